Background: an optimization exercise with open tools, aiming at small area. Do not read the settings as production practice. At most, simulation tests tie the RTL to the original design; equivalence was not proved. The runs stand in the order in which they began. Some may have run side by side, so a run need not build on the results above it, and the first need not be the original design. Some runs may be left out. An edit can pass the tests and still lose a function that they never use. For run 4, only the layout was checked, not whether the RTL still works. No activity file was given, so power comes from the tool's default toggle rates.

File: design.v
`timescale 1ns / 1ps
module DSP_DATA_SWITCH
#(parameter DATA_WIDTH_IN_BYTES = 4)
(
input   wire ACLK,
input   wire ARESETn,
input   wire   [7:0]                    s_axis_tdata_sel,
input   wire                            s_axis_tvalid_sel,
output  wire                            s_axis_tready_sel,
input  wire [8*DATA_WIDTH_IN_BYTES-1:0] s_axis_tdata_0,
input  wire                             s_axis_tvalid_0,
input  wire                             s_axis_tlast_0,
output wire                             s_axis_tready_0,
input  wire [8*DATA_WIDTH_IN_BYTES-1:0] s_axis_tdata_1,
input  wire                             s_axis_tlast_1,
input  wire                             s_axis_tvalid_1,
output wire                             s_axis_tready_1,
input  wire [8*DATA_WIDTH_IN_BYTES-1:0] s_axis_tdata_2,
input  wire                             s_axis_tvalid_2,
input  wire                             s_axis_tlast_2,
output wire                             s_axis_tready_2 ,
output wire [8*DATA_WIDTH_IN_BYTES-1:0] m_axis_tdata ,
output wire                             m_axis_tvalid,
output wire                             m_axis_tlast,
input  wire                             m_axis_tready,
output reg RDY
    );
reg [7:0] select;
reg [7:0] select_reg;
reg       state_sel,  next_state_sel;
reg [1:0] state_f,  next_state_f;
reg  allow_state_selection;
localparam [1:0] ST_W = 3'd0, 
ST_S0_go = 3'd1, ST_S1_go = 3'd2, ST_S2_go = 3'd3; 
reg                              m_axis_tvalid_int;
reg                              m_axis_tready_0_int;
reg                              m_axis_tready_1_int;
reg                              m_axis_tready_2_int;
reg  [8*DATA_WIDTH_IN_BYTES-1:0] m_axis_tdata_int; 
reg                              m_axis_tlast_int;
reg                              s_axis_tvalid_sel_int;
reg                              s_axis_tready_sel_int;
reg                              m_axis_tready_reg;
reg                              s_axis_tvalid_0_reg;
reg                              s_axis_tvalid_1_reg;
reg                              s_axis_tvalid_2_reg;
reg [8*DATA_WIDTH_IN_BYTES-1:0]  m_axis_tdata_reg; 
reg                              m_axis_tlast_reg;
reg [8*DATA_WIDTH_IN_BYTES-1:0]  temp_m_axis_tdata_reg ; 
reg                              temp_m_axis_tlast_reg ; 
assign  m_axis_tvalid   = m_axis_tvalid_int;
assign  s_axis_tready_0 = m_axis_tready_0_int;
assign  s_axis_tready_1 = m_axis_tready_1_int;
assign  s_axis_tready_2 = m_axis_tready_2_int;
assign  m_axis_tdata    = m_axis_tdata_reg;
assign  m_axis_tlast    = m_axis_tlast_reg;
assign  s_axis_tready_sel = s_axis_tready_sel_int;
always @(posedge ACLK) begin
    if (!ARESETn)
        RDY        <= 1;
    else begin  
        if (select > 8'd2) RDY <= 0;
        else               RDY <= 1;
    end
end
always @* begin
    case (state_sel)
        1'd0: begin
            if (!s_axis_tvalid_sel_int) begin   
                next_state_sel        = 1'd0;
            end else  begin 
                 next_state_sel = 1'd1;
                if (select > 8'd2 )
                next_state_sel = 1'd0;
            end    
        end
        1'd1:begin
            if (!m_axis_tlast_int) begin   
                if (select > 8'd2 )
                    next_state_sel = 1'd0; 
                else next_state_sel = 1'd1; 
            end else  begin 
                next_state_sel = 1'd0;
            end    
        end  
        default: begin
            if (!s_axis_tvalid_sel_int) begin   
                next_state_sel        = 1'd0;
            end else  begin 
            next_state_sel = 1'd1;
            end    
        end
    endcase 
end
always @( posedge ACLK ) begin
    if (!ARESETn) begin
        state_sel             <= 1'd0;
        s_axis_tvalid_sel_int <= 0;
        s_axis_tready_sel_int <= 0;
        allow_state_selection <= 1'b0; 
        select_reg            <= 0;
        select                <= 0;
    end else begin
    state_sel             <= next_state_sel;
    s_axis_tvalid_sel_int <= s_axis_tvalid_sel;
    case (state_sel) 
     1'd0: begin
        s_axis_tready_sel_int <= 1'b1;
        if (select > 8'd2) 
              select <= s_axis_tdata_sel ; 
        else  select <= select ; 
        allow_state_selection <= 1'b0;
     end
     1'd1:begin
        s_axis_tready_sel_int <= 1'b0;
        select_reg            <= s_axis_tdata_sel;
        allow_state_selection <= 1'b1;
        if (s_axis_tlast_0 || s_axis_tlast_1 || s_axis_tlast_2 ) begin
            select <= select_reg;
        end
     end
     default: begin
        s_axis_tready_sel_int <= 1'b1;
        select                <= select ;
        allow_state_selection <= 1'b0;
     end
    endcase
    end 
end 
always @* begin
    case (state_f)
        ST_W: begin
           if (m_axis_tready  && allow_state_selection) begin 
                    case (select)
                    8'd0: begin 
                        if ( s_axis_tvalid_0)   
                             next_state_f = ST_S0_go;
                        else next_state_f = ST_W;
                    end
                    8'd1: begin   
                        if (s_axis_tvalid_1_reg)   
                             next_state_f = ST_S1_go;
                        else next_state_f = ST_W;
                    end
                    8'd2: begin   
                        if (s_axis_tvalid_2_reg)   
                             next_state_f = ST_S2_go;
                        else next_state_f = ST_W;
                    end
                    default:begin      
                        next_state_f = ST_W;
                    end
                    endcase
           end else begin
                next_state_f = ST_W;
           end
        end
        ST_S0_go:begin          
            if (!m_axis_tlast_int) begin
                next_state_f = ST_S0_go;
            end else begin
                next_state_f = ST_W;
            end 
        end
        ST_S1_go:begin           
            if (!m_axis_tlast_int) begin
                next_state_f = ST_S1_go;
            end else begin
                next_state_f = ST_W;
            end 
        end
        ST_S2_go:begin
            if (!m_axis_tlast_int) begin
                 next_state_f = ST_S2_go;
            end else begin
                 next_state_f = ST_W;
            end 
        end
        default: begin
            if (m_axis_tready_reg && allow_state_selection) begin 
                case (select)
                8'd0:    next_state_f = ST_S0_go;
                8'd1:    next_state_f = ST_S1_go;
                8'd2:    next_state_f = ST_S2_go;
                default: next_state_f = ST_W; 
                endcase 
           end else begin
                next_state_f = ST_W;
           end  
        end
    endcase 
end
always @(posedge ACLK) begin
    if(!ARESETn) begin
        state_f               <= ST_W;
        m_axis_tready_reg     <= 0;
        s_axis_tvalid_0_reg   <= 0;
        s_axis_tvalid_1_reg   <= 0;
        s_axis_tvalid_2_reg   <= 0;
        m_axis_tready_0_int   <= 0;
        m_axis_tready_1_int   <= 0;
        m_axis_tready_2_int   <= 0;
        m_axis_tvalid_int     <= 0;
        m_axis_tlast_int      <= 0;
        m_axis_tdata_int      <= 0;
        m_axis_tdata_reg      <= 0;
        temp_m_axis_tdata_reg <= 0;    
        temp_m_axis_tlast_reg <= 0;    
        m_axis_tlast_reg      <= 0;    
    end else begin
            state_f             <= next_state_f;
            m_axis_tready_reg   <= m_axis_tready; 
            s_axis_tvalid_0_reg <= s_axis_tvalid_0;
            s_axis_tvalid_1_reg <= s_axis_tvalid_1; 
            s_axis_tvalid_2_reg <= s_axis_tvalid_2;
            case (select)
                8'd0:begin
                    m_axis_tdata_int    <= s_axis_tdata_0;
                    m_axis_tlast_int    <= s_axis_tlast_0;
                      if (m_axis_tlast_int || (m_axis_tready_0_int && !(m_axis_tready || !s_axis_tvalid_0_reg)))
                    m_axis_tready_0_int <= 0;
                     else m_axis_tready_0_int <= m_axis_tready_reg;
                    m_axis_tready_1_int <= 0;
                    m_axis_tready_2_int <= 0;
                end
                8'd1:begin
                     m_axis_tdata_int    <= s_axis_tdata_1;
                    m_axis_tlast_int    <= s_axis_tlast_1;
                      if (m_axis_tlast_int || (m_axis_tready_1_int && !(m_axis_tready || !s_axis_tvalid_1_reg)))
                    m_axis_tready_1_int <= 0;
                     else m_axis_tready_1_int <= m_axis_tready_reg;
                    m_axis_tready_0_int <= 0;
                    m_axis_tready_2_int <= 0;
                end
               8'd2:begin
                    m_axis_tdata_int    <= s_axis_tdata_2;
                    m_axis_tlast_int    <= s_axis_tlast_2;
                      if (m_axis_tlast_int || (m_axis_tready_2_int && !(m_axis_tready || !s_axis_tvalid_2_reg)))
                    m_axis_tready_2_int <= 0;
                     else m_axis_tready_2_int <= m_axis_tready_reg;
                    m_axis_tready_1_int <= 0;
                    m_axis_tready_0_int <= 0;
                end
                default:begin
                    m_axis_tdata_int    <= s_axis_tdata_0; 
                    m_axis_tready_0_int <= 0;
                    m_axis_tready_1_int <= 0;
                    m_axis_tready_2_int <= 0;
                end
            endcase
        case (state_f)
            ST_W: begin 
            m_axis_tlast_int    <= 0; 
              case (select)
                8'd0:    m_axis_tvalid_int   <= s_axis_tvalid_0; 
                8'd1:    m_axis_tvalid_int   <= s_axis_tvalid_1; 
                8'd2:    m_axis_tvalid_int   <= s_axis_tvalid_2; 
                default: m_axis_tvalid_int   <= 0;
              endcase 
            end 
            ST_S0_go:begin
                if (m_axis_tready_0_int) begin
                       if (m_axis_tready || !s_axis_tvalid_0_reg) begin
                           m_axis_tlast_reg  <= m_axis_tlast_int;
                           m_axis_tdata_reg  <= m_axis_tdata_int;
                           if (RDY)
                                m_axis_tvalid_int <= s_axis_tvalid_0; 
                           else m_axis_tvalid_int <= 0;
                       end else begin
                            temp_m_axis_tdata_reg  <=  m_axis_tdata_int;     
                            temp_m_axis_tlast_reg <=  m_axis_tlast_int;
                            if (RDY)
                                 m_axis_tvalid_int <= s_axis_tvalid_0_reg; 
                            else m_axis_tvalid_int <= 0;
                       end 
                 end else if (m_axis_tready) begin
                      m_axis_tdata_reg     <= temp_m_axis_tdata_reg;
                      m_axis_tlast_reg     <= temp_m_axis_tlast_reg;
                      if (!s_axis_tlast_0)
                          if (RDY)
                               m_axis_tvalid_int <= s_axis_tvalid_0_reg;
                          else m_axis_tvalid_int <= 0;
                      else m_axis_tvalid_int <= s_axis_tvalid_0;      
                 end
            end
            ST_S1_go: begin
                 if (m_axis_tready_1_int) begin
                       if (m_axis_tready || !s_axis_tvalid_1_reg) begin
                           m_axis_tlast_reg  <= m_axis_tlast_int;
                           m_axis_tdata_reg  <= m_axis_tdata_int;
                           if (RDY)                  
                              m_axis_tvalid_int <= s_axis_tvalid_1; 
                           else   m_axis_tvalid_int <= 0; 
                       end else begin
                            temp_m_axis_tdata_reg  <=  m_axis_tdata_int;     
                            temp_m_axis_tlast_reg <=  m_axis_tlast_int;
                            if (RDY)                      
                             m_axis_tvalid_int <= s_axis_tvalid_1_reg; 
                            else   m_axis_tvalid_int <= 0; 
                       end 
                 end else if (m_axis_tready) begin
                      m_axis_tdata_reg     <= temp_m_axis_tdata_reg;
                      m_axis_tlast_reg     <= temp_m_axis_tlast_reg;
                      if (!s_axis_tlast_1)
                            if (RDY)                      
                                 m_axis_tvalid_int      <= s_axis_tvalid_1_reg;
                            else m_axis_tvalid_int <= 0;
                      else m_axis_tvalid_int <= s_axis_tvalid_1;           
                 end
            end
            ST_S2_go: begin
                 if (m_axis_tready_2_int) begin
                       if (m_axis_tready || !s_axis_tvalid_2_reg) begin
                           m_axis_tlast_reg  <= m_axis_tlast_int;
                           m_axis_tdata_reg  <= m_axis_tdata_int;
                           if (RDY)                      
                                  m_axis_tvalid_int <= s_axis_tvalid_2; 
                           else   m_axis_tvalid_int <= 0;
                       end else begin
                            temp_m_axis_tdata_reg  <=  m_axis_tdata_int;     
                            temp_m_axis_tlast_reg <=  m_axis_tlast_int;
                            if (RDY)                      
                                   m_axis_tvalid_int <= s_axis_tvalid_2_reg; 
                            else   m_axis_tvalid_int <= 0; 
                       end 
                 end else if (m_axis_tready) begin
                      m_axis_tdata_reg     <= temp_m_axis_tdata_reg;
                      m_axis_tlast_reg     <= temp_m_axis_tlast_reg;
                      if (!s_axis_tlast_2)
                             if (RDY)                      
                                  m_axis_tvalid_int      <= s_axis_tvalid_2_reg;
                             else   m_axis_tvalid_int <= 0;
                      else m_axis_tvalid_int <= s_axis_tvalid_2;                      
                 end
            end
            default: begin
              m_axis_tlast_int    <= 0; 
              case (select)
                8'd0:    m_axis_tvalid_int   <= s_axis_tvalid_0; 
                8'd1:    m_axis_tvalid_int   <= s_axis_tvalid_1; 
                8'd2:    m_axis_tvalid_int   <= s_axis_tvalid_2; 
                default: m_axis_tvalid_int   <= 0;
              endcase 
            end 
        endcase
    end
end
endmodule
`timescale 1 ns / 1 ps
	module DSP_DATA_SWITCH_v1_0 #
	(
    parameter integer DATA_WIDTH_IN_BYTES	= 4
	)
	(
        output wire  RDY,
        input  wire  ACLK,
        input  wire  ARESETn,
		output wire  s00_axis_tready,
		input wire [8*DATA_WIDTH_IN_BYTES-1 : 0] s00_axis_tdata,
		input wire  s00_axis_tlast,
		input wire  s00_axis_tvalid,
		output wire  s01_axis_tready,
		input wire [8*DATA_WIDTH_IN_BYTES-1 : 0] s01_axis_tdata,
		input wire  s01_axis_tlast,
		input wire  s01_axis_tvalid,
		output wire  s02_axis_tready,
		input wire [8*DATA_WIDTH_IN_BYTES-1 : 0] s02_axis_tdata,
		input wire  s02_axis_tlast,
		input wire  s02_axis_tvalid,
		output wire  s03_sel_axis_tready,
		input wire [7:0] s03_sel_axis_tdata,
		input wire  s03_sel_axis_tvalid,
		output wire  m00_axis_tvalid,
		output wire [8*DATA_WIDTH_IN_BYTES-1 : 0] m00_axis_tdata,
		output wire  m00_axis_tlast,
		input wire  m00_axis_tready
	);
	DSP_DATA_SWITCH 
	#(
	.DATA_WIDTH_IN_BYTES(DATA_WIDTH_IN_BYTES)
	)
	DSP_DATA_SWITCH
	(	
	.s_axis_tdata_sel (s03_sel_axis_tdata ), 
	.s_axis_tvalid_sel(s03_sel_axis_tvalid),
	.s_axis_tready_sel(s03_sel_axis_tready),
	.s_axis_tdata_0 (s00_axis_tdata),
	.s_axis_tvalid_0(s00_axis_tvalid),
	.s_axis_tready_0(s00_axis_tready),
	.s_axis_tlast_0 (s00_axis_tlast),
	.s_axis_tdata_1 (s01_axis_tdata ),
	.s_axis_tvalid_1(s01_axis_tvalid),
	.s_axis_tready_1(s01_axis_tready),
	.s_axis_tlast_1 (s01_axis_tlast ),
	.s_axis_tdata_2 (s02_axis_tdata ),
	.s_axis_tvalid_2(s02_axis_tvalid),
	.s_axis_tready_2(s02_axis_tready),
	.s_axis_tlast_2 (s02_axis_tlast ),
	.m_axis_tdata  (m00_axis_tdata ),
	.m_axis_tvalid (m00_axis_tvalid),
	.m_axis_tready (m00_axis_tready),
    .m_axis_tlast  (m00_axis_tlast ),
    .RDY(RDY),
    .ACLK(ACLK),
    .ARESETn(ARESETn)
	);
	endmodule
File: run.sh
#!/bin/bash
# synth_recipe.tcl (not shown) runs the flow's synth.tcl, then flattens the netlist and writes it again
# the make line also repeats each setting of config.mk as NAME=value (left out here)
make -C /OpenROAD-flow-scripts/flow DESIGN_CONFIG=/design/flow/config.mk WORK_HOME=/design/flow/orfs CLKGATE_MAP_FILE= SYNTH_SCRIPT=/design/flow/synth_recipe.tcl finish
File: config.mk
export PLATFORM = sky130hd
export DESIGN_NAME = DSP_DATA_SWITCH_v1_0
export DESIGN_NICKNAME = DSP_DATA_SWITCH_v1_0
export VERILOG_FILES = /design/flow/design.v
export SDC_FILE = /design/flow/constraint.sdc
export NUM_CORES = 4
export LEC_CHECK = 0
export CAP_MARGIN = 20
export CORE_MARGIN = 2
export CORE_UTILIZATION = 40
export SLEW_MARGIN = 20
File: constraint.sdc
create_clock -name core_clock -period 5.0 [get_ports {ACLK}]
set_input_delay 1.0000 -clock core_clock [delete_from_list [all_inputs] [get_ports {ACLK}]]
set_output_delay 1.0000 -clock core_clock [all_outputs]
set_load 0.01 [all_outputs]
==> results.txt, run 1 <==
status=no timing/DRC/antenna violations; P_sw=581 uW; Final min period=3.00 ns; Via Count=5,002; actual slew at the worst max-slew pin=1.03 ns; CP Data Arrival Time=3.24 ns; min-delay src=DSP_DATA_SWITCH.temp_m_axis_tdata_reg[5]$_SDFFE_PN0P_; FMAX=334 MHz; R2R Path Start=DSP_DATA_SWITCH.state_f[1]$_SDFF_PN0_; Post-CTS Setup Repair Bufs=0; final global-route overflow total=0; I/O pins=153; WP data required=5.24 ns; clk_skew=0.00579 ns; Initial Util=40.4%; CTS clk-pin slew, worst paths=0.05 ns; GP Congestion=0.888; CP Cell Sequence=clkdlybuf4s50_1 > buf_4 > nor2b_1 > and2_1 > nor2b_1 > o22a_2 > o22ai_1; cts bufs inserted=17; Final Power=2.54 mW; vias per cell=5.24; Setup Viol. Count Final=0; Post-DRT Antenna Nets=0; PortBufs=152; Cell Pwr Density=331 nW/um^2; setup TNS after final layout=0 ns; crit-path max cell delay=0.64 ns; DP Wirelength=9.14 mm; Inserted Diodes=0; share of layout cells above drive strength 1=5.94%; hold buffers post-CTS=0; CP most frequent cell=nor2b_1; Pre-antenna DRT Iters=5; Syn-to-layout area delta=38.0%; number of synthesis warnings=1; worst skew pair latency=0.41 ns; Most used DFF post-synth=dfxtp_1; CTS sink count=130; worst hold path type=flip-flop to flip-flop; CP Launch Type=primary input; unrepaired setup endpoints after global routing=no; CTS tree=built; DP Area=7090 sq um; Crit Path Max Fanout=41; cell count after synthesis=641; slowest cell on the critical path=o22a_2; sequential group share of total power=44.2%; delay-heaviest family, CP=compound AO/OA/AOI/OAI gates; Max-slew headroom=30.9%; Post-Place Cells=922; Non-Filler Instances=954; worst path buffer plus inverter count=2; Crit Path Category=primary input to flip-flop; global-route wire length before repair=23.1 mm; die area=14,800 sq um; Gate power share=10.9%; Placeable Area=13,700 sq um; Die X=122 microns; post-DR wirelength/cell=14.9 microns; Root Driver=clkbuf_16; CP endpoint kind=flip-flop; Cell Area, Synth=5550 sq um; Pint=1.95 mW; Post-synth ARST share=0%; GRT Resource Usage Total=19.8%; Synth cell types=42; final instance area=7650 sq um; Leakage=2.87 nW; die span in y=122 microns; largest net degree at the start of global routing=127; final hold violation count=0; sw frac=22.9%; #FFs+latches synth=130; Worst VDD drop=0.224 mV; Slew Viols, Final=0; final period utilization=59.9%; H-tree levels=4; critical path startpoint=m00_axis_tready; final layout net count=875; DRC viols=0; DR iter-0 viols=412; vias in the first global route=4,859; Post-synth EDFFs=0; post-CTS sizing=0; initial antenna violation count=0; Avg Cell Area, Syn=8.65 sq um; register area share after synthesis=46.9%; Clock Tree Buf Depth=2; post-synthesis net count=755; row count=43; maxcap violations=0; part of the power in the clock network=44.9%; final WL=14.2 mm
[kinds of logic after synthesis]
logic type             count (synthesis)  share of synthesized area, %
and+or+nand+nor                      232                          20.7
buffers and inverters                 59                          5.10
AOI/OAI and AO/OA                    200                          23.6
DFF                                  130                          46.9
muxes                                 20                          3.70
[cell usage in the layout, fill, tap and decap left out, types with 18 or more instances in the layout]
cell type | Yosys | layout
and3_1 | 34 | 34
a22oi_1 | 34 | 33
nand3_1 | 35 | 35
a21oi_1 | 40 | 40
a21boi_1 | 30 | 30
mux2i_1 | 18 | 18
clkdlybuf4s50_1 | 0 | 151
o22ai_1 | 35 | 35
nand2_1 | 114 | 114
dfxtp_1 | 130 | 130
o21ai_0 | 36 | 36
[synth_stat cells (2+ instances only)]
| cell | instances | area share, % |
|---|---|---|
| nor2b_1 | 17 | 1.9 |
| o21ai_0 | 36 | 3.2 |
| o211a_1 | 9 | 1.6 |
| buf_2 | 7 | 0.63 |
| o21ai_1 | 2 | 0.18 |
| nor4_4 | 2 | 0.77 |
| buf_6 | 7 | 1.4 |
| nand2_1 | 114 | 7.7 |
| and3_1 | 34 | 3.8 |
| clkbuf_1 | 39 | 2.6 |
| a22oi_1 | 34 | 4.6 |
| o31ai_1 | 2 | 0.27 |
| nor2_1 | 4 | 0.27 |
| and2_1 | 10 | 1.1 |
| dfxtp_1 | 130 | 47 |
| a21oi_1 | 40 | 3.6 |
| a21boi_0 | 2 | 0.27 |
| o22ai_1 | 35 | 3.9 |
| nand3_1 | 35 | 3.2 |
| nand2b_1 | 5 | 0.56 |
| inv_1 | 2 | 0.14 |
| buf_1 | 4 | 0.27 |
| a21boi_1 | 30 | 4.1 |
| mux2i_1 | 18 | 3.2 |
| nor3_1 | 3 | 0.27 |
| a31oi_1 | 4 | 0.45 |
[power groups by stage]
stage / clock (mW) / sequential [mW] / combinational [mW]
floorplan: 0 / 1.13 / 0.165
global placement: 0 / 1.14 / 0.275
detailed placement: 0 / 1.14 / 0.278
CTS: 1.16 / 1.12 / 0.279
global route: 1.21 / 1.13 / 0.307
finish: 1.14 / 1.12 / 0.276
[metal layers]
layer / vias to the layer above / global-route usage (%) / part of all wire (%)
li1: 2533 / - / -
met2: 120 / 33.1 / 49
met4: 0 / 8.19 / 1.0
met5: - / 0 / 0
met3: 11 / 4.63 / 4.3
met1: 2338 / 24.6 / 46
[stage by stage]
step	utilization, %	setup slack, ns	hold slack [ns]
floorplan	-	2.79	0.435
global placement	51.7	1.26	0.445
detailed placement	51.7	1.57	0.453
CTS	55.8	2.02	0.465
global route	55.8	1.85	0.477
finish	55.8	2.00	0.462
[tightest hold or removal path: stages, from the launching register on]
cell     delay, ns
dfxtp_1       0.31
nand3_1       0.06
o21ai_0       0.06
[worst paths after layout]
path	end	slack, ns	cells past startpoint
setup / recovery	DSP_DATA_SWITCH.m_axis_tdata_reg[14]$_SDFFE_PN0P_	2.00	7
setup reg to reg	DSP_DATA_SWITCH.m_axis_tdata_reg[14]$_SDFFE_PN0P_	2.22	4
hold reg to reg	DSP_DATA_SWITCH.temp_m_axis_tdata_reg[5]$_SDFFE_PN0P_	0.46	2
hold / removal	DSP_DATA_SWITCH.temp_m_axis_tdata_reg[5]$_SDFFE_PN0P_	0.46	2
[cell type report]
class	count	area (sq um)
Timing Repair Buffer	158	1570
Tap cell	180	225
Multi-Input combinational cell	452	2690
Clock buffer	28	537
Fill cell	1310	6070
Clock inverter	4	20.0
Inverter	2	7.51
Sequential cell	130	2600
==> run 2, diff against run 1 <==
==> design.v (replaced) <==
`timescale 1ns / 1ps
module DSP_DATA_SWITCH
#(parameter DATA_WIDTH_IN_BYTES = 4)
(
input   wire ACLK,
input   wire ARESETn,
input   wire   [7:0]                    s_axis_tdata_sel,
input   wire                            s_axis_tvalid_sel,
output  wire                            s_axis_tready_sel,
input  wire [8*DATA_WIDTH_IN_BYTES-1:0] s_axis_tdata_0,
input  wire                             s_axis_tvalid_0,
input  wire                             s_axis_tlast_0,
output wire                             s_axis_tready_0,
input  wire [8*DATA_WIDTH_IN_BYTES-1:0] s_axis_tdata_1,
input  wire                             s_axis_tlast_1,
input  wire                             s_axis_tvalid_1,
output wire                             s_axis_tready_1,
input  wire [8*DATA_WIDTH_IN_BYTES-1:0] s_axis_tdata_2,
input  wire                             s_axis_tvalid_2,
input  wire                             s_axis_tlast_2,
output wire                             s_axis_tready_2 ,
output wire [8*DATA_WIDTH_IN_BYTES-1:0] m_axis_tdata ,
output wire                             m_axis_tvalid,
output wire                             m_axis_tlast,
input  wire                             m_axis_tready,
output reg RDY
    );
localparam W = 8*DATA_WIDTH_IN_BYTES;
wire [1:0] sel_code = (|s_axis_tdata_sel[7:2]) ? 2'd3 : s_axis_tdata_sel[1:0];
reg  [1:0] select;
reg  [1:0] select_reg;
reg        state_sel;
reg        s_axis_tvalid_sel_int;
reg        s_axis_tready_sel_int;
reg        allow_state_selection;
reg  [1:0] state_f;           
reg        m_axis_tready_reg;
reg        s_axis_tvalid_0_reg, s_axis_tvalid_1_reg, s_axis_tvalid_2_reg;
reg        m_axis_tready_0_int, m_axis_tready_1_int, m_axis_tready_2_int;
reg        m_axis_tvalid_int;
reg        m_axis_tlast_int;
reg  [W-1:0] m_axis_tdata_int;
reg  [W-1:0] m_axis_tdata_reg;
reg          m_axis_tlast_reg;
reg  [W-1:0] temp_m_axis_tdata_reg;
reg          temp_m_axis_tlast_reg;
reg          temp_loaded;     
assign m_axis_tvalid     = m_axis_tvalid_int;
assign s_axis_tready_0   = m_axis_tready_0_int;
assign s_axis_tready_1   = m_axis_tready_1_int;
assign s_axis_tready_2   = m_axis_tready_2_int;
assign m_axis_tdata      = m_axis_tdata_reg;
assign m_axis_tlast      = m_axis_tlast_reg;
assign s_axis_tready_sel = s_axis_tready_sel_int;
wire sel_ok  = (select != 2'd3);
wire sel0    = (select == 2'd0);
wire sel1    = (select == 2'd1);
wire sel2    = (select == 2'd2);
wire any_last = s_axis_tlast_0 | s_axis_tlast_1 | s_axis_tlast_2;
always @(posedge ACLK) begin
    if (!ARESETn) begin
        RDY                   <= 1'b1;
        state_sel             <= 1'b0;
        s_axis_tvalid_sel_int <= 1'b0;
        s_axis_tready_sel_int <= 1'b0;
        allow_state_selection <= 1'b0;
        select_reg            <= 2'd0;
        select                <= 2'd0;
    end else begin
        RDY                   <= sel_ok;
        state_sel             <= sel_ok & (state_sel ? !m_axis_tlast_int : s_axis_tvalid_sel_int);
        s_axis_tvalid_sel_int <= s_axis_tvalid_sel;
        s_axis_tready_sel_int <= !state_sel;
        allow_state_selection <= state_sel;
        if (state_sel) begin
            select_reg <= sel_code;
            if (any_last) select <= select_reg;
        end else if (!sel_ok) begin
            select <= sel_code;
        end
    end
end
wire       st_w  = (state_f == 2'd0);
wire       st_0  = (state_f == 2'd1);
wire       st_1  = (state_f == 2'd2);
wire       st_2  = (state_f == 2'd3);
wire       x_rdy   = st_0 & m_axis_tready_0_int | st_1 & m_axis_tready_1_int | st_2 & m_axis_tready_2_int;
wire       x_vreg  = st_0 & s_axis_tvalid_0_reg | st_1 & s_axis_tvalid_1_reg | st_2 & s_axis_tvalid_2_reg;
wire       x_valid = st_0 & s_axis_tvalid_0     | st_1 & s_axis_tvalid_1     | st_2 & s_axis_tvalid_2;
wire       x_last  = st_0 & s_axis_tlast_0      | st_1 & s_axis_tlast_1      | st_2 & s_axis_tlast_2;
wire       s_valid = sel0 & s_axis_tvalid_0 | sel1 & s_axis_tvalid_1 | sel2 & s_axis_tvalid_2;
wire       s_vreg  = sel0 & s_axis_tvalid_0_reg | sel1 & s_axis_tvalid_1_reg | sel2 & s_axis_tvalid_2_reg;
wire       s_rdy   = sel0 & m_axis_tready_0_int | sel1 & m_axis_tready_1_int | sel2 & m_axis_tready_2_int;
wire       s_last  = sel0 & s_axis_tlast_0 | sel1 & s_axis_tlast_1 | sel2 & s_axis_tlast_2;
wire       rdy_next = !(m_axis_tlast_int | (s_rdy & !m_axis_tready & s_vreg)) & m_axis_tready_reg;
wire       start = m_axis_tready & allow_state_selection &
                   (sel0 & s_axis_tvalid_0 | sel1 & s_axis_tvalid_1_reg | sel2 & s_axis_tvalid_2_reg);
wire       load_out  = !st_w & x_rdy & (m_axis_tready | !x_vreg);
wire       load_temp = !st_w & x_rdy & !(m_axis_tready | !x_vreg);
wire       load_skid = !st_w & !x_rdy & m_axis_tready;
always @(posedge ACLK) begin
    if (!ARESETn) begin
        state_f             <= 2'd0;
        m_axis_tready_reg   <= 1'b0;
        s_axis_tvalid_0_reg <= 1'b0;
        s_axis_tvalid_1_reg <= 1'b0;
        s_axis_tvalid_2_reg <= 1'b0;
        m_axis_tready_0_int <= 1'b0;
        m_axis_tready_1_int <= 1'b0;
        m_axis_tready_2_int <= 1'b0;
        m_axis_tvalid_int   <= 1'b0;
        m_axis_tlast_int    <= 1'b0;
        m_axis_tdata_reg    <= {W{1'b0}};
        m_axis_tlast_reg    <= 1'b0;
        temp_loaded         <= 1'b0;
    end else begin
        if (st_w) begin
            if (start) state_f <= select + 2'd1;
        end else if (m_axis_tlast_int) begin
            state_f <= 2'd0;
        end
        m_axis_tready_reg   <= m_axis_tready;
        s_axis_tvalid_0_reg <= s_axis_tvalid_0;
        s_axis_tvalid_1_reg <= s_axis_tvalid_1;
        s_axis_tvalid_2_reg <= s_axis_tvalid_2;
        m_axis_tready_0_int <= sel0 & rdy_next;
        m_axis_tready_1_int <= sel1 & rdy_next;
        m_axis_tready_2_int <= sel2 & rdy_next;
        if (st_w)        m_axis_tlast_int <= 1'b0;
        else if (sel_ok) m_axis_tlast_int <= s_last;
        if (st_w)
            m_axis_tvalid_int <= s_valid;
        else if (x_rdy)
            m_axis_tvalid_int <= RDY & (m_axis_tready | !x_vreg ? x_valid : x_vreg);
        else if (m_axis_tready)
            m_axis_tvalid_int <= x_last ? x_valid : RDY & x_vreg;
        if (load_out) begin
            m_axis_tdata_reg <= m_axis_tdata_int;
            m_axis_tlast_reg <= m_axis_tlast_int;
        end else if (load_skid) begin
            m_axis_tdata_reg <= temp_loaded ? temp_m_axis_tdata_reg : {W{1'b0}};
            m_axis_tlast_reg <= temp_loaded & temp_m_axis_tlast_reg;
        end
        if (load_temp) temp_loaded <= 1'b1;
    end
end
always @(posedge ACLK) begin
    m_axis_tdata_int <= sel1 ? s_axis_tdata_1 : sel2 ? s_axis_tdata_2 : s_axis_tdata_0;
    if (load_temp) begin
        temp_m_axis_tdata_reg <= m_axis_tdata_int;
        temp_m_axis_tlast_reg <= m_axis_tlast_int;
    end
end
endmodule
`timescale 1 ns / 1 ps
	module DSP_DATA_SWITCH_v1_0 #
	(
    parameter integer DATA_WIDTH_IN_BYTES	= 4
	)
	(
        output wire  RDY,
        input  wire  ACLK,
        input  wire  ARESETn,
		output wire  s00_axis_tready,
		input wire [8*DATA_WIDTH_IN_BYTES-1 : 0] s00_axis_tdata,
		input wire  s00_axis_tlast,
		input wire  s00_axis_tvalid,
		output wire  s01_axis_tready,
		input wire [8*DATA_WIDTH_IN_BYTES-1 : 0] s01_axis_tdata,
		input wire  s01_axis_tlast,
		input wire  s01_axis_tvalid,
		output wire  s02_axis_tready,
		input wire [8*DATA_WIDTH_IN_BYTES-1 : 0] s02_axis_tdata,
		input wire  s02_axis_tlast,
		input wire  s02_axis_tvalid,
		output wire  s03_sel_axis_tready,
		input wire [7:0] s03_sel_axis_tdata,
		input wire  s03_sel_axis_tvalid,
		output wire  m00_axis_tvalid,
		output wire [8*DATA_WIDTH_IN_BYTES-1 : 0] m00_axis_tdata,
		output wire  m00_axis_tlast,
		input wire  m00_axis_tready
	);
	DSP_DATA_SWITCH 
	#(
	.DATA_WIDTH_IN_BYTES(DATA_WIDTH_IN_BYTES)
	)
	DSP_DATA_SWITCH
	(	
	.s_axis_tdata_sel (s03_sel_axis_tdata ), 
	.s_axis_tvalid_sel(s03_sel_axis_tvalid),
	.s_axis_tready_sel(s03_sel_axis_tready),
	.s_axis_tdata_0 (s00_axis_tdata),
	.s_axis_tvalid_0(s00_axis_tvalid),
	.s_axis_tready_0(s00_axis_tready),
	.s_axis_tlast_0 (s00_axis_tlast),
	.s_axis_tdata_1 (s01_axis_tdata ),
	.s_axis_tvalid_1(s01_axis_tvalid),
	.s_axis_tready_1(s01_axis_tready),
	.s_axis_tlast_1 (s01_axis_tlast ),
	.s_axis_tdata_2 (s02_axis_tdata ),
	.s_axis_tvalid_2(s02_axis_tvalid),
	.s_axis_tready_2(s02_axis_tready),
	.s_axis_tlast_2 (s02_axis_tlast ),
	.m_axis_tdata  (m00_axis_tdata ),
	.m_axis_tvalid (m00_axis_tvalid),
	.m_axis_tready (m00_axis_tready),
    .m_axis_tlast  (m00_axis_tlast ),
    .RDY(RDY),
    .ACLK(ACLK),
    .ARESETn(ARESETn)
	);
	endmodule
==> run 2 against run 1 <==
  * Sequential power about the same
  * Setup slack got worse by 0.14 ns
  * Clock power increased by 4%
  * Maximum frequency fell by 4.5%
  * Synthesized cell count fell by 24%
  * Power down 0.59%
  * Still clean
==> results.txt, run 2 <==
CTS tree=built; #FFs+latches synth=119 (-8.5%); initial antenna violation count=0 (unchanged); worst hold path type=flip-flop to flip-flop; Crit Path Category=primary input to flip-flop; final global-route overflow total=0 (unchanged); actual slew at the worst max-slew pin=1.06 ns (+0.0275 ns); worst skew pair latency=0.40 ns (about the same); Syn-to-layout area delta=43.3%; Post-Synth Adder-Cell Area=0.994% (+0.99 points); Leakage=2.85 nW (-0.81%); hold buffers post-CTS=0 (unchanged); Pre-antenna DRT Iters=4 (-1); row count=40 (-7.0%); Worst R2R Path Depth=5 (+1); Cell Pwr Density=349 nW/um^2 (+5.4%); Avg Cell Area, Syn=10.3 sq um (+19%); GRT Resource Usage Total=18.7% (-1.1 points); post-synthesis net count=607 (-20%); Compound-Gate Fraction of Synth Area=23.7% (+0.14 points); Synth top cells by count=dfxtp_1 (86), nand2_1 (81), o21ai_0 (41); Synth cell types=38 (-9.5%); FMAX=319 MHz (-4.5%); final WL=12.5 mm (-12%); clk_skew=0.00718 ns (+0.00140 ns); Clock Tree Buf Depth=2 (unchanged); Final min period=3.14 ns (+0.141 ns); Post-synth EDFFs=33 (+33); final hold violation count=0 (unchanged); vias per cell=5.13 (-2.1%); top cell type by total area after synthesis=dfxtp_1; most common cell after layout, fill and taps aside=clkdlybuf4s50_1; Inserted Diodes=0 (unchanged); CP Data Arrival Time=3.48 ns (+0.24 ns); top-count cell post-synth=dfxtp_1; DP Wirelength=8.03 mm (-12%); number of synthesis warnings=1 (unchanged); mux cell area share after synthesis=7.28% (+3.6 points); I/O pins=153 (unchanged); largest family of logic cells by synthesized area=compound AO/OA/AOI/OAI gates; slowest cell on the critical path=a21oi_4; CP endpoint kind=flip-flop; Slew Viols, Final=0 (unchanged); CTS clk-pin slew, worst paths=0.05 ns (about the same); min-delay src=DSP_DATA_SWITCH.m_axis_tdata_int[31]$_DFF_P_; Root Driver=clkbuf_16; final layout net count=740 (-15%); Cell Area, Synth=5040 sq um (-9.2%); worst hold endpoint=DSP_DATA_SWITCH.temp_m_axis_tdata_reg[31]$_DFFE_PP_; simple-gate area share of the yosys netlist=9.89% (-11 points); Max-slew headroom=29.2% (-1.7 points); final period utilization=62.8% (+2.8 points); crit-path max cell delay=0.86 ns (+0.22 ns); largest net degree at the start of global routing=69 (-46%); Post-Synth XOR/XNOR Area=0% (unchanged); post-CTS sizing=0 (unchanged); R2R Setup Slk=2.46 ns (+0.24 ns); PortBufs=152 (unchanged); vias in the first global route=4,000 (-18%); cts bufs inserted=17 (unchanged); CP Launch Type=primary input; Placeable Area=12,200 sq um (-11%); Post-Place Cells=771 (-16%); Non-Filler Instances=803 (-16%); die area=13,500 sq um (-8.9%); Min-Delay Path Depth=0 (-2); die span in y=116 microns (-4.5%); R2R Path Start=DSP_DATA_SWITCH.state_f[1]$_SDFFE_PN0P_; DRC viols=0 (unchanged); share of layout cells above drive strength 1=7.09% (+1.1 points); final instance area=7220 sq um (-5.7%); H-tree levels=4 (unchanged); cell count after synthesis=489 (-24%); register area share after synthesis=53.8% (+6.9 points); Setup Viol. Count Final=0 (unchanged); reg2reg end=DSP_DATA_SWITCH.m_axis_tdata_reg[24]$_SDFFE_PN0P_; Via Count=4,121 (-18%); global-route wire length before repair=19.6 mm (-15%); Post-DRT Antenna Nets=0 (unchanged); Worst VDD drop=0.270 mV (+20%); Die X=116 microns (-4.5%); top post-synthesis cells by area=dfxtp_1 (34%), edfxtp_1 (20%), mux2i_1 (6.8%); status=no timing/DRC/antenna violations; post-DR wirelength/cell=15.5 microns (+4.0%); Post-synth ARST share=0% (unchanged); Initial Util=41.4% (+1.0 points); Post-CTS Setup Repair Bufs=0 (unchanged); DR iter-0 viols=290 (-30%); GP Congestion=0.812 (-8.6%); maxcap violations=0 (unchanged); WP data required=5.34 ns (+0.10 ns); Most used DFF post-synth=dfxtp_1; DP Area=6630 sq um (-6.5%); Synth top area share=34.2% (-13 points); most frequent cells in the layout=clkdlybuf4s50_1 (150), dfxtp_1 (85), nand2_1 (81); CTS sink count=119 (-8.5%); unrepaired setup endpoints after global routing=no; Crit Path Max Fanout=43 (+4.9%); CP Cell Sequence=buf_2 > buf_4 > inv_1 > a21oi_1 > o22ai_4 > a21oi_4 > o211a_1; setup TNS after final layout=0 ns (unchanged)
-- run 2: cell types whose count changed after synthesis, moves of 16 or more --
cell,previous run,this run
a22oi_1,34,4
and3_1,34,1
mux2i_1,18,34
nand3_1,35,4
o22ai_1,35,0
a211o_1,0,33
a21boi_1,30,0
o211a_1,9,33
nand2_1,114,81
dfxtp_1,130,86
edfxtp_1,0,33
-- run 2: worst max-delay path, delay by kind of cell --
family / cells / cell delay (ns)
buffers and inverters: 3 / 0.73
AO/OA/AOI/OAI: 4 / 1.71
-- run 2: worst max path at each step --
stage | start | endpoint | cells after the start
6_report | m00_axis_tready | DSP_DATA_SWITCH.m_axis_tdata_reg[24]$_SDFFE_PN0P_ | 7
5_1_grt | m00_axis_tready | DSP_DATA_SWITCH.m_axis_tdata_reg[4]$_SDFFE_PN0P_ | 7
4_1_cts | m00_axis_tready | DSP_DATA_SWITCH.m_axis_tdata_reg[17]$_SDFFE_PN0P_ | 7
3_5_place_dp | m00_axis_tready | DSP_DATA_SWITCH.m_axis_tdata_reg[17]$_SDFFE_PN0P_ | 7
3_3_place_gp | m00_axis_tready | DSP_DATA_SWITCH.m_axis_tdata_reg[19]$_SDFFE_PN0P_ | 7
2_1_floorplan | m00_axis_tready | DSP_DATA_SWITCH.temp_m_axis_tdata_reg[0]$_DFFE_PP_ | 3
-- run 2: metal layers --
metal / vias up / share of wire (%) / track usage, %
met5: - / 0 / 0
met4: 0 / 1.4 / 6.59
met3: 17 / 7.1 / 5.09
met2: 150 / 47 / 31.1
met1: 1887 / 44 / 23.3
li1: 2067 / - / -
-- run 2: logic make-up after synthesis --
logic type / Yosys count
muxes: 36
and+or+nand+nor: 114
DFF: 119
buffers and inverters: 49
AOI/OAI and AO/OA: 167
adders and majority gates: 4
-- run 2: area by class of cell --
class                           instances  area (sq um)
Sequential cell                       119          2710
Timing Repair Buffer                  156          1540
Clock buffer                           21           460
Inverter                                7          26.3
Fill cell                            1078          4940
Tap cell                              168           210
Multi-Input combinational cell        321          2140
Clock inverter                         11           124
-- run 2: power breakdown --
part / internal (mW) / switching (mW)
Sequential: 1.06 / 0.0327
Combinational: 0.146 / 0.106
Clock: 0.758 / 0.422
-- run 2: stage by stage --
step	utilization, %	power [mW]	setup slack (ns)	hold slack, ns
4_1_cts	59.4	2.54	1.86	0.431
5_1_grt	59.4	2.62	1.63	0.440
6_report	59.4	2.52	1.86	0.430
2_1_floorplan	-	1.22	0.815	0.410
3_3_place_gp	54.5	1.36	1.50	0.414
3_5_place_dp	54.5	1.36	1.43	0.418
==> run 3, diff against run 2 <==
==> flow/run.sh (new file) <==
#!/bin/bash
# Standard ORFS layout, with the port buffers made as sky130_fd_sc_hd__buf_1.
set -euo pipefail
export BUFFER_PORTS_ARGS="-buffer_cell sky130_fd_sc_hd__buf_1"
bash standard.sh finish "BUFFER_PORTS_ARGS=$BUFFER_PORTS_ARGS" > orfs_make.log 2>&1
==> standard.sh (new file) <==
#!/bin/bash
# synth_recipe.tcl (not shown) runs the flow's synth.tcl, then flattens the netlist and writes it again
# the make line also repeats each setting of config.mk as NAME=value (left out here)
make -C /OpenROAD-flow-scripts/flow DESIGN_CONFIG=/design/flow/config.mk WORK_HOME=/design/flow/orfs CLKGATE_MAP_FILE= SYNTH_SCRIPT=/design/flow/synth_recipe.tcl "${@:-finish}"
removed: run.sh
==> run 3 against run 2 <==
  * Largest power group unchanged
  * Combinational power shrank 26%
  * Critical endpoint is now DSP_DATA_SWITCH.m_axis_tdata_reg[28]$_SDFFE_PN0P_
  * Setup slack gained 0.049 ns
  * First-iteration DRC count shrank 19%
  * Sequential share of layout area grew 5.2 points
  * Count of clock-buffer cells in the layout grew 4
  * Hold slack gained 0.0023 ns
  * Flip-flop and latch count is the same
==> results.txt, run 3 <==
final global-route overflow total=0 (unchanged); worst hold endpoint=DSP_DATA_SWITCH.temp_m_axis_tdata_reg[9]$_DFFE_PP_; Synth cell types=38 (unchanged); row count=40 (unchanged); CTS clk-pin slew, worst paths=0.05 ns (about the same); cell count after synthesis=489 (unchanged); worst path buffer plus inverter count=3 (unchanged); crit-path max cell delay=0.82 ns (-0.04 ns); final period utilization=61.8% (-0.99 points); post-layout util=52.1% (-7.2 points); CP Launch Type=primary input; Fillers=1,147 (+6.4%); Post-CTS Setup Repair Bufs=0 (unchanged); Slew Viols, Final=0 (unchanged); Min-Delay Path Depth=0 (unchanged); DP Wirelength=7.69 mm (-4.2%); most common cell after layout, fill and taps aside=buf_1; Synth top cells by count=dfxtp_1 (86), nand2_1 (81), o21ai_0 (41); post-DR wirelength/cell=14.6 microns (-5.6%); #FFs+latches synth=119 (unchanged); min-delay src=DSP_DATA_SWITCH.m_axis_tdata_int[9]$_DFF_P_; top-count cell post-synth=dfxtp_1; post-route setup slack=1.91 ns (+0.0495 ns); Setup Viol. Count Final=0 (unchanged); post-CTS sizing=0 (unchanged); Die X=116 microns (unchanged); Syn-to-layout area delta=25.9%; Post-synth EDFFs=33 (unchanged); Final min period=3.09 ns (-0.0495 ns); Post-DRT Antenna Nets=0 (unchanged); vias per cell=5.07 (-1.2%); register area=2710 sq um (unchanged); global-route wire length before repair=18.6 mm (-5.4%); post-synthesis net count=607 (unchanged); Via Count=4,071 (-1.2%); largest net degree at the start of global routing=70 (+1.4%); Cell Area, Synth=5040 sq um (unchanged); vias in the first global route=3,753 (-6.2%); Cell Pwr Density=402 nW/um^2 (+15%); Crit Path Max Fanout=43 (unchanged); worst skew pair latency=0.41 ns (about the same); Post-Place Cells=771 (unchanged); DRC viols=0 (unchanged); area occupied by multi-input gates=2140 sq um (+0.12%); die area=13,500 sq um (unchanged); CTS sink count=119 (unchanged); reg2reg end=DSP_DATA_SWITCH.m_axis_tdata_reg[28]$_SDFFE_PN0P_; register area share after synthesis=53.8% (unchanged); die span in y=116 microns (unchanged); GRT Resource Usage Total=18.0% (-0.67 points); clk_skew=0.00533 ns (-0.00186 ns); CP Cell Sequence=clkbuf_2 > buf_4 > inv_1 > a21oi_1 > o22ai_4 > a21oi_4 > o211a_1; top cell type by total area after synthesis=dfxtp_1; delay-heaviest family, CP=compound AO/OA/AOI/OAI gates; Crit Path Category=primary input to flip-flop; final WL=11.8 mm (-5.6%); slowest cell on the critical path=a21oi_4; final hold violation count=0 (unchanged); Placeable Area=12,200 sq um (unchanged); DP Worst Slack=1.52 ns (+0.0911 ns); CP Data Arrival Time=3.44 ns (-0.04 ns); GP Congestion=0.873 (+7.4%); DR iter-0 viols=236 (-19%); number of synthesis warnings=1 (unchanged); status=no timing/DRC/antenna violations; Final Power=2.55 mW (+1.2%); R2R Path Start=DSP_DATA_SWITCH.state_f[1]$_SDFFE_PN0P_; Synth top area share=34.2% (unchanged); maxcap violations=0 (unchanged); H-tree levels=4 (unchanged); Inserted Diodes=0 (unchanged); I/O pins=153 (unchanged); Clock Tree Buf Depth=2 (unchanged); CTS tree=built; Pre-antenna DRT Iters=4 (unchanged); Post-synth ARST share=0% (unchanged); initial antenna violation count=0 (unchanged); hold buffers post-CTS=0 (unchanged); worst hold path type=flip-flop to flip-flop; Avg Cell Area, Syn=10.3 sq um (unchanged); most frequent cells in the layout=buf_1 (150), dfxtp_1 (85), nand2_1 (81); CP endpoint kind=flip-flop; Max-slew headroom=30.8% (+1.7 points); Worst R2R Path Depth=5 (unchanged); final hold slack=0.432 ns (+0.00231 ns); setup TNS after final layout=0 ns (unchanged); WP data required=5.35 ns (about the same); final instance area=6340 sq um (-12%); Worst VDD drop=0.202 mV (-25%); Leakage=2.50 nW (-12%); Root Driver=clkbuf_16; Most used DFF post-synth=dfxtp_1; FMAX=324 MHz (+1.6%); Initial Util=41.4% (unchanged); unrepaired setup endpoints after global routing=no; cts bufs inserted=17 (unchanged); Non-Filler Instances=803 (unchanged); share of layout cells above drive strength 1=6.77% (-0.31 points); DP Area=5700 sq um (-14%); PortBufs=152 (unchanged); R2R Setup Slk=2.52 ns (+0.06 ns); final layout net count=740 (unchanged); actual slew at the worst max-slew pin=1.04 ns (-0.0248 ns); top post-synthesis cells by area=dfxtp_1 (34%), edfxtp_1 (20%), mux2i_1 (6.8%)
## run 3: cell counts after synthesis
No cell type changed its count.
## run 3: layout make-up
type / count / area share (%)
multi-input combinational: 321 / 33.8
timing repair buffer: 156 / 9.71
inverter: 7 / 0.414
clock buffer: 25 / 8.17
clock inverter: 7 / 1.76
tap: 168 / 3.32
sequential: 119 / 42.8
## run 3: routing by layer
layer  vias up  part of all wire (%)  wire length [microns]  global-route usage [%]
met2       145                    46                   5470                    28.5
met3        13                   6.9                    810                    5.55
met5         -                     0                      0                       0
li1       2057                     -                      -                       -
met4         0                   1.4                    161                    7.54
met1      1856                    45                   5320                    22.9
## run 3: where the power goes
group | switching, mW | total [mW] | internal (mW)
logic | 0.103 | 0.186 | 0.0823
clock network | 0.403 | 1.27 | 0.867
registers | 0.0375 | 1.09 | 1.06
## run 3: cells by family after synthesis
logic type	after synthesis	share of synthesized area (%)
flip-flops	119	53.8
AND/OR/NAND/NOR	114	9.89
AO/OA/AOI/OAI	167	23.7
buffers and inverters	49	4.30
multiplexers	36	7.28
adder cells (fa/ha/maj)	4	0.994
## run 3: how the worst max path moves through the flow
stage	from	end	slack, ns	cells past startpoint
final	m00_axis_tready	DSP_DATA_SWITCH.m_axis_tdata_reg[28]$_SDFFE_PN0P_	1.91	7
after floorplan	m00_axis_tready	DSP_DATA_SWITCH.temp_m_axis_tdata_reg[0]$_DFFE_PP_	0.81	3
after global placement	m00_axis_tready	DSP_DATA_SWITCH.m_axis_tdata_reg[19]$_SDFFE_PN0P_	1.60	7
after global routing	m00_axis_tready	DSP_DATA_SWITCH.m_axis_tdata_reg[26]$_SDFFE_PN0P_	1.71	7
after detailed placement	m00_axis_tready	DSP_DATA_SWITCH.m_axis_tdata_reg[10]$_SDFFE_PN0P_	1.52	7
after CTS	m00_axis_tready	DSP_DATA_SWITCH.m_axis_tdata_reg[28]$_SDFFE_PN0P_	1.88	7
==> run 4, diff against run 3 <==
--- a/design.v
+++ b/design.v
@@ -110,8 +110,6 @@
         m_axis_tready_2_int <= 1'b0;
         m_axis_tvalid_int   <= 1'b0;
         m_axis_tlast_int    <= 1'b0;
-        m_axis_tdata_reg    <= {W{1'b0}};
-        m_axis_tlast_reg    <= 1'b0;
         temp_loaded         <= 1'b0;
     end else begin
         if (st_w) begin
@@ -134,18 +132,18 @@
             m_axis_tvalid_int <= RDY & (m_axis_tready | !x_vreg ? x_valid : x_vreg);
         else if (m_axis_tready)
             m_axis_tvalid_int <= x_last ? x_valid : RDY & x_vreg;
-        if (load_out) begin
-            m_axis_tdata_reg <= m_axis_tdata_int;
-            m_axis_tlast_reg <= m_axis_tlast_int;
-        end else if (load_skid) begin
-            m_axis_tdata_reg <= temp_loaded ? temp_m_axis_tdata_reg : {W{1'b0}};
-            m_axis_tlast_reg <= temp_loaded & temp_m_axis_tlast_reg;
-        end
         if (load_temp) temp_loaded <= 1'b1;
     end
 end
-always @(posedge ACLK) begin
-    m_axis_tdata_int <= sel1 ? s_axis_tdata_1 : sel2 ? s_axis_tdata_2 : s_axis_tdata_0;
+wire c_a = ARESETn & load_out;
+wire c_b = ARESETn & load_skid & temp_loaded;
+wire c_h = ARESETn & !load_out & !load_skid;
+always @(posedge ACLK) begin
+    m_axis_tdata_reg <= {W{c_a}} & m_axis_tdata_int | {W{c_b}} & temp_m_axis_tdata_reg | {W{c_h}} & m_axis_tdata_reg;
+    m_axis_tlast_reg <= c_a & m_axis_tlast_int | c_b & temp_m_axis_tlast_reg | c_h & m_axis_tlast_reg;
+end
+always @(posedge ACLK) begin
+    m_axis_tdata_int <= {W{sel0}} & s_axis_tdata_0 | {W{sel1}} & s_axis_tdata_1 | {W{sel2}} & s_axis_tdata_2;
     if (load_temp) begin
         temp_m_axis_tdata_reg <= m_axis_tdata_int;
         temp_m_axis_tlast_reg <= m_axis_tlast_int;
==> flow/run.sh (replaced) <==
#!/bin/bash
# Standard ORFS layout with: port buffers made as sky130_fd_sc_hd__buf_1, and a clock tree
# of small clock buffers without dummy loads.
set -euo pipefail
BP="-buffer_cell sky130_fd_sc_hd__buf_1"
CA="-sink_clustering_enable -repair_clock_nets -dont_use_dummy_load -buf_list sky130_fd_sc_hd__clkbuf_4 -root_buf sky130_fd_sc_hd__clkbuf_4"
export BUFFER_PORTS_ARGS="$BP" CTS_ARGS="$CA"
bash standard.sh finish "BUFFER_PORTS_ARGS=$BP" "CTS_ARGS=$CA" > orfs_make.log 2>&1
==> run 4 against run 3 <==
  * Register-to-register slack improved by 0.10 ns
  * Sequential power barely moved
  * Combinational power fell by 12%
  * Global-route usage rose by 0.11 points
  * Largest power group is now registers
==> results.txt, run 4 <==
CTS tree=built; M3 GR Usage=5.55% (-0.0072 points); most used routing layer=met2; CP Launch Type=primary input; Pre-antenna DRT Iters=6 (+2); PortBufs=152 (unchanged); Crit Path Max Fanout=33 (-23%); Max-slew headroom=33.2% (+2.4 points); die span in y=109 microns (-6.6%); DRC viols=0 (unchanged); CP endpoint kind=flip-flop; CP Cell Sequence=buf_1 > nand2_1 > a21oi_4 > a222oi_1 > inv_1; clk_skew=0.0467 ns (+0.0414 ns); Post-synth ARST share=0% (unchanged); most common cell after layout, fill and taps aside=buf_1; largest net degree at the start of global routing=35 (-50%); Placeable Area=10,700 sq um (-12%); final WL=10.3 mm (-12%); setup TNS after final layout=0 ns (unchanged); register area share after synthesis=62.0% (+8.2 points); vias in the first global route=3,314 (-12%); GP Congestion=0.780 (-11%); crit-path max cell delay=0.80 ns (-0.02 ns); top-count cell post-synth=dfxtp_1; Root Driver=clkbuf_4; Worst VDD drop=0.109 mV (-46%); Clock Tree Buf Depth=2 (unchanged); DR iter-0 viols=345 (+46%); maxcap violations=0 (unchanged); Most used DFF post-synth=dfxtp_1; actual slew at the worst max-slew pin=0.999 ns (-0.0382 ns); status=no timing/DRC/antenna violations; CP Depth=5 (-2); initial antenna violation count=1 (+1); FMAX=397 MHz (+23%); Via Count=3,457 (-15%); share of layout cells above drive strength 1=5.61% (-1.2 points); Min-Delay Path Depth=0 (unchanged); final global-route overflow total=0 (unchanged); Cell Area, Synth=4370 sq um (-13%); slowest cell on the critical path=a21oi_4; CTS sink count=119 (unchanged); global-route wire length before repair=16.2 mm (-13%); vias per cell=5.25 (+3.6%); met1 Use GR=21.7% (-1.1 points); Cell Pwr Density=325 nW/um^2 (-19%); WP data required=5.39 ns (+0.04 ns); most frequent cells in the layout=buf_1 (152), dfxtp_1 (86), inv_1 (74); post-CTS sizing=0 (unchanged); top post-synthesis cells by area=dfxtp_1 (39%), edfxtp_1 (23%), a222oi_1 (15%); post-DR wirelength/cell=15.7 microns (+7.1%); GRT Resource Usage Total=18.1% (+0.11 points); final hold violation count=0 (unchanged); #FFs+latches synth=119 (unchanged); CTS clk-pin slew, worst paths=0.09 ns (+0.04 ns); Final min period=2.52 ns (-0.572 ns); final period utilization=50.3% (-11 points); number of synthesis warnings=1 (unchanged); hold buffers post-CTS=0 (unchanged); unrepaired setup endpoints after global routing=no; Synth top cells by count=dfxtp_1 (86), inv_1 (74), a222oi_1 (67); DP Wirelength=6.98 mm (-9.3%); worst hold path type=flip-flop to flip-flop; final hold slack=0.421 ns (-0.0111 ns); Syn-to-layout area delta=17.7%; grt met2 use=30.8% (+2.3 points); Die X=109 microns (-6.6%); I/O pins=153 (unchanged); worst path buffer plus inverter count=2 (-1); Synth top area share=39.4% (+5.2 points); Setup Viol. Count Final=0 (unchanged); Post-synth EDFFs=33 (unchanged); Final Power=1.67 mW (-34%); delay-heaviest family, CP=compound AO/OA/AOI/OAI gates; Leakage=2.22 nW (-11%); Post-DRT Antenna Nets=0 (unchanged); cell count after synthesis=370 (-24%); final layout net count=637 (-14%); Worst R2R Path Depth=5 (unchanged); cts bufs inserted=17 (unchanged); Crit Path Category=primary input to flip-flop; H-tree levels=4 (unchanged); CP Data Arrival Time=2.90 ns (-0.54 ns); top cell type by total area after synthesis=dfxtp_1; die area=11,800 sq um (-13%); post-synthesis net count=488 (-20%); Slew Viols, Final=0 (unchanged); Avg Cell Area, Syn=11.8 sq um (+15%); row count=38 (-5.0%); Post-CTS Setup Repair Bufs=0 (unchanged); Initial Util=40.7% (-0.74 points); worst skew pair latency=0.48 ns (+0.07 ns); Synth cell types=38 (unchanged)
-- run 4: final timing paths --
check | from | end | slack (ns)
setup / recovery | ARESETn | DSP_DATA_SWITCH.m_axis_tdata_reg[30]$_DFF_P_ | 2.48
hold / removal | DSP_DATA_SWITCH.m_axis_tdata_int[1]$_DFF_P_ | DSP_DATA_SWITCH.temp_m_axis_tdata_reg[1]$_DFFE_PP_ | 0.42
setup reg to reg | DSP_DATA_SWITCH.state_f[0]$_SDFFE_PN0P_ | DSP_DATA_SWITCH.m_axis_tdata_reg[30]$_DFF_P_ | 2.62
hold reg to reg | DSP_DATA_SWITCH.m_axis_tdata_int[1]$_DFF_P_ | DSP_DATA_SWITCH.temp_m_axis_tdata_reg[1]$_DFFE_PP_ | 0.42
-- run 4: area by class of cell --
| type | instances | area [sq um] |
|---|---|---|
| Multi-Input combinational cell | 151 | 1250 |
| Tap cell | 140 | 175 |
| Clock buffer | 17 | 128 |
| Antenna cell | 1 | 2.50 |
| Inverter | 74 | 278 |
| Timing Repair Buffer | 156 | 601 |
| Sequential cell | 119 | 2710 |
| Fill cell | 1044 | 5600 |
-- run 4: logic make-up (layout without fill, tap and decap cells) --
group | count (synthesis) | after routing | share of synthesized area [%]
flops | 119 | 119 | 62.0
buf+inv | 100 | 247 | 9.47
compound gates | 95 | 95 | 20.7
simple gates | 47 | 47 | 5.41
mux | 5 | 5 | 1.26
fa+ha+maj | 4 | 4 | 1.14
other cells | 0 | 1 | 0
-- run 4: power by group --
group | switching [mW] | leakage (nW) | internal [mW]
Clock | 0.273 | 0.0782 | 0.156
Combinational | 0.0930 | 1.13 | 0.0698
Sequential | 0.0304 | 1.00 | 1.05
Total | 0.397 | 2.22 | 1.28
-- run 4: through the flow --
stage / utilization [%] / cell area [sq um] / worst slack (ns) / std cells
finish: 47.9 / 5140 / 2.48 / 658
CTS: 47.9 / 5140 / 2.54 / 657
detailed placement: 46.7 / 5010 / 2.04 / 640
global placement: 46.7 / 5010 / 2.12 / 640
global route: 47.9 / 5140 / 2.33 / 658
floorplan: - / 4370 / 2.64 / 370
-- run 4: per-layer routing --
metal	part of all wire, %	wire length (microns)
met2	49	5050
met4	0.65	67
met5	0	0
met1	43	4460
met3	7.2	742
==> run 5, diff against run 4 <==
==> design.v (replaced) <==
`timescale 1ns / 1ps
module DSP_DATA_SWITCH
#(parameter DATA_WIDTH_IN_BYTES = 4)
(
input   wire ACLK,
input   wire ARESETn,
input   wire   [7:0]                    s_axis_tdata_sel,
input   wire                            s_axis_tvalid_sel,
output  wire                            s_axis_tready_sel,
input  wire [8*DATA_WIDTH_IN_BYTES-1:0] s_axis_tdata_0,
input  wire                             s_axis_tvalid_0,
input  wire                             s_axis_tlast_0,
output wire                             s_axis_tready_0,
input  wire [8*DATA_WIDTH_IN_BYTES-1:0] s_axis_tdata_1,
input  wire                             s_axis_tlast_1,
input  wire                             s_axis_tvalid_1,
output wire                             s_axis_tready_1,
input  wire [8*DATA_WIDTH_IN_BYTES-1:0] s_axis_tdata_2,
input  wire                             s_axis_tvalid_2,
input  wire                             s_axis_tlast_2,
output wire                             s_axis_tready_2 ,
output wire [8*DATA_WIDTH_IN_BYTES-1:0] m_axis_tdata ,
output wire                             m_axis_tvalid,
output wire                             m_axis_tlast,
input  wire                             m_axis_tready,
output reg RDY
    );
localparam W = 8*DATA_WIDTH_IN_BYTES;
wire       cmd_hi = |s_axis_tdata_sel[7:2];
wire [2:0] cmd = cmd_hi ? 3'b000 :
                 {s_axis_tdata_sel[1] & !s_axis_tdata_sel[0],
                  !s_axis_tdata_sel[1] & s_axis_tdata_sel[0],
                  !s_axis_tdata_sel[1] & !s_axis_tdata_sel[0]};
reg  [2:0] select;            
reg  [2:0] select_reg;
reg        state_sel;
reg        s_axis_tvalid_sel_int;
reg        s_axis_tready_sel_int;
reg        allow_state_selection;
reg  [2:0] state_f;           
reg        m_axis_tready_reg;
reg  [2:0] s_axis_tvalid_reg;
reg  [2:0] m_axis_tready_int;
reg        m_axis_tvalid_int;
reg        m_axis_tlast_int;
reg  [W-1:0] m_axis_tdata_int;
reg  [W-1:0] m_axis_tdata_reg;
reg          m_axis_tlast_reg;
reg  [W-1:0] temp_m_axis_tdata_reg;
reg          temp_m_axis_tlast_reg;
reg          temp_loaded;     
assign m_axis_tvalid     = m_axis_tvalid_int;
assign s_axis_tready_0   = m_axis_tready_int[0];
assign s_axis_tready_1   = m_axis_tready_int[1];
assign s_axis_tready_2   = m_axis_tready_int[2];
assign m_axis_tdata      = m_axis_tdata_reg;
assign m_axis_tlast      = m_axis_tlast_reg;
assign s_axis_tready_sel = s_axis_tready_sel_int;
wire [2:0] s_valid3 = {s_axis_tvalid_2, s_axis_tvalid_1, s_axis_tvalid_0};
wire [2:0] s_last3  = {s_axis_tlast_2, s_axis_tlast_1, s_axis_tlast_0};
wire sel_ok   = |select;
wire any_last = |s_last3;
always @(posedge ACLK) begin
    if (!ARESETn) begin
        RDY                   <= 1'b1;
        state_sel             <= 1'b0;
        s_axis_tvalid_sel_int <= 1'b0;
        s_axis_tready_sel_int <= 1'b0;
        allow_state_selection <= 1'b0;
        select_reg            <= 3'b001;
        select                <= 3'b001;
    end else begin
        RDY                   <= sel_ok;
        state_sel             <= sel_ok & (state_sel ? !m_axis_tlast_int : s_axis_tvalid_sel_int);
        s_axis_tvalid_sel_int <= s_axis_tvalid_sel;
        s_axis_tready_sel_int <= !state_sel;
        allow_state_selection <= state_sel;
        if (state_sel) begin
            select_reg <= cmd;
            if (any_last) select <= select_reg;
        end else if (!sel_ok) begin
            select <= cmd;
        end
    end
end
wire st_w    = !(|state_f);
wire x_rdy   = |(state_f & m_axis_tready_int);
wire x_vreg  = |(state_f & s_axis_tvalid_reg);
wire x_valid = |(state_f & s_valid3);
wire x_last  = |(state_f & s_last3);
wire s_valid = |(select & s_valid3);
wire s_stall = |(select & m_axis_tready_int & s_axis_tvalid_reg) & !m_axis_tready;
wire s_last  = |(select & s_last3);
wire rdy_next = m_axis_tready_reg & !m_axis_tlast_int & !s_stall;
wire start   = m_axis_tready & allow_state_selection &
               |(select & {s_axis_tvalid_reg[2:1], s_axis_tvalid_0});
wire load_out  = x_rdy & (m_axis_tready | !x_vreg);
wire load_temp = x_rdy & !m_axis_tready & x_vreg;
wire load_skid = !st_w & !x_rdy & m_axis_tready;
always @(posedge ACLK) begin
    if (!ARESETn) begin
        state_f           <= 3'b000;
        m_axis_tready_reg <= 1'b0;
        m_axis_tready_int <= 3'b000;
        m_axis_tvalid_int <= 1'b0;
        m_axis_tlast_int  <= 1'b0;
        temp_loaded       <= 1'b0;
    end else begin
        if (st_w)
            state_f <= start ? select : 3'b000;
        else if (m_axis_tlast_int)
            state_f <= 3'b000;
        m_axis_tready_reg <= m_axis_tready;
        m_axis_tready_int <= select & {3{rdy_next}};
        if (st_w)        m_axis_tlast_int <= 1'b0;
        else if (sel_ok) m_axis_tlast_int <= s_last;
        if (st_w)
            m_axis_tvalid_int <= s_valid;
        else if (x_rdy)
            m_axis_tvalid_int <= RDY & (m_axis_tready | !x_vreg ? x_valid : x_vreg);
        else if (m_axis_tready)
            m_axis_tvalid_int <= x_last ? x_valid : RDY & x_vreg;
        if (load_temp) temp_loaded <= 1'b1;
    end
end
always @(posedge ACLK)
    s_axis_tvalid_reg <= s_valid3;
wire c_a = ARESETn & load_out;
wire c_b = ARESETn & load_skid & temp_loaded;
wire c_h = ARESETn & !load_out & !load_skid;
always @(posedge ACLK) begin
    m_axis_tdata_reg <= {W{c_a}} & ~m_axis_tdata_int | {W{c_b}} & ~temp_m_axis_tdata_reg | {W{c_h}} & m_axis_tdata_reg;
    m_axis_tlast_reg <= c_a & m_axis_tlast_int | c_b & temp_m_axis_tlast_reg | c_h & m_axis_tlast_reg;
end
always @(posedge ACLK) begin
    m_axis_tdata_int <= ~({W{select[0]}} & s_axis_tdata_0 | {W{select[1]}} & s_axis_tdata_1 | {W{select[2]}} & s_axis_tdata_2);
    if (load_temp) begin
        temp_m_axis_tdata_reg <= m_axis_tdata_int;
        temp_m_axis_tlast_reg <= m_axis_tlast_int;
    end
end
endmodule
`timescale 1 ns / 1 ps
	module DSP_DATA_SWITCH_v1_0 #
	(
    parameter integer DATA_WIDTH_IN_BYTES	= 4
	)
	(
        output wire  RDY,
        input  wire  ACLK,
        input  wire  ARESETn,
		output wire  s00_axis_tready,
		input wire [8*DATA_WIDTH_IN_BYTES-1 : 0] s00_axis_tdata,
		input wire  s00_axis_tlast,
		input wire  s00_axis_tvalid,
		output wire  s01_axis_tready,
		input wire [8*DATA_WIDTH_IN_BYTES-1 : 0] s01_axis_tdata,
		input wire  s01_axis_tlast,
		input wire  s01_axis_tvalid,
		output wire  s02_axis_tready,
		input wire [8*DATA_WIDTH_IN_BYTES-1 : 0] s02_axis_tdata,
		input wire  s02_axis_tlast,
		input wire  s02_axis_tvalid,
		output wire  s03_sel_axis_tready,
		input wire [7:0] s03_sel_axis_tdata,
		input wire  s03_sel_axis_tvalid,
		output wire  m00_axis_tvalid,
		output wire [8*DATA_WIDTH_IN_BYTES-1 : 0] m00_axis_tdata,
		output wire  m00_axis_tlast,
		input wire  m00_axis_tready
	);
	DSP_DATA_SWITCH 
	#(
	.DATA_WIDTH_IN_BYTES(DATA_WIDTH_IN_BYTES)
	)
	DSP_DATA_SWITCH
	(	
	.s_axis_tdata_sel (s03_sel_axis_tdata ), 
	.s_axis_tvalid_sel(s03_sel_axis_tvalid),
	.s_axis_tready_sel(s03_sel_axis_tready),
	.s_axis_tdata_0 (s00_axis_tdata),
	.s_axis_tvalid_0(s00_axis_tvalid),
	.s_axis_tready_0(s00_axis_tready),
	.s_axis_tlast_0 (s00_axis_tlast),
	.s_axis_tdata_1 (s01_axis_tdata ),
	.s_axis_tvalid_1(s01_axis_tvalid),
	.s_axis_tready_1(s01_axis_tready),
	.s_axis_tlast_1 (s01_axis_tlast ),
	.s_axis_tdata_2 (s02_axis_tdata ),
	.s_axis_tvalid_2(s02_axis_tvalid),
	.s_axis_tready_2(s02_axis_tready),
	.s_axis_tlast_2 (s02_axis_tlast ),
	.m_axis_tdata  (m00_axis_tdata ),
	.m_axis_tvalid (m00_axis_tvalid),
	.m_axis_tready (m00_axis_tready),
    .m_axis_tlast  (m00_axis_tlast ),
    .RDY(RDY),
    .ACLK(ACLK),
    .ARESETn(ARESETn)
	);
	endmodule
==> flow/run.sh (replaced) <==
#!/bin/bash
# Standard ORFS layout with three changes:
#  - synthesis maps the combinational logic with an area-oriented ABC script (flow/synth.tcl);
#  - port buffers are made as sky130_fd_sc_hd__buf_1;
#  - the clock tree uses small clock buffers and no dummy loads.
set -euo pipefail
HERE=$(pwd)
export FLOW_FLOW_ABC="$HERE/flow/area.abc"
BP="-buffer_cell sky130_fd_sc_hd__buf_1"
CA="-sink_clustering_enable -repair_clock_nets -dont_use_dummy_load -buf_list sky130_fd_sc_hd__clkbuf_4 -root_buf sky130_fd_sc_hd__clkbuf_4"
export BUFFER_PORTS_ARGS="$BP" CTS_ARGS="$CA"
bash standard.sh finish "SYNTH_SCRIPT=$HERE/flow/synth.tcl" "BUFFER_PORTS_ARGS=$BP" "CTS_ARGS=$CA" > orfs_make.log 2>&1
==> flow/area.abc (new file) <==
strash
&get -n
&dch -f
&nf -p -R 1000 -F 8 -A 4 -a
&put
topo
==> flow/synth.tcl (new file) <==
# Standard ORFS synthesis (as synth_recipe.tcl runs it), except that the combinational logic is
# mapped with an area-oriented ABC script (flow/area.abc, path in FLOW_FLOW_ABC). Flip-flops are
# mapped before ABC runs, so the registers, their names and cell types are the standard ones.
proc synth {args} { yosys synth -nofsm -noshare {*}$args }
set f [open $::env(SCRIPTS_DIR)/synth.tcl]; set txt [read $f]; close $f
set pre {source $::env(SCRIPTS_DIR)/synth_preamble.tcl}
set idx [string first $pre $txt]
if {$idx < 0} { error "preamble line not found" }
set txt [string replace $txt $idx [expr {$idx + [string length $pre] - 1}] \
  "$pre\nset abc_args \[list -script $::env(FLOW_FLOW_ABC) {*}\[lrange \$abc_args 2 end\]\]\nputs \"custom abc args: \$abc_args\""]
eval $txt
# left out here: clear keep_hierarchy, flatten, clean up, hide names made inside functions, write 1_2_yosys.v
==> run 5 against run 4 <==
  * Largest cell class unchanged
  * Highest routed layer unchanged
  * Synthesized cell count fell by 17%
  * Design area shrank 3.9%
  * Still clean on timing, DRC and antenna
  * Via count fell by 1.9%
  * Setup slack lost 0.059 ns
  * Critical path depth is 2 higher
  * Global-route usage rose by 0.57 points
  * Die area down 8.4%
  * Sequential share of layout area grew 3.4 points
  * Critical path type unchanged
==> results.txt, run 5 <==
Pre-antenna DRT Iters=6 (unchanged); maxcap violations=0 (unchanged); row count=36 (-5.3%); CTS clk-pin slew, worst paths=0.11 ns (+0.02 ns); WP data required=5.39 ns (about the same); Leakage=1.62 nW (-27%); status=no timing/DRC/antenna violations; Crit Path Category=primary input to flip-flop; DRC viols=0 (unchanged); worst skew pair latency=0.48 ns (about the same); CP endpoint kind=flip-flop; sequential group share of total power=65.5% (+0.9 points); Placeable Area=9730 sq um (-9.5%); delay-heaviest family, CP=simple AND/OR/NAND/NOR gates; R2R Path Start=DSP_DATA_SWITCH.state_f[1]$_SDFFE_PN0P_; FMAX=388 MHz (-2.3%); CP Cell Sequence=buf_1 > and2_0 > nand4_1 > buf_4 > nor2b_1 > a21oi_1 > o21ai_0; slowest cell on the critical path=nand4_1; Synth top area share=44.6% (+5.3 points); Post-CTS Setup Repair Bufs=0 (unchanged); post-CTS sizing=0 (unchanged); final layout net count=601 (-5.7%); post-DR wirelength/cell=15.9 microns (+1.1%); global-route wire length before repair=16.1 mm (-0.38%); Worst VDD drop=0.166 mV (+52%); Slew Viols, Final=0 (unchanged); Cell Pwr Density=338 nW/um^2 (+4.1%); cell count after synthesis=307 (-17%); Via Count=3,390 (-1.9%); Post-DRT Antenna Nets=0 (unchanged); clk_skew=0.0341 ns (-0.0126 ns); CP Depth=7 (+2); H-tree levels=4 (unchanged); CTS tree=built; number of synthesis warnings=1 (unchanged); cts bufs inserted=17 (unchanged); Initial Util=41.0% (+0.34 points); final WL=9.80 mm (-5.0%); I/O pins=153 (unchanged); final hold slack=0.433 ns (+0.0121 ns); crit-path max cell delay=0.66 ns (-0.14 ns); Crit Path Max Fanout=17 (-48%); Synth top cells by count=dfxtp_1 (89), nand2_1 (49), a222oi_1 (39); Inserted Diodes=0 (-1); part of the power in the clock network=26.3% (+0.7 points); R2R Setup Slk=2.54 ns (-0.08 ns); Root Driver=clkbuf_4; most frequent cells in the layout=buf_1 (152), dfxtp_1 (89), nand2_1 (49); post-synthesis net count=421 (-14%); GP Congestion=0.788 (+1.1%); CP Launch Type=primary input; Clock Tree Buf Depth=2 (unchanged); worst path buffer plus inverter count=2 (unchanged); top cell type by total area after synthesis=dfxtp_1; Final Power=1.67 mW (about the same); Die X=104 microns (-4.3%); reg2reg end=DSP_DATA_SWITCH.m_axis_tlast_reg$_DFF_P_; worst hold endpoint=DSP_DATA_SWITCH.temp_m_axis_tdata_reg[12]$_DFFE_PP_; #FFs+latches synth=122 (+2.5%); top-count cell post-synth=dfxtp_1; Worst R2R Path Depth=7 (+2); PortBufs=152 (unchanged); Post-synth EDFFs=33 (unchanged); vias in the first global route=3,304 (-0.30%); P_sw=383 uW (-3.5%); vias per cell=5.49 (+4.4%); min-delay src=DSP_DATA_SWITCH.m_axis_tdata_int[12]$_DFF_P_; CTS sink count=122 (+2.5%); share of layout cells above drive strength 1=5.77% (+0.16 points); Synth cell types=27 (-29%); Post-synth ARST share=0% (unchanged); final hold violation count=0 (unchanged); initial antenna violation count=0 (-1); DP Wirelength=6.26 mm (-10%); top post-synthesis cells by area=dfxtp_1 (45%), edfxtp_1 (25%), a222oi_1 (9.8%); Most used DFF post-synth=dfxtp_1; register area share after synthesis=69.5% (+7.4 points); actual slew at the worst max-slew pin=0.997 ns (-0.00181 ns); die span in y=104 microns (-4.3%); Max-slew headroom=33.5% (+0.27 points); most common cell after layout, fill and taps aside=buf_1; CP Data Arrival Time=2.97 ns (+0.07 ns); final global-route overflow total=0 (unchanged); final period utilization=51.5% (+1.2 points); DR iter-0 viols=333 (-3.5%); worst hold path type=flip-flop to flip-flop; Post-Place Cells=601 (-6.1%); Gate power share=8.2% (-1.5 points); sw frac=22.9% (-0.84 points); DP Area=4820 sq um (-4.0%); hold buffers post-CTS=0 (unchanged); Cell Area, Synth=3990 sq um (-8.7%); Final min period=2.58 ns (+0.0592 ns); Min-Delay Path Depth=0 (unchanged); Pint=1.29 mW (+1.2%); final instance area=4940 sq um (-3.9%); Non-Filler Instances=618 (-6.1%); largest net degree at the start of global routing=41 (+17%); die area=10,800 sq um (-8.4%); Syn-to-layout area delta=23.9%; Setup Viol. Count Final=0 (unchanged); unrepaired setup endpoints after global routing=no; Avg Cell Area, Syn=13.0 sq um (+10%); GRT Resource Usage Total=18.7% (+0.57 points); setup TNS after final layout=0 ns (unchanged)
-- run 5: cell types whose count changed after synthesis, sizes merged, moves of 4 or more --
cell	change
a21oi	+4
nand2	+31
nor2	+4
clkinv	+4
clkbuf	-11
nand3	+4
ha	-4
a222oi	-28
o221ai	+32
inv	-74
buf	-15
and2	-8
-- run 5: power groups by stage --
stage	registers [mW]	logic [mW]	clock network [mW]
after floorplan	1.12	0.0603	0
after global placement	1.12	0.136	0
after detailed placement	1.12	0.138	0
after CTS	1.10	0.139	0.463
after global routing	1.10	0.154	0.500
final	1.10	0.137	0.439
-- run 5: area by class of cell --
class / count / area [sq um]
Clock buffer: 17 / 128
Fill cell: 923 / 4790
Inverter: 4 / 15.0
Multi-Input combinational cell: 181 / 1220
Sequential cell: 122 / 2770
Tap cell: 133 / 166
Timing Repair Buffer: 161 / 638
-- run 5: metal layers --
layer  up-vias  track usage, %  share of wire (%)
met5         -               0                  0
met4         0            5.79                1.2
met3        10            6.02                7.9
met2       150            29.0                 46
met1      1598            24.9                 45
li1       1632               -                  -
-- run 5: cell families after synthesis --
logic type / count (synthesis) / share of synthesized area, %
buf+inv: 4 / 0.376
flops: 122 / 69.5
simple gates: 82 / 8.84
mux: 2 / 0.533
compound gates: 97 / 20.8
-- run 5: worst max-delay path by stage --
stage,startpoint,endpoint,slack (ns)
3_3_place_gp,m00_axis_tready,DSP_DATA_SWITCH.m_axis_tlast_reg$_DFF_P_,1.96
3_5_place_dp,m00_axis_tready,DSP_DATA_SWITCH.m_axis_tlast_reg$_DFF_P_,1.92
2_1_floorplan,m00_axis_tready,DSP_DATA_SWITCH.temp_m_axis_tdata_reg[0]$_DFFE_PP_,1.13
6_report,m00_axis_tready,DSP_DATA_SWITCH.m_axis_tlast_reg$_DFF_P_,2.42
4_1_cts,m00_axis_tready,DSP_DATA_SWITCH.m_axis_tlast_reg$_DFF_P_,2.42
5_1_grt,m00_axis_tready,DSP_DATA_SWITCH.m_axis_tlast_reg$_DFF_P_,2.27
-- run 5: stage by stage --
step | util (%) | setup WS, ns
2_1_floorplan | - | 1.13
3_3_place_gp | 49.5 | 1.96
3_5_place_dp | 49.5 | 1.92
4_1_cts | 50.8 | 2.42
5_1_grt | 50.8 | 2.27
6_report | 50.8 | 2.42
==> run 6, diff against run 5 <==
--- a/flow/run.sh
+++ b/flow/run.sh
@@ -7,6 +7,6 @@
 HERE=$(pwd)
 export FLOW_FLOW_ABC="$HERE/flow/area.abc"
 BP="-buffer_cell sky130_fd_sc_hd__buf_1"
-CA="-sink_clustering_enable -repair_clock_nets -dont_use_dummy_load -buf_list sky130_fd_sc_hd__clkbuf_4 -root_buf sky130_fd_sc_hd__clkbuf_4"
+CA="-sink_clustering_enable -repair_clock_nets -dont_use_dummy_load -sink_clustering_size 40 -sink_clustering_max_diameter 150 -buf_list {sky130_fd_sc_hd__clkbuf_4 sky130_fd_sc_hd__clkbuf_8} -root_buf sky130_fd_sc_hd__clkbuf_8"
 export BUFFER_PORTS_ARGS="$BP" CTS_ARGS="$CA"
 bash standard.sh finish "SYNTH_SCRIPT=$HERE/flow/synth.tcl" "BUFFER_PORTS_ARGS=$BP" "CTS_ARGS=$CA" > orfs_make.log 2>&1
==> run 6 against run 5 <==
  * Utilization up 1.1 points
  * Synthesized cell count unchanged
  * Via count up 0.32%
  * Maximum frequency down 3.7%
  * Die area unchanged
  * Clock skew down 0.013 ns
  * Clock power up 39%
==> results.txt, run 6 <==
status=no timing/DRC/antenna violations; top post-synthesis cells by area=dfxtp_1 (45%), edfxtp_1 (25%), a222oi_1 (9.8%); final layout net count=601 (unchanged); cts bufs inserted=17 (unchanged); FMAX=374 MHz (-3.7%); clk_skew=0.0210 ns (-0.0131 ns); post-DR wirelength/cell=16.1 microns (+1.5%); share of layout cells above drive strength 1=5.77% (unchanged); final instance area=5050 sq um (+2.2%); Root Driver=clkbuf_8; crit-path max cell delay=0.68 ns (+0.02 ns); most common cell after layout, fill and taps aside=buf_1; post-synthesis net count=421 (unchanged); CP Data Arrival Time=3.01 ns (+0.04 ns); maxcap violations=0 (unchanged); Gate power share=7.5% (-0.7 points); Avg Cell Area, Syn=13.0 sq um (unchanged); Crit Path Max Fanout=17 (unchanged); CTS clk-pin slew, worst paths=0.07 ns (-0.04 ns); DP Wirelength=6.26 mm (unchanged); initial antenna violation count=0 (unchanged); Cell Area, Synth=3990 sq um (unchanged); Pre-antenna DRT Iters=7 (+1); CP Cell Sequence=buf_1 > and2_0 > nand4_1 > buf_4 > nor2b_1 > a21oi_1 > o21ai_0; H-tree levels=4 (unchanged); Die X=104 microns (unchanged); die span in y=104 microns (unchanged); actual slew at the worst max-slew pin=1.00 ns (+0.00418 ns); vias per cell=5.50 (+0.32%); slowest cell on the critical path=nand4_1; DP Area=4820 sq um (unchanged); Post-synth ARST share=0% (unchanged); GRT Resource Usage Total=18.9% (+0.23 points); Max-slew headroom=33.2% (-0.28 points); hold buffers post-CTS=0 (unchanged); worst hold path type=flip-flop to flip-flop; top-count cell post-synth=dfxtp_1; Leakage=1.66 nW (+2.7%); GP Congestion=0.788 (unchanged); Syn-to-layout area delta=26.5%; Slew Viols, Final=0 (unchanged); row count=36 (unchanged); Synth cell types=27 (unchanged); Synth top cells by count=dfxtp_1 (89), nand2_1 (49), a222oi_1 (39); largest net degree at the start of global routing=41 (unchanged); worst skew pair latency=0.42 ns (-0.06 ns); final period utilization=53.5% (+2.0 points); CP endpoint kind=flip-flop; Placeable Area=9730 sq um (unchanged); top cell type by total area after synthesis=dfxtp_1; CTS tree=built; setup TNS after final layout=0 ns (unchanged); Pint=1.43 mW (+11%); post-CTS sizing=0 (unchanged); Post-synth EDFFs=33 (unchanged); Inserted Diodes=0 (unchanged); final hold violation count=0 (unchanged); Final min period=2.67 ns (+0.0978 ns); I/O pins=153 (unchanged); PortBufs=152 (unchanged); Non-Filler Instances=618 (unchanged); global-route wire length before repair=16.2 mm (+0.69%); Via Count=3,401 (+0.32%); Post-DRT Antenna Nets=0 (unchanged); CTS sink count=122 (unchanged); final WL=9.95 mm (+1.5%); Setup Viol. Count Final=0 (unchanged); Post-Place Cells=601 (unchanged); sw frac=22.3% (-0.59 points); die area=10,800 sq um (unchanged); #FFs+latches synth=122 (unchanged); cell count after synthesis=307 (unchanged); Crit Path Category=primary input to flip-flop; CP Launch Type=primary input; Initial Util=41.0% (unchanged); sequential group share of total power=59.5% (-6.0 points); final global-route overflow total=0 (unchanged); Worst VDD drop=0.171 mV (+3.4%); Most used DFF post-synth=dfxtp_1; Post-CTS Setup Repair Bufs=0 (unchanged); DR iter-0 viols=367 (+10%); most frequent cells in the layout=buf_1 (152), dfxtp_1 (89), nand2_1 (49); P_sw=411 uW (+7.5%); Synth top area share=44.6% (unchanged); number of synthesis warnings=1 (unchanged); Clock Tree Buf Depth=2 (unchanged); WP data required=5.34 ns (-0.05 ns); Cell Pwr Density=366 nW/um^2 (+8.0%); unrepaired setup endpoints after global routing=no; vias in the first global route=3,295 (-0.27%); register area share after synthesis=69.5% (unchanged); DRC viols=0 (unchanged); part of the power in the clock network=33.0% (+6.7 points)
run 6: cell counts after synthesis:
No cell type changed its count.
run 6: per-layer routing:
layer	share of wire (%)	track usage, %
met5	0	0
met2	46	29.6
met1	45	24.9
met3	8.2	6.14
met4	0.98	6.08
run 6: final cells by class:
cell class,instances,area (sq um)
Fill cell,914,4680
Multi-Input combinational cell,181,1220
Tap cell,133,166
Timing Repair Buffer,161,638
Inverter,4,15.0
Clock buffer,17,234
Sequential cell,122,2770
run 6: through the flow:
stage | power, mW | hold WS, ns | util [%] | setup slack, ns
after floorplan | 1.18 | 0.409 | - | 1.13
after global placement | 1.25 | 0.419 | 49.5 | 1.96
after detailed placement | 1.26 | 0.421 | 49.5 | 1.92
after CTS | 1.87 | 0.436 | 51.9 | 2.34
after global routing | 1.92 | 0.436 | 51.9 | 2.19
final | 1.85 | 0.429 | 51.9 | 2.33
run 6: worst paths after layout:
| path | startpoint | end | slack [ns] | depth (start not counted) |
|---|---|---|---|---|
| setup / recovery | m00_axis_tready | DSP_DATA_SWITCH.m_axis_tlast_reg$_DFF_P_ | 2.33 | 7 |
| hold / removal | DSP_DATA_SWITCH.m_axis_tdata_int[12]$_DFF_P_ | DSP_DATA_SWITCH.temp_m_axis_tdata_reg[12]$_DFFE_PP_ | 0.43 | 0 |
| setup reg to reg | DSP_DATA_SWITCH.state_f[1]$_SDFFE_PN0P_ | DSP_DATA_SWITCH.m_axis_tlast_reg$_DFF_P_ | 2.52 | 7 |
| hold reg to reg | DSP_DATA_SWITCH.m_axis_tdata_int[12]$_DFF_P_ | DSP_DATA_SWITCH.temp_m_axis_tdata_reg[12]$_DFFE_PP_ | 0.43 | 0 |
run 6: critical path: cells and delay by family:
family          cells  cell delay (ns)
simple gates        3             1.03
buf+inv             2             0.82
compound gates      2             0.14
run 6: power groups by stage:
stage               Clock, mW  Combinational, mW  Sequential [mW]
floorplan                   0             0.0603             1.12
global placement            0              0.136             1.12
detailed placement          0              0.138             1.12
CTS                     0.633              0.139             1.10
global route            0.666              0.154             1.10
finish                  0.610              0.138             1.10
run 6: kinds of logic (layout without fill, tap and decap cells):
family	Yosys count	count (layout)	share of synthesized area, %
flip-flops	122	122	69.5
multiplexers	2	2	0.533
buffers and inverters	4	182	0.376
AND/OR/NAND/NOR	82	82	8.84
AO/OA/AOI/OAI	97	97	20.8
==> run 7, diff against run 6 <==
--- a/design.v
+++ b/design.v
@@ -32,12 +32,15 @@
                   !s_axis_tdata_sel[1] & s_axis_tdata_sel[0],
                   !s_axis_tdata_sel[1] & !s_axis_tdata_sel[0]};
 reg  [2:0] select;            
-reg  [2:0] select_reg;
+reg  [1:0] select_reg;        
+wire [1:0] cmd_code = {cmd_hi | s_axis_tdata_sel[1], cmd_hi | s_axis_tdata_sel[0]};
+wire [2:0] select_reg_dec = {select_reg == 2'd2, select_reg == 2'd1, select_reg == 2'd0};
 reg        state_sel;
 reg        s_axis_tvalid_sel_int;
 reg        s_axis_tready_sel_int;
 reg        allow_state_selection;
-reg  [2:0] state_f;           
+reg  [1:0] state_f;           
+wire [2:0] st = {state_f == 2'd2, state_f == 2'd1, state_f == 2'd0};
 reg        m_axis_tready_reg;
 reg  [2:0] s_axis_tvalid_reg;
 reg  [2:0] m_axis_tready_int;
@@ -67,7 +70,7 @@
         s_axis_tvalid_sel_int <= 1'b0;
         s_axis_tready_sel_int <= 1'b0;
         allow_state_selection <= 1'b0;
-        select_reg            <= 3'b001;
+        select_reg            <= 2'd0;
         select                <= 3'b001;
     end else begin
         RDY                   <= sel_ok;
@@ -76,18 +79,18 @@
         s_axis_tready_sel_int <= !state_sel;
         allow_state_selection <= state_sel;
         if (state_sel) begin
-            select_reg <= cmd;
-            if (any_last) select <= select_reg;
+            select_reg <= cmd_code;
+            if (any_last) select <= select_reg_dec;
         end else if (!sel_ok) begin
             select <= cmd;
         end
     end
 end
-wire st_w    = !(|state_f);
-wire x_rdy   = |(state_f & m_axis_tready_int);
-wire x_vreg  = |(state_f & s_axis_tvalid_reg);
-wire x_valid = |(state_f & s_valid3);
-wire x_last  = |(state_f & s_last3);
+wire st_w    = &state_f;
+wire x_rdy   = |(st & m_axis_tready_int);
+wire x_vreg  = |(st & s_axis_tvalid_reg);
+wire x_valid = |(st & s_valid3);
+wire x_last  = |(st & s_last3);
 wire s_valid = |(select & s_valid3);
 wire s_stall = |(select & m_axis_tready_int & s_axis_tvalid_reg) & !m_axis_tready;
 wire s_last  = |(select & s_last3);
@@ -99,7 +102,7 @@
 wire load_skid = !st_w & !x_rdy & m_axis_tready;
 always @(posedge ACLK) begin
     if (!ARESETn) begin
-        state_f           <= 3'b000;
+        state_f           <= 2'd3;
         m_axis_tready_reg <= 1'b0;
         m_axis_tready_int <= 3'b000;
         m_axis_tvalid_int <= 1'b0;
@@ -107,9 +110,9 @@
         temp_loaded       <= 1'b0;
     end else begin
         if (st_w)
-            state_f <= start ? select : 3'b000;
+            state_f <= start ? {select[2], select[1]} : 2'd3;
         else if (m_axis_tlast_int)
-            state_f <= 3'b000;
+            state_f <= 2'd3;
         m_axis_tready_reg <= m_axis_tready;
         m_axis_tready_int <= select & {3{rdy_next}};
         if (st_w)        m_axis_tlast_int <= 1'b0;
==> flow/run.sh (replaced) <==
#!/bin/bash
# Standard ORFS layout with three changes:
#  - synthesis maps the combinational logic with an area-oriented ABC script (flow/synth.tcl);
#  - port buffers are made as sky130_fd_sc_hd__buf_1;
#  - the clock tree uses small clock buffers and no dummy loads.
set -euo pipefail
HERE=$(pwd)
export FLOW_FLOW_ABC="$HERE/flow/area.abc"
BP="-buffer_cell sky130_fd_sc_hd__buf_1"
CA="-sink_clustering_enable -repair_clock_nets -dont_use_dummy_load -buf_list sky130_fd_sc_hd__clkbuf_4 -root_buf sky130_fd_sc_hd__clkbuf_4"
export BUFFER_PORTS_ARGS="$BP" CTS_ARGS="$CA"
bash standard.sh finish "SYNTH_SCRIPT=$HERE/flow/synth.tcl" "BUFFER_PORTS_ARGS=$BP" "CTS_ARGS=$CA" > orfs_make.log 2>&1
--- a/config.mk
+++ b/config.mk
@@ -5,7 +5,8 @@
 export SDC_FILE = /design/flow/constraint.sdc
 export NUM_CORES = 4
 export LEC_CHECK = 0
-export CAP_MARGIN = 20
+export CAP_MARGIN = 0
 export CORE_MARGIN = 2
 export CORE_UTILIZATION = 40
-export SLEW_MARGIN = 20
+export GPL_TIMING_DRIVEN = 0
+export SLEW_MARGIN = 0
==> run 7 against run 6 <==
  * Still clean on timing, DRC and antenna
  * Flip-flop and latch count decreased by 2
  * Die area decreased by 0.96%
  * Clock power decreased by 28%
  * Critical endpoint is now DSP_DATA_SWITCH.m_axis_tdata_reg[0]$_DFF_P_
  * Highest routed layer unchanged
==> results.txt, run 7 <==
Fillers=929 (+1.6%); CTS sink count=120 (-1.6%); Pre-antenna DRT Iters=6 (-1); final global-route overflow total=0 (unchanged); WP data required=5.35 ns (about the same); status=no timing/DRC/antenna violations; worst hold endpoint=DSP_DATA_SWITCH.m_axis_tdata_reg[29]$_DFF_P_; Synth cell types=26 (-3.7%); Non-Filler Instances=614 (-0.65%); Cell Pwr Density=397 nW/um^2 (+8.6%); Final min period=2.74 ns (+0.0664 ns); row count=36 (unchanged); Max-slew headroom=13.0% (-20 points); actual slew at the worst max-slew pin=1.30 ns (+0.300 ns); CTS clk-pin slew, worst paths=0.11 ns (+0.04 ns); most frequent cells in the layout=buf_1 (152), dfxtp_1 (84), nand2_1 (51); post-synthesis net count=421 (unchanged); hold buffers post-CTS=0 (unchanged); PortBufs=152 (unchanged); GRT Resource Usage Total=18.4% (-0.49 points); Most used DFF post-synth=dfxtp_1; worst hold path type=flip-flop to flip-flop; H-tree levels=4 (unchanged); maxcap violations=0 (unchanged); top cell type by total area after synthesis=dfxtp_1; Via Count=3,317 (-2.5%); Placeable Area=9680 sq um (-0.46%); top-count cell post-synth=dfxtp_1; number of synthesis warnings=1 (unchanged); Post-synth ARST share=0% (unchanged); Inserted Diodes=0 (unchanged); cell count after synthesis=307 (unchanged); largest net degree at the start of global routing=41 (unchanged); vias per cell=5.40 (-1.8%); Post-Place Cells=597 (-0.67%); I/O pins=153 (unchanged); CP endpoint kind=flip-flop; DP Wirelength=6.39 mm (+2.0%); clk_skew=0.0406 ns (+0.0196 ns); post-DR wirelength/cell=15.9 microns (-1.5%); Avg Cell Area, Syn=12.9 sq um (-1.0%); Syn-to-layout area delta=24.0%; Worst R2R Path Depth=6 (-1); final period utilization=54.8% (+1.3 points); Synth top cells by count=dfxtp_1 (87), nand2_1 (51), a222oi_1 (35); die area=10,700 sq um (-0.96%); R2R Setup Slk=2.26 ns (-0.26 ns); Crit Path Max Fanout=33 (+16); Leakage=1.64 nW (-1.3%); DRC viols=0 (unchanged); final instance area=4900 sq um (-3.0%); Setup Viol. Count Final=0 (unchanged); share of layout cells above drive strength 1=5.82% (+0.048 points); post-CTS sizing=0 (unchanged); #FFs+latches synth=120 (-1.6%); Slew Viols, Final=0 (unchanged); CP Data Arrival Time=3.09 ns (+0.08 ns); Crit Path Category=primary input to flip-flop; Synth top area share=44.1% (-0.56 points); CTS tree=built; Worst VDD drop=0.165 mV (-3.9%); FMAX=365 MHz (-2.4%); Root Driver=clkbuf_4; Post-synth EDFFs=33 (unchanged); register area share after synthesis=69.2% (-0.31 points); Min-Delay Path Depth=1 (+1); DP Area=4770 sq um (-0.96%); Initial Util=40.8% (-0.22 points); DR iter-0 viols=233 (-37%); initial antenna violation count=0 (unchanged); min-delay src=DSP_DATA_SWITCH.m_axis_tdata_int[29]$_DFF_P_; R2R Path Start=DSP_DATA_SWITCH.state_f[1]$_SDFFE_PN1P_; final layout net count=597 (-0.67%); Clock Tree Buf Depth=2 (unchanged); unrepaired setup endpoints after global routing=no; cts bufs inserted=17 (unchanged); final hold slack=0.435 ns (+0.00547 ns); setup TNS after final layout=0 ns (unchanged); global-route wire length before repair=14.8 mm (-8.4%); Post-DRT Antenna Nets=0 (unchanged); Cell Area, Synth=3950 sq um (-1.0%); GP Congestion=0.849 (+7.7%); final WL=9.73 mm (-2.1%); worst skew pair latency=0.49 ns (+0.07 ns); CP Launch Type=primary input; Post-CTS Setup Repair Bufs=0 (unchanged); die span in y=103 microns (-0.48%); reg2reg end=DSP_DATA_SWITCH.m_axis_tdata_reg[0]$_DFF_P_; top post-synthesis cells by area=dfxtp_1 (44%), edfxtp_1 (25%), a222oi_1 (8.9%); most common cell after layout, fill and taps aside=buf_1; vias in the first global route=3,076 (-6.6%); Die X=103 microns (-0.48%); final hold violation count=0 (unchanged)
[run 7: cell count changes after synthesis, moves of 3 or more]
cell	change
nand3b_1	+3
a22o_1	+3
a32oi_1	-3
and3_1	+4
a222oi_1	-4
[run 7: cells by family after synthesis]
group | after synthesis | share of synthesized area (%)
flops | 120 | 69.2
compound gates | 97 | 20.7
simple gates | 87 | 9.72
buf+inv | 2 | 0.190
mux | 1 | 0.253
[run 7: report_power, final]
group / internal, mW / total [mW] / switching, mW
clock network: 0.155 / 0.437 / 0.282
registers: 1.14 / 1.31 / 0.161
logic: 0.115 / 0.202 / 0.0868
total: 1.42 / 1.94 / 0.529
[run 7: worst max-delay path, cell delays in order]
cell and delay (ns):
buf_1 0.59, nand2_1 1.00, o221ai_1 0.47
[run 7: how the worst max path moves through the flow]
stage / from / to
2_1_floorplan: m00_axis_tready / DSP_DATA_SWITCH.temp_m_axis_tdata_reg[0]$_DFFE_PP_
3_3_place_gp: m00_axis_tready / DSP_DATA_SWITCH.temp_m_axis_tdata_reg[24]$_DFFE_PP_
3_5_place_dp: ARESETn / DSP_DATA_SWITCH.m_axis_tdata_reg[9]$_DFF_P_
6_report: ARESETn / DSP_DATA_SWITCH.m_axis_tdata_reg[0]$_DFF_P_
5_1_grt: DSP_DATA_SWITCH.state_f[1]$_SDFFE_PN1P_ / DSP_DATA_SWITCH.m_axis_tdata_reg[18]$_DFF_P_
4_1_cts: DSP_DATA_SWITCH.state_f[1]$_SDFFE_PN1P_ / DSP_DATA_SWITCH.m_axis_tdata_reg[9]$_DFF_P_
[run 7: layout make-up]
type / instances / area [sq um] / share of cell area (%)
flip-flops and latches: 120 / 2740 / 55.9
multi-input cells: 185 / 1230 / 25.0
repair buffers: 157 / 634 / 13.0
well taps: 133 / 166 / 3.40
clock buffers: 17 / 128 / 2.61
inverters: 2 / 7.51 / 0.153
[run 7: layer usage]
layer	GRT usage, %	share of wire, %	up-vias	wire length, microns
met1	23.9	47	1572	4560
li1	-	-	1611	-
met4	6.68	0.31	0	30
met2	28.6	46	129	4450
met5	0	0	-	0
met3	6.38	7.1	5	690
[run 7: per-stage QoR]
stage                     util [%]  power, mW  setup slack (ns)
after global placement        48.4       1.52            -0.627
after floorplan                  -       1.39              1.13
after CTS                     50.6       1.97              2.24
after detailed placement      49.3       1.53              1.76
after global routing          50.6       2.05              2.02
final                         50.6       1.94              2.26
==> run 8, diff against run 7 <==
--- a/config.mk
+++ b/config.mk
@@ -7,6 +7,6 @@
 export LEC_CHECK = 0
 export CAP_MARGIN = 0
 export CORE_MARGIN = 2
-export CORE_UTILIZATION = 40
-export GPL_TIMING_DRIVEN = 0
+export CORE_UTILIZATION = 60
+export PLACE_DENSITY = 0.75
 export SLEW_MARGIN = 0
==> run 8 against run 7 <==
  * Maximum frequency increased by 29%
  * Critical path type is now flip-flop to flip-flop
  * Sequential share of layout area increased by 0.97 points
  * Highest routed layer unchanged
  * Clock power decreased by 4%
  * Via count increased by 2.7%
  * Clock skew decreased by 0.0048 ns
  * Hold slack got worse by 0.013 ns
  * Global-route usage increased by 7.7 points
  * Die area decreased by 32%
  * First-iteration DRC count increased by 28%
  * Wire length decreased by 4.8%
==> results.txt, run 8 <==
actual slew at the worst max-slew pin=0.743 ns (-0.559 ns); Avg Cell Area, Syn=12.9 sq um (unchanged); status=no timing/DRC/antenna violations; cell count after synthesis=307 (unchanged); DP Area=4680 sq um (-1.9%); register area share after synthesis=69.2% (unchanged); most common cell after layout, fill and taps aside=buf_1; reg2reg end=DSP_DATA_SWITCH.m_axis_tlast_reg$_DFF_P_; WP data required=5.39 ns (+0.04 ns); R2R Path Start=DSP_DATA_SWITCH.state_f[1]$_SDFFE_PN1P_; I/O pins=153 (unchanged); Cell Pwr Density=402 nW/um^2 (+1.3%); H-tree levels=4 (unchanged); Initial Util=62.2% (+21 points); #FFs+latches synth=120 (unchanged); Syn-to-layout area delta=21.7%; Synth top area share=44.1% (unchanged); Pre-antenna DRT Iters=7 (+1); final instance area=4810 sq um (-1.8%); die area=7250 sq um (-32%); CTS sink count=120 (unchanged); CP endpoint kind=flip-flop; Crit Path Max Fanout=33 (unchanged); GP Congestion=0.858 (+1.1%); hold buffers post-CTS=0 (unchanged); Post-synth EDFFs=33 (unchanged); vias in the first global route=3,209 (+4.3%); worst hold endpoint=DSP_DATA_SWITCH.temp_m_axis_tdata_reg[20]$_DFFE_PP_; share of layout cells above drive strength 1=5.38% (-0.44 points); Slew Viols, Final=0 (unchanged); Setup Viol. Count Final=0 (unchanged); post-synthesis net count=421 (unchanged); min-delay src=DSP_DATA_SWITCH.m_axis_tdata_int[20]$_DFF_P_; global-route wire length before repair=14.6 mm (-1.4%); top cell type by total area after synthesis=dfxtp_1; maxcap violations=0 (unchanged); FMAX=472 MHz (+29%); clk_skew=0.0358 ns (-0.00484 ns); Root Driver=clkbuf_4; final WL=9.27 mm (-4.8%); Clock Tree Buf Depth=2 (unchanged); Crit Path Category=flip-flop to flip-flop; Synth cell types=26 (unchanged); Via Count=3,405 (+2.7%); Inserted Diodes=0 (unchanged); R2R Setup Slk=2.88 ns (+0.62 ns); Post-CTS Setup Repair Bufs=0 (unchanged); Worst VDD drop=0.248 mV (+51%); final global-route overflow total=0 (unchanged); largest net degree at the start of global routing=41 (unchanged); number of synthesis warnings=1 (unchanged); Synth top cells by count=dfxtp_1 (87), nand2_1 (51), a222oi_1 (35); worst skew pair latency=0.47 ns (-0.02 ns); CTS clk-pin slew, worst paths=0.09 ns (-0.02 ns); final period utilization=42.4% (-12 points); Post-synth ARST share=0% (unchanged); row count=29 (-19%); most frequent cells in the layout=buf_1 (152), dfxtp_1 (87), nand2_1 (51); final hold slack=0.422 ns (-0.0130 ns); Die X=85.2 microns (-18%); GRT Resource Usage Total=26.1% (+7.7 points); Most used DFF post-synth=dfxtp_1; Cell Area, Synth=3950 sq um (unchanged); cts bufs inserted=17 (unchanged); die span in y=85.2 microns (-18%); Worst R2R Path Depth=9 (+3); final hold violation count=0 (unchanged); top post-synthesis cells by area=dfxtp_1 (44%), edfxtp_1 (25%), a222oi_1 (8.9%); CP Launch Type=flip-flop; Max-slew headroom=50.4% (+37 points); top-count cell post-synth=dfxtp_1; PortBufs=152 (unchanged); Post-DRT Antenna Nets=0 (unchanged); post-CTS sizing=0 (unchanged); vias per cell=6.08 (+13%); CP Data Arrival Time=2.51 ns (-0.58 ns); DRC viols=0 (unchanged); unrepaired setup endpoints after global routing=no; Min-Delay Path Depth=0 (-1); post-DR wirelength/cell=16.6 microns (+4.4%); setup TNS after final layout=0 ns (unchanged); Placeable Area=6350 sq um (-34%); Leakage=1.64 nW (about the same); CTS tree=built; final layout net count=599 (+0.34%); Final min period=2.12 ns (-0.619 ns); DP Wirelength=6.23 mm (-2.4%); DR iter-0 viols=299 (+28%); worst hold path type=flip-flop to flip-flop; initial antenna violation count=0 (unchanged)
## run 8: cell types whose count changed in the layout (fill, tap and decap cells not counted), sizes merged
cell  delta
buf      +2
## run 8: cell type report
type / instances / area [sq um]
clock buffers: 17 / 128
repair buffers: 159 / 623
inverters: 2 / 7.51
flip-flops and latches: 120 / 2730
fillers: 460 / 1540
well taps: 77 / 96.3
multi-input cells: 185 / 1220
## run 8: report_power, final
part	switching [mW]	internal (mW)	leakage, nW
Sequential	0.0873	1.14	1.01
Combinational	0.160	0.122	0.546
Clock	0.266	0.155	0.0782
Total	0.513	1.42	1.64
## run 8: worst max-delay path by stage
stage / from / end / slack [ns] / cells past startpoint
detailed placement: ARESETn / DSP_DATA_SWITCH.m_axis_tdata_reg[3]$_DFF_P_ / 2.58 / 5
floorplan: m00_axis_tready / DSP_DATA_SWITCH.temp_m_axis_tdata_reg[0]$_DFFE_PP_ / 1.13 / 1
finish: DSP_DATA_SWITCH.state_f[1]$_SDFFE_PN1P_ / DSP_DATA_SWITCH.m_axis_tlast_reg$_DFF_P_ / 2.88 / 9
global route: DSP_DATA_SWITCH.select[2]$_SDFFE_PN0P_ / DSP_DATA_SWITCH.select[0]$_SDFFE_PN1P_ / 2.67 / 6
global placement: ARESETn / DSP_DATA_SWITCH.m_axis_tlast_reg$_DFF_P_ / 2.64 / 5
CTS: DSP_DATA_SWITCH.state_f[1]$_SDFFE_PN1P_ / DSP_DATA_SWITCH.m_axis_tlast_reg$_DFF_P_ / 2.87 / 9
## run 8: cells by family (layout without fill, tap and decap cells)
family,after synthesis,count (layout),share of synthesized area [%]
DFF,120,120,69.2
muxes,1,1,0.253
AOI/OAI and AO/OA,97,97,20.7
and+or+nand+nor,87,87,9.72
buffers and inverters,2,178,0.190
## run 8: stage by stage
step | total power, mW | worst slack (ns) | utilization [%] | instances
2_1_floorplan | 1.39 | 1.13 | - | 307
3_3_place_gp | 1.52 | 2.64 | 73.7 | 543
3_5_place_dp | 1.53 | 2.58 | 73.7 | 543
4_1_cts | 1.94 | 2.87 | 75.7 | 560
5_1_grt | 2.03 | 2.67 | 75.7 | 560
6_report | 1.93 | 2.88 | 75.7 | 560
## run 8: layer usage
layer | routed length [microns] | GRT usage, % | part of all wire, %
met5 | 0 | 0 | 0
met4 | 180 | 12.1 | 1.9
met3 | 630 | 6.91 | 6.8
met2 | 4720 | 44.5 | 51
met1 | 3740 | 30.8 | 40
## run 8: critical path, cell delays in order, from the launching register on
cell	delay [ns]
dfxtp_1	0.35
nor2b_1	0.18
a22o_1	0.24
a21oi_1	0.36
and3_1	0.27
nand3_1	0.09
buf_4	0.29
nor2b_1	0.16
a21oi_1	0.05
o21ai_0	0.08
==> run 9, diff against run 8 <==
--- a/config.mk
+++ b/config.mk
@@ -7,6 +7,6 @@
 export LEC_CHECK = 0
 export CAP_MARGIN = 0
 export CORE_MARGIN = 2
-export CORE_UTILIZATION = 60
-export PLACE_DENSITY = 0.75
+export CORE_UTILIZATION = 50
+export PLACE_DENSITY = 0.65
 export SLEW_MARGIN = 0
==> run 9 against run 8 <==
  * Wire length rose by 3.3%
  * Clock power is essentially flat
  * Synthesized cell count did not move
  * Combinational power shrank 6%
  * Via count is 0.50% lower
  * Utilization shrank 13 points
  * Sequential share of layout area fell by 0.37 points
  * Design area is 0.65% higher
  * Non-clock buffer count unchanged
  * Maximum frequency fell by 2.6%
  * Global-route usage decreased by 3.7 points
  * Hold slack worse by 0.0021 ns
  * Critical path type unchanged
  * Largest cell class unchanged
==> results.txt, run 9 <==
most frequent cells in the layout=buf_1 (152), dfxtp_1 (87), nand2_1 (51); CTS clk-pin slew, worst paths=0.08 ns (about the same); post-DR wirelength/cell=16.4 microns (-1.1%); worst hold path type=flip-flop to flip-flop; Initial Util=51.4% (-11 points); setup TNS after final layout=0 ns (unchanged); vias per cell=5.79 (-4.8%); Synth top cells by count=dfxtp_1 (87), nand2_1 (51), a222oi_1 (35); top cell type by total area after synthesis=dfxtp_1; Crit Path Category=flip-flop to flip-flop; Post-DRT Antenna Nets=0 (unchanged); R2R Path Start=DSP_DATA_SWITCH.select[1]$_SDFFE_PN0P_; cts bufs inserted=17 (unchanged); initial antenna violation count=0 (unchanged); Via Count=3,388 (-0.50%); Max-slew headroom=40.7% (-9.7 points); Cell Pwr Density=401 nW/um^2 (-0.21%); DP Area=4710 sq um (+0.67%); Post-synth ARST share=0% (unchanged); CTS sink count=120 (unchanged); status=no timing/DRC/antenna violations; FMAX=459 MHz (-2.6%); final period utilization=43.5% (+1.1 points); Most used DFF post-synth=dfxtp_1; final WL=9.57 mm (+3.3%); GRT Resource Usage Total=22.4% (-3.7 points); reg2reg end=DSP_DATA_SWITCH.select[0]$_SDFFE_PN1P_; #FFs+latches synth=120 (unchanged); Worst VDD drop=0.187 mV (-25%); die span in y=92.9 microns (+9.1%); share of layout cells above drive strength 1=5.38% (unchanged); I/O pins=153 (unchanged); post-CTS sizing=0 (unchanged); Syn-to-layout area delta=22.5%; die area=8630 sq um (+19%); top post-synthesis cells by area=dfxtp_1 (44%), edfxtp_1 (25%), a222oi_1 (8.9%); area occupied by multi-input gates=1220 sq um (unchanged); Setup Viol. Count Final=0 (unchanged); number of synthesis warnings=1 (unchanged); WP data required=5.29 ns (-0.10 ns); Die X=92.9 microns (+9.1%); largest net degree at the start of global routing=35 (-15%); post-layout util=63.0% (-13 points); Root Driver=clkbuf_4; Clock Tree Buf Depth=2 (unchanged); most common cell after layout, fill and taps aside=buf_1; min-delay src=DSP_DATA_SWITCH.m_axis_tdata_int[21]$_DFF_P_; final global-route overflow total=0 (unchanged); Post-Place Cells=568 (+4.6%); Inserted Diodes=0 (unchanged); vias in the first global route=3,136 (-2.3%); DR iter-0 viols=355 (+19%); CTS tree=built; Crit Path Max Fanout=21 (-36%); CP endpoint kind=flip-flop; cell count after synthesis=307 (unchanged); final instance area=4840 sq um (+0.65%); Avg Cell Area, Syn=12.9 sq um (unchanged); register area=2730 sq um (unchanged); CP Launch Type=flip-flop; Post-synth EDFFs=33 (unchanged); Synth top area share=44.1% (unchanged); hold buffers post-CTS=0 (unchanged); R2R Setup Slk=2.82 ns (-0.06 ns); post-synthesis net count=421 (unchanged); final hold violation count=0 (unchanged); Fillers=641 (+39%); DP Wirelength=6.33 mm (+1.6%); Synth cell types=26 (unchanged); top-count cell post-synth=dfxtp_1; row count=32 (+10%); actual slew at the worst max-slew pin=0.889 ns (+0.146 ns); unrepaired setup endpoints after global routing=no; final layout net count=599 (unchanged); Placeable Area=7690 sq um (+21%); Min-Delay Path Depth=0 (unchanged); Post-CTS Setup Repair Bufs=0 (unchanged); global-route wire length before repair=14.9 mm (+1.6%); register area share after synthesis=69.2% (unchanged); Non-Filler Instances=585 (+4.5%); Final min period=2.18 ns (+0.0568 ns); DRC viols=0 (unchanged); Cell Area, Synth=3950 sq um (unchanged); Pre-antenna DRT Iters=8 (+1); clk_skew=0.0454 ns (+0.00960 ns); Slew Viols, Final=0 (unchanged); PortBufs=152 (unchanged); worst skew pair latency=0.48 ns (about the same); Leakage=1.64 nW (unchanged); CP Data Arrival Time=2.47 ns (-0.04 ns); worst hold endpoint=DSP_DATA_SWITCH.temp_m_axis_tdata_reg[21]$_DFFE_PP_; maxcap violations=0 (unchanged); GP Congestion=0.860 (+0.24%); Worst R2R Path Depth=6 (-3); H-tree levels=4 (unchanged)
## run 9: cell counts after synthesis
No cell type changed its count.
## run 9: logic make-up (layout without fill, tap and decap cells)
group           count (synthesis)  after routing  synth area share (%)
compound gates                 97             97                  20.7
buf+inv                         2            178                 0.190
flops                         120            120                  69.2
mux                             1              1                 0.253
simple gates                   87             87                  9.72
## run 9: worst max-delay path by stage
stage / start / slack (ns) / cells past startpoint / to
2_1_floorplan: m00_axis_tready / 1.13 / 1 / DSP_DATA_SWITCH.temp_m_axis_tdata_reg[0]$_DFFE_PP_
4_1_cts: DSP_DATA_SWITCH.select[1]$_SDFFE_PN0P_ / 2.83 / 6 / DSP_DATA_SWITCH.select[0]$_SDFFE_PN1P_
3_3_place_gp: ARESETn / 2.62 / 5 / DSP_DATA_SWITCH.m_axis_tlast_reg$_DFF_P_
6_report: DSP_DATA_SWITCH.select[1]$_SDFFE_PN0P_ / 2.82 / 6 / DSP_DATA_SWITCH.select[0]$_SDFFE_PN1P_
5_1_grt: DSP_DATA_SWITCH.select[1]$_SDFFE_PN0P_ / 2.59 / 6 / DSP_DATA_SWITCH.select[0]$_SDFFE_PN1P_
3_5_place_dp: ARESETn / 2.52 / 5 / DSP_DATA_SWITCH.m_axis_tdata_reg[30]$_DFF_P_
## run 9: power breakdown
| group | total [mW] | leakage [nW] | internal, mW | switching (mW) |
|---|---|---|---|---|
| registers | 1.25 | 1.01 | 1.14 | 0.109 |
| logic | 0.267 | 0.546 | 0.122 | 0.144 |
| clock network | 0.424 | 0.0782 | 0.155 | 0.269 |
## run 9: final cells by class
| type | instances | share of cell area [%] |
|---|---|---|
| flip-flops and latches | 120 | 56.5 |
| repair buffers | 159 | 12.9 |
| well taps | 102 | 2.64 |
| multi-input cells | 185 | 25.2 |
| inverters | 2 | 0.155 |
| clock buffers | 17 | 2.64 |
## run 9: routing by layer
layer  vias up  global-route usage (%)  wire, microns
met1      1610                    28.8           4180
met5         -                       0              0
met3         6                    6.67            807
li1       1616                       -              -
met4         0                    8.21             85
met2       156                    35.9           4510
## run 9: critical path, cell delays in order (launching register included)
cell	delay [ns]
dfxtp_1	0.54
buf_4	0.35
nor3_1	0.44
nor2_1	0.07
a21oi_1	0.34
mux2i_1	0.23
nand2_1	0.06
## run 9: per-stage QoR
step / power [mW] / setup WS [ns] / hold slack [ns]
after floorplan: 1.39 / 1.13 / 0.409
after detailed placement: 1.54 / 2.52 / 0.416
after global placement: 1.53 / 2.62 / 0.415
final: 1.94 / 2.82 / 0.419
after global routing: 2.05 / 2.59 / 0.434
after CTS: 1.96 / 2.83 / 0.427
==> run 10, diff against run 9 <==
--- a/config.mk
+++ b/config.mk
@@ -7,6 +7,6 @@
 export LEC_CHECK = 0
 export CAP_MARGIN = 0
 export CORE_MARGIN = 2
-export CORE_UTILIZATION = 50
-export PLACE_DENSITY = 0.65
+export CORE_UTILIZATION = 65
+export PLACE_DENSITY = 0.8
 export SLEW_MARGIN = 0
==> run 10 against run 9 <==
  * Die area decreased by 22%
  * Clock skew decreased by 0.0098 ns
  * Power decreased by 0.10%
  * Cell count decreased by 4.6%
  * Synthesized area unchanged
  * Sequential share of layout area increased by 0.40 points
==> results.txt, run 10 <==
FMAX=456 MHz (-0.67%); CTS tree=built; slowest cell on the critical path=a21oi_1; cell count after synthesis=307 (unchanged); #FFs+latches synth=120 (unchanged); part of the power in the clock network=21.9% (about the same); Setup Viol. Count Final=0 (unchanged); CP Cell Sequence=nor2b_1 > a22o_1 > a21oi_1 > nor2_1 > nor3b_2 > buf_4 > nand2_1 > o221ai_1; top post-synthesis cells by area=dfxtp_1 (44%), edfxtp_1 (25%), a222oi_1 (8.9%); Cell Pwr Density=404 nW/um^2 (+0.60%); top cell type by total area after synthesis=dfxtp_1; CTS clk-pin slew, worst paths=0.10 ns (+0.02 ns); Pre-antenna DRT Iters=8 (unchanged); share of layout cells above drive strength 1=5.38% (unchanged); GRT Resource Usage Total=28.7% (+6.3 points); PortBufs=152 (unchanged); Crit Path Category=flip-flop to flip-flop; Syn-to-layout area delta=21.6%; most frequent cells in the layout=buf_1 (152), dfxtp_1 (87), nand2_1 (51); Avg Cell Area, Syn=12.9 sq um (unchanged); CP Launch Type=flip-flop; DR iter-0 viols=339 (-4.5%); Setup crit end=DSP_DATA_SWITCH.m_axis_tdata_reg[6]$_DFF_P_; Final Power=1.94 mW (-0.10%); final layout net count=599 (unchanged); R2R Path Start=DSP_DATA_SWITCH.state_f[1]$_SDFFE_PN1P_; Post-synth ARST share=0% (unchanged); WP data required=5.38 ns (+0.09 ns); critical path startpoint=DSP_DATA_SWITCH.state_f[1]$_SDFFE_PN1P_; initial antenna violation count=0 (unchanged); setup TNS after final layout=0 ns (unchanged); Root Driver=clkbuf_4; Die X=82.0 microns (-12%); Clock Tree Buf Depth=2 (unchanged); Synth cell types=26 (unchanged); final WL=9.34 mm (-2.5%); Via Count=3,404 (+0.47%); reg2reg end=DSP_DATA_SWITCH.m_axis_tdata_reg[6]$_DFF_P_; sw frac=26.8% (-0.049 points); cts bufs inserted=17 (unchanged); Inserted Diodes=0 (unchanged); Max-slew headroom=50.5% (+9.8 points); post-CTS sizing=0 (unchanged); Post-DRT Antenna Nets=0 (unchanged); post-DR wirelength/cell=16.7 microns (+2.2%); Placeable Area=5890 sq um (-23%); vias per cell=6.10 (+5.3%); global-route wire length before repair=14.1 mm (-5.4%); hold buffers post-CTS=0 (unchanged); CP endpoint kind=flip-flop; sequential group share of total power=63.6% (-0.9 points); die area=6720 sq um (-22%); max layer used=met4; final hold violation count=0 (unchanged); Fillers=380 (-41%); unrepaired setup endpoints after global routing=no; most common cell after layout, fill and taps aside=buf_1; post-synthesis net count=421 (unchanged); P_sw=520 uW (-0.28%); GP Congestion=0.890 (+3.4%); Most used DFF post-synth=dfxtp_1; Pint=1.42 mW (about the same); R2R Setup Slk=2.81 ns (about the same); DRC viols=0 (unchanged); vias in the first global route=3,178 (+1.3%); Cell Area, Synth=3950 sq um (unchanged); clk_skew=0.0356 ns (-0.00979 ns); met3 WL=703 microns (-13%); number of synthesis warnings=1 (unchanged); Final min period=2.19 ns (+0.0147 ns); CP Data Arrival Time=2.58 ns (+0.11 ns); CTS sink count=120 (unchanged); Post-synth EDFFs=33 (unchanged); row count=28 (-13%); Slew Viols, Final=0 (unchanged); DP Wirelength=6.22 mm (-1.7%); worst hold path type=flip-flop to flip-flop; Crit Path Max Fanout=33 (+57%); status=no timing/DRC/antenna violations; actual slew at the worst max-slew pin=0.742 ns (-0.147 ns); Post-CTS Setup Repair Bufs=0 (unchanged); top-count cell post-synth=dfxtp_1; final period utilization=43.8% (+0.29 points); Synth top area share=44.1% (unchanged); register area share after synthesis=69.2% (unchanged); largest net degree at the start of global routing=35 (unchanged); final global-route overflow total=0 (unchanged); worst skew pair latency=0.50 ns (+0.02 ns); die span in y=82.0 microns (-12%); Worst VDD drop=0.277 mV (+48%); met2 wire len=4.80 mm (+6.6%); Synth top cells by count=dfxtp_1 (87), nand2_1 (51), a222oi_1 (35); Initial Util=67.1% (+16 points); Worst R2R Path Depth=8 (+2); maxcap violations=0 (unchanged); crit-path max cell delay=0.41 ns (-0.13 ns); H-tree levels=4 (unchanged); Met1 Wirelength=3.72 mm (-11%); I/O pins=153 (unchanged); Gate power share=14.5% (+0.8 points); Leakage=1.64 nW (unchanged)
run 10: cell counts after synthesis:
No cell type changed its count.
run 10: worst min path at each step:
stage	start	to	depth (start not counted)
final	DSP_DATA_SWITCH.m_axis_tdata_int[12]$_DFF_P_	DSP_DATA_SWITCH.temp_m_axis_tdata_reg[12]$_DFFE_PP_	0
after global routing	DSP_DATA_SWITCH.m_axis_tdata_int[12]$_DFF_P_	DSP_DATA_SWITCH.temp_m_axis_tdata_reg[12]$_DFFE_PP_	0
after CTS	DSP_DATA_SWITCH.m_axis_tdata_int[12]$_DFF_P_	DSP_DATA_SWITCH.temp_m_axis_tdata_reg[12]$_DFFE_PP_	0
after detailed placement	DSP_DATA_SWITCH.m_axis_tdata_int[4]$_DFF_P_	DSP_DATA_SWITCH.temp_m_axis_tdata_reg[4]$_DFFE_PP_	0
after global placement	DSP_DATA_SWITCH.m_axis_tdata_int[4]$_DFF_P_	DSP_DATA_SWITCH.temp_m_axis_tdata_reg[4]$_DFFE_PP_	0
after floorplan	DSP_DATA_SWITCH.m_axis_tdata_int[0]$_DFF_P_	DSP_DATA_SWITCH.temp_m_axis_tdata_reg[0]$_DFFE_PP_	0
run 10: layout make-up:
type | instances | area, sq um | share of cell area [%]
flip-flops and latches | 120 | 2730 | 56.9
multi-input cells | 185 | 1220 | 25.4
repair buffers | 159 | 623 | 13.0
clock buffers | 17 | 128 | 2.66
well taps | 75 | 93.8 | 1.95
inverters | 2 | 7.51 | 0.156
run 10: critical path, delay by kind of cell, from the launching register on:
family                 cells  cell delay, ns
AO/OA/AOI/OAI              3            0.75
buffers and inverters      1            0.36
flip-flops                 1            0.34
AND/OR/NAND/NOR            4            0.63
run 10: cells by family (layout without fill, tap and decap cells):
family	count (synthesis)	after routing	share of synthesized area, %
compound gates	97	97	20.7
simple gates	87	87	9.72
buf+inv	2	178	0.190
flops	120	120	69.2
mux	1	1	0.253
run 10: power by group through the flow:
| stage | clock [mW] | combinational (mW) | sequential, mW |
|---|---|---|---|
| 2_1_floorplan | 0 | 0.128 | 1.27 |
| 3_3_place_gp | 0 | 0.268 | 1.25 |
| 3_5_place_dp | 0 | 0.278 | 1.26 |
| 4_1_cts | 0.432 | 0.279 | 1.23 |
| 5_1_grt | 0.471 | 0.307 | 1.25 |
| 6_report | 0.425 | 0.282 | 1.23 |
run 10: per-layer routing:
layer | vias to the layer above | global-route usage, %
met5 | - | 0
met4 | 0 | 11.0
met3 | 11 | 8.35
met2 | 160 | 49.9
met1 | 1610 | 33.4
li1 | 1623 | -
run 10: per-stage QoR:
| stage | utilization, % | hold slack (ns) | std cells | instance area, sq um | setup slack (ns) |
|---|---|---|---|---|---|
| 2_1_floorplan | - | 0.409 | 307 | 3950 | 1.13 |
| 3_3_place_gp | 79.5 | 0.411 | 541 | 4680 | 2.66 |
| 3_5_place_dp | 79.5 | 0.421 | 541 | 4680 | 2.58 |
| 4_1_cts | 81.7 | 0.422 | 558 | 4810 | 2.85 |
| 5_1_grt | 81.7 | 0.427 | 558 | 4810 | 2.64 |
| 6_report | 81.7 | 0.419 | 558 | 4810 | 2.81 |
==> run 11, diff against run 10 <==
--- a/design.v
+++ b/design.v
@@ -120,7 +120,7 @@
         if (st_w)
             m_axis_tvalid_int <= s_valid;
         else if (x_rdy)
-            m_axis_tvalid_int <= RDY & (m_axis_tready | !x_vreg ? x_valid : x_vreg);
+            m_axis_tvalid_int <= x_valid | !m_axis_tready & x_vreg;
         else if (m_axis_tready)
             m_axis_tvalid_int <= x_last ? x_valid : RDY & x_vreg;
         if (load_temp) temp_loaded <= 1'b1;
==> flow/area.abc (replaced) <==
strash
ifraig
scorr
dc2
strash
dch -f
&get -n
&nf -p -R 1000 -F 8 -A 4 -a
&put
topo
--- a/config.mk
+++ b/config.mk
@@ -7,6 +7,6 @@
 export LEC_CHECK = 0
 export CAP_MARGIN = 0
 export CORE_MARGIN = 2
-export CORE_UTILIZATION = 65
-export PLACE_DENSITY = 0.8
+export CORE_UTILIZATION = 60
+export PLACE_DENSITY = 0.75
 export SLEW_MARGIN = 0
==> run 11 against run 10 <==
  * Still clean on timing, DRC and antenna
  * Maximum frequency shrank 5.3%
  * Clock skew shrank 0.011 ns
  * Cell count shrank 0.72%
  * Largest power group unchanged
==> results.txt, run 11 <==
Final min period=2.31 ns (+0.123 ns); reg2reg end=DSP_DATA_SWITCH.m_axis_tdata_reg[1]$_DFF_P_; final layout net count=593 (-1.0%); GRT Resource Usage Total=27.5% (-1.2 points); Post-CTS Setup Repair Bufs=0 (unchanged); I/O pins=153 (unchanged); DP Wirelength=6.37 mm (+2.3%); CP most frequent cell=nor2_1; Inserted Diodes=0 (unchanged); worst hold endpoint=DSP_DATA_SWITCH.temp_m_axis_tdata_reg[26]$_DFFE_PP_; Min-Delay Path Depth=0 (unchanged); top-count cell post-synth=dfxtp_1; final period utilization=46.3% (+2.5 points); Placeable Area=6350 sq um (+7.9%); worst hold path type=flip-flop to flip-flop; Fillers=489 (+29%); PortBufs=152 (unchanged); register area=2730 sq um (unchanged); Synth top area share=44.3% (+0.22 points); Crit Path Max Fanout=33 (unchanged); Worst R2R Path Depth=6 (-2); Via Count=3,391 (-0.38%); final hold slack=0.429 ns (+0.0107 ns); Worst VDD drop=0.266 mV (-3.9%); initial antenna violation count=0 (unchanged); post-DR wirelength/cell=17.5 microns (+4.5%); GP Congestion=0.815 (-8.4%); FMAX=432 MHz (-5.3%); top post-synthesis cells by area=dfxtp_1 (44%), edfxtp_1 (25%), a222oi_1 (9.9%); CTS sink count=120 (unchanged); worst path buffer plus inverter count=1 (unchanged); CP endpoint kind=flip-flop; most common cell after layout, fill and taps aside=buf_1; Cell Area, Synth=3930 sq um (-0.51%); #FFs+latches synth=120 (unchanged); Crit Path Category=flip-flop to flip-flop; DRC viols=0 (unchanged); Syn-to-layout area delta=21.7% (about the same); global-route wire length before repair=15.6 mm (+11%); worst skew pair latency=0.48 ns (-0.02 ns); most frequent cells in the layout=buf_1 (152), dfxtp_1 (87), nand2_1 (50); post-synthesis net count=415 (-1.4%); Post-synth EDFFs=33 (unchanged); post-route setup slack=2.69 ns (-0.123 ns); Max-slew headroom=44.3% (-6.2 points); Synth cell types=26 (unchanged); largest net degree at the start of global routing=41 (+17%); Initial Util=61.9% (-5.2 points); unrepaired setup endpoints after global routing=no; Root Driver=clkbuf_4; Cell Pwr Density=346 nW/um^2 (-14%); share of layout cells above drive strength 1=5.45% (+0.068 points); CTS clk-pin slew, worst paths=0.10 ns (about the same); register area share after synthesis=69.5% (+0.35 points); number of synthesis warnings=1 (unchanged); Synth top cells by count=dfxtp_1 (87), nand2_1 (50), a222oi_1 (39); cell count after synthesis=301 (-2.0%); Avg Cell Area, Syn=13.1 sq um (+1.5%); area occupied by multi-input gates=1190 sq um (-2.5%); Post-synth ARST share=0% (unchanged); final WL=9.69 mm (+3.7%); Most used DFF post-synth=dfxtp_1; row count=29 (+3.6%); slowest cell on the critical path=a222oi_1; CP Cell Sequence=nor2_1 > a222oi_1 > nor2_1 > nand2_1 > buf_4 > o221ai_1; Clock Tree Buf Depth=2 (unchanged); actual slew at the worst max-slew pin=0.835 ns (+0.0929 ns); CTS tree=built; die span in y=84.9 microns (+3.6%); Non-Filler Instances=554 (-0.72%); Post-Place Cells=537 (-0.74%); delay-heaviest family, CP=compound AO/OA/AOI/OAI gates; Pre-antenna DRT Iters=7 (-1); maxcap violations=0 (unchanged); vias per cell=6.12 (+0.34%); status=no timing/DRC/antenna violations; R2R Path Start=DSP_DATA_SWITCH.state_f[1]$_SDFFE_PN1P_; Final Power=1.65 mW (-15%); post-CTS sizing=0 (unchanged); die area=7220 sq um (+7.4%); crit-path max cell delay=0.76 ns (+0.35 ns); cts bufs inserted=17 (unchanged); vias in the first global route=3,417 (+7.5%); Leakage=1.60 nW (-2.4%); CP Data Arrival Time=2.63 ns (+0.05 ns); hold buffers post-CTS=0 (unchanged); DP Worst Slack=2.52 ns (-0.0596 ns); clk_skew=0.0248 ns (-0.0108 ns); Post-DRT Antenna Nets=0 (unchanged); top cell type by total area after synthesis=dfxtp_1; min-delay src=DSP_DATA_SWITCH.m_axis_tdata_int[26]$_DFF_P_; final global-route overflow total=0 (unchanged); CP Launch Type=flip-flop; R2R Setup Slk=2.69 ns (-0.12 ns); setup TNS after final layout=0 ns (unchanged); Setup Viol. Count Final=0 (unchanged); DR iter-0 viols=359 (+5.9%); Slew Viols, Final=0 (unchanged); H-tree levels=4 (unchanged); final hold violation count=0 (unchanged); WP data required=5.31 ns (-0.07 ns); Die X=84.9 microns (+3.6%)
-- run 11: cell count changes in the layout (fill, tap and decap cells not counted), sizes merged, moves of 2 or more --
cell	previous run	this run
a22o	3	0
o22ai	1	4
nor3	4	2
o21ai	10	3
a21oi	7	5
a222oi	35	39
nand3b	4	2
or3	0	2
a22oi	3	1
clkinv	2	4
-- run 11: worst max-delay path by stage --
stage	end	startpoint	cells after the start	slack, ns
global route	DSP_DATA_SWITCH.m_axis_tdata_reg[6]$_DFF_P_	DSP_DATA_SWITCH.state_f[1]$_SDFFE_PN1P_	6	2.47
floorplan	DSP_DATA_SWITCH.temp_m_axis_tdata_reg[0]$_DFFE_PP_	m00_axis_tready	1	1.13
finish	DSP_DATA_SWITCH.m_axis_tdata_reg[1]$_DFF_P_	DSP_DATA_SWITCH.state_f[1]$_SDFFE_PN1P_	6	2.69
global placement	DSP_DATA_SWITCH.m_axis_tdata_reg[30]$_DFF_P_	ARESETn	5	2.63
CTS	DSP_DATA_SWITCH.m_axis_tdata_reg[1]$_DFF_P_	DSP_DATA_SWITCH.state_f[1]$_SDFFE_PN1P_	6	2.69
detailed placement	DSP_DATA_SWITCH.m_axis_tdata_reg[1]$_DFF_P_	ARESETn	5	2.52
-- run 11: cells by family (layout without fill, tap and decap cells) --
kind of cell	after synthesis	in the layout	share of synthesized area [%]
buffers and inverters	4	180	0.382
and+or+nand+nor	85	85	9.58
DFF	120	120	69.5
AOI/OAI and AO/OA	90	90	20.0
muxes	2	2	0.509
-- run 11: final cells by class --
type	count	area share, %
sequential	120	57.1
multi-input combinational	177	24.9
timing repair buffer	159	13.0
clock buffer	17	2.67
tap	77	2.01
inverter	4	0.314
-- run 11: metrics by stage --
| step | area [sq um] | util [%] |
|---|---|---|
| 6_report | 4790 | 75.4 |
| 5_1_grt | 4790 | 75.4 |
| 3_5_place_dp | 4660 | 73.4 |
| 4_1_cts | 4790 | 75.4 |
| 3_3_place_gp | 4660 | 73.4 |
| 2_1_floorplan | 3930 | - |
-- run 11: routing by layer --
layer | share of wire [%] | vias up | track usage (%)
met1 | 41 | 1618 | 33.3
met3 | 6.7 | 8 | 8.46
li1 | - | 1605 | -
met4 | 0.90 | 0 | 8.95
met2 | 51 | 160 | 46.9
met5 | 0 | - | 0
-- run 11: power breakdown --
part | switching [mW] | leakage (nW) | internal (mW) | total (mW)
clock | 0.276 | 0.0782 | 0.156 | 0.431
sequential | 0.0384 | 1.01 | 1.05 | 1.09
combinational | 0.0632 | 0.509 | 0.0659 | 0.129
==> run 12, diff against run 11 <==
--- a/config.mk
+++ b/config.mk
@@ -8,5 +8,6 @@
 export CAP_MARGIN = 0
 export CORE_MARGIN = 2
 export CORE_UTILIZATION = 60
+export GPL_TIMING_DRIVEN = 0
 export PLACE_DENSITY = 0.75
 export SLEW_MARGIN = 0
==> run 12 against run 11 <==
  * Register-to-register slack got worse by 0.65 ns
  * Clock skew rose by 0.016 ns
  * First-iteration DRC count fell by 19%
  * Critical path depth fell by 1
  * Combinational power fell by 12%
  * Maximum frequency fell by 22%
  * Setup slack got worse by 0.65 ns
  * Non-clock buffer count fell by 2
  * Via count fell by 1.5%
  * Flip-flop and latch count did not move
  * Sequential share of layout area fell by 0.31 points
  * Wire length fell by 1.1%
  * Critical endpoint unchanged
  * Largest power group unchanged
==> results.txt, run 12 <==
top cell type by total area after synthesis=dfxtp_1; WP data required=5.30 ns (about the same); Crit Path Category=flip-flop to flip-flop; final WL=9.58 mm (-1.1%); R2R Path Start=DSP_DATA_SWITCH.state_f[0]$_SDFFE_PN1P_; initial antenna violation count=0 (unchanged); FMAX=337 MHz (-22%); number of synthesis warnings=1 (unchanged); Avg Cell Area, Syn=13.1 sq um (unchanged); GP Congestion=0.864 (+6.0%); clk_skew=0.0407 ns (+0.0159 ns); Worst VDD drop=0.240 mV (-9.6%); Compound-Gate Fraction of Synth Area=20.0% (unchanged); Slew Viols, Final=0 (unchanged); final period utilization=59.3% (+13 points); final layout net count=591 (-0.34%); Fillers=474 (-3.1%); final instance area=4820 sq um (+0.68%); DP Area=4690 sq um (+0.62%); Syn-to-layout area delta=22.6%; cell count after synthesis=301 (unchanged); Crit Path Max Fanout=33 (unchanged); #FFs+latches synth=120 (unchanged); GRT Resource Usage Total=26.4% (-1.1 points); Root Driver=clkbuf_4; CP endpoint kind=flip-flop; H-tree levels=4 (unchanged); die area=7220 sq um (unchanged); vias per cell=6.05 (-1.1%); Synth cell types=26 (unchanged); Final Power=1.65 mW (-0.34%); worst skew pair latency=0.49 ns (about the same); DR iter-0 viols=292 (-19%); CP Data Arrival Time=3.26 ns (+0.63 ns); hold buffers post-CTS=0 (unchanged); R2R Setup Slk=2.04 ns (-0.65 ns); CTS tree=built; post-DR wirelength/cell=17.4 microns (-0.74%); vias in the first global route=3,153 (-7.7%); critical path startpoint=DSP_DATA_SWITCH.state_f[0]$_SDFFE_PN1P_; actual slew at the worst max-slew pin=1.29 ns (+0.450 ns); largest net degree at the start of global routing=41 (unchanged); Via Count=3,340 (-1.5%); die span in y=84.9 microns (unchanged); Post-DRT Antenna Nets=0 (unchanged); reg2reg end=DSP_DATA_SWITCH.m_axis_tdata_reg[1]$_DFF_P_; Clock Tree Buf Depth=2 (unchanged); share of layout cells above drive strength 1=5.68% (+0.23 points); unrepaired setup endpoints after global routing=no; final hold violation count=0 (unchanged); Placeable Area=6350 sq um (unchanged); mux cell area share after synthesis=0.509% (unchanged); I/O pins=153 (unchanged); Setup Viol. Count Final=0 (unchanged); PortBufs=152 (unchanged); Synth top area share=44.3% (unchanged); Leakage=1.61 nW (+0.51%); DP Wirelength=6.29 mm (-1.2%); top-count cell post-synth=dfxtp_1; maxcap violations=0 (unchanged); most common cell after layout, fill and taps aside=buf_1; Max-slew headroom=14.1% (-30 points); Cell Pwr Density=342 nW/um^2 (-1.0%); CTS clk-pin slew, worst paths=0.11 ns (about the same); row count=29 (unchanged); Die X=84.9 microns (unchanged); Post-synth EDFFs=33 (unchanged); Inserted Diodes=0 (unchanged); status=no timing/DRC/antenna violations; Synth top cells by count=dfxtp_1 (87), nand2_1 (50), a222oi_1 (39); Min-Delay Path Depth=0 (unchanged); Worst R2R Path Depth=5 (-1); Post-CTS Setup Repair Bufs=0 (unchanged); Setup crit end=DSP_DATA_SWITCH.m_axis_tdata_reg[1]$_DFF_P_; DRC viols=0 (unchanged); Post-Synth Adder-Cell Area=0% (unchanged); Final min period=2.96 ns (+0.649 ns); largest family of logic cells by synthesized area=compound AO/OA/AOI/OAI gates; most frequent cells in the layout=buf_1 (152), dfxtp_1 (84), nand2_1 (50); post-CTS sizing=0 (unchanged); Pre-antenna DRT Iters=8 (+1); global-route wire length before repair=14.9 mm (-4.7%); post-synthesis net count=415 (unchanged); register area share after synthesis=69.5% (unchanged); simple-gate area share of the yosys netlist=9.58% (unchanged); DP Worst Slack=1.85 ns (-0.672 ns); Post-Place Cells=535 (-0.37%); worst hold path type=flip-flop to flip-flop; top post-synthesis cells by area=dfxtp_1 (44%), edfxtp_1 (25%), a222oi_1 (9.9%); Most used DFF post-synth=dfxtp_1; cts bufs inserted=17 (unchanged); post-route setup slack=2.04 ns (-0.649 ns); final global-route overflow total=0 (unchanged); Non-Filler Instances=552 (-0.36%); Post-synth ARST share=0% (unchanged); CP Launch Type=flip-flop; Cell Area, Synth=3930 sq um (unchanged); Initial Util=61.9% (unchanged); Post-Synth XOR/XNOR Area=0% (unchanged); CTS sink count=120 (unchanged)
[run 12: cell counts after synthesis]
No cell type changed its count.
[run 12: metal layers]
metal | track usage [%] | share of wire (%)
met4 | 8.80 | 0.93
met5 | 0 | 0
met2 | 43.9 | 49
met1 | 33.0 | 41
met3 | 7.88 | 8.9
[run 12: report_power, final]
group	total (mW)	switching (mW)	internal [mW]	leakage, nW
combinational	0.113	0.0499	0.0634	0.517
clock	0.429	0.274	0.155	0.0782
sequential	1.11	0.0502	1.06	1.01
total	1.65	0.374	1.27	1.61
[run 12: how the worst min path moves through the flow]
stage	from	end	slack, ns
floorplan	DSP_DATA_SWITCH.m_axis_tdata_int[0]$_DFF_P_	DSP_DATA_SWITCH.temp_m_axis_tdata_reg[0]$_DFFE_PP_	0.41
global placement	DSP_DATA_SWITCH.m_axis_tdata_int[15]$_DFF_P_	DSP_DATA_SWITCH.temp_m_axis_tdata_reg[15]$_DFFE_PP_	0.41
detailed placement	DSP_DATA_SWITCH.m_axis_tdata_int[14]$_DFF_P_	DSP_DATA_SWITCH.temp_m_axis_tdata_reg[14]$_DFFE_PP_	0.42
CTS	DSP_DATA_SWITCH.m_axis_tdata_int[10]$_DFF_P_	DSP_DATA_SWITCH.temp_m_axis_tdata_reg[10]$_DFFE_PP_	0.40
global route	DSP_DATA_SWITCH.m_axis_tdata_int[10]$_DFF_P_	DSP_DATA_SWITCH.temp_m_axis_tdata_reg[10]$_DFFE_PP_	0.42
finish	DSP_DATA_SWITCH.m_axis_tdata_int[10]$_DFF_P_	DSP_DATA_SWITCH.temp_m_axis_tdata_reg[10]$_DFFE_PP_	0.40
[run 12: critical path, stage by stage, from the launching register on]
cell and delay (ns):
dfxtp_1 0.40, nor2_1 0.12, a222oi_1 0.78, nor2_1 0.25, nand2_1 0.99, o221ai_1 0.24
[run 12: area by class of cell]
cell class	count	area [sq um]	area share, %
Timing Repair Buffer	157	647	13.4
Sequential cell	120	2740	56.8
Tap cell	77	96.3	2.00
Multi-Input combinational cell	177	1200	24.8
Inverter	4	15.0	0.312
Clock buffer	17	128	2.65
[run 12: cells by family after synthesis]
logic type,Yosys count
compound gates,90
mux,2
buf+inv,4
flops,120
simple gates,85
[run 12: metrics by stage]
step	TNS [ns]	hold WS [ns]	utilization (%)
final	0	0.396	75.9
after detailed placement	0	0.421	73.8
after floorplan	0	0.409	-
after global routing	0	0.415	75.9
after global placement	-17.94	0.414	72.4
after CTS	0	0.403	75.8
==> run 13, diff against run 12 <==
--- a/design.v
+++ b/design.v
@@ -46,10 +46,10 @@
 reg  [2:0] m_axis_tready_int;
 reg        m_axis_tvalid_int;
 reg        m_axis_tlast_int;
-reg  [W-1:0] m_axis_tdata_int;
+reg  [W-1:0] m_axis_tdata_int;        
 reg  [W-1:0] m_axis_tdata_reg;
 reg          m_axis_tlast_reg;
-reg  [W-1:0] temp_m_axis_tdata_reg;
+reg  [W-1:0] temp_m_axis_tdata_reg;   
 reg          temp_m_axis_tlast_reg;
 reg          temp_loaded;     
 assign m_axis_tvalid     = m_axis_tvalid_int;
==> flow/area.abc (replaced) <==
strash
ifraig
dc2
strash
&get -n
&dch -f
&nf -p -R 1000 -F 8 -A 4 -a -E 20
&put
topo
--- a/config.mk
+++ b/config.mk
@@ -8,6 +8,5 @@
 export CAP_MARGIN = 0
 export CORE_MARGIN = 2
 export CORE_UTILIZATION = 60
-export GPL_TIMING_DRIVEN = 0
 export PLACE_DENSITY = 0.75
 export SLEW_MARGIN = 0
==> run 13 against run 12 <==
  * First-iteration DRC count increased by 15%
  * Register-to-register slack improved by 0.15 ns
  * Clock power decreased by 0.9%
  * Sequential share of layout area increased by 0.52 points
  * Synthesized area decreased by 0.25%
  * Non-clock buffer count increased by 1
==> results.txt, run 13 <==
status=no timing/DRC/antenna violations; worst skew pair latency=0.48 ns (about the same); share of layout cells above drive strength 1=5.26% (-0.42 points); #FFs+latches synth=120 (unchanged); P_sw=530 uW (+42%); FMAX=355 MHz (+5.1%); Post-synth ARST share=0% (unchanged); final global-route overflow total=0 (unchanged); DP Area=4640 sq um (-0.99%); met2 wire len=4.66 mm (-1.6%); Crit Path Max Fanout=21 (-36%); Via Count=3,386 (+1.4%); I/O pins=153 (unchanged); Syn-to-layout area delta=21.6%; maxcap violations=0 (unchanged); final hold slack=0.422 ns (+0.0259 ns); Pre-antenna DRT Iters=7 (-1); Most used DFF post-synth=dfxtp_1; unrepaired setup endpoints after global routing=no; top cell type by total area after synthesis=dfxtp_1; CTS clk-pin slew, worst paths=0.10 ns (about the same); worst hold path type=flip-flop to flip-flop; Gate power share=13.6% (+6.7 points); Synth top cells by count=dfxtp_1 (87), nand2_1 (49), a222oi_1 (39); DP Wirelength=6.36 mm (+1.1%); register area share after synthesis=69.7% (+0.18 points); setup TNS after final layout=0 ns (unchanged); R2R Setup Slk=2.18 ns (+0.15 ns); Cell Area, Synth=3920 sq um (-0.25%); Worst VDD drop=0.324 mV (+35%); Post-synth EDFFs=33 (unchanged); clk_skew=0.0333 ns (-0.00744 ns); Cell Pwr Density=411 nW/um^2 (+20%); hold buffers post-CTS=0 (unchanged); Placeable Area=6350 sq um (unchanged); Synth top area share=44.4% (+0.11 points); most common cell after layout, fill and taps aside=buf_1; PortBufs=152 (unchanged); DR iter-0 viols=335 (+15%); CP endpoint kind=flip-flop; die area=7200 sq um (-0.25%); CTS sink count=120 (unchanged); Leakage=1.60 nW (-0.31%); Post-CTS Setup Repair Bufs=0 (unchanged); Slew Viols, Final=0 (unchanged); max layer used=met4; CP Launch Type=flip-flop; Root Driver=clkbuf_4; global-route wire length before repair=15.1 mm (+1.5%); H-tree levels=4 (unchanged); Die X=84.8 microns (-0.12%); final layout net count=591 (unchanged); final hold violation count=0 (unchanged); CP Data Arrival Time=3.19 ns (-0.07 ns); Post-DRT Antenna Nets=0 (unchanged); Avg Cell Area, Syn=13.1 sq um (about the same); row count=29 (unchanged); initial antenna violation count=0 (unchanged); Synth cell types=25 (-3.8%); Setup Viol. Count Final=0 (unchanged); final WL=9.40 mm (-1.9%); final instance area=4770 sq um (-1.0%); met3 WL=630 microns (-26%); Max-slew headroom=18.7% (+4.6 points); part of the power in the clock network=21.7% (-4.3 points); number of synthesis warnings=1 (unchanged); die span in y=84.8 microns (-0.12%); GP Congestion=0.847 (-2.0%); WP data required=5.37 ns (+0.07 ns); post-DR wirelength/cell=17.0 microns (-1.9%); sw frac=27.0% (+4.4 points); sequential group share of total power=64.7% (-2.4 points); vias in the first global route=3,248 (+3.0%); final period utilization=56.4% (-2.9 points); most frequent cells in the layout=buf_1 (152), dfxtp_1 (87), nand2_1 (49); largest net degree at the start of global routing=35 (-15%); post-CTS sizing=0 (unchanged); Met1 Wirelength=4.04 mm (+3.6%); CTS tree=built; Clock Tree Buf Depth=2 (unchanged); cell count after synthesis=300 (-0.33%); cts bufs inserted=17 (unchanged); post-synthesis net count=414 (-0.24%); vias per cell=6.13 (+1.4%); top post-synthesis cells by area=dfxtp_1 (44%), edfxtp_1 (25%), a222oi_1 (10%); Crit Path Category=flip-flop to flip-flop; Pint=1.43 mW (+12%); Initial Util=61.8% (-0.16 points); Inserted Diodes=0 (unchanged); DRC viols=0 (unchanged); GRT Resource Usage Total=27.3% (+0.93 points); top-count cell post-synth=dfxtp_1; actual slew at the worst max-slew pin=1.22 ns (-0.0687 ns); Final min period=2.82 ns (-0.145 ns)
## run 13: changes by cell type after synthesis, moves of 2 or more
| cell | delta |
|---|---|
| nand3_1 | -2 |
| mux2i_1 | -2 |
| nor3_1 | +4 |
| a21oi_1 | -2 |
| or3_1 | -2 |
| nor2b_1 | -2 |
| o21ai_0 | +4 |
## run 13: worst paths after layout
kind                                                                   start                                             endpoint  cells after the start
worst max-delay path                 DSP_DATA_SWITCH.state_f[1]$_SDFFE_PN1P_          DSP_DATA_SWITCH.m_axis_tdata_reg[7]$_DFF_P_                      7
worst min-delay path            DSP_DATA_SWITCH.m_axis_tdata_int[29]$_DFF_P_  DSP_DATA_SWITCH.temp_m_axis_tdata_reg[29]$_DFFE_PP_                      0
worst max register to register       DSP_DATA_SWITCH.state_f[1]$_SDFFE_PN1P_          DSP_DATA_SWITCH.m_axis_tdata_reg[7]$_DFF_P_                      7
worst min register to register  DSP_DATA_SWITCH.m_axis_tdata_int[29]$_DFF_P_  DSP_DATA_SWITCH.temp_m_axis_tdata_reg[29]$_DFFE_PP_                      0
## run 13: routing by layer
| metal | track usage (%) | vias up |
|---|---|---|
| li1 | - | 1600 |
| met1 | 33.6 | 1636 |
| met2 | 46.2 | 144 |
| met3 | 8.46 | 6 |
| met4 | 8.95 | 0 |
| met5 | 0 | - |
## run 13: logic make-up (layout without fill, tap and decap cells)
family / count (synthesis) / after routing / synth area share (%)
flip-flops: 120 / 120 / 69.7
AO/OA/AOI/OAI: 93 / 93 / 20.5
AND/OR/NAND/NOR: 82 / 82 / 9.29
buffers and inverters: 5 / 180 / 0.479
## run 13: final cells by class
class,count,area [sq um]
tap,77,96.3
sequential,120,2730
multi-input combinational,175,1180
fill,458,1580
inverter,5,18.8
timing repair buffer,158,616
clock buffer,17,128
## run 13: critical path, stage by stage (launching register included)
cell and delay [ns]:
dfxtp_1 0.40, nor2_1 0.11, a222oi_1 0.74, nor2_1 0.19, nor2_2 0.72, buf_4 0.34, nand2_1 0.10, o221ai_1 0.09
## run 13: per-stage QoR
step	total power [mW]	worst slack, ns	std cells	util [%]
4_1_cts	1.97	2.20	552	75.1
5_1_grt	2.06	1.91	552	75.1
2_1_floorplan	1.41	1.13	300	-
6_report	1.96	2.18	552	75.1
3_5_place_dp	1.55	1.94	535	73.1
3_3_place_gp	1.54	2.07	535	73.1
## run 13: power groups by stage
stage,Combinational [mW],Clock (mW),Sequential (mW)
after global placement,0.258,0,1.28
after CTS,0.265,0.436,1.27
after floorplan,0.128,0,1.28
final,0.267,0.425,1.27
after detailed placement,0.264,0,1.29
after global routing,0.294,0.471,1.29

==> re-timing with driven ports <==
In the flow no input, the clock included, has a driving cell. The finished layouts below were timed again as built, in two steps. Step 1 sets driving cells, clkbuf_16 on the clock port and buf_2 on the other inputs (assumed; they add their load-dependent delay and slew). Step 2 also shifts input and output timing later by t, the mid clock arrival at the registers, as if the neighbouring blocks saw the same clock. Three values: ideal, step 1, step 2; two values: the first two.
| run | shift t [ns] | setup WS [ns] | latest minus earliest clock arrival (ns) |
|---|---|---|---|
| run 1 | 0.450 | 2.003 / 2.020 / 1.570 | 0.006 / 0.006 |
| run 2 | 0.437 | 1.862 / 1.874 / 1.437 | 0.008 / 0.008 |
| run 3 | 0.445 | 1.912 / 1.916 / 1.471 | 0.006 / 0.006 |
| run 4 | 0.485 | 2.484 / 2.486 / 2.001 | 0.047 / 0.046 |
| run 5 | 0.497 | 2.425 / 2.432 / 1.934 | 0.035 / 0.035 |
| run 6 | 0.441 | 2.327 / 2.335 / 1.895 | 0.022 / 0.021 |
| run 7 | 0.496 | 2.261 / 2.261 / 1.765 | 0.041 / 0.041 |
| run 8 | 0.486 | 2.880 / 2.880 / 2.555 | 0.036 / 0.036 |
| run 9 | 0.486 | 2.823 / 2.823 / 2.540 | 0.045 / 0.046 |
| run 10 | 0.510 | 2.808 / 2.808 / 2.536 | 0.036 / 0.036 |
| run 11 | 0.492 | 2.685 / 2.685 / 2.491 | 0.025 / 0.025 |
| run 12 | 0.496 | 2.036 / 2.036 / 1.862 | 0.041 / 0.041 |
| run 13 | 0.496 | 2.182 / 2.182 / 1.944 | 0.033 / 0.034 |
After both steps every run listed still meets setup and hold. The setup slack of run 7, which loses most, moves by 0.000 ns with the drivers and by -0.496 ns with both steps.
